Source: an optimization exercise on an open RTL-to-GDS flow (aim: small area and a short achievable clock period). Production flows keep margins and buffers that such runs may drop.
In this exercise RTL edits were held to simulation tests only and were not proved equivalent to the original.
Order is by start time. A run may have started before the one above it ended, and the first run may already hold edits.
Some runs may be left out. An edit can pass the tests and still lose a function that they never use.
No activity file was given, so power comes from the tool's default toggle rates. The clock port is modelled as an ideal driver; clocking choices that lean on that would not hold on a real chip.

==> design/flow/design.v <==
`timescale 1ns / 1ps
module IF_ID_Register(
    clk,
    rst,
    pc_incr4_IF,
    inst_IF,
    pc_incr4_ID,
    inst_ID  
);
    input clk;
    input rst;
    input [31 : 0] pc_incr4_IF;
    input [31 : 0] inst_IF;
    output reg [31 : 0] pc_incr4_ID;
    output reg [31 : 0] inst_ID;
    always @(posedge clk or posedge rst) begin
        if(rst) begin
            pc_incr4_ID <= 32'd0;
            inst_ID <= 32'd0;
        end
        else begin
            pc_incr4_ID <= pc_incr4_IF;
            inst_ID <= inst_IF;
        end
    end
endmodule
`timescale 1ns / 1ps
module ID_EX_Register(
    clk,
    rst,
    reg_dst_ID,
    write_regf_ID,
    alu_src_ID,
    aluop_ID,
    write_dmem_ID,
    read_dmem_ID,
    mem_to_reg_ID,
    is_branch_ID,
    reg_dst_EX,
    write_regf_EX,
    alu_src_EX,
    aluop_EX,
    write_dmem_EX,
    read_dmem_EX,
    mem_to_reg_EX,
    is_branch_EX,
    pc_incr4_ID,
    regf_rdata1_ID,
    regf_rdata2_ID,
    imm_signed_ID,
    rt_ID,
    rd_ID,
    pc_incr4_EX,
    regf_rdata1_EX,
    regf_rdata2_EX,
    imm_signed_EX,
    rt_EX,
    rd_EX
);
    input clk;
    input rst;
    input reg_dst_ID;
    input write_regf_ID;
    input alu_src_ID;
    input [2:0] aluop_ID;
    input write_dmem_ID;
    input read_dmem_ID;
    input mem_to_reg_ID;
    input is_branch_ID;
    output reg reg_dst_EX;
    output reg write_regf_EX;
    output reg alu_src_EX;
    output reg [2:0] aluop_EX;
    output reg write_dmem_EX;
    output reg read_dmem_EX;
    output reg mem_to_reg_EX;
    output reg is_branch_EX;
    input [31:0] pc_incr4_ID;
    input [31:0] regf_rdata1_ID;
    input [31:0] regf_rdata2_ID;
    input [31:0] imm_signed_ID;
    input [4:0] rt_ID;
    input [4:0] rd_ID;
    output reg [31:0] pc_incr4_EX;
    output reg [31:0] regf_rdata1_EX;
    output reg [31:0] regf_rdata2_EX;
    output reg [31:0] imm_signed_EX;
    output reg [4:0] rt_EX;
    output reg [4:0] rd_EX;
    always @(posedge clk or posedge rst) begin
        if(rst) begin
            reg_dst_EX <= 1'b0;
            write_regf_EX <= 1'b0;
            alu_src_EX <= 1'b0;
            aluop_EX <= 3'b000;
            write_dmem_EX <= 1'b0;
            read_dmem_EX <= 1'b0;
            mem_to_reg_EX <= 1'b0;
            is_branch_EX <= 1'b0;
            pc_incr4_EX <= 32'd0;
            regf_rdata1_EX <= 32'd0;
            regf_rdata2_EX <= 32'd0;
            imm_signed_EX <= 32'd0;
            rt_EX <= 5'd0;
            rd_EX <= 5'd0;
        end
        else begin 
            reg_dst_EX <= reg_dst_ID;
            write_regf_EX <= write_regf_ID;
            alu_src_EX <= alu_src_ID;
            aluop_EX <= aluop_ID;
            write_dmem_EX <= write_dmem_ID;
            read_dmem_EX <= read_dmem_ID;
            mem_to_reg_EX <= mem_to_reg_ID;
            is_branch_EX <= is_branch_ID;
            pc_incr4_EX <= pc_incr4_ID;
            regf_rdata1_EX <= regf_rdata1_ID;
            regf_rdata2_EX <= regf_rdata2_ID;
            imm_signed_EX <= imm_signed_ID;
            rt_EX <= rt_ID;
            rd_EX <= rd_ID;
        end
    end
endmodule
`timescale 1ns / 1ps
module EX_MEM_Register(
    clk,
    rst,
    zero_EX,
    write_regf_EX,
    write_dmem_EX,
    read_dmem_EX,
    mem_to_reg_EX,
    is_branch_EX,
    zero_MEM,
    write_regf_MEM,
    write_dmem_MEM,
    read_dmem_MEM,
    mem_to_reg_MEM,
    is_branch_MEM,
    pc_temp_EX,
    alu_result_EX,
    regf_rdata2_EX,
    waddr_regf_EX,
    pc_temp_MEM,
    alu_result_MEM,
    regf_rdata2_MEM,
    waddr_regf_MEM
    );
    input clk;
    input rst;
    input zero_EX;
    input write_regf_EX;
    input write_dmem_EX;
    input read_dmem_EX;
    input mem_to_reg_EX;
    input is_branch_EX;
    output reg zero_MEM;
    output reg write_regf_MEM;
    output reg write_dmem_MEM;
    output reg read_dmem_MEM;
    output reg mem_to_reg_MEM;
    output reg is_branch_MEM;
    input [31:0] pc_temp_EX;
    input [31:0] alu_result_EX;
    input [31:0] regf_rdata2_EX;
    input [4:0] waddr_regf_EX;
    output reg [31:0] pc_temp_MEM;
    output reg [31:0] alu_result_MEM;
    output reg [31:0] regf_rdata2_MEM;
    output reg [4:0] waddr_regf_MEM;
    always @(posedge clk or posedge rst) begin
        if(rst) begin
            zero_MEM <= 1'b0;
            write_regf_MEM <= 1'b0;
            write_dmem_MEM <= 1'b0;
            read_dmem_MEM <= 1'b0;
            mem_to_reg_MEM <= 1'b0;
            is_branch_MEM <= 1'b0;
            pc_temp_MEM <= 32'd0;
            alu_result_MEM <= 32'd0;
            regf_rdata2_MEM <= 32'd0;
            waddr_regf_MEM <= 5'd0;
        end
        else begin 
            zero_MEM <= zero_EX;
            write_regf_MEM <= write_regf_EX;
            write_dmem_MEM <= write_dmem_EX;
            read_dmem_MEM <= read_dmem_EX;
            mem_to_reg_MEM <= mem_to_reg_EX;
            is_branch_MEM <= is_branch_EX;
            pc_temp_MEM <= pc_temp_EX;
            alu_result_MEM <= alu_result_EX;
            regf_rdata2_MEM <= regf_rdata2_EX;
            waddr_regf_MEM <= waddr_regf_EX;
        end
    end
endmodule
`timescale 1ns / 1ps
module MEM_WB_Register(
    clk,
    rst,
    write_regf_MEM,
    mem_to_reg_MEM,
    write_regf_WB,
    mem_to_reg_WB,
    dmem_rdata_MEM,
    alu_result_MEM,
    waddr_regf_MEM,
    dmem_rdata_WB,
    alu_result_WB,
    waddr_regf_WB
    );
    input clk;
    input rst;
    input write_regf_MEM;
    input mem_to_reg_MEM;
    output reg write_regf_WB;
    output reg mem_to_reg_WB;
    input [31:0] dmem_rdata_MEM;
    input [31:0] alu_result_MEM;
    input [4:0] waddr_regf_MEM;
    output reg [31:0] dmem_rdata_WB;
    output reg [31:0] alu_result_WB;
    output reg [4:0] waddr_regf_WB;
    always @(posedge clk or posedge rst) begin
        if(rst) begin
            write_regf_WB <= 1'b0;
            mem_to_reg_WB <= 1'b0;
            dmem_rdata_WB <= 32'd0;
            alu_result_WB <= 32'd0;
            waddr_regf_WB <= 32'd0;
        end
        else begin 
            write_regf_WB <= write_regf_MEM;
            mem_to_reg_WB <= mem_to_reg_MEM;
            dmem_rdata_WB <= dmem_rdata_MEM;
            alu_result_WB <= alu_result_MEM;
            waddr_regf_WB <= waddr_regf_MEM;
        end
    end
endmodule
`timescale 1ns / 1ps
module pipeline_processor(
clk,
rst,
prg_data,
dmem_rdata,
prg_addr,
raddr_dmem,
waddr_dmem,
wdata_dmem,
write_dmem,
read_dmem
);
parameter R_OP =  6'b00_0000;
parameter LW_OP =  6'b10_0011 ;
parameter SW_OP =  6'b10_1011;
parameter BEQ_OP =  6'b00_0100;
parameter ADDI_OP =  6'b00_1000;
parameter LUI_OP = 6'b00_1111;
parameter ADD_FUNC = 6'b10_0000;
parameter SUB_FUNC =  6'b10_0010;
parameter AND_FUNC =  6'b10_0100;
parameter OR_FUNC =  6'b10_0101;
parameter SLT_FUNC =  6'b10_1010;
input clk;  
input rst;  
input [31:0] prg_data;
input [31:0] dmem_rdata;  
output [31:0] prg_addr;
output [31:0] raddr_dmem; 
output [31:0] waddr_dmem; 
output [31:0] wdata_dmem; 
output write_dmem; 
output read_dmem; 
wire [31:0] inst;  
wire [31:0] inst_ID;
reg [31:0] regf [0:31];  
wire [4:0] raddr1_regf;
wire [4:0] raddr2_regf;
wire [4:0] waddr_regf;
wire [4:0] waddr_regf_MEM;
wire [4:0] waddr_regf_WB;
wire [31:0] wdata_regf;
reg [31:0] regf_rdata1;
wire [31:0] regf_rdata1_EX;
reg [31:0] regf_rdata2;
wire [31:0] regf_rdata2_EX;
wire [31:0] regf_rdata2_MEM;
reg write_regf;
wire write_regf_EX;
wire write_regf_MEM;
wire write_regf_WB;
wire [31:0] raddr_dmem;
wire [31:0] waddr_dmem;
wire [31:0] wdata_dmem;
wire [31:0] dmem_rdata;
wire [31:0] dmem_rdata_WB;
wire write_dmem;
reg write_dmem_ID;
wire write_dmem_EX;
wire write_dmem_MEM;
wire read_dmem;
reg read_dmem_ID;
wire read_dmem_EX;
wire read_dmem_MEM;
reg [2:0] aluop;
wire [2:0] aluop_EX;
wire [31:0] op1_alu;
wire [31:0] op2_alu;
reg [31:0] alu_result;
wire [31:0] alu_result_MEM;
wire [31:0] alu_result_WB;
reg zero;
wire zero_MEM;
reg [31:0] pc;
wire [31:0] pc_incr4;
wire [31:0] pc_incr4_ID;
wire [31:0] pc_incr4_EX;
wire [31:0] pc_temp;
wire [31:0] pc_temp_MEM;
wire [5:0] op;
wire [5:0] func;
wire [4:0] rs;
wire [4:0] rt;
wire [4:0] rt_EX;
wire [4:0] rd;
wire [4:0] rd_EX;
wire [15:0] imm;
wire [31:0] imm_signed;
wire [31:0] imm_signed_EX;
reg alu_src;
wire alu_src_EX;
reg reg_dst;
wire reg_dst_EX;
reg mem_to_reg;
wire mem_to_reg_EX;
wire mem_to_reg_MEM;
wire mem_to_reg_WB;
wire pc_src;
reg is_branch;
wire is_branch_EX;
wire is_branch_MEM;
IF_ID_Register pipelined_if_reg(
    .clk(clk),
    .rst(rst),
    .pc_incr4_IF(pc_incr4),
    .inst_IF(inst),
    .pc_incr4_ID(pc_incr4_ID),
    .inst_ID(inst_ID)  
);
ID_EX_Register pipelined_id_reg(
    .clk(clk),
    .rst(rst),
    .reg_dst_ID(reg_dst),
    .write_regf_ID(write_regf),
    .alu_src_ID(alu_src),
    .aluop_ID(aluop),
    .write_dmem_ID(write_dmem_ID),
    .read_dmem_ID(read_dmem_ID),
    .mem_to_reg_ID(mem_to_reg),
    .is_branch_ID(is_branch),
    .reg_dst_EX(reg_dst_EX),
    .write_regf_EX(write_regf_EX),
    .alu_src_EX(alu_src_EX),
    .aluop_EX(aluop_EX),
    .write_dmem_EX(write_dmem_EX),
    .read_dmem_EX(read_dmem_EX),
    .mem_to_reg_EX(mem_to_reg_EX),
    .is_branch_EX(is_branch_EX),
    .pc_incr4_ID(pc_incr4_ID),
    .regf_rdata1_ID(regf_rdata1),
    .regf_rdata2_ID(regf_rdata2),
    .imm_signed_ID(imm_signed),
    .rt_ID(rt),
    .rd_ID(rd),
    .pc_incr4_EX(pc_incr4_EX),
    .regf_rdata1_EX(regf_rdata1_EX),
    .regf_rdata2_EX(regf_rdata2_EX),
    .imm_signed_EX(imm_signed_EX),
    .rt_EX(rt_EX),
    .rd_EX(rd_EX)
);
EX_MEM_Register pipelined_mem_reg(
    .clk(clk),
    .rst(rst),
    .zero_EX(zero),
    .write_regf_EX(write_regf_EX),
    .write_dmem_EX(write_dmem_EX),
    .read_dmem_EX(read_dmem_EX),
    .mem_to_reg_EX(mem_to_reg_EX),
    .is_branch_EX(is_branch_EX),
    .zero_MEM(zero_MEM),
    .write_regf_MEM(write_regf_MEM),
    .write_dmem_MEM(write_dmem_MEM),
    .read_dmem_MEM(read_dmem_MEM),
    .mem_to_reg_MEM(mem_to_reg_MEM),
    .is_branch_MEM(is_branch_MEM),
    .pc_temp_EX(pc_temp),
    .alu_result_EX(alu_result),
    .regf_rdata2_EX(regf_rdata2_EX),
    .waddr_regf_EX(waddr_regf),
    .pc_temp_MEM(pc_temp_MEM),
    .alu_result_MEM(alu_result_MEM),
    .regf_rdata2_MEM(regf_rdata2_MEM),
    .waddr_regf_MEM(waddr_regf_MEM)
);
MEM_WB_Register pipelined_wb_reg(
    .clk(clk),
    .rst(rst),
    .write_regf_MEM(write_regf_MEM),
    .mem_to_reg_MEM(mem_to_reg_MEM),
    .write_regf_WB(write_regf_WB),
    .mem_to_reg_WB(mem_to_reg_WB),
    .dmem_rdata_MEM(dmem_rdata),
    .alu_result_MEM(alu_result_MEM),
    .waddr_regf_MEM(waddr_regf_MEM),
    .dmem_rdata_WB(dmem_rdata_WB),
    .alu_result_WB(alu_result_WB),
    .waddr_regf_WB(waddr_regf_WB)
);
always @(posedge clk) begin
    if(write_regf_WB && waddr_regf_WB != 0) begin
        regf[waddr_regf_WB] <= wdata_regf;
    end
end
always @(*) begin
    regf_rdata1 = (raddr1_regf == 0) ? 32'd0 :
                  (write_regf_WB && waddr_regf_WB == raddr1_regf) ? wdata_regf : regf[raddr1_regf];
    regf_rdata2 = (raddr2_regf == 0) ? 32'd0 :
                  (write_regf_WB && waddr_regf_WB == raddr2_regf) ? wdata_regf : regf[raddr2_regf];
end
assign raddr_dmem = alu_result_MEM;
assign waddr_dmem = alu_result_MEM;
assign wdata_dmem = regf_rdata2_MEM;
assign write_dmem = write_dmem_MEM;
assign read_dmem = read_dmem_MEM;
always @(*) begin
    casex (aluop_EX)
        3'b000: alu_result = op1_alu & op2_alu;
        3'b001: alu_result = op1_alu | op2_alu;
        3'b010: alu_result = op1_alu + op2_alu;
        3'b011: alu_result = op2_alu << 16;      
        3'b110: alu_result = op1_alu - op2_alu;
        3'b111: alu_result = $signed(op1_alu) < $signed(op2_alu);
        default: alu_result = 0;	
    endcase
    zero = (alu_result == 32'd0) ? 1'b1 : 1'b0;
end
assign inst = prg_data;
assign op = inst_ID[31:26];
assign func = inst_ID[5:0];
assign rs = inst_ID[25:21];
assign rt = inst_ID[20:16];
assign rd = inst_ID[15:11];
assign imm = inst_ID[15:0];
assign imm_signed = {{16{imm[15]}},imm[15:0]};
assign raddr1_regf = rs;
assign raddr2_regf = rt;
assign wdata_regf = (mem_to_reg_WB) ? dmem_rdata_WB : alu_result_WB;
assign waddr_regf = (reg_dst_EX) ? rd_EX : rt_EX;
assign op1_alu = regf_rdata1_EX;
assign op2_alu = (alu_src_EX) ? imm_signed_EX : regf_rdata2_EX;
assign pc_src = (zero_MEM && is_branch_MEM) ? 1'b1 : 1'b0;
assign prg_addr = pc;
assign pc_incr4 = pc + 4;
assign pc_temp = pc_incr4_EX + (imm_signed_EX << 2);
always @(posedge clk or posedge rst) begin
    if(rst) begin
        pc <= 0;
    end
    else begin
        pc <= (pc_src) ? pc_temp_MEM : pc_incr4;
    end
end
always @(*) begin
    case(op)
        R_OP:       
            case(func)
                ADD_FUNC: {reg_dst, write_regf, alu_src, aluop, write_dmem_ID, read_dmem_ID, mem_to_reg, is_branch} = 10'b1100100000;  
                SUB_FUNC: {reg_dst, write_regf, alu_src, aluop, write_dmem_ID, read_dmem_ID, mem_to_reg, is_branch} = 10'b1101100000;  
                AND_FUNC: {reg_dst, write_regf, alu_src, aluop, write_dmem_ID, read_dmem_ID, mem_to_reg, is_branch} = 10'b1100000000;  
                OR_FUNC: {reg_dst, write_regf, alu_src, aluop, write_dmem_ID, read_dmem_ID, mem_to_reg, is_branch} = 10'b1100010000;  
                SLT_FUNC: {reg_dst, write_regf, alu_src, aluop, write_dmem_ID, read_dmem_ID, mem_to_reg, is_branch} = 10'b1101110000;  
                default: {reg_dst, write_regf, alu_src, aluop, write_dmem_ID, read_dmem_ID, mem_to_reg, is_branch} = 10'b0000000000;
            endcase
        LW_OP: {reg_dst, write_regf, alu_src, aluop, write_dmem_ID, read_dmem_ID, mem_to_reg, is_branch} = 10'b0110100110;  
        SW_OP: {reg_dst, write_regf, alu_src, aluop, write_dmem_ID, read_dmem_ID, mem_to_reg, is_branch} = 10'b0010101000;  
        BEQ_OP: {reg_dst, write_regf, alu_src, aluop, write_dmem_ID, read_dmem_ID, mem_to_reg, is_branch} = 10'b0001100001;  
        ADDI_OP: {reg_dst, write_regf, alu_src, aluop, write_dmem_ID, read_dmem_ID, mem_to_reg, is_branch} = 10'b0110100000;  
        LUI_OP: {reg_dst, write_regf, alu_src, aluop, write_dmem_ID, read_dmem_ID, mem_to_reg, is_branch} = 10'b0110110000;  
        default: {reg_dst, write_regf, alu_src, aluop, write_dmem_ID, read_dmem_ID, mem_to_reg, is_branch} = 10'b0000000000;
    endcase
end
endmodule
==> design/flow/run.sh <==
#!/bin/bash
# synth_recipe.tcl (not shown) runs the flow's synth.tcl, then flattens the netlist and writes it again
# the make line also repeats each setting of config.mk as NAME=value (left out here)
make -C /OpenROAD-flow-scripts/flow DESIGN_CONFIG=/design/flow/config.mk WORK_HOME=/design/flow/orfs CLKGATE_MAP_FILE= SYNTH_SCRIPT=/design/flow/synth_recipe.tcl finish
==> design/flow/config.mk <==
export PLATFORM = sky130hd
export DESIGN_NAME = pipeline_processor
export DESIGN_NICKNAME = pipeline_processor
export VERILOG_FILES = /design/flow/design.v
export SDC_FILE = /design/flow/constraint.sdc
export NUM_CORES = 4
export LEC_CHECK = 0
export CAP_MARGIN = 20
export CORE_MARGIN = 2
export CORE_UTILIZATION = 40
export SLEW_MARGIN = 20
==> design/flow/constraint.sdc <==
create_clock -name core_clock -period 6.0 [get_ports {clk}]
set_input_delay 1.2000 -clock core_clock [delete_from_list [all_inputs] [get_ports {clk}]]
set_output_delay 1.2000 -clock core_clock [all_outputs]
set_load 0.01 [all_outputs]
==> results.cfg, run 1 <==
[worst_setup_path]
reg2reg_depth = 14
worstSetupPathType = flip-flop to flip-flop
cp_max_fo = 17
start_kind = flip-flop
endpoint_kind = flip-flop
crit_arrival_ns = 6.11
r2r_slack_ns = 0.58
r2r-end = pipelined_mem_reg.zero_MEM
rr_startpoint = pipelined_id_reg.alu_src_EX
cp-endpoint = pipelined_mem_reg.zero_MEM
startpoint = pipelined_id_reg.alu_src_EX
cp_data_required_time_ns = 6.69

[synthesis]
synthAdderAreaFrac = 0.0252
seq_area_frac_synth = 0.613
synth_compound_area_frac = 0.0538
synthSimpleGateAreaFrac = 0.0368
yosysTopAreaCellShare = 0.463
synth-xor-area-share = 0.0121
synth_area_mm2 = 0.0665
syn_avg_cell_area_um2 = 17.1
synth_common_cells = 1,024 x edfxtp_1, 598 x mux4_2, 399 x dfrtp_1
synth.area.mux_share = 0.233
synth_ff_type = edfxtp_1
synth_most_common_cell = edfxtp_1
synth_top_family_by_area = multiplexers
synth_cell_type_count = 86
netlist_top_cells_area = edfxtp_1 46%, mux4_2 20%, dfrtp_1 15%, ha_1 2.4%, mux2i_1 2.2%
synth_warnings = 5
syn_inst = 3886
synth_top_area_cell = edfxtp_1
synth-edff-count = 1024
async_reset_ff_frac = 0.280
ys_seq_elements = 1423

[finish]
instances_no_fill = 6409
regMostFlops = regf
drive_gt1_frac = 0.252
largest_reg_flops = 1024
final_nets = 4289
multi_input_comb_area_mm2 = 0.0244
design_area_mm2 = 0.0765
fillerInstances = 13931
regArea_mm2 = 0.0408
final_util = 0.464
area_growth_pct = 15.1

[global_route]
grt_pass1_wl_um = 293000
grt_max_degree = 114
grt_pass1_vias = 39396
grt_overflow_total = 0
antenna_found_initial = 11
grt_use_total = 0.243

[route]
vias_per_cell = 6.06
drt_wl_total_um = 206000
drt.antenna.violating_nets = 0
drc_errors = 0
wl_per_cell_um = 32.1
drt_first_pass_iters = 5
dr.first_iter.drc_count = 4745
vias = 38816

[placement]
gp_congestion = 0.966
placed_cell_area_mm2 = 0.0714
placement.io_buffers = 195
dp_cells = 6128
place_hpwl_um = 128000

[clocking]
cts_buffers = 150
cts-root-buf = clkbuf_16
cts_hold_buf = 0
cts_htree_levels = 4
clk_latency_ns = 0.80
clk_pin_slew_ns = 0.07
postCtsSetupBuffers = 0
clock_path_buffers = 3
cts_tree = done
numClockSinks = 1423
postCtsResizedCells = 0

[min_path]
min_path_type = flip-flop to flip-flop

[run]
maxCapViolCount = 0

[timing]
setup_violations = 0
fin_crit_ns = 5.42
rsz0062_at_grt = no
fin_crit_sh = 0.903
hold_violations = 0
fmax_mhz = 185
tns_ns = 0
finalMaxSlewViolations = 0
slew_headroom = 0.249
worst_pin_slew_ns = 1.12
skew_ns = 0.0275

[die]
io_pins = 196
initial_core_util = 0.403
die_w_um = 412
rows = 149
die-area_mm2 = 0.169
core_mm2 = 0.165
die_h_um = 412

[power]
p_per_area_mw_per_mm2 = 322
p_leak_nw = 27.1
max-vdd-ir-drop_uv = 287

[run_status]
status = complete, no violations
through the flow:
step	power (W)	setup slack [ns]	hold WS (ns)
after floorplan	0.0138	-0.572	0.331
final	0.0246	0.581	0.341
after global placement	0.0153	0.730	0.332
after global routing	0.0255	0.373	0.345
after detailed placement	0.0153	0.642	0.335
after CTS	0.0248	0.619	0.340
cell usage in the layout, fill, tap and decap left out, types with 66 or more instances in the layout:
master,netlist,final
xnor2_1,66,66
mux2i_1,144,144
clkbuf_16,0,157
inv_1,135,134
buf_4,35,92
nor2_1,192,158
mux4_2,598,598
clkdlybuf4s50_1,0,195
a211oi_1,135,135
dfrtp_1,399,387
edfxtp_1,1024,1024
ha_1,129,129
a21oi_1,153,153
nor2b_1,70,70
where the power goes:
group / total [W] / leakage, nW / internal (W) / switching [W]
clock: 0.00955 / 2.46 / 0.00563 / 0.00393
combinational: 0.00353 / 10.3 / 0.00140 / 0.00212
sequential: 0.0116 / 14.4 / 0.0112 / 0.000360
how the worst min path moves through the flow:
| stage | start | endpoint | cells after the start |
|---|---|---|---|
| 4_1_cts | pipelined_mem_reg.waddr_regf_MEM[1] | pipelined_wb_reg.waddr_regf_WB[1] | 0 |
| 3_3_place_gp | pipelined_if_reg.pc_incr4_ID[1] | pipelined_id_reg.pc_incr4_EX[1] | 0 |
| 2_1_floorplan | pipelined_if_reg.inst_ID[10] | pipelined_id_reg.imm_signed_EX[10] | 0 |
| 5_1_grt | pipelined_mem_reg.waddr_regf_MEM[1] | pipelined_wb_reg.waddr_regf_WB[1] | 0 |
| 3_5_place_dp | pipelined_if_reg.pc_incr4_ID[23] | pipelined_id_reg.pc_incr4_EX[23] | 0 |
| 6_report | pipelined_if_reg.pc_incr4_ID[18] | pipelined_id_reg.pc_incr4_EX[18] | 0 |
cell type report:
type | count | area share
Antenna cell | 5 | 0.000164
Clock buffer | 214 | 0.0564
Clock inverter | 62 | 0.00980
Inverter | 139 | 0.00687
Multi-Input combinational cell | 2072 | 0.319
Sequential cell | 1423 | 0.533
Tap cell | 2189 | 0.0358
Timing Repair Buffer | 305 | 0.0394
worst max-delay path, stage by stage (launching register included):
cell and delay (ns):
dfrtp_1 0.32, buf_4 0.33, mux2i_1 0.76, ha_1 0.47
or4_4 0.58, a2111oi_4 0.20, nand2b_4 0.23, or2_1 0.15
xnor2_1 0.13, o221ai_1 0.19, or4_1 0.55, or4_1 0.55
nor4_1 0.40, nand4b_1 0.17, nor4b_2 0.27
logic make-up after synthesis:
logic type                 Yosys count
AOI/OAI and AO/OA                  530
xor gates and xnor gates            92
adders and majority gates          132
buffers and inverters              422
DFF                               1423
muxes                              794
other                                1
and+or+nand+nor                    492
per-layer routing:
metal  vias up  track usage  part of all wire
met4         4       0.0889             0.036
li1      16006            -                 -
met1     20624        0.335              0.40
met5         -            0           0.00013
met2      1825        0.392              0.48
met3       357       0.0384             0.078
==> run 2: changes to the inputs <==
==> design/flow/design.v (replaced) <==
`timescale 1ns / 1ps
module pipeline_processor(
    clk,
    rst,
    prg_data,
    dmem_rdata,
    prg_addr,
    raddr_dmem,
    waddr_dmem,
    wdata_dmem,
    write_dmem,
    read_dmem
);
input clk;
input rst;
input [31:0] prg_data;
input [31:0] dmem_rdata;
output [31:0] prg_addr;
output [31:0] raddr_dmem;
output [31:0] waddr_dmem;
output [31:0] wdata_dmem;
output write_dmem;
output read_dmem;
integer i;
reg [31:2] pc;
wire [31:2] pc_incr4 = pc + 30'd1;
assign prg_addr = {pc, 2'b00};
reg        valid_ID;
reg [31:0] inst_ID;
reg [31:2] pc_incr4_ID;
always @(posedge clk or posedge rst) begin
    if (rst) valid_ID <= 1'b0;
    else     valid_ID <= 1'b1;
end
always @(posedge clk) begin
    inst_ID     <= prg_data;
    pc_incr4_ID <= pc_incr4;
end
wire [5:0]  op   = inst_ID[31:26];
wire [4:0]  rs   = inst_ID[25:21];
wire [4:0]  rt   = inst_ID[20:16];
wire [4:0]  rd   = inst_ID[15:11];
wire [15:0] imm  = inst_ID[15:0];
wire [5:0]  func = inst_ID[5:0];
wire is_r    = (op == 6'b00_0000);
wire f_add   = is_r && (func == 6'b10_0000);
wire f_sub   = is_r && (func == 6'b10_0010);
wire f_and   = is_r && (func == 6'b10_0100);
wire f_or    = is_r && (func == 6'b10_0101);
wire f_slt   = is_r && (func == 6'b10_1010);
wire is_lw   = (op == 6'b10_0011);
wire is_sw   = (op == 6'b10_1011);
wire is_beq  = (op == 6'b00_0100);
wire is_addi = (op == 6'b00_1000);
wire is_lui  = (op == 6'b00_1111);
wire r_write   = f_add | f_sub | f_and | f_or | f_slt;
wire [4:0] dest_ID = is_r ? rd : rt;
wire write_regf_ID = valid_ID && (r_write | is_lw | is_addi | is_lui) && (dest_ID != 5'd0);
wire use_imm       = is_lw | is_sw | is_addi | is_lui;
reg [31:0] regf [1:31];
reg [31:0] rs_val;
reg [31:0] rt_val;
always @(*) begin
    rs_val = 32'd0;
    rt_val = 32'd0;
    for (i = 1; i < 32; i = i + 1) begin
        rs_val = rs_val | ({32{rs == i}} & regf[i]);
        rt_val = rt_val | ({32{rt == i}} & regf[i]);
    end
end
wire [31:0] imm_sext = {{16{imm[15]}}, imm};
wire [31:0] imm_ext  = is_lui ? {imm, 16'd0} : imm_sext;
wire [31:2] target_ID = pc_incr4_ID + imm_sext[29:0];
reg [31:0] a_EX;
reg [31:0] b_EX;
reg [31:0] c_EX;
reg [4:0]  waddr_EX;
reg write_regf_EX, read_dmem_EX, write_dmem_EX, is_branch_EX;
reg alu_sub_EX, alu_slt_EX, alu_and_EX, alu_or_EX, alu_lui_EX;
always @(posedge clk) begin
    a_EX     <= rs_val;
    b_EX     <= use_imm ? imm_ext : rt_val;
    c_EX     <= is_beq ? {target_ID, 2'b00} : rt_val;
    waddr_EX <= dest_ID;
    alu_sub_EX <= f_sub | f_slt;
    alu_slt_EX <= f_slt;
    alu_and_EX <= f_and;
    alu_or_EX  <= f_or;
    alu_lui_EX <= is_lui;
end
always @(posedge clk or posedge rst) begin
    if (rst) begin
        write_regf_EX <= 1'b0;
        read_dmem_EX  <= 1'b0;
        write_dmem_EX <= 1'b0;
        is_branch_EX  <= 1'b0;
    end else begin
        write_regf_EX <= write_regf_ID;
        read_dmem_EX  <= valid_ID && is_lw;
        write_dmem_EX <= valid_ID && is_sw;
        is_branch_EX  <= valid_ID && is_beq;
    end
end
wire [31:0] sum = a_EX + (alu_sub_EX ? ~b_EX : b_EX) + {31'd0, alu_sub_EX};
wire slt = (a_EX[31] != b_EX[31]) ? a_EX[31] : sum[31];
reg [31:0] alu_result;
always @(*) begin
    if (alu_and_EX)      alu_result = a_EX & b_EX;
    else if (alu_or_EX)  alu_result = a_EX | b_EX;
    else if (alu_lui_EX) alu_result = b_EX;
    else if (alu_slt_EX) alu_result = {31'd0, slt};
    else                 alu_result = sum;
end
wire taken_EX = is_branch_EX && (a_EX == b_EX);
reg [31:0] alu_result_MEM;
reg [31:0] c_MEM;
reg [4:0]  waddr_MEM;
reg write_regf_MEM, read_dmem_MEM, write_dmem_MEM, taken_MEM;
always @(posedge clk) begin
    alu_result_MEM <= alu_result;
    c_MEM          <= c_EX;
    waddr_MEM      <= waddr_EX;
end
always @(posedge clk or posedge rst) begin
    if (rst) begin
        write_regf_MEM <= 1'b0;
        read_dmem_MEM  <= 1'b0;
        write_dmem_MEM <= 1'b0;
        taken_MEM      <= 1'b0;
    end else begin
        write_regf_MEM <= write_regf_EX;
        read_dmem_MEM  <= read_dmem_EX;
        write_dmem_MEM <= write_dmem_EX;
        taken_MEM      <= taken_EX;
    end
end
assign raddr_dmem = alu_result_MEM;
assign waddr_dmem = alu_result_MEM;
assign wdata_dmem = c_MEM;
assign write_dmem = write_dmem_MEM;
assign read_dmem  = read_dmem_MEM;
wire [31:0] wdata_regf = read_dmem_MEM ? dmem_rdata : alu_result_MEM;
always @(posedge clk) begin
    for (i = 1; i < 32; i = i + 1)
        if (write_regf_MEM && waddr_MEM == i)
            regf[i] <= wdata_regf;
end
always @(posedge clk or posedge rst) begin
    if (rst) pc <= 30'd0;
    else     pc <= taken_MEM ? c_MEM[31:2] : pc_incr4;
end
endmodule
==> run 2 against run 1 <==
- still clean
- combinational power up 5%
- critical path depth fell by 3
- cell count down 6.5%
- hold slack lost 0.016 ns
- sequential cell count shrank 155
- fmax rose by 43%
- synthesized cell count up 1.3%
- clock skew increased by 0.0072 ns
- routed wire length increased by 22%
- largest power group unchanged
==> results.cfg, run 2 <==
[min_path]
min_path_type = flip-flop to flip-flop
hold_end = c_MEM[18]
min-delay-start = c_EX[18]
hold_depth = 0

[synthesis]
synth_compound_area_frac = 0.183
synth-edff-count = 992
synth_area_mm2 = 0.0540
synth.area.mux_share = 0.0149
synthSimpleGateAreaFrac = 0.0696
synth_ff_type = edfxtp_1
ys_seq_elements = 1268
syn_avg_cell_area_um2 = 13.7
synth_cell_type_count = 72
synth_top_area_cell = edfxtp_1
async_reset_ff_frac = 0.0308
synth_warnings = 2
yosysTopAreaCellShare = 0.552
synth_common_cells = 992 x edfxtp_1, 588 x a22oi_1, 237 x dfxtp_1
syn_inst = 3937
synthAdderAreaFrac = 0.0295
synth_most_common_cell = edfxtp_1
netlist_top_cells_area = edfxtp_1 55%, dfxtp_1 8.8%, a22oi_1 8.2%, ha_1 2.9%, a221oi_1 2.8%
seq_area_frac_synth = 0.658
synth_top_family_by_area = compound AO/OA/AOI/OAI gates
synth-xor-area-share = 0.0175

[finish]
multi_input_comb_area_mm2 = 0.0177
final_util = 0.473
regArea_mm2 = 0.0355
largest_reg_flops = 992
final_nets = 4297
fillerInstances = 11638
drive_gt1_frac = 0.121
final_cell_mix = 992 x edfxtp_1, 588 x a22oi_1, 234 x dfxtp_1
area_growth_pct = 17.1
layout_commonest_cell = edfxtp_1
regMostFlops = regf

[clocking]
postCtsResizedCells = 0
cts_tree = done
cts_buffers = 133
cts_hold_buf = 0
cts_htree_levels = 4
postCtsSetupBuffers = 0
clk_latency_ns = 0.79
clk_pin_slew_ns = 0.06
cts-root-buf = clkbuf_16
numClockSinks = 1268
clock_path_buffers = 3

[timing]
skew_ns = 0.0347
fin_crit_sh = 0.632
worst_pin_slew_ns = 1.32
rsz0062_at_grt = no
hold_violations = 0
fin_crit_ns = 3.79
tns_ns = 0
finalMaxSlewViolations = 0
fmax_mhz = 264
setup_violations = 0
worst_hold_slack_ns = 0.325
slew_headroom = 0.120

[power]
pwr-share-seq = 0.479
p_sw_frac = 0.280
switchingPower_w = 0.00666
clkPwrFrac = 0.364
max-vdd-ir-drop_uv = 191
pwr-share-comb = 0.156
p_per_area_mw_per_mm2 = 376
p_leak_nw = 21.5
p_int_w = 0.0171

[route]
drt.antenna.violating_nets = 0
dr.first_iter.drc_count = 10456
wl_per_cell_um = 42.0
vias_per_cell = 7.30
drc_errors = 0
drt_wl_total_um = 252000
drt_first_pass_iters = 11
vias = 43732

[worst_setup_path]
crit_arrival_ns = 4.45
r2r_slack_ns = 2.21
worst_path_max_delay_cell = dfxtp_2
cp_data_required_time_ns = 6.66
crit_chain = buf_4, xor2_1, ha_1, nor2b_1, o2111ai_1, a31oi_2, a21oi_1, o21ai_1, a311oi_1, o21ai_0, a22o_1
r2r-end = alu_result_MEM[22]
critPathBufInv = 1
reg2reg_depth = 11
rr_startpoint = alu_sub_EX
endpoint_kind = flip-flop
cp_max_fo = 18
worstSetupPathType = flip-flop to flip-flop
start_kind = flip-flop
cp_top_family = compound AO/OA/AOI/OAI gates
slowest_delay_ns = 0.62

[global_route]
grt_overflow_total = 0
grt_pass1_vias = 40581
grt_use_total = 0.356
grt_max_degree = 53
grt_pass1_wl_um = 335000
antenna_found_initial = 15

[run]
maxCapViolCount = 0

[die]
core_mm2 = 0.134
die_w_um = 371
die_h_um = 371
rows = 134
initial_core_util = 0.404
die-area_mm2 = 0.138
io_pins = 196

[run_status]
status = complete, no violations

[placement]
gp_congestion = 0.941
place_hpwl_um = 139000
placement.io_buffers = 193
## run 2: cell count changes after synthesis, moves of 140 or more
| cell | previous run | this run |
|---|---|---|
| mux4_2 | 598 | 0 |
| a22o_1 | 2 | 161 |
| a22oi_1 | 16 | 588 |
| mux2i_1 | 144 | 4 |
| dfrtp_1 | 399 | 39 |
| dfxtp_1 | 0 | 237 |
| a221oi_1 | 4 | 174 |
## run 2: through the flow
stage	setup WS (ns)	cell area, um^2	total power, W	std cells
after global routing	2.04	63200	0.0243	5984
final	2.21	63200	0.0238	5994
after detailed placement	2.28	58600	0.0151	5736
after CTS	2.26	63200	0.0236	5982
after global placement	2.29	58600	0.0151	5734
after floorplan	2.71	54000	0.0132	3938
## run 2: worst max path at each step
stage,to,startpoint,depth (start not counted)
3_5_place_dp,alu_result_MEM[22],alu_sub_EX,11
2_1_floorplan,alu_result_MEM[20],alu_sub_EX,15
3_3_place_gp,alu_result_MEM[22],alu_sub_EX,11
4_1_cts,alu_result_MEM[22],alu_sub_EX,11
6_report,alu_result_MEM[22],alu_sub_EX,11
5_1_grt,alu_result_MEM[20],alu_sub_EX,13
## run 2: power groups by stage
stage / logic, W / clock network (W) / registers (W)
floorplan: 0.00198 / 0 / 0.0112
global placement: 0.00353 / 0 / 0.0116
detailed placement: 0.00356 / 0 / 0.0116
CTS: 0.00357 / 0.00866 / 0.0114
global route: 0.00392 / 0.00899 / 0.0114
finish: 0.00372 / 0.00866 / 0.0114
## run 2: final cells by class
type                            count  area share
Antenna cell                       10    0.000396
Clock buffer                      171      0.0599
Clock inverter                     75      0.0124
Inverter                           91     0.00540
Multi-Input combinational cell   2304       0.280
Sequential cell                  1268       0.562
Tap cell                         1768      0.0350
Timing Repair Buffer              307      0.0458
## run 2: kinds of logic after synthesis
family / after synthesis
other: 2
XOR/XNOR: 108
adder cells (fa/ha/maj): 126
multiplexers: 72
buffers and inverters: 366
AND/OR/NAND/NOR: 722
AO/OA/AOI/OAI: 1273
flip-flops: 1268
## run 2: worst reg2reg max path: stages (launching register included)
cell       delay [ns]
dfxtp_2          0.62
buf_4            0.42
xor2_1           0.21
ha_1             0.29
nor2b_1          0.18
o2111ai_1        0.28
a31oi_2          0.22
a21oi_1          0.34
o21ai_1          0.19
a311oi_1         0.52
o21ai_0          0.21
a22o_1           0.22
## run 2: routing by layer
metal / share of wire / up-vias / track usage
li1: - / 16454 / -
met1: 0.33 / 21076 / 0.432
met2: 0.41 / 4912 / 0.505
met3: 0.18 / 1274 / 0.181
met4: 0.075 / 16 / 0.206
met5: 0.00069 / - / 0.00524
==> run 3: changes to the inputs <==
--- a/design/flow/design.v
+++ b/design/flow/design.v
@@ -22,5 +22,5 @@
 output write_dmem;
 output read_dmem;
-integer i;
+integer i, k, j;
 reg [31:2] pc;
 wire [31:2] pc_incr4 = pc + 30'd1;
@@ -58,4 +58,5 @@
 wire write_regf_ID = valid_ID && (r_write | is_lw | is_addi | is_lui) && (dest_ID != 5'd0);
 wire use_imm       = is_lw | is_sw | is_addi | is_lui;
+wire sub_ID        = f_sub | f_slt;
 reg [31:0] regf [1:31];
 reg [31:0] rs_val;
@@ -65,5 +66,5 @@
     rt_val = 32'd0;
     for (i = 1; i < 32; i = i + 1) begin
-        rs_val = rs_val | ({32{rs == i}} & regf[i]);
+        rs_val = rs_val | ({32{rs == i && !is_lui}} & regf[i]);
         rt_val = rt_val | ({32{rt == i}} & regf[i]);
     end
@@ -71,21 +72,21 @@
 wire [31:0] imm_sext = {{16{imm[15]}}, imm};
 wire [31:0] imm_ext  = is_lui ? {imm, 16'd0} : imm_sext;
+wire [31:0] b_ID     = use_imm ? imm_ext : rt_val;
 wire [31:2] target_ID = pc_incr4_ID + imm_sext[29:0];
 reg [31:0] a_EX;
-reg [31:0] b_EX;
+reg [31:0] p_EX;
 reg [31:0] c_EX;
 reg [4:0]  waddr_EX;
 reg write_regf_EX, read_dmem_EX, write_dmem_EX, is_branch_EX;
-reg alu_sub_EX, alu_slt_EX, alu_and_EX, alu_or_EX, alu_lui_EX;
+reg alu_sub_EX, alu_slt_EX, alu_and_EX, alu_or_EX;
 always @(posedge clk) begin
     a_EX     <= rs_val;
-    b_EX     <= use_imm ? imm_ext : rt_val;
+    p_EX     <= rs_val ^ b_ID ^ {32{sub_ID}};
     c_EX     <= is_beq ? {target_ID, 2'b00} : rt_val;
     waddr_EX <= dest_ID;
-    alu_sub_EX <= f_sub | f_slt;
+    alu_sub_EX <= sub_ID;
     alu_slt_EX <= f_slt;
     alu_and_EX <= f_and;
     alu_or_EX  <= f_or;
-    alu_lui_EX <= is_lui;
 end
 always @(posedge clk or posedge rst) begin
@@ -102,15 +103,33 @@
     end
 end
-wire [31:0] sum = a_EX + (alu_sub_EX ? ~b_EX : b_EX) + {31'd0, alu_sub_EX};
-wire slt = (a_EX[31] != b_EX[31]) ? a_EX[31] : sum[31];
+reg [31:0] gp [0:5];
+reg [31:0] pp [0:5];
+always @(*) begin
+    gp[0] = a_EX & ~p_EX;
+    pp[0] = p_EX;
+    gp[0][0] = p_EX[0] ? alu_sub_EX : a_EX[0];
+    for (k = 0; k < 5; k = k + 1) begin
+        for (j = 0; j < 32; j = j + 1) begin
+            if (j[k]) begin
+                gp[k+1][j] = gp[k][j] | (pp[k][j] & gp[k][(j >> k << k) - 1]);
+                pp[k+1][j] = pp[k][j] & pp[k][(j >> k << k) - 1];
+            end else begin
+                gp[k+1][j] = gp[k][j];
+                pp[k+1][j] = pp[k][j];
+            end
+        end
+    end
+end
+wire [31:0] carry = {gp[5][30:0], alu_sub_EX};
+wire [31:0] sum = p_EX ^ carry;
+wire slt = p_EX[31] ? sum[31] : a_EX[31];
 reg [31:0] alu_result;
 always @(*) begin
-    if (alu_and_EX)      alu_result = a_EX & b_EX;
-    else if (alu_or_EX)  alu_result = a_EX | b_EX;
-    else if (alu_lui_EX) alu_result = b_EX;
+    if (alu_and_EX)      alu_result = a_EX & ~p_EX;
+    else if (alu_or_EX)  alu_result = a_EX | p_EX;
     else if (alu_slt_EX) alu_result = {31'd0, slt};
     else                 alu_result = sum;
 end
-wire taken_EX = is_branch_EX && (a_EX == b_EX);
+wire taken_EX = is_branch_EX && (p_EX == 32'd0);
 reg [31:0] alu_result_MEM;
 reg [31:0] c_MEM;
--- a/design/flow/config.mk
+++ b/design/flow/config.mk
@@ -9,3 +9,4 @@
 export CORE_MARGIN = 2
 export CORE_UTILIZATION = 40
+export SETUP_SLACK_MARGIN = 3.0
 export SLEW_MARGIN = 20
==> run 3 against run 2 <==
- critical endpoint is now p_EX[1]
- global-route usage up 4.7 points
- still clean on timing, DRC and antenna
- fmax is 19% higher
- non-clock buffer count rose by 331
- routed wire length up 13%
- critical path depth rose by 1
- area after synthesis decreased by 0.91%
==> results.cfg, run 3 <==
[timing]
slew_headroom = 0.147
worst_pin_slew_ns = 1.28
worst_slack_ns = 2.81
setup_violations = 0
tns_ns = 0
fin_crit_ns = 3.19
hold_violations = 0
fmax_mhz = 314
skew_ns = 0.0540
fin_crit_sh = 0.531
finalMaxSlewViolations = 0
rsz0062_at_grt = yes

[placement]
placement.io_buffers = 193
place_hpwl_um = 169000
gp_congestion = 1.04
placed_cell_area_mm2 = 0.0585
dp_cells = 5854
place_ws_ns = 1.68

[clocking]
cts_htree_levels = 4
cts-root-buf = clkbuf_16
cts_hold_buf = 0
cts_buffers = 135
clk_latency_ns = 0.82
clk_pin_slew_ns = 0.06
clock_path_buffers = 3
numClockSinks = 1267
cts_tree = done

[route]
drc_errors = 0
drt_first_pass_iters = 20
vias = 47977
dr.first_iter.drc_count = 12330
wl_per_cell_um = 44.6
drt.antenna.violating_nets = 0
drt_wl_total_um = 285000
vias_per_cell = 7.51

[worst_setup_path]
slowest_delay_ns = 0.54
worst_path_max_delay_cell = buf_4
cpMostUsedCell = nand2_1
reg2reg_depth = 12
cp_max_fo = 17
cp_top_family = buffers and inverters
endpoint_kind = flip-flop
startpoint = inst_ID[20]
r2r_slack_ns = 2.81
cp.depth = 12
cp_data_required_time_ns = 6.66
worstSetupPathType = flip-flop to flip-flop
cp-endpoint = p_EX[1]
critPathBufInv = 2
crit_chain = nand3_2, nor2_4, buf_4, buf_6, a22oi_1, nand2_1, nor3_1, nand2_1, a21o_1, o21ai_0, a32oi_2, xnor2_2
rr_startpoint = inst_ID[20]
r2r-end = p_EX[1]
start_kind = flip-flop
crit_arrival_ns = 3.85

[finish]
largest_reg_flops = 992
instances_no_fill = 6388
final_nets = 4586
final_cell_mix = 992 x edfxtp_1, 700 x a22oi_1, 330 x buf_4
layout_commonest_cell = edfxtp_1
design_area_mm2 = 0.0669
drive_gt1_frac = 0.226
regArea_mm2 = 0.0356
regMostFlops = regf
area_growth_pct = 25.1
multi_input_comb_area_mm2 = 0.0182
fillerInstances = 11313
final_util = 0.503

[die]
die_w_um = 370
die-area_mm2 = 0.137
io_pins = 196
die_h_um = 370
rows = 134
core_mm2 = 0.133
initial_core_util = 0.402

[power]
p_leak_nw = 22.9
max-vdd-ir-drop_uv = 194
pwr-share-comb = 0.170
p_int_w = 0.0171
switchingPower_w = 0.00692
p_sw_frac = 0.288
pwr-share-seq = 0.474
p_per_area_mw_per_mm2 = 360
clkPwrFrac = 0.356

[global_route]
grt_max_degree = 40
antenna_found_initial = 19
grt_pass1_wl_um = 373000
grt_use_total = 0.403
grt_overflow_total = 0
grt_pass1_vias = 43921

[synthesis]
synth-edff-count = 992
ys_seq_elements = 1267
netlist_top_cells_area = edfxtp_1 56%, a22oi_1 9.9%, dfxtp_1 8.8%, dfrtp_1 1.8%, mux2_2 1.7%
synth_area_mm2 = 0.0535
synth_top_area_cell = edfxtp_1
syn_inst = 4001
synth_ff_type = edfxtp_1
synth_warnings = 4
synth_cell_type_count = 80
synth_common_cells = 992 x edfxtp_1, 705 x a22oi_1, 236 x dfxtp_1
yosysTopAreaCellShare = 0.557
synth_most_common_cell = edfxtp_1
seq_area_frac_synth = 0.663
async_reset_ff_frac = 0.0308
syn_avg_cell_area_um2 = 13.4

[run_status]
status = complete, no violations

[min_path]
min_path_type = flip-flop to flip-flop

[run]
maxCapViolCount = 0
-- run 3: changes by cell type in the layout (fill, tap and decap cells not counted), moves of 41 or more --
cell / change
ha_1: -95
inv_1: -66
dfxtp_1: -46
a22o_1: -81
or4_1: -41
a22oi_1: +112
buf_4: +224
buf_12: +49
buf_6: +44
nand2_1: +127
nand3_1: -89
a221oi_1: -109
-- run 3: worst min-delay path by stage --
stage           startpoint            to  slack (ns)  cells after the start
6_report          c_EX[24]     c_MEM[24]        0.32                      0
5_1_grt           c_EX[10]     c_MEM[10]        0.33                      0
4_1_cts           c_EX[24]     c_MEM[24]        0.32                      0
3_5_place_dp      c_EX[10]     c_MEM[10]        0.31                      0
3_3_place_gp   waddr_EX[2]  waddr_MEM[2]        0.31                      0
2_1_floorplan      c_EX[0]      c_MEM[0]        0.31                      0
-- run 3: power groups by stage --
stage               sequential [W]  clock, W  combinational, W
finish                      0.0114   0.00856           0.00409
global route                0.0114   0.00891           0.00418
CTS                         0.0114   0.00856           0.00376
detailed placement          0.0116         0           0.00355
global placement            0.0116         0           0.00351
floorplan                   0.0113         0           0.00188
-- run 3: repair_timing --
action                                 CTS  global route
setup endpoints to repair              148           125
resized for setup                      239           135
setup buffers                          197            62
endpoints found under the hold margin    0             0
cloned                                   6             1
pin swaps                               98            89
-- run 3: final cells by class --
| class | count | area share |
|---|---|---|
| Tap cell | 1768 | 0.0331 |
| Clock buffer | 183 | 0.0560 |
| Antenna cell | 19 | 0.000711 |
| Multi-Input combinational cell | 2422 | 0.272 |
| Clock inverter | 66 | 0.0109 |
| Inverter | 25 | 0.00140 |
| Timing Repair Buffer | 638 | 0.0944 |
| Sequential cell | 1267 | 0.532 |
-- run 3: per-stage QoR --
step	total power, W	hold WS, ns
CTS	0.0237	0.322
global route	0.0245	0.329
global placement	0.0151	0.310
finish	0.0241	0.321
detailed placement	0.0151	0.312
floorplan	0.0132	0.310
-- run 3: worst reg2reg max path: cells and delay by family (launching register included) --
kind            cells  cell delay [ns]
compound gates      4             0.78
xor+xnor            1             0.12
buf+inv             2             0.99
flops               1             0.43
simple gates        5             0.76
-- run 3: layer usage --
layer  track usage  vias up  wire length (um)
met5        0.0161        -               777
met4         0.306       28             30500
met3         0.239     2047             52800
met2         0.544     5746            110000
met1         0.461    22925             91400
li1              -    17231                 -
-- run 3: kinds of logic after synthesis --
logic type      share of synthesized area
compound gates                      0.179
xor+xnor                           0.0183
fa+ha+maj                         0.00739
buf+inv                            0.0261
flops                               0.663
mux                                0.0245
other cells                      0.000140
simple gates                       0.0817
==> run 4: changes to the inputs <==
--- a/design/flow/design.v
+++ b/design/flow/design.v
@@ -28,5 +28,5 @@
 reg        valid_ID;
 reg [31:0] inst_ID;
-reg [31:2] pc_incr4_ID;
+reg [31:2] tp_ID;
 always @(posedge clk or posedge rst) begin
     if (rst) valid_ID <= 1'b0;
@@ -35,5 +35,5 @@
 always @(posedge clk) begin
     inst_ID     <= prg_data;
-    pc_incr4_ID <= pc_incr4;
+    tp_ID       <= pc_incr4 ^ {{14{prg_data[15]}}, prg_data[15:0]};
 end
 wire [5:0]  op   = inst_ID[31:26];
@@ -60,18 +60,37 @@
 wire sub_ID        = f_sub | f_slt;
 reg [31:0] regf [1:31];
-reg [31:0] rs_val;
-reg [31:0] rt_val;
-always @(*) begin
-    rs_val = 32'd0;
-    rt_val = 32'd0;
-    for (i = 1; i < 32; i = i + 1) begin
-        rs_val = rs_val | ({32{rs == i && !is_lui}} & regf[i]);
-        rt_val = rt_val | ({32{rt == i}} & regf[i]);
-    end
-end
+wire [32*32-1:0] regf_flat;
+assign regf_flat[31:0] = 32'd0;
+genvar gi;
+generate
+    for (gi = 1; gi < 32; gi = gi + 1) begin : g_flat
+        assign regf_flat[gi*32 +: 32] = regf[gi];
+    end
+endgenerate
+wire [31:0] rs_val;
+wire [31:0] rt_val;
+rf_read read_rs (.regs(regf_flat), .addr(rs), .data(rs_val));
+rf_read read_rt (.regs(regf_flat), .addr(rt), .data(rt_val));
 wire [31:0] imm_sext = {{16{imm[15]}}, imm};
 wire [31:0] imm_ext  = is_lui ? {imm, 16'd0} : imm_sext;
 wire [31:0] b_ID     = use_imm ? imm_ext : rt_val;
-wire [31:2] target_ID = pc_incr4_ID + imm_sext[29:0];
+reg [29:0] tg [0:5];
+reg [29:0] tpp [0:5];
+always @(*) begin
+    tg[0] = imm_sext[29:0] & ~tp_ID;
+    tpp[0] = tp_ID;
+    for (k = 0; k < 5; k = k + 1) begin
+        for (j = 0; j < 30; j = j + 1) begin
+            if (j[k]) begin
+                tg[k+1][j] = tg[k][j] | (tpp[k][j] & tg[k][(j >> k << k) - 1]);
+                tpp[k+1][j] = tpp[k][j] & tpp[k][(j >> k << k) - 1];
+            end else begin
+                tg[k+1][j] = tg[k][j];
+                tpp[k+1][j] = tpp[k][j];
+            end
+        end
+    end
+end
+wire [31:2] target_ID = tp_ID ^ {tg[5][28:0], 1'b0};
 reg [31:0] a_EX;
 reg [31:0] p_EX;
@@ -79,5 +98,5 @@
 reg [4:0]  waddr_EX;
 reg write_regf_EX, read_dmem_EX, write_dmem_EX, is_branch_EX;
-reg alu_sub_EX, alu_slt_EX, alu_and_EX, alu_or_EX;
+reg alu_sub_EX, alu_slt_EX, alu_and_EX, alu_or_EX, alu_xor_EX;
 always @(posedge clk) begin
     a_EX     <= rs_val;
@@ -89,4 +108,5 @@
     alu_and_EX <= f_and;
     alu_or_EX  <= f_or;
+    alu_xor_EX <= is_lui;
 end
 always @(posedge clk or posedge rst) begin
@@ -128,4 +148,5 @@
     if (alu_and_EX)      alu_result = a_EX & ~p_EX;
     else if (alu_or_EX)  alu_result = a_EX | p_EX;
+    else if (alu_xor_EX) alu_result = a_EX ^ p_EX;    
     else if (alu_slt_EX) alu_result = {31'd0, slt};
     else                 alu_result = sum;
@@ -170,2 +191,24 @@
 end
 endmodule
+module rf_read(regs, addr, data);
+input  [32*32-1:0] regs;
+input  [4:0]  addr;
+output [31:0] data;
+wire [31:0] sel = 32'd1 << addr;
+wire [31:0] g [0:10];
+genvar gi;
+generate
+    for (gi = 0; gi < 10; gi = gi + 1) begin : g_aoi
+        rf_aoi3 u (.a(regs[(3*gi+1)*32 +: 32]), .b(regs[(3*gi+2)*32 +: 32]), .c(regs[(3*gi+3)*32 +: 32]),
+                   .sa(sel[3*gi+1]), .sb(sel[3*gi+2]), .sc(sel[3*gi+3]), .y(g[gi]));
+    end
+endgenerate
+assign g[10] = ~({32{sel[31]}} & regs[31*32 +: 32]);
+assign data = ~(g[0] & g[1] & g[2] & g[3]) | ~(g[4] & g[5] & g[6] & g[7]) | ~(g[8] & g[9] & g[10]);
+endmodule
+module rf_aoi3(a, b, c, sa, sb, sc, y);
+input  [31:0] a, b, c;
+input  sa, sb, sc;
+output [31:0] y;
+assign y = ~(({32{sa}} & a) | ({32{sb}} & b) | ({32{sc}} & c));
+endmodule
--- a/design/flow/config.mk
+++ b/design/flow/config.mk
@@ -11,2 +11,4 @@
 export SETUP_SLACK_MARGIN = 3.0
 export SLEW_MARGIN = 20
+export SYNTH_HIERARCHICAL = 1
+export SYNTH_MINIMUM_KEEP_SIZE = 0
==> run 4 against run 3 <==
- utilization is 3.8 points lower
- final area down 7.4%
- routed wire length is 32% lower
- combinational power shrank 1%
- fmax up 3.8%
- cell count fell by 12%
- count of clock-buffer cells in the layout did not move
- critical path type unchanged
- largest power group unchanged
- hold slack about the same
==> results.cfg, run 4 <==
[synthesis]
synth-edff-count = 992
synth-xor-area-share = 0.0276
synth.area.mux_share = 0.0199
synth_top_family_by_area = compound AO/OA/AOI/OAI gates
synth_most_common_cell = edfxtp_1
async_reset_ff_frac = 0.0308
netlist_top_cells_area = edfxtp_1 56%, a222oi_1 12%, dfxtp_1 8.9%, buf_6 2.6%, xnor2_1 2.0%
synth_top_area_cell = edfxtp_1
synth_warnings = 13
synth_area_mm2 = 0.0536
synth_common_cells = 992 x edfxtp_1, 642 x a222oi_1, 237 x dfxtp_1
synth_compound_area_frac = 0.165
synth_ff_type = edfxtp_1
synth_cell_type_count = 89
synthAdderAreaFrac = 0.0152
syn_inst = 3564
synthSimpleGateAreaFrac = 0.0595
seq_area_frac_synth = 0.663
yosysTopAreaCellShare = 0.556
ys_seq_elements = 1268
syn_avg_cell_area_um2 = 15.0

[worst_setup_path]
crit_arrival_ns = 3.72
cp_max_fo = 17
cp_data_required_time_ns = 6.65
endpoint_kind = flip-flop
reg2reg_depth = 11
start_kind = flip-flop
r2r-end = c_EX[21]
worstSetupPathType = flip-flop to flip-flop
rr_startpoint = inst_ID[18]
r2r_slack_ns = 2.93

[finish]
final_util = 0.465
diodes = 0
drive_gt1_frac = 0.159
largest_reg_flops = 992
layout_commonest_cell = edfxtp_1
final_nets = 3904
regMostFlops = regf
final_cell_mix = 992 x edfxtp_1, 642 x a222oi_1, 213 x dfxtp_1
area_growth_pct = 15.6

[route]
drt_first_pass_iters = 14
drt.antenna.violating_nets = 0
drc_errors = 0
wl_per_cell_um = 34.3
vias_per_cell = 6.78
drt_wl_total_um = 194000
vias = 38277
dr.first_iter.drc_count = 10245

[timing]
fin_crit_ns = 3.07
setup_violations = 0
tns_ns = 0
fin_crit_sh = 0.512
worst_pin_slew_ns = 1.19
hold_violations = 0
fmax_mhz = 326
finalMaxSlewViolations = 0
skew_ns = 0.0264
slew_headroom = 0.203
rsz0062_at_grt = yes

[die]
die_h_um = 370
die-area_mm2 = 0.137
core_mm2 = 0.133
rows = 134
initial_core_util = 0.402
io_pins = 196
die_w_um = 370

[min_path]
hold_depth = 0
min_path_type = flip-flop to flip-flop
min-delay-start = c_EX[12]
hold_end = c_MEM[12]

[clocking]
numClockSinks = 1268
clk_latency_ns = 0.75
cts-root-buf = clkbuf_16
cts_buffers = 136
clock_path_buffers = 3
cts_htree_levels = 4
clk_pin_slew_ns = 0.06
cts_tree = done

[global_route]
grt_overflow_total = 0
grt_use_total = 0.272
grt_max_degree = 47
grt_pass1_vias = 36694
antenna_found_initial = 8
grt_pass1_wl_um = 267000

[power]
max-vdd-ir-drop_uv = 264
p_leak_nw = 21.1
power.total_w = 0.0237
p_per_area_mw_per_mm2 = 383

[run_status]
status = complete, no violations

[placement]
place_hpwl_um = 115000
placement.io_buffers = 193
gp_congestion = 0.971

[run]
maxCapViolCount = 0
-- run 4: changes by cell type after synthesis, sizes merged, moves of 64 or more --
cell | before | now
a222oi | 44 | 642
a22oi | 705 | 2
buf | 115 | 233
a221oi | 102 | 26
inv | 24 | 92
clkbuf | 175 | 56
a2111o | 0 | 64
a21oi | 135 | 54
a22o | 80 | 4
nor2 | 226 | 151
-- run 4: timing repair --
item | CTS | global route
cloned | 0 | 3
resized for setup | 60 | 90
buffers inserted | 11 | 45
endpoints found under the setup margin | 84 | 51
pin swaps | 8 | 55
hold buffers | 0 | 0
-- run 4: area by class of cell --
type,instances,area [um^2]
clock buffers,183,3750
clock inverters,63,568
fillers,11510,71300
inverters,93,349
multi-input cells,1914,16100
flip-flops and latches,1268,35600
well taps,1768,2210
repair buffers,360,3420
-- run 4: Yosys stat by module, one instance, submodules excluded --
| module | cells | times used | flops+latches | cell area (um^2) |
|---|---|---|---|---|
| rf_read | 178 | 2 | 0 | 1140 |
| rf_aoi3 | 41 | 20 | 0 | 403 |
| pipeline_processor | 2388 | 1 | 1268 | 43200 |
-- run 4: worst max path at each step --
stage | cells after the start | slack, ns | endpoint | from
6_report | 11 | 2.93 | c_EX[21] | inst_ID[18]
5_1_grt | 10 | 2.94 | p_EX[18] | inst_ID[17]
4_1_cts | 1 | 2.95 | raddr_dmem[22] | alu_result_MEM[22]
3_5_place_dp | 10 | 2.61 | p_EX[1] | inst_ID[19]
3_3_place_gp | 8 | 2.58 | p_EX[1] | inst_ID[26]
2_1_floorplan | 11 | 3.35 | alu_result_MEM[27] | p_EX[4]
-- run 4: routing by layer --
metal,part of all wire,track usage
met5,0.00035,0.00245
met4,0.037,0.102
met3,0.16,0.0983
met2,0.43,0.400
met1,0.37,0.367
-- run 4: cell families (layout without fill, tap and decap cells) --
| kind of cell | Yosys count | in the layout |
|---|---|---|
| DFF | 1268 | 1268 |
| AOI/OAI and AO/OA | 948 | 948 |
| and+or+nand+nor | 632 | 632 |
| buffers and inverters | 383 | 699 |
| xor gates and xnor gates | 169 | 169 |
| muxes | 97 | 97 |
| adders and majority gates | 65 | 65 |
| other | 2 | 3 |
-- run 4: per-stage QoR --
step	worst slack, ns	area [um^2]	hold slack, ns	instances
after floorplan	3.35	53600	0.310	3565
after CTS	2.95	61200	0.322	5600
after detailed placement	2.61	56700	0.312	5343
after global placement	2.58	56600	0.310	5342
after global routing	2.94	62000	0.328	5649
final	2.93	62000	0.321	5649
-- run 4: critical path, stage by stage, from the launching register on --
cell,delay (ns)
dfxtp_4,0.37
clkbuf_2,0.19
nand3b_1,0.13
buf_4,0.16
nor2_4,0.59
buf_4,0.52
a222oi_1,0.13
nand4_1,0.16
a2111o_1,0.32
buf_4,0.17
nand2_1,0.07
o21ai_1,0.13
-- run 4: report_power, final --
part | internal (W) | leakage [nW] | switching [W]
clock network | 0.00476 | 2.13 | 0.00348
logic | 0.00137 | 7.58 | 0.00267
registers | 0.0109 | 11.4 | 0.000547
==> run 5: changes to the inputs <==
--- a/design/flow/design.v
+++ b/design/flow/design.v
@@ -26,21 +26,10 @@
 wire [31:2] pc_incr4 = pc + 30'd1;
 assign prg_addr = {pc, 2'b00};
-reg        valid_ID;
-reg [31:0] inst_ID;
-reg [31:2] tp_ID;
-always @(posedge clk or posedge rst) begin
-    if (rst) valid_ID <= 1'b0;
-    else     valid_ID <= 1'b1;
-end
-always @(posedge clk) begin
-    inst_ID     <= prg_data;
-    tp_ID       <= pc_incr4 ^ {{14{prg_data[15]}}, prg_data[15:0]};
-end
-wire [5:0]  op   = inst_ID[31:26];
-wire [4:0]  rs   = inst_ID[25:21];
-wire [4:0]  rt   = inst_ID[20:16];
-wire [4:0]  rd   = inst_ID[15:11];
-wire [15:0] imm  = inst_ID[15:0];
-wire [5:0]  func = inst_ID[5:0];
+wire [5:0]  op   = prg_data[31:26];
+wire [4:0]  rs   = prg_data[25:21];
+wire [4:0]  rt   = prg_data[20:16];
+wire [4:0]  rd   = prg_data[15:11];
+wire [15:0] imm  = prg_data[15:0];
+wire [5:0]  func = prg_data[5:0];
 wire is_r    = (op == 6'b00_0000);
 wire f_add   = is_r && (func == 6'b10_0000);
@@ -54,9 +43,42 @@
 wire is_addi = (op == 6'b00_1000);
 wire is_lui  = (op == 6'b00_1111);
-wire r_write   = f_add | f_sub | f_and | f_or | f_slt;
-wire [4:0] dest_ID = is_r ? rd : rt;
-wire write_regf_ID = valid_ID && (r_write | is_lw | is_addi | is_lui) && (dest_ID != 5'd0);
-wire use_imm       = is_lw | is_sw | is_addi | is_lui;
-wire sub_ID        = f_sub | f_slt;
+wire [4:0]  dest     = is_r ? rd : rt;
+wire        write_rf = (f_add | f_sub | f_and | f_or | f_slt | is_lw | is_addi | is_lui) && (dest != 5'd0);
+wire [31:0] rs_dec   = is_lui ? 32'd0 : (32'd1 << rs);
+wire [31:0] rt_dec   = 32'd1 << rt;
+wire [29:0] imm_word = {{14{imm[15]}}, imm};
+reg [31:1] rs_sel_ID;
+reg [31:1] rt_sel_ID;
+reg [15:0] imm_ID;
+reg [4:0]  dest_ID;
+reg [31:2] tp_ID;
+reg use_imm_ID, lui_ID, sub_ID, and_ID, or_ID, slt_ID;
+reg write_regf_ID, read_dmem_ID, write_dmem_ID, is_branch_ID;
+always @(posedge clk) begin
+    rs_sel_ID  <= rs_dec[31:1];
+    rt_sel_ID  <= rt_dec[31:1];
+    imm_ID     <= imm;
+    dest_ID    <= dest;
+    tp_ID      <= pc ^ imm_word;
+    use_imm_ID <= is_lw | is_sw | is_addi | is_lui;
+    lui_ID     <= is_lui;
+    sub_ID     <= f_sub | f_slt;
+    and_ID     <= f_and;
+    or_ID      <= f_or;
+    slt_ID     <= f_slt;
+end
+always @(posedge clk or posedge rst) begin
+    if (rst) begin
+        write_regf_ID <= 1'b0;
+        read_dmem_ID  <= 1'b0;
+        write_dmem_ID <= 1'b0;
+        is_branch_ID  <= 1'b0;
+    end else begin
+        write_regf_ID <= write_rf;
+        read_dmem_ID  <= is_lw;
+        write_dmem_ID <= is_sw;
+        is_branch_ID  <= is_beq;
+    end
+end
 reg [31:0] regf [1:31];
 wire [32*32-1:0] regf_flat;
@@ -70,14 +92,15 @@
 wire [31:0] rs_val;
 wire [31:0] rt_val;
-rf_read read_rs (.regs(regf_flat), .addr(rs), .data(rs_val));
-rf_read read_rt (.regs(regf_flat), .addr(rt), .data(rt_val));
-wire [31:0] imm_sext = {{16{imm[15]}}, imm};
-wire [31:0] imm_ext  = is_lui ? {imm, 16'd0} : imm_sext;
-wire [31:0] b_ID     = use_imm ? imm_ext : rt_val;
-reg [29:0] tg [0:5];
-reg [29:0] tpp [0:5];
+rf_read read_rs (.regs(regf_flat), .sel({rs_sel_ID, 1'b0}), .data(rs_val));
+rf_read read_rt (.regs(regf_flat), .sel({rt_sel_ID, 1'b0}), .data(rt_val));
+wire [31:0] imm_ext = lui_ID ? {imm_ID, 16'd0} : {{16{imm_ID[15]}}, imm_ID};
+wire [31:0] b_ID    = use_imm_ID ? imm_ext : rt_val;
+wire [29:0] t_imm = {{14{imm_ID[15]}}, imm_ID};
+reg  [29:0] tg [0:5];
+reg  [29:0] tpp [0:5];
 always @(*) begin
-    tg[0] = imm_sext[29:0] & ~tp_ID;
+    tg[0] = t_imm & ~tp_ID;
     tpp[0] = tp_ID;
+    tg[0][0] = tp_ID[2] | t_imm[0];
     for (k = 0; k < 5; k = k + 1) begin
         for (j = 0; j < 30; j = j + 1) begin
@@ -92,5 +115,5 @@
     end
 end
-wire [31:2] target_ID = tp_ID ^ {tg[5][28:0], 1'b0};
+wire [31:2] target_ID = tp_ID ^ {tg[5][28:0], 1'b1};
 reg [31:0] a_EX;
 reg [31:0] p_EX;
@@ -98,15 +121,14 @@
 reg [4:0]  waddr_EX;
 reg write_regf_EX, read_dmem_EX, write_dmem_EX, is_branch_EX;
-reg alu_sub_EX, alu_slt_EX, alu_and_EX, alu_or_EX, alu_xor_EX;
-always @(posedge clk) begin
-    a_EX     <= rs_val;
-    p_EX     <= rs_val ^ b_ID ^ {32{sub_ID}};
-    c_EX     <= is_beq ? {target_ID, 2'b00} : rt_val;
-    waddr_EX <= dest_ID;
+reg alu_sub_EX, alu_slt_EX, alu_and_EX, alu_or_EX;
+always @(posedge clk) begin
+    a_EX       <= rs_val;
+    p_EX       <= rs_val ^ b_ID ^ {32{sub_ID}};
+    c_EX       <= is_branch_ID ? {target_ID, 2'b00} : rt_val;
+    waddr_EX   <= dest_ID;
     alu_sub_EX <= sub_ID;
-    alu_slt_EX <= f_slt;
-    alu_and_EX <= f_and;
-    alu_or_EX  <= f_or;
-    alu_xor_EX <= is_lui;
+    alu_slt_EX <= slt_ID;
+    alu_and_EX <= and_ID;
+    alu_or_EX  <= or_ID;
 end
 always @(posedge clk or posedge rst) begin
@@ -118,7 +140,7 @@
     end else begin
         write_regf_EX <= write_regf_ID;
-        read_dmem_EX  <= valid_ID && is_lw;
-        write_dmem_EX <= valid_ID && is_sw;
-        is_branch_EX  <= valid_ID && is_beq;
+        read_dmem_EX  <= read_dmem_ID;
+        write_dmem_EX <= write_dmem_ID;
+        is_branch_EX  <= is_branch_ID;
     end
 end
@@ -148,5 +170,4 @@
     if (alu_and_EX)      alu_result = a_EX & ~p_EX;
     else if (alu_or_EX)  alu_result = a_EX | p_EX;
-    else if (alu_xor_EX) alu_result = a_EX ^ p_EX;    
     else if (alu_slt_EX) alu_result = {31'd0, slt};
     else                 alu_result = sum;
@@ -191,9 +212,8 @@
 end
 endmodule
-module rf_read(regs, addr, data);
+module rf_read(regs, sel, data);
 input  [32*32-1:0] regs;
-input  [4:0]  addr;
+input  [31:0] sel;
 output [31:0] data;
-wire [31:0] sel = 32'd1 << addr;
 wire [31:0] g [0:10];
 genvar gi;
--- a/design/flow/config.mk
+++ b/design/flow/config.mk
@@ -9,5 +9,5 @@
 export CORE_MARGIN = 2
 export CORE_UTILIZATION = 40
-export SETUP_SLACK_MARGIN = 3.0
+export SETUP_SLACK_MARGIN = 3.3
 export SLEW_MARGIN = 20
 export SYNTH_HIERARCHICAL = 1
==> run 5 against run 4 <==
- highest routed layer unchanged
- critical path type is now input pin to flip-flop
- cell count decreased by 1.9%
- total power decreased by 1.2%
- still clean
- sequential cell count increased by 59
- register-to-register slack improved by 0.41 ns
- critical path depth decreased by 5
- setup slack improved by 0.39 ns
==> results.cfg, run 5 <==
[run_status]
status = complete, no violations

[power]
max-vdd-ir-drop_uv = 217
switchingPower_w = 0.00632
clkPwrFrac = 0.355
pwr-share-comb = 0.144
power.total_w = 0.0235
p_leak_nw = 20.4
p_per_area_mw_per_mm2 = 386
pwr-share-seq = 0.501
p_sw_frac = 0.270
p_int_w = 0.0171

[route]
drt_first_pass_iters = 15
vias_per_cell = 6.72
drc_errors = 0
wl_per_cell_um = 33.4
vias = 37215
dr.first_iter.drc_count = 8460
drt.antenna.violating_nets = 0
drt_wl_total_um = 185000

[worst_setup_path]
r2r_slack_ns = 3.34
crit_arrival_ns = 3.30
endpoint_kind = flip-flop
critPathBufInv = 1
cp_max_fo = 7
r2r-end = p_EX[22]
worst_path_max_delay_cell = or4_4
start_kind = input pin
crit_chain = buf_2, or4_4, or3_4, mux2_4, or4_4, o21a_1
worstSetupPathType = input pin to flip-flop
reg2reg_depth = 7
slowest_delay_ns = 0.54
cp_top_family = simple AND/OR/NAND/NOR gates
rr_startpoint = rt_sel_ID[20]
cp_data_required_time_ns = 6.62
cpMostUsedCell = or4_4

[global_route]
grt_use_total = 0.262
antenna_found_initial = 7
grt_pass1_wl_um = 257000
grt_pass1_vias = 36601
grt_max_degree = 63
grt_overflow_total = 0

[placement]
gp_congestion = 0.914
placement.io_buffers = 193
place_hpwl_um = 108000

[finish]
area_growth_pct = 14.1
drive_gt1_frac = 0.130
largest_reg_flops = 992
regMostFlops = regf
fillerInstances = 11465
layout_commonest_cell = edfxtp_1
final_cell_mix = 992 x edfxtp_1, 640 x a222oi_1, 269 x dfxtp_1
final_nets = 3739

[synthesis]
syn_avg_cell_area_um2 = 15.2
netlist_top_cells_area = edfxtp_1 56%, a222oi_1 12%, dfxtp_1 11%, buf_6 2.7%, dfrtp_1 2.0%
synth_most_common_cell = edfxtp_1
synth_area_mm2 = 0.0533
synth_top_area_cell = edfxtp_1
synth_ff_type = edfxtp_1
synth_cell_type_count = 67
synth-edff-count = 992
ys_seq_elements = 1327
synth_common_cells = 992 x edfxtp_1, 640 x a222oi_1, 293 x dfxtp_1
yosysTopAreaCellShare = 0.559
seq_area_frac_synth = 0.689
async_reset_ff_frac = 0.0317
syn_inst = 3498
synth_warnings = 13

[min_path]
hold_end = c_MEM[11]
hold_depth = 0
min-delay-start = c_EX[11]
min_path_type = flip-flop to flip-flop

[clocking]
clk_latency_ns = 0.75
numClockSinks = 1327
cts_buffers = 135
cts_htree_levels = 4
cts_hold_buf = 0
cts-root-buf = clkbuf_16
clk_pin_slew_ns = 0.06
cts_tree = done
clock_path_buffers = 3

[timing]
tns_ns = 0
finalMaxSlewViolations = 0
rsz0062_at_grt = yes
skew_ns = 0.0327
setup_violations = 0
hold_violations = 0
fin_crit_ns = 2.68
slew_headroom = 0.294
fmax_mhz = 374
worst_pin_slew_ns = 1.06
fin_crit_sh = 0.446

[die]
io_pins = 196
die_w_um = 369
die_h_um = 369
initial_core_util = 0.404
rows = 133
core_mm2 = 0.132
die-area_mm2 = 0.136

[run]
maxCapViolCount = 0
==> run 5: what timing repair did <==
action / CTS / global route
pin swaps: 3 / 6
gates resized for setup: 187 / 31
endpoints found under the setup margin: 143 / 27
setup buffers: 30 / 1
==> run 5: how the worst max path moves through the flow <==
stage,startpoint,endpoint,slack (ns),cells after the start
6_report,prg_data[29],write_regf_ID,3.32,6
5_1_grt,p_EX[1],alu_result_MEM[31],3.23,9
4_1_cts,prg_data[26],write_regf_ID,3.19,6
3_5_place_dp,prg_data[30],write_regf_ID,2.04,6
3_3_place_gp,prg_data[30],write_regf_ID,2.03,6
2_1_floorplan,prg_data[29],write_regf_ID,2.75,6
==> run 5: layout make-up <==
class                      count  area, um^2  area share
sequential                  1327       36800       0.604
multi-input combinational   1851       14600       0.240
clock buffer                 187        3840      0.0631
timing repair buffer         330        2830      0.0465
tap                         1755        2200      0.0361
clock inverter                61         517     0.00849
inverter                      27         101     0.00167
antenna                        3        7.51    0.000123
==> run 5: Yosys stat by module (local to each module, per instance) <==
module | area [um^2] | times used | cells | flops+latches
rf_aoi3 | 403 | 20 | 41 | 0
rf_read | 915 | 2 | 131 | 0
pipeline_processor | 43400 | 1 | 2416 | 1327
==> run 5: power by group through the flow <==
stage	sequential (W)	clock, W	combinational (W)
global placement	0.0120	0	0.00333
floorplan	0.0118	0	0.00195
detailed placement	0.0119	0	0.00339
finish	0.0118	0.00832	0.00338
CTS	0.0118	0.00838	0.00328
global route	0.0118	0.00874	0.00359
==> run 5: cell families after synthesis <==
logic type / synth area share
compound gates: 0.161
buf+inv: 0.0444
mux: 0.0182
flops: 0.689
fa+ha+maj: 0.000235
xor+xnor: 0.0246
other cells: 0.0000704
simple gates: 0.0632
==> run 5: layer usage <==
metal / part of all wire / track usage
met2: 0.46 / 0.414
met3: 0.15 / 0.0885
met1: 0.35 / 0.326
met4: 0.039 / 0.117
met5: 0.00015 / 0
==> run 5: per-stage QoR <==
step	setup WS, ns	cell area [um^2]	hold slack (ns)	util	instances
after detailed placement	2.04	56200	0.312	0.427	5259
after CTS	3.19	60700	0.321	0.461	5537
final	3.32	60800	0.320	0.462	5541
after global placement	2.03	56200	0.311	0.427	5259
after floorplan	2.75	53300	0.310	-	3499
after global routing	3.23	60800	0.327	0.462	5538
==> run 6: changes to the inputs <==
--- a/design/flow/config.mk
+++ b/design/flow/config.mk
@@ -9,5 +9,5 @@
 export CORE_MARGIN = 2
 export CORE_UTILIZATION = 40
-export SETUP_SLACK_MARGIN = 3.3
+export SETUP_SLACK_MARGIN = 3.6
 export SLEW_MARGIN = 20
 export SYNTH_HIERARCHICAL = 1
==> run 6 against run 5 <==
- still clean
- sequential share of layout area down 1.1 points
- non-clock buffer count up 70
- via count up 1.4%
- sequential power about the same
- clock power down 2%
- setup slack better by 0.060 ns
- largest cell class unchanged
==> results.cfg, run 6 <==
[synthesis]
synth-xor-area-share = 0.0246
synth_top_family_by_area = compound AO/OA/AOI/OAI gates
synth_ff_type = edfxtp_1
synth_cell_type_count = 67
synth_warnings = 13
synth_area_mm2 = 0.0533
synth_most_common_cell = edfxtp_1
synthAdderAreaFrac = 0.000235
syn_avg_cell_area_um2 = 15.2
async_reset_ff_frac = 0.0317
synth_compound_area_frac = 0.161
synth.area.mux_share = 0.0182
ys_seq_elements = 1327
yosysTopAreaCellShare = 0.559
syn_inst = 3498
synth_top_area_cell = edfxtp_1
synth_common_cells = 992 x edfxtp_1, 640 x a222oi_1, 293 x dfxtp_1
netlist_top_cells_area = edfxtp_1 56%, a222oi_1 12%, dfxtp_1 11%, buf_6 2.7%, dfrtp_1 2.0%
synthSimpleGateAreaFrac = 0.0632
synth-edff-count = 992
seq_area_frac_synth = 0.689

[route]
met1_length_um = 67000
top_layer_used = met5
drt_wl_total_um = 190000
drt_first_pass_iters = 14
drc_errors = 0
vias_per_cell = 6.74
wl_per_cell_um = 34.0
dr.first_iter.drc_count = 9097
drt.antenna.violating_nets = 0
met3_length_um = 27100
vias = 37750
met2_length_um = 87800

[timing]
worst_pin_slew_ns = 1.03
hold_violations = 0
fin_crit_sh = 0.436
rsz0062_at_grt = yes
fmax_mhz = 382
setup_violations = 0
skew_ns = 0.0225
fin_crit_ns = 2.62
slew_headroom = 0.312
finalMaxSlewViolations = 0
tns_ns = 0

[clocking]
clk_pin_slew_ns = 0.06
clk_latency_ns = 0.76
numClockSinks = 1327
cts_htree_levels = 4
clock_path_buffers = 3
cts_tree = done
cts_hold_buf = 0
cts-root-buf = clkbuf_16
cts_buffers = 135

[run_status]
status = complete, no violations

[finish]
instances_no_fill = 5601
drive_gt1_frac = 0.207
area_growth_pct = 16.8
regMostFlops = regf
largest_reg_flops = 992
final_cell_mix = 992 x edfxtp_1, 640 x a222oi_1, 204 x dfxtp_1
final_nets = 3809
layout_commonest_cell = edfxtp_1

[power]
p_per_area_mw_per_mm2 = 383
max-vdd-ir-drop_uv = 228
power.total_w = 0.0239
switchingPower_w = 0.00648
clkPwrFrac = 0.343
p_int_w = 0.0174
p_leak_nw = 20.9
p_sw_frac = 0.271
pwr-share-seq = 0.498
pwr-share-comb = 0.159

[die]
die-area_mm2 = 0.136
io_pins = 196
core_mm2 = 0.132
die_h_um = 369
initial_core_util = 0.404
die_w_um = 369
rows = 133

[min_path]
min_path_type = flip-flop to flip-flop

[worst_setup_path]
cp_data_required_time_ns = 6.64
start_kind = flip-flop
endpoint_kind = flip-flop
worstSetupPathType = flip-flop to flip-flop
crit_arrival_ns = 3.26
r2r_slack_ns = 3.38
cp_max_fo = 7

[global_route]
grt_use_total = 0.268
antenna_found_initial = 2
grt_pass1_vias = 36773
grt_pass1_wl_um = 261000
grt_max_degree = 63
grt_overflow_total = 0

[placement]
dp_cells = 5262
placement.io_buffers = 193
place_hpwl_um = 107000
gp_congestion = 0.885

[run]
maxCapViolCount = 0
[run 6: cell counts after synthesis]
No cell type changed its count.
[run 6: worst paths after layout]
| kind | start | end | depth (start not counted) |
|---|---|---|---|
| setup reg to reg | rt_sel_ID[7] | c_EX[27] | 7 |
| hold / removal | c_EX[24] | c_MEM[24] | 0 |
| hold reg to reg | c_EX[24] | c_MEM[24] | 0 |
| max in group asynchronous | rst | pc[24] | 2 |
| min in group asynchronous | rst | pc[3] | 2 |
| setup / recovery | rt_sel_ID[7] | c_EX[27] | 7 |
[run 6: metrics by stage]
step	utilization	setup WS (ns)	hold WS, ns	area, um^2
5_1_grt	0.472	3.38	0.327	62300
4_1_cts	0.465	3.37	0.322	61300
3_3_place_gp	0.427	2.03	0.312	56200
2_1_floorplan	-	2.75	0.310	53400
6_report	0.472	3.38	0.320	62300
3_5_place_dp	0.427	2.04	0.312	56200
[run 6: power by group through the flow]
stage / clock [W] / sequential, W / combinational [W]
final: 0.00819 / 0.0119 / 0.00379
after global routing: 0.00862 / 0.0119 / 0.00400
after CTS: 0.00825 / 0.0119 / 0.00357
after detailed placement: 0 / 0.0120 / 0.00340
after global placement: 0 / 0.0120 / 0.00334
after floorplan: 0 / 0.0118 / 0.00195
[run 6: kinds of logic (layout without fill, tap and decap cells)]
| group | after synthesis | count (layout) |
|---|---|---|
| and+or+nand+nor | 666 | 666 |
| AOI/OAI and AO/OA | 943 | 943 |
| other | 1 | 3 |
| DFF | 1327 | 1327 |
| muxes | 89 | 89 |
| xor gates and xnor gates | 150 | 150 |
| adders and majority gates | 1 | 1 |
| buffers and inverters | 321 | 667 |
[run 6: modules after synthesis, one instance, submodules excluded]
module / cells / flops+latches / copies in the design
pipeline_processor: 2416 / 1327 / 1
rf_aoi3: 41 / 0 / 20
rf_read: 131 / 0 / 2
[run 6: worst max-delay path, cell delays in order (launching register included)]
cell and delay, ns:
dfxtp_4 0.36, buf_12 0.15, buf_12 0.14, a222oi_1 0.37, nand4_1 0.40, a2111o_1 0.63, buf_6 0.17, mux2_4 0.25
[run 6: what timing repair did]
action                     in CTS  in global routing
resized for setup             806                162
buffers inserted               56                 36
hold endpoints to repair        0                  0
gates cloned                    1                  5
setup endpoints to repair     207                452
pin swaps                      30                 93
[run 6: routing by layer]
metal | vias to the layer above | GRT usage
li1 | 15495 | -
met1 | 18706 | 0.329
met2 | 3035 | 0.428
met3 | 512 | 0.0827
met4 | 2 | 0.130
met5 | - | 0
[run 6: cell type report]
type | instances | area [um^2]
Clock inverter | 59 | 493
Fill cell | 11369 | 69500
Tap cell | 1755 | 2200
Antenna cell | 1 | 2.50
Timing Repair Buffer | 400 | 4000
Inverter | 27 | 103
Multi-Input combinational cell | 1851 | 14800
Clock buffer | 181 | 3740
Sequential cell | 1327 | 37000
==> run 7: changes to the inputs <==
--- a/design/flow/design.v
+++ b/design/flow/design.v
@@ -26,25 +26,13 @@
 wire [31:2] pc_incr4 = pc + 30'd1;
 assign prg_addr = {pc, 2'b00};
-wire [5:0]  op   = prg_data[31:26];
-wire [4:0]  rs   = prg_data[25:21];
-wire [4:0]  rt   = prg_data[20:16];
-wire [4:0]  rd   = prg_data[15:11];
-wire [15:0] imm  = prg_data[15:0];
-wire [5:0]  func = prg_data[5:0];
-wire is_r    = (op == 6'b00_0000);
-wire f_add   = is_r && (func == 6'b10_0000);
-wire f_sub   = is_r && (func == 6'b10_0010);
-wire f_and   = is_r && (func == 6'b10_0100);
-wire f_or    = is_r && (func == 6'b10_0101);
-wire f_slt   = is_r && (func == 6'b10_1010);
-wire is_lw   = (op == 6'b10_0011);
-wire is_sw   = (op == 6'b10_1011);
-wire is_beq  = (op == 6'b00_0100);
-wire is_addi = (op == 6'b00_1000);
-wire is_lui  = (op == 6'b00_1111);
-wire [4:0]  dest     = is_r ? rd : rt;
-wire        write_rf = (f_add | f_sub | f_and | f_or | f_slt | is_lw | is_addi | is_lui) && (dest != 5'd0);
-wire [31:0] rs_dec   = is_lui ? 32'd0 : (32'd1 << rs);
-wire [31:0] rt_dec   = 32'd1 << rt;
+wire [31:1] rs_dec, rt_dec;
+wire [4:0]  dest;
+wire write_rf, use_imm, is_lui, is_sub, is_and, is_or, is_slt, is_lw, is_sw, is_beq;
+if_decode decode (
+    .inst(prg_data), .rs_dec(rs_dec), .rt_dec(rt_dec), .dest(dest),
+    .write_rf(write_rf), .use_imm(use_imm), .is_lui(is_lui), .is_sub(is_sub),
+    .is_and(is_and), .is_or(is_or), .is_slt(is_slt), .is_lw(is_lw), .is_sw(is_sw),
+    .is_beq(is_beq));
+wire [15:0] imm = prg_data[15:0];
 wire [29:0] imm_word = {{14{imm[15]}}, imm};
 reg [31:1] rs_sel_ID;
@@ -56,15 +44,15 @@
 reg write_regf_ID, read_dmem_ID, write_dmem_ID, is_branch_ID;
 always @(posedge clk) begin
-    rs_sel_ID  <= rs_dec[31:1];
-    rt_sel_ID  <= rt_dec[31:1];
+    rs_sel_ID  <= rs_dec;
+    rt_sel_ID  <= rt_dec;
     imm_ID     <= imm;
     dest_ID    <= dest;
     tp_ID      <= pc ^ imm_word;
-    use_imm_ID <= is_lw | is_sw | is_addi | is_lui;
+    use_imm_ID <= use_imm;
     lui_ID     <= is_lui;
-    sub_ID     <= f_sub | f_slt;
-    and_ID     <= f_and;
-    or_ID      <= f_or;
-    slt_ID     <= f_slt;
+    sub_ID     <= is_sub;
+    and_ID     <= is_and;
+    or_ID      <= is_or;
+    slt_ID     <= is_slt;
 end
 always @(posedge clk or posedge rst) begin
@@ -233,2 +221,37 @@
 assign y = ~(({32{sa}} & a) | ({32{sb}} & b) | ({32{sc}} & c));
 endmodule
+module if_decode(inst, rs_dec, rt_dec, dest, write_rf, use_imm, is_lui, is_sub,
+                 is_and, is_or, is_slt, is_lw, is_sw, is_beq);
+input  [31:0] inst;
+output [31:1] rs_dec;       
+output [31:1] rt_dec;       
+output [4:0]  dest;
+output write_rf, use_imm, is_lui, is_sub, is_and, is_or, is_slt, is_lw, is_sw, is_beq;
+wire [5:0] op   = inst[31:26];
+wire [4:0] rs   = inst[25:21];
+wire [4:0] rt   = inst[20:16];
+wire [4:0] rd   = inst[15:11];
+wire [5:0] func = inst[5:0];
+wire is_r    = (op == 6'b00_0000);
+wire f_add   = is_r && (func == 6'b10_0000);
+wire f_sub   = is_r && (func == 6'b10_0010);
+wire f_and   = is_r && (func == 6'b10_0100);
+wire f_or    = is_r && (func == 6'b10_0101);
+wire f_slt   = is_r && (func == 6'b10_1010);
+wire is_addi = (op == 6'b00_1000);
+assign is_lw  = (op == 6'b10_0011);
+assign is_sw  = (op == 6'b10_1011);
+assign is_beq = (op == 6'b00_0100);
+assign is_lui = (op == 6'b00_1111);
+assign dest     = is_r ? rd : rt;
+assign write_rf = f_add | f_sub | f_and | f_or | f_slt | is_lw | is_addi | is_lui;
+assign use_imm  = is_lw | is_sw | is_addi | is_lui;
+assign is_sub   = f_sub | f_slt;
+assign is_and   = f_and;
+assign is_or    = f_or;
+assign is_slt   = f_slt;
+wire [31:0] rs_one = 32'd1 << rs;
+wire [31:0] rt_one = 32'd1 << rt;
+assign rs_dec = is_lui ? 31'd0 : rs_one[31:1];
+assign rt_dec = rt_one[31:1];
+endmodule
==> design/flow/flow/run.sh (new file) <==
#!/bin/bash
# Own layout flow: the standard layout (standard.sh), with smaller port
# buffers and no dummy clock-tree loads. Each tool's log is in orfs/logs/;
# standard.sh's own output goes to standard.log.
set -euo pipefail
export BUFFER_PORTS_ARGS="-buffer_cell sky130_fd_sc_hd__buf_2"
export CTS_ARGS="-sink_clustering_enable -repair_clock_nets -dont_use_dummy_load -buf_list {sky130_fd_sc_hd__clkbuf_4 sky130_fd_sc_hd__clkbuf_8}"
bash standard.sh > standard.log 2>&1
==> design/flow/standard.sh (new file) <==
#!/bin/bash
# synth_recipe.tcl (not shown) runs the flow's synth.tcl, then flattens the netlist and writes it again
# the make line also repeats each setting of config.mk as NAME=value (left out here)
make -C /OpenROAD-flow-scripts/flow DESIGN_CONFIG=/design/flow/config.mk WORK_HOME=/design/flow/orfs CLKGATE_MAP_FILE= SYNTH_SCRIPT=/design/flow/synth_recipe.tcl "${@:-finish}"
--- a/design/flow/config.mk
+++ b/design/flow/config.mk
@@ -8,6 +8,7 @@
 export CAP_MARGIN = 20
 export CORE_MARGIN = 2
-export CORE_UTILIZATION = 40
-export SETUP_SLACK_MARGIN = 3.6
+export CORE_UTILIZATION = 50
+export CTS_BUF_LIST = sky130_fd_sc_hd__clkbuf_4 sky130_fd_sc_hd__clkbuf_8
+export SETUP_SLACK_MARGIN = 3.5
 export SLEW_MARGIN = 20
 export SYNTH_HIERARCHICAL = 1
removed: design/flow/run.sh
==> run 7 against run 6 <==
- fmax decreased by 4.7%
- combinational power decreased by 1%
- routed wire length increased by 1.6%
- sequential power about the same
- utilization increased by 9.4 points
- largest power group unchanged
- final area decreased by 4.0%
- die area decreased by 20%
- clock skew increased by 0.034 ns
- setup slack got worse by 0.13 ns
==> results.cfg, run 7 <==
[run_status]
status = complete, no violations

[clocking]
clock_path_buffers = 3
cts_htree_levels = 4
cts_hold_buf = 0
cts_buffers = 208
clk_latency_ns = 0.90
cts_tree = done
numClockSinks = 1327
cts-root-buf = clkbuf_8
clk_pin_slew_ns = 0.06

[power]
p_leak_nw = 20.2
max-vdd-ir-drop_uv = 292
p_per_area_mw_per_mm2 = 366

[synthesis]
yosysTopAreaCellShare = 0.558
ys_seq_elements = 1327
synth_area_mm2 = 0.0534
synth_ff_type = edfxtp_1
synth_warnings = 13
async_reset_ff_frac = 0.0317
syn_avg_cell_area_um2 = 15.1
synth_most_common_cell = edfxtp_1
netlist_top_cells_area = edfxtp_1 56%, a222oi_1 12%, dfxtp_1 11%, buf_6 2.7%, dfrtp_1 2.0%
seq_area_frac_synth = 0.688
synth_top_area_cell = edfxtp_1
syn_inst = 3534
synth-edff-count = 992
synth_common_cells = 992 x edfxtp_1, 640 x a222oi_1, 293 x dfxtp_1
synth_cell_type_count = 86

[run]
maxCapViolCount = 0

[finish]
regMostFlops = regf
final_cell_mix = 992 x edfxtp_1, 640 x a222oi_1, 208 x clkbuf_8
fillerInstances = 8250
largest_reg_flops = 992
final_nets = 3882
layout_commonest_cell = edfxtp_1
area_growth_pct = 12.0
design_area_mm2 = 0.0598
multi_input_comb_area_mm2 = 0.0147
regArea_mm2 = 0.0370
drive_gt1_frac = 0.217

[placement]
placement.io_buffers = 193
place_ws_ns = 3.28
placed_cell_area_mm2 = 0.0548
gp_congestion = 0.925
place_hpwl_um = 112000

[global_route]
grtUsageMet2 = 0.531
antenna_found_initial = 9
grt_use_met3 = 0.0981
grt_pass1_vias = 38047
grt_overflow_total = 0
gr-usage-met1 = 0.421
grt_use_total = 0.338
grt_pass1_wl_um = 262000
grt_max_degree = 63
busiest_layer = met2

[timing]
worst_hold_slack_ns = 0.317
rsz0062_at_grt = yes
worst_pin_slew_ns = 1.16
hold_violations = 0
worst_slack_ns = 3.25
fmax_mhz = 364
fin_crit_ns = 2.75
skew_ns = 0.0568
tns_ns = 0
setup_violations = 0
fin_crit_sh = 0.458
slew_headroom = 0.225
finalMaxSlewViolations = 0

[worst_setup_path]
crit_arrival_ns = 1.55
cp_max_fo = 2
cp_data_required_time_ns = 4.80
worstSetupPathType = flip-flop to output port
start_kind = flip-flop
endpoint_kind = output port

[die]
rows = 119
core_mm2 = 0.106
die-area_mm2 = 0.109
io_pins = 196
initial_core_util = 0.506
die_h_um = 331
die_w_um = 331

[route]
drt.antenna.violating_nets = 0
vias_per_cell = 7.35
vias = 38287
dr.first_iter.drc_count = 9485
drc_errors = 0
drt_first_pass_iters = 10
wl_per_cell_um = 37.2
drt_wl_total_um = 193000

[min_path]
min_path_type = flip-flop to flip-flop
run 7: cell types whose count changed after synthesis, sizes merged, moves of 7 or more:
| cell | before | now |
|---|---|---|
| o21bai | 1 | 9 |
| nand4 | 149 | 142 |
| mux2i | 33 | 16 |
| and2 | 5 | 12 |
| or3 | 12 | 5 |
| o21ai | 71 | 89 |
| a21oi | 81 | 101 |
| mux2 | 56 | 42 |
| nor2 | 175 | 195 |
| nor3 | 22 | 15 |
run 7: critical path, cell delays in order, from the launching register on:
cell,delay (ns)
dfrtp_2,0.42
buf_12,0.13
buf_6,0.11
run 7: metrics by stage:
| stage | utilization | total power (W) | std cells |
|---|---|---|---|
| 6_report | 0.566 | 0.0219 | 5207 |
| 2_1_floorplan | - | 0.0137 | 3535 |
| 3_3_place_gp | 0.519 | 0.0150 | 4912 |
| 5_1_grt | 0.566 | 0.0225 | 5205 |
| 4_1_cts | 0.559 | 0.0217 | 5170 |
| 3_5_place_dp | 0.519 | 0.0151 | 4912 |
run 7: layout make-up:
class,instances,share of cell area
sequential,1327,0.619
multi-input combinational,1882,0.245
timing repair buffer,365,0.0569
clock buffer,208,0.0479
tap,1391,0.0291
inverter,31,0.00195
antenna,3,0.000126
run 7: per-module statistics from Yosys, one instance, submodules excluded:
module	flops+latches	cells inside
pipeline_processor	1327	2318
rf_aoi3	0	41
rf_read	0	131
if_decode	0	134
run 7: path summary, 6_finish.rpt:
kind	startpoint	to	slack, ns	cells past startpoint
hold reg to reg	c_EX[22]	c_MEM[22]	0.32	0
setup / recovery	read_dmem_MEM	read_dmem	3.25	2
max in group asynchronous	rst	pc[28]	4.73	2
hold / removal	c_EX[22]	c_MEM[22]	0.32	0
min in group asynchronous	rst	pc[4]	0.55	2
setup reg to reg	rs_sel_ID[18]	p_EX[24]	3.42	5
run 7: kinds of logic after synthesis:
| family | count (synthesis) | share of synthesized area |
|---|---|---|
| buffers and inverters | 326 | 0.0447 |
| adder cells (fa/ha/maj) | 1 | 0.000234 |
| AND/OR/NAND/NOR | 679 | 0.0650 |
| AO/OA/AOI/OAI | 991 | 0.166 |
| XOR/XNOR | 151 | 0.0248 |
| multiplexers | 58 | 0.0119 |
| other | 1 | 0.0000702 |
| flip-flops | 1327 | 0.688 |
run 7: metal layers:
metal	up-vias	wire length, um
li1	15527	-
met1	18857	67000
met2	3223	87800
met3	670	27900
met4	10	10800
met5	-	67
run 7: report_power, final:
part           leakage (nW)  switching [W]  internal, W
sequential             11.9       0.000545       0.0114
combinational          6.75        0.00245      0.00130
clock                  1.50        0.00317      0.00303
total                  20.2        0.00617       0.0157
run 7: timing repair:
| action | CTS | global route |
|---|---|---|
| pin swaps | 2 | 22 |
| hold endpoints to repair | 0 | 0 |
| gates resized for setup | 255 | 86 |
| gates cloned | 1 | 3 |
| buffers inserted | 49 | 31 |
| setup endpoints to repair | 170 | 299 |
==> run 8: changes to the inputs <==
--- a/design/flow/design.v
+++ b/design/flow/design.v
@@ -213,5 +213,14 @@
 endgenerate
 assign g[10] = ~({32{sel[31]}} & regs[31*32 +: 32]);
-assign data = ~(g[0] & g[1] & g[2] & g[3]) | ~(g[4] & g[5] & g[6] & g[7]) | ~(g[8] & g[9] & g[10]);
+wire [31:0] h0, h1, h2;
+rf_nand4 n0 (.a(g[0]), .b(g[1]), .c(g[2]), .d(g[3]), .y(h0));
+rf_nand4 n1 (.a(g[4]), .b(g[5]), .c(g[6]), .d(g[7]), .y(h1));
+rf_nand3 n2 (.a(g[8]), .b(g[9]), .c(g[10]), .y(h2));
+assign data = h0 | h1 | h2;
+endmodule
+module rf_nand4(a, b, c, d, y);
+input  [31:0] a, b, c, d;
+output [31:0] y;
+assign y = ~(a & b & c & d);
 endmodule
 module rf_aoi3(a, b, c, sa, sb, sc, y);
@@ -256,2 +265,7 @@
 assign rt_dec = rt_one[31:1];
 endmodule
+module rf_nand3(a, b, c, y);
+input  [31:0] a, b, c;
+output [31:0] y;
+assign y = ~(a & b & c);
+endmodule
==> design/flow/run.sh (new file) <==
#!/bin/bash
# synth_recipe.tcl (not shown) runs the flow's synth.tcl, then flattens the netlist and writes it again
# the make line also repeats each setting of config.mk as NAME=value (left out here)
make -C /OpenROAD-flow-scripts/flow DESIGN_CONFIG=/design/flow/config.mk WORK_HOME=/design/flow/orfs CLKGATE_MAP_FILE= SYNTH_SCRIPT=/design/flow/synth_recipe.tcl finish
--- a/design/flow/config.mk
+++ b/design/flow/config.mk
@@ -8,7 +8,6 @@
 export CAP_MARGIN = 20
 export CORE_MARGIN = 2
-export CORE_UTILIZATION = 50
-export CTS_BUF_LIST = sky130_fd_sc_hd__clkbuf_4 sky130_fd_sc_hd__clkbuf_8
-export SETUP_SLACK_MARGIN = 3.5
+export CORE_UTILIZATION = 40
+export SETUP_SLACK_MARGIN = 3.6
 export SLEW_MARGIN = 20
 export SYNTH_HIERARCHICAL = 1
removed: design/flow/flow/run.sh
removed: design/flow/standard.sh
==> run 8 against run 7 <==
- still clean
- non-clock buffer count is 29 higher
- fmax rose by 5.7%
- combinational power grew 4%
- count of clock-buffer cells in the layout decreased by 18
- critical path type unchanged
- largest cell class unchanged
- highest routed layer unchanged
==> results.cfg, run 8 <==
[global_route]
grt_max_degree = 63
grt_pass1_vias = 37012
grt_use_total = 0.274
grt_overflow_total = 0
antenna_found_initial = 6
grt_pass1_wl_um = 267000

[worst_setup_path]
crit_chain = buf_12, buf_6
reg2reg_depth = 7
critPathBufInv = 2
r2r_slack_ns = 3.45
cp.depth = 2
cp_data_required_time_ns = 4.80
slowest_delay_ns = 0.42
worst_path_max_delay_cell = dfrtp_2
endpoint_kind = output port
rr_startpoint = rs_sel_ID[13]
start_kind = flip-flop
worstSetupPathType = flip-flop to output port
r2r-end = p_EX[8]
cp_top_family = flip-flops
cp_max_fo = 2
crit_arrival_ns = 1.40

[clocking]
cts_hold_buf = 0
numClockSinks = 1327
cts_htree_levels = 4
clk_pin_slew_ns = 0.05
cts-root-buf = clkbuf_16
clock_path_buffers = 3
cts_tree = done
clk_latency_ns = 0.78
cts_buffers = 136

[timing]
setup_violations = 0
rsz0062_at_grt = yes
fin_crit_ns = 2.60
skew_ns = 0.0397
slew_headroom = 0.321
fin_crit_sh = 0.433
finalMaxSlewViolations = 0
fmax_mhz = 385
tns_ns = 0
worst_pin_slew_ns = 1.02
hold_violations = 0

[synthesis]
seq_area_frac_synth = 0.688
synthSimpleGateAreaFrac = 0.0785
synth_top_area_cell = edfxtp_1
async_reset_ff_frac = 0.0317
syn_avg_cell_area_um2 = 14.8
syn_inst = 3598
synth-xor-area-share = 0.0248
synth-edff-count = 992
netlist_top_cells_area = edfxtp_1 56%, a222oi_1 12%, dfxtp_1 11%, buf_6 2.7%, dfrtp_1 2.0%
synth.area.mux_share = 0.0119
synth_most_common_cell = edfxtp_1
synth_top_family_by_area = compound AO/OA/AOI/OAI gates
yosysTopAreaCellShare = 0.558
synth_cell_type_count = 85
synth_area_mm2 = 0.0534
synthAdderAreaFrac = 0.000234
ys_seq_elements = 1327
synth_common_cells = 992 x edfxtp_1, 640 x a222oi_1, 293 x dfxtp_1
synth_compound_area_frac = 0.152
synth_ff_type = edfxtp_1
synth_warnings = 13

[finish]
regMostFlops = regf
final_util = 0.474
fillerInstances = 11436
final_nets = 3903
final_cell_mix = 992 x edfxtp_1, 640 x a222oi_1, 193 x dfxtp_1
area_growth_pct = 18.1
layout_commonest_cell = edfxtp_1
largest_reg_flops = 992
drive_gt1_frac = 0.219

[min_path]
min-delay-start = c_EX[26]
hold_depth = 0
hold_end = c_MEM[26]
min_path_type = flip-flop to flip-flop

[route]
drt_first_pass_iters = 14
wl_per_cell_um = 35.0
drt.antenna.violating_nets = 0
dr.first_iter.drc_count = 9617
drc_errors = 0
vias = 38882
vias_per_cell = 6.80
drt_wl_total_um = 200000

[die]
rows = 134
die_w_um = 369
initial_core_util = 0.402
io_pins = 196
core_mm2 = 0.133
die-area_mm2 = 0.136
die_h_um = 369

[power]
p_leak_nw = 20.8
max-vdd-ir-drop_uv = 306
p_per_area_mw_per_mm2 = 380

[run]
maxCapViolCount = 0

[placement]
placement.io_buffers = 193
place_hpwl_um = 108000
gp_congestion = 0.921

[run_status]
status = complete, no violations
-- run 8: where the power goes --
part           leakage [nW]  internal [W]  total (W)  switching (W)
Combinational          6.83       0.00140    0.00391        0.00250
Sequential             11.9        0.0114     0.0119       0.000563
Clock                  2.07       0.00450    0.00813        0.00363
-- run 8: how the worst max path moves through the flow --
stage                              start       endpoint  slack [ns]
after floorplan           write_regf_MEM    regf[12][0]        3.44
after global placement      prg_data[29]  rs_sel_ID[15]        2.85
after detailed placement    prg_data[29]  rs_sel_ID[13]        2.85
after CTS                  read_dmem_MEM      read_dmem        3.37
after global routing       read_dmem_MEM      read_dmem        3.36
final                      read_dmem_MEM      read_dmem        3.40
-- run 8: kinds of logic (layout without fill, tap and decap cells) --
| family | after synthesis | after routing |
|---|---|---|
| other cells | 1 | 6 |
| simple gates | 807 | 807 |
| compound gates | 927 | 927 |
| buf+inv | 326 | 674 |
| xor+xnor | 151 | 151 |
| mux | 58 | 58 |
| fa+ha+maj | 1 | 1 |
| flops | 1327 | 1327 |
-- run 8: layout make-up --
type                       instances  area (um^2)  area share
tap                             1768         2210      0.0351
clock inverter                    59          467     0.00740
timing repair buffer             394         4340      0.0689
sequential                      1327        37000       0.587
inverter                          31          126     0.00200
multi-input combinational       1946        15100       0.240
antenna                            4         10.0    0.000159
clock buffer                     190         3750      0.0595
-- run 8: through the flow --
stage	setup slack [ns]	instance area, um^2	hold WS, ns	instances	total power [W]
floorplan	3.44	53400	0.310	3599	0.0137
global placement	2.85	56300	0.311	5369	0.0154
detailed placement	2.85	56300	0.312	5369	0.0154
CTS	3.37	61300	0.325	5661	0.0237
global route	3.36	63000	0.327	5715	0.0246
finish	3.40	63000	0.325	5719	0.0240
-- run 8: modules after synthesis, one instance, submodules excluded --
module	area (um^2)	copies in the design
pipeline_processor	42800	1
if_decode	713	1
rf_aoi3	403	20
rf_read	354	2
rf_nand4	200	4
rf_nand3	160	2
-- run 8: timing repair --
item | in CTS | in global routing
gates resized for setup | 810 | 285
setup buffers | 42 | 39
setup endpoints to repair | 219 | 578
pin swaps | 41 | 166
cloned | 1 | 15
-- run 8: metal layers --
layer	up-vias	track usage	routed length [um]
met1	19202	0.345	69600
met3	623	0.0826	29900
li1	15715	-	-
met4	2	0.130	10800
met5	-	0	11
met2	3340	0.432	89600
==> run 9: changes to the inputs <==
==> design/flow/flow/run.sh (new file) <==
#!/bin/bash
# Own layout flow: the standard layout (standard.sh), with smaller port
# buffers, larger clock-tree sink clusters and no dummy clock-tree loads.
# Each tool's log is in orfs/logs/; standard.sh's own output goes to
# standard.log.
set -euo pipefail
export BUFFER_PORTS_ARGS="-buffer_cell sky130_fd_sc_hd__buf_2"
export CTS_ARGS="-sink_clustering_enable -repair_clock_nets -dont_use_dummy_load -sink_clustering_size 30 -sink_clustering_max_diameter 100"
bash standard.sh > standard.log 2>&1
==> design/flow/standard.sh (new file) <==
#!/bin/bash
# synth_recipe.tcl (not shown) runs the flow's synth.tcl, then flattens the netlist and writes it again
# the make line also repeats each setting of config.mk as NAME=value (left out here)
make -C /OpenROAD-flow-scripts/flow DESIGN_CONFIG=/design/flow/config.mk WORK_HOME=/design/flow/orfs CLKGATE_MAP_FILE= SYNTH_SCRIPT=/design/flow/synth_recipe.tcl "${@:-finish}"
removed: design/flow/run.sh
==> run 9 against run 8 <==
- utilization shrank 2.9 points
- clock skew grew 0.069 ns
- area after synthesis is the same
- clock power shrank 47%
- die area is the same
- still clean
==> results.cfg, run 9 <==
[route]
dr.first_iter.drc_count = 9522
drt_wl_total_um = 192000
met2_length_um = 84000
met1_length_um = 69200
drt_first_pass_iters = 10
vias = 37780
met3_length_um = 29100
drc_errors = 0
top_layer_used = met5
vias_per_cell = 6.87
wl_per_cell_um = 34.9
drt.antenna.violating_nets = 0

[synthesis]
synth_most_common_cell = edfxtp_1
ys_seq_elements = 1327
syn_inst = 3598
synth_top_area_cell = edfxtp_1
syn_avg_cell_area_um2 = 14.8
async_reset_ff_frac = 0.0317
synth_ff_type = edfxtp_1
synth-edff-count = 992
seq_area_frac_synth = 0.688
synth_area_mm2 = 0.0534
netlist_top_cells_area = edfxtp_1 56%, a222oi_1 12%, dfxtp_1 11%, buf_6 2.7%, dfrtp_1 2.0%
synth_cell_type_count = 85
yosysTopAreaCellShare = 0.558
synth_common_cells = 992 x edfxtp_1, 640 x a222oi_1, 293 x dfxtp_1
synth_warnings = 13

[timing]
setup_violations = 0
rsz0062_at_grt = yes
fin_crit_sh = 0.425
skew_ns = 0.108
fmax_mhz = 392
fin_crit_ns = 2.55
hold_violations = 0
worst_pin_slew_ns = 0.993
finalMaxSlewViolations = 0
tns_ns = 0
slew_headroom = 0.338

[min_path]
min-delay-start = write_dmem_EX
hold_depth = 0
min_path_type = flip-flop to flip-flop

[die]
die_w_um = 369
initial_core_util = 0.402
rows = 134
core_mm2 = 0.133
die_h_um = 369
io_pins = 196
die-area_mm2 = 0.136

[worst_setup_path]
startpoint = rt_sel_ID[13]
crit_arrival_ns = 3.16
worstSetupPathType = flip-flop to flip-flop
rr_startpoint = rt_sel_ID[13]
cp_data_required_time_ns = 6.61
endpoint_kind = flip-flop
r2r_slack_ns = 3.45
reg2reg_depth = 8
start_kind = flip-flop
cp_max_fo = 8

[finish]
final_nets = 3800
drive_gt1_frac = 0.199
instances_no_fill = 5500
largest_reg_flops = 992
area_growth_pct = 10.9
regMostFlops = regf
final_cell_mix = 992 x edfxtp_1, 640 x a222oi_1, 196 x dfxtp_1
layout_commonest_cell = edfxtp_1
design_area_mm2 = 0.0592

[placement]
placed_cell_area_mm2 = 0.0553
dp_cells = 5366
gp_congestion = 0.915
place_hpwl_um = 110000
placement.io_buffers = 193

[global_route]
antenna_found_initial = 9
grt_overflow_total = 0
grt_pass1_vias = 35554
grt_pass1_wl_um = 258000
grt_max_degree = 63
grt_use_total = 0.264

[clocking]
cts_buffers = 52
cts-root-buf = clkbuf_16
cts_htree_levels = 2
clk_pin_slew_ns = 0.11
clock_path_buffers = 3
cts_tree = done
clk_latency_ns = 0.73
numClockSinks = 1327

[run]
maxCapViolCount = 0

[run_status]
status = complete, no violations

[power]
p_leak_nw = 19.2
max-vdd-ir-drop_uv = 246
p_per_area_mw_per_mm2 = 339
run 9: cell counts after synthesis:
Identical to the previous run, type by type.
run 9: cell families after synthesis:
family,Yosys count,synth area share
fa+ha+maj,1,0.000234
xor+xnor,151,0.0248
other cells,1,0.0000702
flops,1327,0.688
mux,58,0.0119
simple gates,807,0.0785
compound gates,927,0.152
buf+inv,326,0.0447
run 9: power breakdown:
part / total, W / switching, W / internal (W)
Combinational: 0.00388 / 0.00254 / 0.00135
Sequential: 0.0119 / 0.000565 / 0.0114
Clock: 0.00427 / 0.00270 / 0.00156
run 9: worst paths after layout:
| kind | to |
|---|---|
| max | p_EX[25] |
| min | write_dmem_MEM |
| max reg2reg | p_EX[25] |
| min reg2reg | write_dmem_MEM |
| max in group asynchronous | read_dmem_MEM |
| min in group asynchronous | read_dmem_ID |
run 9: per-stage QoR:
stage / hold slack, ns / util / setup slack, ns / power (W)
4_1_cts: 0.278 / 0.436 / 3.49 / 0.0198
3_3_place_gp: 0.312 / 0.416 / 3.30 / 0.0151
2_1_floorplan: 0.310 / - / 3.44 / 0.0137
5_1_grt: 0.274 / 0.445 / 3.42 / 0.0206
6_report: 0.276 / 0.445 / 3.45 / 0.0201
3_5_place_dp: 0.312 / 0.416 / 3.26 / 0.0152
run 9: what timing repair did:
item                                    4_1_cts  5_1_grt
hold buffers                                  0        0
endpoints found under the setup margin      274      372
buffers inserted                             46       27
hold endpoints to repair                      0        0
gates cloned                                  0        8
resized for setup                           287      203
pin swaps                                    46      133
run 9: layout make-up:
cell class / count / area, um^2
Antenna cell: 1 / 2.50
Clock buffer: 52 / 1300
Fill cell: 11676 / 73800
Inverter: 31 / 119
Multi-Input combinational cell: 1946 / 15000
Sequential cell: 1327 / 37000
Tap cell: 1768 / 2210
Timing Repair Buffer: 375 / 3550
run 9: worst max-delay path: stages (launching register included):
cell and delay (ns):
dfxtp_4 0.38, buf_12 0.13, clkbuf_16 0.18, a222oi_1 0.44, nand4_1 0.42, or3_4 0.50, nor2_1 0.13, a21oi_1 0.07
xnor2_1 0.18
run 9: layer usage:
layer | vias to the layer above | global-route usage
met5 | - | 0
met4 | 2 | 0.125
met3 | 475 | 0.0766
met2 | 3189 | 0.399
met1 | 18744 | 0.351
li1 | 15370 | -
run 9: Yosys stat by module (local to each module, per instance):
module              flops+latches  cells  cell area (um^2)  copies in the design
rf_nand4                        0     32               200                     4
rf_nand3                        0     32               160                     2
if_decode                       0    134               713                     1
rf_read                         0     67               354                     2
rf_aoi3                         0     41               403                    20
pipeline_processor           1327   2318             42800                     1
==> run 10: changes to the inputs <==
--- a/design/flow/design.v
+++ b/design/flow/design.v
@@ -166,5 +166,7 @@
 reg [4:0]  waddr_MEM;
 reg write_regf_MEM, read_dmem_MEM, write_dmem_MEM, taken_MEM;
-always @(posedge clk) begin
+reg mem_to_reg_MEM;
+always @(posedge clk) begin
+    mem_to_reg_MEM <= read_dmem_EX;
     alu_result_MEM <= alu_result;
     c_MEM          <= c_EX;
@@ -189,5 +191,5 @@
 assign write_dmem = write_dmem_MEM;
 assign read_dmem  = read_dmem_MEM;
-wire [31:0] wdata_regf = read_dmem_MEM ? dmem_rdata : alu_result_MEM;
+wire [31:0] wdata_regf = mem_to_reg_MEM ? dmem_rdata : alu_result_MEM;
 always @(posedge clk) begin
     for (i = 1; i < 32; i = i + 1)
==> run 10 against run 9 <==
- hold slack improved by 0.054 ns
- fmax rose by 0.22%
- routed wire length rose by 1.1%
- total power fell by 0.35%
- global-route usage rose by 0.18 points
- largest cell class unchanged
==> results.cfg, run 10 <==
[route]
drc_errors = 0
drt_first_pass_iters = 11
wl_per_cell_um = 35.3
vias_per_cell = 6.92
dr.first_iter.drc_count = 9495
vias = 38028
drt_wl_total_um = 194000
drt.antenna.violating_nets = 0

[die]
io_pins = 196
die_w_um = 369
die-area_mm2 = 0.136
initial_core_util = 0.402
rows = 134
die_h_um = 369
core_mm2 = 0.133

[worst_setup_path]
worstSetupPathType = flip-flop to flip-flop
r2r-end = p_EX[22]
start_kind = flip-flop
endpoint_kind = flip-flop
crit_arrival_ns = 3.15
rr_startpoint = rt_sel_ID[10]
r2r_slack_ns = 3.46
cp_data_required_time_ns = 6.60
reg2reg_depth = 7
cp-endpoint = p_EX[22]
startpoint = rt_sel_ID[10]
cp_max_fo = 16

[timing]
skew_ns = 0.0905
worst_pin_slew_ns = 1.04
setup_violations = 0
fmax_mhz = 393
fin_crit_sh = 0.424
rsz0062_at_grt = yes
slew_headroom = 0.308
hold_violations = 0
fin_crit_ns = 2.54
tns_ns = 0
finalMaxSlewViolations = 0

[run]
maxCapViolCount = 0

[clocking]
clk_latency_ns = 0.72
cts_tree = done
clk_pin_slew_ns = 0.12
clock_path_buffers = 3
cts_buffers = 52
cts-root-buf = clkbuf_16
numClockSinks = 1328
cts_htree_levels = 2

[synthesis]
syn_inst = 3599
synth_common_cells = 992 x edfxtp_1, 640 x a222oi_1, 294 x dfxtp_1
synth_most_common_cell = edfxtp_1
ys_seq_elements = 1328
synth_warnings = 13
synth-edff-count = 992
yosysTopAreaCellShare = 0.558
synth_ff_type = edfxtp_1
seq_area_frac_synth = 0.688
syn_avg_cell_area_um2 = 14.8
synth_area_mm2 = 0.0534
synth_top_area_cell = edfxtp_1
synth_cell_type_count = 85
netlist_top_cells_area = edfxtp_1 56%, a222oi_1 12%, dfxtp_1 11%, buf_6 2.7%, dfrtp_1 2.0%
async_reset_ff_frac = 0.0316

[power]
clkPwrFrac = 0.214
pwr-share-seq = 0.595
max-vdd-ir-drop_uv = 266
p_leak_nw = 19.2
p_per_area_mw_per_mm2 = 339
pwr-share-comb = 0.191
switchingPower_w = 0.00580
p_int_w = 0.0142
p_sw_frac = 0.290

[finish]
fillerInstances = 11645
area_growth_pct = 10.6
final_cell_mix = 992 x edfxtp_1, 640 x a222oi_1, 199 x dfxtp_1
final_util = 0.444
layout_commonest_cell = edfxtp_1
drive_gt1_frac = 0.196
largest_reg_flops = 992
regMostFlops = regf
final_nets = 3796

[placement]
gp_congestion = 0.936
place_hpwl_um = 110000
placement.io_buffers = 193

[global_route]
antenna_found_initial = 8
grt_overflow_total = 0
grt_max_degree = 63
grt_use_total = 0.266
grt_pass1_wl_um = 262000
grt_pass1_vias = 35674

[min_path]
min_path_type = flip-flop to flip-flop

[run_status]
status = complete, no violations
[run 10: cell count changes in the layout (fill, tap and decap cells not counted), sizes merged]
cell and change:
buf -10, clkbuf +5, dfxtp +1, diode +1
[run 10: critical path, stage by stage, from the launching register on]
cell	delay (ns)
dfxtp_4	0.39
buf_12	0.16
a222oi_1	0.53
nand4_1	0.46
or3_4	0.52
nor2_1	0.11
a21oi_1	0.07
xnor2_1	0.17
[run 10: worst min path at each step]
stage / slack [ns] / depth (start not counted) / to / from
after floorplan: 0.31 / 0 / alu_and_EX / and_ID
after global placement: 0.31 / 0 / waddr_EX[4] / dest_ID[4]
after detailed placement: 0.31 / 0 / c_MEM[14] / c_EX[14]
after CTS: 0.33 / 0 / c_MEM[14] / c_EX[14]
after global routing: 0.34 / 0 / c_MEM[16] / c_EX[16]
final: 0.33 / 0 / c_MEM[21] / c_EX[21]
[run 10: power groups by stage]
stage               combinational (W)  sequential (W)  clock (W)
floorplan                     0.00191          0.0118          0
global placement              0.00318          0.0120          0
detailed placement            0.00321          0.0120          0
CTS                           0.00357          0.0119    0.00433
global route                  0.00401          0.0119    0.00460
finish                        0.00382          0.0119    0.00429
[run 10: area by class of cell]
type / count / area (um^2) / area share
tap: 1768 / 2210 / 0.0375
multi-input combinational: 1946 / 15000 / 0.254
inverter: 31 / 120 / 0.00203
antenna: 2 / 5.00 / 0.0000848
clock buffer: 52 / 1300 / 0.0220
sequential: 1328 / 37000 / 0.626
timing repair buffer: 370 / 3460 / 0.0585
[run 10: timing repair]
| item | CTS | global route |
|---|---|---|
| pin swaps | 26 | 111 |
| resized for setup | 247 | 207 |
| hold buffers | 0 | 0 |
| endpoints found under the setup margin | 282 | 394 |
| cloned | 0 | 11 |
| buffers inserted | 37 | 29 |
[run 10: layer usage]
metal	vias up	part of all wire	GRT usage
li1	15379	-	-
met2	3272	0.44	0.407
met3	510	0.15	0.0792
met4	6	0.051	0.120
met5	-	0.00036	0
met1	18861	0.35	0.349
[run 10: logic make-up after synthesis]
family,count (synthesis),share of synthesized area
buffers and inverters,326,0.0447
and+or+nand+nor,807,0.0785
AOI/OAI and AO/OA,927,0.152
DFF,1328,0.688
muxes,58,0.0119
other,1,0.0000702
adders and majority gates,1,0.000234
xor gates and xnor gates,151,0.0248
[run 10: per-module statistics from Yosys, one instance, submodules excluded]
module / cell area (um^2) / cells inside / times used / flops+latches
rf_nand4: 200 / 32 / 4 / 0
rf_aoi3: 403 / 41 / 20 / 0
rf_nand3: 160 / 32 / 2 / 0
if_decode: 713 / 134 / 1 / 0
rf_read: 354 / 67 / 2 / 0
pipeline_processor: 42800 / 2319 / 1 / 1328
[run 10: through the flow]
stage               instance area (um^2)  total power (W)  cells  hold WS, ns  setup slack, ns
floorplan                          53500           0.0137   3600        0.310             3.44
global placement                   55300           0.0151   5365        0.312             3.11
detailed placement                 55300           0.0152   5366        0.312             3.07
CTS                                57800           0.0198   5455        0.328             3.49
global route                       59000           0.0205   5495        0.335             3.49
finish                             59100           0.0200   5497        0.330             3.46
==> run 11: changes to the inputs <==
--- a/design/flow/config.mk
+++ b/design/flow/config.mk
@@ -8,5 +8,6 @@
 export CAP_MARGIN = 20
 export CORE_MARGIN = 2
-export CORE_UTILIZATION = 40
+export CORE_UTILIZATION = 50
+export PLACE_DENSITY = 0.72
 export SETUP_SLACK_MARGIN = 3.6
 export SLEW_MARGIN = 20
==> run 11 against run 10 <==
- clock skew decreased by 0.023 ns
- routed wire length fell by 8.8%
- global-route usage rose by 4.6 points
- hold slack better by 0.0018 ns
- largest cell class unchanged
- final area down 1.6%
- non-clock buffer count is 2 lower
- die area down 20%
- count of clock-buffer cells in the layout decreased by 2
- combinational power increased by 2%
- clock power fell by 3%
- synthesized cell count stayed put
- still clean
==> results.cfg, run 11 <==
[run_status]
status = complete, no violations

[timing]
tns_ns = 0
finalMaxSlewViolations = 0
fmax_mhz = 393
hold_violations = 0
slew_headroom = 0.238
setup_violations = 0
skew_ns = 0.0673
fin_crit_ns = 2.54
fin_crit_sh = 0.424
worst_pin_slew_ns = 1.14
worst_hold_slack_ns = 0.331
rsz0062_at_grt = yes

[finish]
regMostFlops = regf
fillerInstances = 8216
final_cell_mix = 992 x edfxtp_1, 640 x a222oi_1, 224 x dfxtp_1
layout_commonest_cell = edfxtp_1
design_area_mm2 = 0.0581
instances_no_fill = 5123
largest_reg_flops = 992
multi_input_comb_area_mm2 = 0.0150
regArea_mm2 = 0.0369
area_growth_pct = 8.76
final_nets = 3792
drive_gt1_frac = 0.187

[synthesis]
netlist_top_cells_area = edfxtp_1 56%, a222oi_1 12%, dfxtp_1 11%, buf_6 2.7%, dfrtp_1 2.0%
synthSimpleGateAreaFrac = 0.0785
synth.area.mux_share = 0.0119
synth-edff-count = 992
synth_top_family_by_area = compound AO/OA/AOI/OAI gates
synth-xor-area-share = 0.0248
syn_avg_cell_area_um2 = 14.8
synth_warnings = 13
seq_area_frac_synth = 0.688
ys_seq_elements = 1328
syn_inst = 3599
synthAdderAreaFrac = 0.000234
synth_top_area_cell = edfxtp_1
synth_area_mm2 = 0.0534
synth_ff_type = edfxtp_1
synth_common_cells = 992 x edfxtp_1, 640 x a222oi_1, 294 x dfxtp_1
async_reset_ff_frac = 0.0316
synth_cell_type_count = 85
synth_compound_area_frac = 0.152
synth_most_common_cell = edfxtp_1
yosysTopAreaCellShare = 0.558

[clocking]
cts_tree = done
cts_htree_levels = 2
clk_latency_ns = 0.70
clock_path_buffers = 3
cts_buffers = 50
clk_pin_slew_ns = 0.11
cts-root-buf = clkbuf_16
numClockSinks = 1328

[die]
die-area_mm2 = 0.109
core_mm2 = 0.106
io_pins = 196
die_w_um = 331
initial_core_util = 0.506
die_h_um = 331
rows = 119

[worst_setup_path]
crit_arrival_ns = 2.86
cp_top_family = simple AND/OR/NAND/NOR gates
start_kind = flip-flop
critPathBufInv = 0
worstSetupPathType = flip-flop to flip-flop
worst_path_max_delay_cell = nor2_4
endpoint_kind = flip-flop
crit_chain = nor2b_1, nand3_1, nor2_4
slowest_delay_ns = 1.00
cp_data_required_time_ns = 6.32
cp_max_fo = 32

[placement]
dp_cells = 4987
gp_congestion = 0.960
placed_cell_area_mm2 = 0.0549
placement.io_buffers = 193
place_hpwl_um = 108000

[run]
maxCapViolCount = 0

[power]
p_leak_nw = 18.9
p_per_area_mw_per_mm2 = 343
max-vdd-ir-drop_uv = 227

[global_route]
grt_pass1_vias = 35224
grt_overflow_total = 0
grt_max_degree = 63
grt_pass1_wl_um = 245000
antenna_found_initial = 8
grt_use_total = 0.312

[route]
wl_per_cell_um = 34.6
vias = 37489
dr.first_iter.drc_count = 9282
vias_per_cell = 7.32
drc_errors = 0
drt_first_pass_iters = 14
drt.antenna.violating_nets = 0
drt_wl_total_um = 177000

[min_path]
min_path_type = flip-flop to flip-flop
==> run 11: cell count changes in the layout (fill, tap and decap cells not counted), sizes merged <==
cell	before	now
diode	2	9
clkinv	1	2
clkbuf	63	52
inv	30	29
buf	359	366
==> run 11: cell families (layout without fill, tap and decap cells) <==
group | count (synthesis) | in the layout
flip-flops | 1328 | 1328
multiplexers | 58 | 58
AO/OA/AOI/OAI | 927 | 927
other | 1 | 11
buffers and inverters | 326 | 449
adder cells (fa/ha/maj) | 1 | 1
XOR/XNOR | 151 | 151
AND/OR/NAND/NOR | 807 | 807
==> run 11: where the power goes <==
part,total (W),internal [W],switching [W]
logic,0.00391,0.00128,0.00262
clock network,0.00414,0.00151,0.00264
registers,0.0119,0.0114,0.000544
==> run 11: layer usage <==
| metal | global-route usage | share of wire | vias to the layer above |
|---|---|---|---|
| met5 | 0.0161 | 0.0013 | - |
| met4 | 0.180 | 0.071 | 4 |
| met3 | 0.102 | 0.15 | 519 |
| met2 | 0.477 | 0.44 | 3220 |
| met1 | 0.388 | 0.33 | 18386 |
| li1 | - | - | 15360 |
==> run 11: path summary, 6_finish.rpt <==
kind                                 from            to  slack (ns)  cells past startpoint
min in group asynchronous             rst         pc[6]        0.66                      2
max                        write_regf_MEM  regf[15][27]        3.46                      3
min                                slt_ID    alu_slt_EX        0.33                      0
min reg2reg                        slt_ID    alu_slt_EX        0.33                      0
max reg2reg                write_regf_MEM  regf[15][27]        3.46                      3
max in group asynchronous             rst        pc[27]        4.73                      2
==> run 11: worst register-to-register path: cells and delay by family (launching register included) <==
| family | cells | cell delay [ns] |
|---|---|---|
| DFF | 1 | 0.44 |
| and+or+nand+nor | 3 | 1.72 |
==> run 11: layout make-up <==
cell class	count	area share
Sequential cell	1328	0.636
Multi-Input combinational cell	1946	0.258
Timing Repair Buffer	368	0.0518
Tap cell	1391	0.0300
Clock buffer	50	0.0215
Inverter	31	0.00202
Antenna cell	9	0.000388
==> run 11: through the flow <==
| step | worst slack (ns) | power, W | util |
|---|---|---|---|
| 6_report | 3.46 | 0.0200 | 0.550 |
| 5_1_grt | 3.37 | 0.0205 | 0.550 |
| 4_1_cts | 3.46 | 0.0197 | 0.543 |
| 3_5_place_dp | 3.18 | 0.0153 | 0.520 |
| 3_3_place_gp | 3.23 | 0.0152 | 0.519 |
| 2_1_floorplan | 3.44 | 0.0137 | - |
==> run 11: modules after synthesis (local to each module, per instance) <==
module	cells inside	flip-flops and latches	copies in the design
if_decode	134	0	1
pipeline_processor	2319	1328	1
rf_aoi3	41	0	20
rf_nand3	32	0	2
rf_nand4	32	0	4
rf_read	67	0	2
==> run 11: what timing repair did <==
action | 4_1_cts | 5_1_grt
endpoints found under the setup margin | 294 | 257
hold buffers | 0 | 0
cloned | 0 | 2
resized for setup | 224 | 128
buffers inserted | 46 | 27
pin swaps | 26 | 103
==> run 12: changes to the inputs <==
--- a/design/flow/design.v
+++ b/design/flow/design.v
@@ -164,6 +164,7 @@
 reg [31:0] alu_result_MEM;
 reg [31:0] c_MEM;
-reg [4:0]  waddr_MEM;
-reg write_regf_MEM, read_dmem_MEM, write_dmem_MEM, taken_MEM;
+reg [3:0]  we_hi_MEM;
+reg [7:0]  we_lo_MEM;
+reg read_dmem_MEM, write_dmem_MEM, taken_MEM;
 reg mem_to_reg_MEM;
 always @(posedge clk) begin
@@ -171,14 +172,14 @@
     alu_result_MEM <= alu_result;
     c_MEM          <= c_EX;
-    waddr_MEM      <= waddr_EX;
+    we_lo_MEM      <= 8'd1 << waddr_EX[2:0];
 end
 always @(posedge clk or posedge rst) begin
     if (rst) begin
-        write_regf_MEM <= 1'b0;
+        we_hi_MEM      <= 4'd0;
         read_dmem_MEM  <= 1'b0;
         write_dmem_MEM <= 1'b0;
         taken_MEM      <= 1'b0;
     end else begin
-        write_regf_MEM <= write_regf_EX;
+        we_hi_MEM      <= write_regf_EX ? (4'd1 << waddr_EX[4:3]) : 4'd0;
         read_dmem_MEM  <= read_dmem_EX;
         write_dmem_MEM <= write_dmem_EX;
@@ -194,5 +195,5 @@
 always @(posedge clk) begin
     for (i = 1; i < 32; i = i + 1)
-        if (write_regf_MEM && waddr_MEM == i)
+        if (we_hi_MEM[i / 8] && we_lo_MEM[i % 8])
             regf[i] <= wdata_regf;
 end
--- a/design/flow/flow/run.sh
+++ b/design/flow/flow/run.sh
@@ -6,4 +6,4 @@
 set -euo pipefail
 export BUFFER_PORTS_ARGS="-buffer_cell sky130_fd_sc_hd__buf_2"
-export CTS_ARGS="-sink_clustering_enable -repair_clock_nets -dont_use_dummy_load -sink_clustering_size 30 -sink_clustering_max_diameter 100"
+export CTS_ARGS="-sink_clustering_enable -repair_clock_nets -dont_use_dummy_load -sink_clustering_size 26 -sink_clustering_max_diameter 90"
 bash standard.sh > standard.log 2>&1
--- a/design/flow/config.mk
+++ b/design/flow/config.mk
@@ -8,7 +8,7 @@
 export CAP_MARGIN = 20
 export CORE_MARGIN = 2
-export CORE_UTILIZATION = 50
-export PLACE_DENSITY = 0.72
-export SETUP_SLACK_MARGIN = 3.6
+export CORE_UTILIZATION = 60
+export PLACE_DENSITY = 0.8
+export SETUP_SLACK_MARGIN = 3.5
 export SLEW_MARGIN = 20
 export SYNTH_HIERARCHICAL = 1
==> run 12 against run 11 <==
- critical endpoint is now c_EX[24]
- synthesized cell count up 1.2%
- final area down 1.5%
- sequential cell count up 6
- fmax down 4.7%
- still clean on timing, DRC and antenna
- critical path depth up 4
==> results.cfg, run 12 <==
[worst_setup_path]
r2r_slack_ns = 3.33
endpoint_kind = flip-flop
cp_data_required_time_ns = 6.55
start_kind = flip-flop
crit_arrival_ns = 3.22
worstSetupPathType = flip-flop to flip-flop
cp_max_fo = 16

[timing]
tns_ns = 0
setup_violations = 0
fmax_mhz = 375
worst_pin_slew_ns = 1.25
fin_crit_ns = 2.67
finalMaxSlewViolations = 0
fin_crit_sh = 0.445
slew_headroom = 0.169
hold_violations = 0
rsz0062_at_grt = yes
skew_ns = 0.0724

[die]
die_h_um = 304
die_w_um = 304
die-area_mm2 = 0.0922
core_mm2 = 0.0886
rows = 109
io_pins = 196
initial_core_util = 0.608

[clocking]
cts-root-buf = clkbuf_16
clk_latency_ns = 0.70
clock_path_buffers = 3
cts_buffers = 57
cts_tree = done
cts_hold_buf = 0
numClockSinks = 1334
clk_pin_slew_ns = 0.10
cts_htree_levels = 2

[global_route]
grt_pass1_vias = 37294
grt_use_total = 0.360
grt_max_degree = 77
antenna_found_initial = 12
grt_pass1_wl_um = 244000
grt_overflow_total = 0

[finish]
final_nets = 3788
layout_commonest_cell = edfxtp_1
final_cell_mix = 992 x edfxtp_1, 640 x a222oi_1, 250 x dfxtp_1
regArea_mm2 = 0.0370
drive_gt1_frac = 0.163
regMostFlops = regf
area_growth_pct = 6.17
fillerInstances = 6104
multi_input_comb_area_mm2 = 0.0150
largest_reg_flops = 992

[synthesis]
synth_ff_type = edfxtp_1
synth_warnings = 13
seq_area_frac_synth = 0.684
ys_seq_elements = 1334
syn_avg_cell_area_um2 = 14.8
synth_top_area_cell = edfxtp_1
synth_common_cells = 992 x edfxtp_1, 640 x a222oi_1, 297 x dfxtp_1
synth_cell_type_count = 80
synth-edff-count = 992
async_reset_ff_frac = 0.0337
yosysTopAreaCellShare = 0.553
syn_inst = 3641
netlist_top_cells_area = edfxtp_1 55%, a222oi_1 12%, dfxtp_1 11%, buf_6 2.7%, dfrtp_1 2.1%
synth_area_mm2 = 0.0539
synth_most_common_cell = edfxtp_1

[run]
maxCapViolCount = 0

[placement]
placement.io_buffers = 193
place_hpwl_um = 103000
gp_congestion = 0.953

[power]
p_per_area_mw_per_mm2 = 341
max-vdd-ir-drop_uv = 314
power.total_w = 0.0195
p_leak_nw = 19.0

[run_status]
status = complete, no violations

[route]
wl_per_cell_um = 36.0
drt_wl_total_um = 176000
vias_per_cell = 7.97
vias = 38980
drc_errors = 0
drt.antenna.violating_nets = 0
dr.first_iter.drc_count = 12300
drt_first_pass_iters = 15

[min_path]
min_path_type = flip-flop to flip-flop
==> run 12: layout make-up <==
class | count | area share
repair buffers | 315 | 0.0386
clock buffers | 57 | 0.0249
diodes | 8 | 0.000350
flip-flops and latches | 1334 | 0.646
multi-input cells | 1976 | 0.262
well taps | 1165 | 0.0255
inverters | 37 | 0.00254
==> run 12: kinds of logic after synthesis <==
kind of cell	count (synthesis)	synth area share
and+or+nand+nor	848	0.0842
AOI/OAI and AO/OA	923	0.151
other	1	0.0000696
buffers and inverters	332	0.0451
xor gates and xnor gates	139	0.0226
adders and majority gates	1	0.000232
muxes	63	0.0128
DFF	1334	0.684
==> run 12: Yosys stat by module (local to each module, per instance) <==
module / times used / cell area [um^2] / flops+latches
rf_nand4: 4 / 200 / 0
rf_read: 2 / 354 / 0
pipeline_processor: 1 / 43300 / 1334
rf_aoi3: 20 / 403 / 0
if_decode: 1 / 713 / 0
rf_nand3: 2 / 160 / 0
==> run 12: power breakdown <==
group	switching [W]	internal, W	total [W]
Clock	0.00267	0.00170	0.00437
Sequential	0.000518	0.0113	0.0118
Combinational	0.00231	0.00100	0.00332
==> run 12: worst paths after layout <==
kind / startpoint / end / cells after the start
max reg2reg: rt_sel_ID[7] / c_EX[24] / 7
max in group asynchronous: rst / pc[2] / 2
min: c_EX[23] / c_MEM[23] / 0
min reg2reg: c_EX[23] / c_MEM[23] / 0
max: rt_sel_ID[7] / c_EX[24] / 7
min in group asynchronous: rst / we_hi_MEM[2] / 2
==> run 12: critical path, cell delays in order, from the launching register on <==
cell      delay [ns]
dfxtp_4         0.37
buf_12          0.15
a222oi_1        0.44
nand4_1         0.51
or3_4           0.57
inv_2           0.06
o21ai_2         0.04
or3_1           0.37
==> run 12: routing by layer <==
metal  vias to the layer above  share of wire  global-route usage
li1                      15451              -                   -
met1                     18570           0.31               0.437
met2                      4170           0.44               0.545
met3                       781           0.19               0.152
met4                         8          0.061               0.197
met5                         -        0.00032                   0
==> run 12: through the flow <==
step / worst slack (ns) / hold slack (ns) / area (um^2) / instances / utilization
2_1_floorplan: 3.64 / 0.310 / 53900 / 3642 / -
3_3_place_gp: 3.22 / 0.311 / 54700 / 4785 / 0.617
3_5_place_dp: 3.20 / 0.312 / 54700 / 4786 / 0.617
4_1_cts: 3.48 / 0.331 / 56300 / 4851 / 0.635
5_1_grt: 3.36 / 0.332 / 57200 / 4884 / 0.645
6_report: 3.33 / 0.326 / 57200 / 4892 / 0.645
==> run 12: repair_timing <==
action | CTS | global route
pin swaps | 19 | 109
gates cloned | 0 | 8
buffers inserted | 8 | 24
gates resized for setup | 54 | 154
setup endpoints to repair | 85 | 80
==> run 13: changes to the inputs <==
--- a/design/flow/config.mk
+++ b/design/flow/config.mk
@@ -8,6 +8,6 @@
 export CAP_MARGIN = 20
 export CORE_MARGIN = 2
-export CORE_UTILIZATION = 60
-export PLACE_DENSITY = 0.8
+export CORE_UTILIZATION = 50
+export PLACE_DENSITY = 0.72
 export SETUP_SLACK_MARGIN = 3.5
 export SLEW_MARGIN = 20
==> run 13 against run 12 <==
- still clean
- setup slack better by 0.069 ns
- critical path depth is 1 higher
- first-iteration DRC count is 13% lower
- fmax is 2.6% higher
- cell count is 5.3% higher
- critical endpoint is now c_EX[28]
- largest cell class unchanged
==> results.cfg, run 13 <==
[run_status]
status = complete, no violations

[global_route]
grt_pass1_wl_um = 251000
antenna_found_initial = 14
grt_use_met3 = 0.115
grt_overflow_total = 0
grtUsageMet2 = 0.475
grt_max_degree = 77
grt_pass1_vias = 36595
busiest_layer = met2
grt_use_total = 0.313
gr-usage-met1 = 0.394

[route]
drc_errors = 0
drt.antenna.violating_nets = 0
drt_wl_total_um = 182000
drt_first_pass_iters = 17
vias_per_cell = 7.46
dr.first_iter.drc_count = 10646
wl_per_cell_um = 35.3
vias = 38437

[synthesis]
async_reset_ff_frac = 0.0337
synth_ff_type = edfxtp_1
syn_avg_cell_area_um2 = 14.8
synth_cell_type_count = 80
synth_common_cells = 992 x edfxtp_1, 640 x a222oi_1, 297 x dfxtp_1
netlist_top_cells_area = edfxtp_1 55%, a222oi_1 12%, dfxtp_1 11%, buf_6 2.7%, dfrtp_1 2.1%
synth_top_area_cell = edfxtp_1
synth_warnings = 13
seq_area_frac_synth = 0.684
syn_inst = 3641
synth_area_mm2 = 0.0539
yosysTopAreaCellShare = 0.553
synth-edff-count = 992
ys_seq_elements = 1334
synth_most_common_cell = edfxtp_1

[timing]
fin_crit_ns = 2.60
fin_crit_sh = 0.433
tns_ns = 0
rsz0062_at_grt = yes
worst_pin_slew_ns = 1.16
slew_headroom = 0.229
hold_violations = 0
finalMaxSlewViolations = 0
setup_violations = 0
fmax_mhz = 385
skew_ns = 0.0613

[min_path]
min_path_type = flip-flop to flip-flop
hold_depth = 0

[clocking]
clk_latency_ns = 0.72
cts_tree = done
cts-root-buf = clkbuf_16
cts_hold_buf = 0
cts_htree_levels = 2
clock_path_buffers = 3
clk_pin_slew_ns = 0.10
cts_buffers = 57
numClockSinks = 1334

[power]
p_per_area_mw_per_mm2 = 340
max-vdd-ir-drop_uv = 338
p_leak_nw = 19.0
power.total_w = 0.0196

[worst_setup_path]
worstSetupPathType = flip-flop to flip-flop
critPathBufInv = 2
slowest_delay_ns = 0.54
crit_chain = buf_12, buf_4, a222oi_1, nand4_1, or3_4, nor2b_1, a21oi_1, nand2_1
cp_top_family = simple AND/OR/NAND/NOR gates
crit_arrival_ns = 3.18
cp.depth = 8
cp_max_fo = 7
reg2reg_depth = 8
cp_data_required_time_ns = 6.58
worst_path_max_delay_cell = or3_4
start_kind = flip-flop
endpoint_kind = flip-flop

[die]
die-area_mm2 = 0.110
initial_core_util = 0.504
rows = 120
die_w_um = 332
core_mm2 = 0.107
io_pins = 196
die_h_um = 332

[placement]
placement.io_buffers = 193
gp_congestion = 0.936
place_hpwl_um = 105000

[finish]
area_growth_pct = 6.98
largest_reg_flops = 992
layout_commonest_cell = edfxtp_1
drive_gt1_frac = 0.171
final_nets = 3813
final_cell_mix = 992 x edfxtp_1, 640 x a222oi_1, 250 x dfxtp_1
regMostFlops = regf

[run]
maxCapViolCount = 0
## run 13: cell count changes in the layout (fill, tap and decap cells not counted), moves of 3 or more
cell     previous run  this run
buf_4              87       119
o21ai_2             5         0
dfrtp_1            24        21
dfxtp_2            40        33
dfxtp_4             7        14
buf_12             11         5
a21oi_2             2         6
dfrtp_2            21        24
a21oi_1            86        82
diode_2             8         3
or3_1              44        41
or3_4              34        37
o21ai_1             7        11
## run 13: power breakdown
| part | internal [W] | leakage [nW] | total, W | switching (W) |
|---|---|---|---|---|
| Combinational | 0.00101 | 6.35 | 0.00335 | 0.00234 |
| Sequential | 0.0113 | 12.0 | 0.0119 | 0.000523 |
| Clock | 0.00170 | 0.702 | 0.00440 | 0.00270 |
## run 13: cells by family (layout without fill, tap and decap cells)
group	count (synthesis)	after routing	share of synthesized area
and+or+nand+nor	848	849	0.0842
buffers and inverters	332	433	0.0451
AOI/OAI and AO/OA	923	923	0.151
other	1	5	0.0000696
xor gates and xnor gates	139	139	0.0226
DFF	1334	1334	0.684
adders and majority gates	1	1	0.000232
muxes	63	63	0.0128
## run 13: timing repair
item | CTS | global route
gates cloned | 0 | 7
setup buffers | 23 | 21
setup endpoints to repair | 130 | 63
resized for setup | 84 | 133
pin swaps | 23 | 106
## run 13: layout make-up
cell class / count / area, um^2
clock buffer: 57 / 1430
timing repair buffer: 339 / 2280
multi-input combinational: 1977 / 15000
antenna: 3 / 7.51
tap: 1403 / 1760
fill: 8514 / 49300
sequential: 1334 / 37000
inverter: 37 / 145
## run 13: worst register-to-register path, cell delays in order, from the launching register on
cell	delay, ns
dfxtp_4	0.41
buf_12	0.16
buf_4	0.15
a222oi_1	0.35
nand4_1	0.50
or3_4	0.55
nor2b_1	0.14
a21oi_1	0.14
nand2_1	0.06
## run 13: final timing paths
| path | startpoint | slack (ns) | endpoint |
|---|---|---|---|
| max in group asynchronous | rst | 4.82 | pc[2] |
| max | rt_sel_ID[10] | 3.40 | c_EX[28] |
| min | c_EX[2] | 0.33 | c_MEM[2] |
| min in group asynchronous | rst | 0.67 | we_hi_MEM[2] |
| min reg2reg | c_EX[2] | 0.33 | c_MEM[2] |
| max reg2reg | rt_sel_ID[10] | 3.40 | c_EX[28] |
## run 13: modules after synthesis (local to each module, per instance)
module              times used  cell area [um^2]
pipeline_processor           1             43300
if_decode                    1               713
rf_aoi3                     20               403
rf_read                      2               354
rf_nand4                     4               200
rf_nand3                     2               160
## run 13: per-layer routing
layer / up-vias / part of all wire / wire length, um
met3: 658 / 0.17 / 31800
met5: - / 0.00059 / 108
met1: 18594 / 0.33 / 60100
li1: 15487 / - / -
met4: 16 / 0.056 / 10100
met2: 3682 / 0.44 / 79900
## run 13: through the flow
stage	cells	util	hold WS [ns]	setup slack [ns]	cell area, um^2
2_1_floorplan	3642	-	0.310	3.64	53900
3_3_place_gp	5039	0.515	0.310	3.21	55100
3_5_place_dp	5039	0.515	0.312	3.25	55100
4_1_cts	5119	0.532	0.324	3.48	56900
5_1_grt	5147	0.539	0.332	3.35	57600
6_report	5150	0.539	0.327	3.40	57600
==> run 14: changes to the inputs <==
--- a/design/flow/config.mk
+++ b/design/flow/config.mk
@@ -10,5 +10,5 @@
 export CORE_UTILIZATION = 50
 export PLACE_DENSITY = 0.72
-export SETUP_SLACK_MARGIN = 3.5
+export SETUP_SLACK_MARGIN = 3.45
 export SLEW_MARGIN = 20
 export SYNTH_HIERARCHICAL = 1
==> run 14 against run 13 <==
- synthesized cell count did not move
- critical endpoint is now p_EX[7]
- highest routed layer unchanged
- clock power barely moved
- still clean on timing, DRC and antenna
- first-iteration DRC count rose by 2.0%
==> results.cfg, run 14 <==
[finish]
layout_commonest_cell = edfxtp_1
regMostFlops = regf
fillerInstances = 8524
final_cell_mix = 992 x edfxtp_1, 640 x a222oi_1, 258 x dfxtp_1
drive_gt1_frac = 0.157
largest_reg_flops = 992
area_growth_pct = 6.38
final_nets = 3793

[synthesis]
synth-edff-count = 992
synth_ff_type = edfxtp_1
async_reset_ff_frac = 0.0337
yosysTopAreaCellShare = 0.553
syn_avg_cell_area_um2 = 14.8
synth_area_mm2 = 0.0539
syn_inst = 3641
synth_warnings = 13
synth_top_area_cell = edfxtp_1
synth_most_common_cell = edfxtp_1
synth_cell_type_count = 80
synth_common_cells = 992 x edfxtp_1, 640 x a222oi_1, 297 x dfxtp_1
netlist_top_cells_area = edfxtp_1 55%, a222oi_1 12%, dfxtp_1 11%, buf_6 2.7%, dfrtp_1 2.1%
ys_seq_elements = 1334
seq_area_frac_synth = 0.684

[placement]
gp_congestion = 0.936
placement.io_buffers = 193
place_hpwl_um = 105000

[timing]
tns_ns = 0
setup_violations = 0
fmax_mhz = 372
skew_ns = 0.0690
hold_violations = 0
rsz0062_at_grt = yes
slew_headroom = 0.230
worst_pin_slew_ns = 1.15
finalMaxSlewViolations = 0
fin_crit_sh = 0.448
fin_crit_ns = 2.69

[worst_setup_path]
cpMostUsedCell = buf_12
slowest_delay_ns = 0.51
worstSetupPathType = flip-flop to flip-flop
cp_data_required_time_ns = 6.54
startpoint = rt_sel_ID[10]
crit_arrival_ns = 3.23
endpoint_kind = flip-flop
cp_max_fo = 9
r2r_slack_ns = 3.31
rr_startpoint = rt_sel_ID[10]
start_kind = flip-flop
crit_chain = buf_12, buf_12, a222oi_1, nand4_1, or3_4, inv_1, o21ai_0, xnor2_1
worst_path_max_delay_cell = or3_4

[power]
power.total_w = 0.0195
p_leak_nw = 18.9
max-vdd-ir-drop_uv = 340
p_per_area_mw_per_mm2 = 341

[global_route]
grt_use_total = 0.312
grt_pass1_wl_um = 251000
grt_pass1_vias = 36467
grt_overflow_total = 0
grt_max_degree = 77
antenna_found_initial = 19

[die]
core_mm2 = 0.107
rows = 120
die-area_mm2 = 0.110
die_h_um = 332
die_w_um = 332
initial_core_util = 0.504
io_pins = 196

[clocking]
clk_pin_slew_ns = 0.10
cts_tree = done
clock_path_buffers = 3
numClockSinks = 1334
cts_htree_levels = 2
cts_buffers = 57
clk_latency_ns = 0.73
cts_hold_buf = 0
cts-root-buf = clkbuf_16

[route]
drt_first_pass_iters = 15
drc_errors = 0
drt_wl_total_um = 182000
wl_per_cell_um = 35.5
vias_per_cell = 7.51
dr.first_iter.drc_count = 10864
drt.antenna.violating_nets = 0
vias = 38542

[run_status]
status = complete, no violations

[min_path]
min_path_type = flip-flop to flip-flop
min-delay-start = c_EX[2]

[run]
maxCapViolCount = 0
==> run 14: stage by stage <==
stage / worst slack (ns) / utilization / std cells / hold slack (ns) / instance area [um^2]
CTS: 3.45 / 0.530 / 5098 / 0.324 / 56600
detailed placement: 3.25 / 0.515 / 5039 / 0.312 / 55100
global route: 3.36 / 0.536 / 5127 / 0.335 / 57300
global placement: 3.21 / 0.515 / 5039 / 0.310 / 55100
finish: 3.31 / 0.536 / 5135 / 0.323 / 57300
floorplan: 3.64 / - / 3642 / 0.310 / 53900
==> run 14: logic make-up (layout without fill, tap and decap cells) <==
group	Yosys count	in the layout	synth area share
flip-flops	1334	1334	0.684
AO/OA/AOI/OAI	923	923	0.151
adder cells (fa/ha/maj)	1	1	0.000232
AND/OR/NAND/NOR	848	849	0.0842
other	1	10	0.0000696
buffers and inverters	332	413	0.0451
XOR/XNOR	139	139	0.0226
multiplexers	63	63	0.0128
==> run 14: timing repair <==
| item | in CTS | in global routing |
|---|---|---|
| pin swaps | 17 | 69 |
| resized for setup | 49 | 112 |
| buffers inserted | 2 | 22 |
| endpoints found under the setup margin | 81 | 67 |
| gates cloned | 0 | 7 |
==> run 14: where the power goes <==
group          internal (W)  switching, W  leakage [nW]
clock               0.00170       0.00270         0.702
combinational      0.000963       0.00232          6.24
sequential           0.0113      0.000538          12.0
==> run 14: final timing paths <==
check | to | cells after the start
worst max-delay path | p_EX[7] | 8
worst min-delay path | c_MEM[2] | 0
worst max register to register | p_EX[7] | 8
worst min register to register | c_MEM[2] | 0
max in group asynchronous | pc[9] | 3
min in group asynchronous | write_regf_EX | 3
==> run 14: layer usage <==
metal | track usage | share of wire | vias up
met5 | 0.00174 | 0.00068 | -
met4 | 0.159 | 0.059 | 18
met3 | 0.114 | 0.18 | 718
met2 | 0.472 | 0.44 | 3689
met1 | 0.395 | 0.33 | 18666
li1 | - | - | 15451
==> run 14: Yosys stat by module, one instance, submodules excluded <==
| module | cells inside | area (um^2) | flip-flops and latches | times used |
|---|---|---|---|---|
| rf_aoi3 | 41 | 403 | 0 | 20 |
| rf_nand3 | 32 | 160 | 0 | 2 |
| rf_read | 67 | 354 | 0 | 2 |
| if_decode | 134 | 713 | 0 | 1 |
| rf_nand4 | 32 | 200 | 0 | 4 |
| pipeline_processor | 2361 | 43300 | 1334 | 1 |
==> run 14: critical path, delay by kind of cell, from the launching register on <==
kind | cells | cell delay [ns]
AOI/OAI and AO/OA | 2 | 0.61
buffers and inverters | 3 | 0.37
and+or+nand+nor | 2 | 0.95
DFF | 1 | 0.37
xor gates and xnor gates | 1 | 0.19
==> run 14: area by class of cell <==
cell class	count	area, um^2	area share
tap	1403	1760	0.0306
inverter	37	145	0.00253
sequential	1334	37000	0.645
clock buffer	57	1430	0.0249
timing repair buffer	319	2100	0.0366
antenna	8	20.0	0.000349
multi-input combinational	1977	14900	0.260

==> port drivers added, routing unchanged <==
No port has a modelled driver above. Below, the same layouts with a new extraction and two added sets of constraints.
Step 1 sets driving cells, clkbuf_16 on the clock port and buf_2 on the other inputs (assumed; they add their load-dependent delay and slew).
Step 2 also shifts input and output timing later by t, the mid clock arrival at the registers, as if the neighbouring blocks saw the same clock.
a / b / c = ideal ports / drivers / drivers and shift; a / b = the first two.
run	shift t [ns]	slack for setup (ns)	hold slack, ns	worst data-port slew with drivers (ns)
run 1	0.877	0.581 / 0.581 / 0.581	0.341 / 0.341 / 0.341	0.06
run 2	0.847	2.209 / 2.209 / 2.209	0.325 / 0.325 / 0.325	0.07
run 3	0.879	2.812 / 2.812 / 2.812	0.321 / 0.321 / 0.321	0.06
run 4	0.809	2.929 / 2.929 / 2.929	0.321 / 0.321 / 0.321	0.06
run 5	0.821	3.323 / 3.266 / 2.548	0.320 / 0.320 / 0.320	0.24
run 6	0.830	3.383 / 3.383 / 2.584	0.320 / 0.320 / 0.320	0.24
run 7	0.939	3.253 / 3.186 / 3.240	0.317 / 0.317 / 0.317	0.04
run 8	0.841	3.401 / 3.320 / 3.002	0.325 / 0.325 / 0.325	0.06
run 9	0.753	3.449 / 3.439 / 3.319	0.276 / 0.276 / 0.276	0.05
run 10	0.748	3.455 / 3.455 / 3.281	0.330 / 0.330 / 0.330	0.05
run 11	0.732	3.457 / 3.448 / 3.105	0.331 / 0.331 / 0.331	0.13
run 12	0.737	3.332 / 3.332 / 3.269	0.326 / 0.326 / 0.326	0.13
run 13	0.762	3.401 / 3.401 / 3.331	0.327 / 0.327 / 0.327	0.14
run 14	0.764	3.312 / 3.312 / 3.312	0.323 / 0.323 / 0.323	0.13
After both steps every run listed still meets setup and hold. For run 6, which loses most, drivers alone change the setup slack by 0.000 ns; drivers and shift together by -0.799 ns.
